From an optimization exercise on the open Yosys and OpenROAD flow, aimed at small area; shortcuts taken in it are not production practice.
Where RTL was checked, it was by simulation tests only, not by an equivalence proof against the original.
The runs stand in the order in which they began. Some may have run side by side, so a run need not build on the results above it, and the first need not be the original design.
The series may have gaps, and a smaller design here may also do less where the tests do not look.
The RTL of runs 1, 4 and 7 was laid out without a check of its function.

==> run.sh <==
#!/bin/bash
# synth_recipe.tcl (not shown) runs the flow's synth.tcl, then flattens the netlist and writes it again
# the make line also repeats each setting of config.mk as NAME=value (left out here)
make -C /OpenROAD-flow-scripts/flow DESIGN_CONFIG=/design/flow/config.mk WORK_HOME=/design/flow/orfs CLKGATE_MAP_FILE= SYNTH_SCRIPT=/design/flow/synth_recipe.tcl finish
==> config.mk <==
export PLATFORM = sky130hd
export DESIGN_NAME = HDR_4f
export DESIGN_NICKNAME = HDR_4f
export VERILOG_FILES = /design/flow/design.v
export SDC_FILE = /design/flow/constraint.sdc
export NUM_CORES = 4
export LEC_CHECK = 0
export CAP_MARGIN = 20
export CORE_MARGIN = 2
export CORE_UTILIZATION = 40
export PLACE_DENSITY = 0.6
export SLEW_MARGIN = 20
==> constraint.sdc <==
create_clock -name core_clock -period 5.0 [get_ports {clk}]
set_input_delay 1.0000 -clock core_clock [delete_from_list [all_inputs] [get_ports {clk}]]
set_output_delay 1.0000 -clock core_clock [all_outputs]
set_load 0.01 [all_outputs]
==> design.v <==
module weight_sum_rom
(
  input  wire       clka ,
  input  wire [7:0] addra,
  output reg  [7:0] douta
);
  reg [7:0] rom_q;
  always @(*)
  begin
    case (addra)
      8'd0: rom_q = 8'h00;
      8'd1: rom_q = 8'h00;
      8'd2: rom_q = 8'h00;
      8'd3: rom_q = 8'h00;
      8'd4: rom_q = 8'h00;
      8'd5: rom_q = 8'h00;
      8'd6: rom_q = 8'h00;
      8'd7: rom_q = 8'h00;
      8'd8: rom_q = 8'h00;
      8'd9: rom_q = 8'h00;
      8'd10: rom_q = 8'h00;
      8'd11: rom_q = 8'h00;
      8'd12: rom_q = 8'h00;
      8'd13: rom_q = 8'h00;
      8'd14: rom_q = 8'h00;
      8'd15: rom_q = 8'h00;
      8'd16: rom_q = 8'h00;
      8'd17: rom_q = 8'h00;
      8'd18: rom_q = 8'h00;
      8'd19: rom_q = 8'h01;
      8'd20: rom_q = 8'h01;
      8'd21: rom_q = 8'h01;
      8'd22: rom_q = 8'h01;
      8'd23: rom_q = 8'h01;
      8'd24: rom_q = 8'h01;
      8'd25: rom_q = 8'h01;
      8'd26: rom_q = 8'h01;
      8'd27: rom_q = 8'h01;
      8'd28: rom_q = 8'h01;
      8'd29: rom_q = 8'h02;
      8'd30: rom_q = 8'h02;
      8'd31: rom_q = 8'h02;
      8'd32: rom_q = 8'h02;
      8'd33: rom_q = 8'h02;
      8'd34: rom_q = 8'h03;
      8'd35: rom_q = 8'h03;
      8'd36: rom_q = 8'h03;
      8'd37: rom_q = 8'h03;
      8'd38: rom_q = 8'h04;
      8'd39: rom_q = 8'h04;
      8'd40: rom_q = 8'h05;
      8'd41: rom_q = 8'h05;
      8'd42: rom_q = 8'h06;
      8'd43: rom_q = 8'h06;
      8'd44: rom_q = 8'h07;
      8'd45: rom_q = 8'h07;
      8'd46: rom_q = 8'h08;
      8'd47: rom_q = 8'h09;
      8'd48: rom_q = 8'h09;
      8'd49: rom_q = 8'h0A;
      8'd50: rom_q = 8'h0B;
      8'd51: rom_q = 8'h0C;
      8'd52: rom_q = 8'h0D;
      8'd53: rom_q = 8'h0E;
      8'd54: rom_q = 8'h0F;
      8'd55: rom_q = 8'h10;
      8'd56: rom_q = 8'h12;
      8'd57: rom_q = 8'h13;
      8'd58: rom_q = 8'h14;
      8'd59: rom_q = 8'h16;
      8'd60: rom_q = 8'h18;
      8'd61: rom_q = 8'h19;
      8'd62: rom_q = 8'h1B;
      8'd63: rom_q = 8'h1D;
      8'd64: rom_q = 8'h1F;
      8'd65: rom_q = 8'h21;
      8'd66: rom_q = 8'h24;
      8'd67: rom_q = 8'h26;
      8'd68: rom_q = 8'h28;
      8'd69: rom_q = 8'h2B;
      8'd70: rom_q = 8'h2E;
      8'd71: rom_q = 8'h30;
      8'd72: rom_q = 8'h33;
      8'd73: rom_q = 8'h36;
      8'd74: rom_q = 8'h3A;
      8'd75: rom_q = 8'h3D;
      8'd76: rom_q = 8'h40;
      8'd77: rom_q = 8'h44;
      8'd78: rom_q = 8'h47;
      8'd79: rom_q = 8'h4B;
      8'd80: rom_q = 8'h4F;
      8'd81: rom_q = 8'h53;
      8'd82: rom_q = 8'h57;
      8'd83: rom_q = 8'h5B;
      8'd84: rom_q = 8'h60;
      8'd85: rom_q = 8'h64;
      8'd86: rom_q = 8'h69;
      8'd87: rom_q = 8'h6D;
      8'd88: rom_q = 8'h72;
      8'd89: rom_q = 8'h77;
      8'd90: rom_q = 8'h7B;
      8'd91: rom_q = 8'h80;
      8'd92: rom_q = 8'h85;
      8'd93: rom_q = 8'h8A;
      8'd94: rom_q = 8'h8F;
      8'd95: rom_q = 8'h94;
      8'd96: rom_q = 8'h99;
      8'd97: rom_q = 8'h9E;
      8'd98: rom_q = 8'hA3;
      8'd99: rom_q = 8'hA8;
      8'd100: rom_q = 8'hAD;
      8'd101: rom_q = 8'hB2;
      8'd102: rom_q = 8'hB7;
      8'd103: rom_q = 8'hBC;
      8'd104: rom_q = 8'hC1;
      8'd105: rom_q = 8'hC5;
      8'd106: rom_q = 8'hCA;
      8'd107: rom_q = 8'hCE;
      8'd108: rom_q = 8'hD3;
      8'd109: rom_q = 8'hD7;
      8'd110: rom_q = 8'hDB;
      8'd111: rom_q = 8'hDF;
      8'd112: rom_q = 8'hE2;
      8'd113: rom_q = 8'hE6;
      8'd114: rom_q = 8'hE9;
      8'd115: rom_q = 8'hEC;
      8'd116: rom_q = 8'hEF;
      8'd117: rom_q = 8'hF2;
      8'd118: rom_q = 8'hF4;
      8'd119: rom_q = 8'hF6;
      8'd120: rom_q = 8'hF8;
      8'd121: rom_q = 8'hFA;
      8'd122: rom_q = 8'hFC;
      8'd123: rom_q = 8'hFD;
      8'd124: rom_q = 8'hFE;
      8'd125: rom_q = 8'hFE;
      8'd126: rom_q = 8'hFF;
      8'd127: rom_q = 8'hFF;
      8'd128: rom_q = 8'hFF;
      8'd129: rom_q = 8'hFE;
      8'd130: rom_q = 8'hFE;
      8'd131: rom_q = 8'hFD;
      8'd132: rom_q = 8'hFC;
      8'd133: rom_q = 8'hFA;
      8'd134: rom_q = 8'hF8;
      8'd135: rom_q = 8'hF6;
      8'd136: rom_q = 8'hF4;
      8'd137: rom_q = 8'hF2;
      8'd138: rom_q = 8'hEF;
      8'd139: rom_q = 8'hEC;
      8'd140: rom_q = 8'hE9;
      8'd141: rom_q = 8'hE6;
      8'd142: rom_q = 8'hE2;
      8'd143: rom_q = 8'hDF;
      8'd144: rom_q = 8'hDB;
      8'd145: rom_q = 8'hD7;
      8'd146: rom_q = 8'hD3;
      8'd147: rom_q = 8'hCE;
      8'd148: rom_q = 8'hCA;
      8'd149: rom_q = 8'hC5;
      8'd150: rom_q = 8'hC1;
      8'd151: rom_q = 8'hBC;
      8'd152: rom_q = 8'hB7;
      8'd153: rom_q = 8'hB2;
      8'd154: rom_q = 8'hAD;
      8'd155: rom_q = 8'hA8;
      8'd156: rom_q = 8'hA3;
      8'd157: rom_q = 8'h9E;
      8'd158: rom_q = 8'h99;
      8'd159: rom_q = 8'h94;
      8'd160: rom_q = 8'h8F;
      8'd161: rom_q = 8'h8A;
      8'd162: rom_q = 8'h85;
      8'd163: rom_q = 8'h80;
      8'd164: rom_q = 8'h7B;
      8'd165: rom_q = 8'h77;
      8'd166: rom_q = 8'h72;
      8'd167: rom_q = 8'h6D;
      8'd168: rom_q = 8'h69;
      8'd169: rom_q = 8'h64;
      8'd170: rom_q = 8'h60;
      8'd171: rom_q = 8'h5B;
      8'd172: rom_q = 8'h57;
      8'd173: rom_q = 8'h53;
      8'd174: rom_q = 8'h4F;
      8'd175: rom_q = 8'h4B;
      8'd176: rom_q = 8'h47;
      8'd177: rom_q = 8'h44;
      8'd178: rom_q = 8'h40;
      8'd179: rom_q = 8'h3D;
      8'd180: rom_q = 8'h3A;
      8'd181: rom_q = 8'h36;
      8'd182: rom_q = 8'h33;
      8'd183: rom_q = 8'h30;
      8'd184: rom_q = 8'h2E;
      8'd185: rom_q = 8'h2B;
      8'd186: rom_q = 8'h28;
      8'd187: rom_q = 8'h26;
      8'd188: rom_q = 8'h24;
      8'd189: rom_q = 8'h21;
      8'd190: rom_q = 8'h1F;
      8'd191: rom_q = 8'h1D;
      8'd192: rom_q = 8'h1B;
      8'd193: rom_q = 8'h19;
      8'd194: rom_q = 8'h18;
      8'd195: rom_q = 8'h16;
      8'd196: rom_q = 8'h14;
      8'd197: rom_q = 8'h13;
      8'd198: rom_q = 8'h12;
      8'd199: rom_q = 8'h10;
      8'd200: rom_q = 8'h0F;
      8'd201: rom_q = 8'h0E;
      8'd202: rom_q = 8'h0D;
      8'd203: rom_q = 8'h0C;
      8'd204: rom_q = 8'h0B;
      8'd205: rom_q = 8'h0A;
      8'd206: rom_q = 8'h09;
      8'd207: rom_q = 8'h09;
      8'd208: rom_q = 8'h08;
      8'd209: rom_q = 8'h07;
      8'd210: rom_q = 8'h07;
      8'd211: rom_q = 8'h06;
      8'd212: rom_q = 8'h06;
      8'd213: rom_q = 8'h05;
      8'd214: rom_q = 8'h05;
      8'd215: rom_q = 8'h04;
      8'd216: rom_q = 8'h04;
      8'd217: rom_q = 8'h03;
      8'd218: rom_q = 8'h03;
      8'd219: rom_q = 8'h03;
      8'd220: rom_q = 8'h03;
      8'd221: rom_q = 8'h02;
      8'd222: rom_q = 8'h02;
      8'd223: rom_q = 8'h02;
      8'd224: rom_q = 8'h02;
      8'd225: rom_q = 8'h02;
      8'd226: rom_q = 8'h01;
      8'd227: rom_q = 8'h01;
      8'd228: rom_q = 8'h01;
      8'd229: rom_q = 8'h01;
      8'd230: rom_q = 8'h01;
      8'd231: rom_q = 8'h01;
      8'd232: rom_q = 8'h01;
      8'd233: rom_q = 8'h01;
      8'd234: rom_q = 8'h01;
      8'd235: rom_q = 8'h01;
      8'd236: rom_q = 8'h00;
      8'd237: rom_q = 8'h00;
      8'd238: rom_q = 8'h00;
      8'd239: rom_q = 8'h00;
      8'd240: rom_q = 8'h00;
      8'd241: rom_q = 8'h00;
      8'd242: rom_q = 8'h00;
      8'd243: rom_q = 8'h00;
      8'd244: rom_q = 8'h00;
      8'd245: rom_q = 8'h00;
      8'd246: rom_q = 8'h00;
      8'd247: rom_q = 8'h00;
      8'd248: rom_q = 8'h00;
      8'd249: rom_q = 8'h00;
      8'd250: rom_q = 8'h00;
      8'd251: rom_q = 8'h00;
      8'd252: rom_q = 8'h00;
      8'd253: rom_q = 8'h00;
      8'd254: rom_q = 8'h00;
      8'd255: rom_q = 8'h00;
      default: rom_q = 8'h00;
    endcase
  end
  always @(posedge clka)
    douta <= rom_q;
endmodule
`timescale 1ns / 10ps
module div_uu(clk, ena, z, d, q, s, div0, ovf);
	parameter z_width = 16;
	parameter d_width = z_width /2;
	input clk;                
	input ena;                
	input  [z_width -1:0] z;  
	input  [d_width -1:0] d;  
	output [d_width -1:0] q;  
	output [d_width -1:0] s;  
	output div0;
	output ovf;
	reg [d_width-1:0] q;
	reg [d_width-1:0] s;
	reg div0;
	reg ovf;
	function [z_width:0] gen_s;
		input [z_width:0] si;
		input [z_width:0] di;
	begin
	  if(si[z_width])
	    gen_s = {si[z_width-1:0], 1'b0} + di;
	  else
	    gen_s = {si[z_width-1:0], 1'b0} - di;
	end
	endfunction
	function [d_width-1:0] gen_q;
		input [d_width-1:0] qi;
		input [z_width:0] si;
	begin
	  gen_q = {qi[d_width-2:0], ~si[z_width]};
	end
	endfunction
	function [d_width-1:0] assign_s;
		input [z_width:0] si;
		input [z_width:0] di;
		reg [z_width:0] tmp;
	begin
	  if(si[z_width])
	    tmp = si + di;
	  else
	    tmp = si;
	  assign_s = tmp[z_width-1:z_width-d_width];
	end
	endfunction
	wire [z_width:0] d_pipe [d_width:0];
	wire [z_width:0] s_pipe [d_width:0];
	wire [d_width-1:0] q_pipe [d_width-1:0];
	wire [d_width:0] div0_pipe, ovf_pipe;
	assign d_pipe[0] = {1'b0, d, {(z_width-d_width){1'b0}} };
	assign s_pipe[0] = {1'b0, z};
	assign q_pipe[0] = {d_width{1'b0}};
	assign ovf_pipe[0]  = !(z[z_width-1:d_width] < d);
	assign div0_pipe[0] = ~|d;
	genvar g;
	generate
	  for (g=1; g <= d_width; g=g+1)
	  begin: stage
	    reg [z_width:0] d_r;
	    reg [z_width:0] s_r;
	    reg             ovf_r, div0_r;
	    always @(posedge clk)
	      if(ena)
	      begin
	        d_r    <= d_pipe[g-1];
	        s_r    <= gen_s(s_pipe[g-1], d_pipe[g-1]);
	        ovf_r  <= ovf_pipe[g-1];
	        div0_r <= div0_pipe[g-1];
	      end
	    assign d_pipe[g]    = d_r;
	    assign s_pipe[g]    = s_r;
	    assign ovf_pipe[g]  = ovf_r;
	    assign div0_pipe[g] = div0_r;
	  end
	  for (g=1; g < d_width; g=g+1)
	  begin: qstage
	    reg [d_width-1:0] q_r;
	    always @(posedge clk)
	      if(ena)
	        q_r <= gen_q(q_pipe[g-1], s_pipe[g]);
	    assign q_pipe[g] = q_r;
	  end
	endgenerate
	always @(posedge clk)
	  if(ena)
	    ovf <= ovf_pipe[d_width];
	always @(posedge clk)
	  if(ena)
	    div0 <= div0_pipe[d_width];
	always @(posedge clk)
	  if(ena)
	    q <= gen_q(q_pipe[d_width-1], s_pipe[d_width]);
	always @(posedge clk)
	  if(ena)
	    s <= assign_s(s_pipe[d_width], d_pipe[d_width]);
endmodule
`timescale 1ns / 10ps
module div_su(clk, ena, z, d, q, s, div0, ovf);
	parameter z_width = 16;
	parameter d_width = z_width /2;
	input clk;               
	input ena;               
	input  [z_width-1:0] z;  
	input  [d_width-1:0] d;  
	output [d_width  :0] q;  
	output [d_width  :0] s;  
	output div0;
	output ovf;
	reg [d_width:0] q, s;
	reg div0;
	reg ovf;
	reg [z_width -1:0] iz;
	reg [d_width -1:0] id;
	reg [d_width +1:0] spipe;
	wire [d_width -1:0] iq, is;
	wire                idiv0, iovf;
	always @(posedge clk)
	  if (ena)
	    id <= d;
	always @(posedge clk)
	  if (ena)
	    if (z[z_width-1])
	       iz <= ~z +1'h1;
	    else
	       iz <= z;
	integer n;
	always @(posedge clk)
	  if(ena)
	  begin
	      spipe[0] <= z[z_width-1];
	      for(n=1; n <= d_width+1; n=n+1)
	         spipe[n] <= spipe[n-1];
	  end
	div_uu #(z_width, d_width)
	divider (
		.clk(clk),
		.ena(ena),
		.z(iz),
		.d(id),
		.q(iq),
		.s(is),
		.div0(idiv0),
		.ovf(iovf)
	);
	always @(posedge clk)
	  if(ena)
	    if(spipe[d_width+1])
	    begin
	        q <= (~iq) + 1'h1;
	        s <= (~is) + 1'h1;
	    end
	    else
	    begin
	        q <= {1'b0, iq};
	        s <= {1'b0, is};
	    end
	always @(posedge clk)
	  if(ena)
	  begin
	      div0 <= idiv0;
	      ovf  <= iovf;
	  end
endmodule
`timescale 1ps / 1ps
module HDR_4f  
#(
  parameter  C_DATA_WIDTH              = 24
)
(
  input  wire                    reset       , 
  input  wire                    clk         , 
  input  wire                    data_in_VS  , 
  input  wire                    data_in_HS  , 
  input  wire                    data_in_DE  , 
  input  wire [C_DATA_WIDTH-1:0] data_in_B   ,  
  input  wire [C_DATA_WIDTH-1:0] data_in_MH  , 
  input  wire [C_DATA_WIDTH-1:0] data_in_ML  ,
  input  wire [C_DATA_WIDTH-1:0] data_in_D   ,  
  output wire                    data_out_VS , 
  output wire                    data_out_HS , 
  output wire                    data_out_DE , 
  output wire [C_DATA_WIDTH+5:0] data_out    
) ;
	localparam PER_CH_DATA_W = C_DATA_WIDTH/3;
	localparam PERCENT30_1024  = 10'd341;
	wire [PER_CH_DATA_W-1:0] dataBr;
	wire [PER_CH_DATA_W-1:0] dataBg;
	wire [PER_CH_DATA_W-1:0] dataBb;
	wire [PER_CH_DATA_W-1:0] dataMHr;
	wire [PER_CH_DATA_W-1:0] dataMHg;
	wire [PER_CH_DATA_W-1:0] dataMHb;
	wire [PER_CH_DATA_W-1:0] dataMLr;
	wire [PER_CH_DATA_W-1:0] dataMLg;
	wire [PER_CH_DATA_W-1:0] dataMLb;
	wire [PER_CH_DATA_W-1:0] dataDr;
	wire [PER_CH_DATA_W-1:0] dataDg;
	wire [PER_CH_DATA_W-1:0] dataDb;
	reg  [PER_CH_DATA_W-1:0] dataBb_d ; 
  reg  [PER_CH_DATA_W-1:0] dataMHb_d; 
  reg  [PER_CH_DATA_W-1:0] dataMLb_d; 
  reg  [PER_CH_DATA_W-1:0] dataDb_d ; 
	reg  [C_DATA_WIDTH-1:0] data_B_d1 ;  
  reg  [C_DATA_WIDTH-1:0] data_MH_d1; 
  reg  [C_DATA_WIDTH-1:0] data_ML_d1;
  reg  [C_DATA_WIDTH-1:0] data_D_d1 ;  
  reg  [C_DATA_WIDTH-1:0] data_B_d2 ;  
  reg  [C_DATA_WIDTH-1:0] data_MH_d2; 
  reg  [C_DATA_WIDTH-1:0] data_ML_d2;
  reg  [C_DATA_WIDTH-1:0] data_D_d2 ;  
  reg  [C_DATA_WIDTH-1:0] data_B_d3 ;  
  reg  [C_DATA_WIDTH-1:0] data_MH_d3; 
  reg  [C_DATA_WIDTH-1:0] data_ML_d3;
  reg  [C_DATA_WIDTH-1:0] data_D_d3 ;  
  reg  [C_DATA_WIDTH-1:0] data_B_d4 ;  
  reg  [C_DATA_WIDTH-1:0] data_MH_d4; 
  reg  [C_DATA_WIDTH-1:0] data_ML_d4;
  reg  [C_DATA_WIDTH-1:0] data_D_d4 ;  
  reg  [C_DATA_WIDTH-1:0] data_B_d5 ;  
  reg  [C_DATA_WIDTH-1:0] data_MH_d5; 
  reg  [C_DATA_WIDTH-1:0] data_ML_d5;
  reg  [C_DATA_WIDTH-1:0] data_D_d5 ;  
  wire [PER_CH_DATA_W-1:0] dataBr_d5;
	wire [PER_CH_DATA_W-1:0] dataBg_d5;
	wire [PER_CH_DATA_W-1:0] dataBb_d5;
	wire [PER_CH_DATA_W-1:0] dataMHr_d5;
	wire [PER_CH_DATA_W-1:0] dataMHg_d5;
	wire [PER_CH_DATA_W-1:0] dataMHb_d5;
	wire [PER_CH_DATA_W-1:0] dataMLr_d5;
	wire [PER_CH_DATA_W-1:0] dataMLg_d5;
	wire [PER_CH_DATA_W-1:0] dataMLb_d5;
	wire [PER_CH_DATA_W-1:0] dataDr_d5;
	wire [PER_CH_DATA_W-1:0] dataDg_d5;
	wire [PER_CH_DATA_W-1:0] dataDb_d5;
	reg  [PER_CH_DATA_W  :0] dataBMr_t1;
	reg  [PER_CH_DATA_W  :0] dataBMg_t1;
	reg  [PER_CH_DATA_W  :0] dataBMb_t1;   
	reg  [PER_CH_DATA_W  :0] dataMDr_t1;
	reg  [PER_CH_DATA_W  :0] dataMDg_t1;
	reg  [PER_CH_DATA_W  :0] dataMDb_t1;   
	reg  [PER_CH_DATA_W+1:0] dataBMDr_t2;
	reg  [PER_CH_DATA_W+1:0] dataBMDg_t2;
	reg  [PER_CH_DATA_W+1:0] dataBMDb_t2;
	reg  [PER_CH_DATA_W+2:0] dataBMDrg_t3;
	reg  [PER_CH_DATA_W+1:0] dataBMDb_t3;
	reg  [PER_CH_DATA_W+3:0] dataBMDrgb_t4;
	reg  [PER_CH_DATA_W  :0] dataBrg ;
  reg  [PER_CH_DATA_W  :0] dataMHrg;
  reg  [PER_CH_DATA_W  :0] dataMLrg;
  reg  [PER_CH_DATA_W  :0] dataDrg ;
  reg  [PER_CH_DATA_W+1:0] dataBrgb ;
  reg  [PER_CH_DATA_W+1:0] dataMHrgb;
  reg  [PER_CH_DATA_W+1:0] dataMLrgb;
  reg  [PER_CH_DATA_W+1:0] dataDrgb ;
	reg  [PER_CH_DATA_W+13:0] L_HDR_t1;
	reg  [PER_CH_DATA_W+11:0] L_B_t1;
  reg  [PER_CH_DATA_W+11:0] L_MH_t1;
  reg  [PER_CH_DATA_W+11:0] L_ML_t1;
  reg  [PER_CH_DATA_W+11:0] L_D_t1;
  reg  [PER_CH_DATA_W+1:0] L_HDR_t2;
	reg  [PER_CH_DATA_W-1:0] L_B_t2;
  reg  [PER_CH_DATA_W-1:0] L_MH_t2;
  reg  [PER_CH_DATA_W-1:0] L_ML_t2;
  reg  [PER_CH_DATA_W-1:0] L_D_t2;
  wire [PER_CH_DATA_W-1:0] w_B_t1 ;
  wire [PER_CH_DATA_W-1:0] w_MH_t1;
  wire [PER_CH_DATA_W-1:0] w_ML_t1;
  wire [PER_CH_DATA_W-1:0] w_D_t1 ;
	assign dataBr  = data_in_B[C_DATA_WIDTH-1:2*PER_CH_DATA_W];
	assign dataBg  = data_in_B[2*PER_CH_DATA_W-1:PER_CH_DATA_W];
	assign dataBb  = data_in_B[PER_CH_DATA_W-1:0];
	assign dataMHr = data_in_MH[C_DATA_WIDTH-1:2*PER_CH_DATA_W]; 
	assign dataMHg = data_in_MH[2*PER_CH_DATA_W-1:PER_CH_DATA_W];
	assign dataMHb = data_in_MH[PER_CH_DATA_W-1:0];              
	assign dataMLr = data_in_ML[C_DATA_WIDTH-1:2*PER_CH_DATA_W]; 
	assign dataMLg = data_in_ML[2*PER_CH_DATA_W-1:PER_CH_DATA_W];
	assign dataMLb = data_in_ML[PER_CH_DATA_W-1:0];     
	assign dataDr  = data_in_D[C_DATA_WIDTH-1:2*PER_CH_DATA_W]; 
	assign dataDg  = data_in_D[2*PER_CH_DATA_W-1:PER_CH_DATA_W];
	assign dataDb  = data_in_D[PER_CH_DATA_W-1:0];   
  always@(posedge clk or posedge reset)
	begin
		if(reset)	
		begin
			data_B_d1   <= 0;
			data_MH_d1  <= 0;
			data_ML_d1  <= 0;
			data_D_d1   <= 0;
			data_B_d2   <= 0;
			data_MH_d2  <= 0;
			data_ML_d2  <= 0;
			data_D_d2   <= 0;
			data_B_d3   <= 0;
			data_MH_d3  <= 0;
			data_ML_d3  <= 0;
			data_D_d3   <= 0;
			data_B_d4   <= 0;
			data_MH_d4  <= 0;
			data_ML_d4  <= 0;
			data_D_d4   <= 0;
			data_B_d5   <= 0;
			data_MH_d5  <= 0;
			data_ML_d5  <= 0;
			data_D_d5   <= 0;
		end
		else
		begin
			data_B_d1   <= data_in_B ;
			data_MH_d1  <= data_in_MH;
			data_ML_d1  <= data_in_ML;
			data_D_d1   <= data_in_D ;
			data_B_d2   <= data_B_d1 ;
			data_MH_d2  <= data_MH_d1;
			data_ML_d2  <= data_ML_d1;
			data_D_d2   <= data_D_d1 ;
			data_B_d3   <= data_B_d2 ;
			data_MH_d3  <= data_MH_d2;
			data_ML_d3  <= data_ML_d2;
			data_D_d3   <= data_D_d2 ;
			data_B_d4   <= data_B_d3 ;
			data_MH_d4  <= data_MH_d3;
			data_ML_d4  <= data_ML_d3;
			data_D_d4   <= data_D_d3 ;
			data_B_d5   <= data_B_d4 ;
			data_MH_d5  <= data_MH_d4;
			data_ML_d5  <= data_ML_d4;
			data_D_d5   <= data_D_d4 ;
		end
	end
	assign dataBr_d5  = data_B_d5[C_DATA_WIDTH-1:2*PER_CH_DATA_W];
	assign dataBg_d5  = data_B_d5[2*PER_CH_DATA_W-1:PER_CH_DATA_W];
	assign dataBb_d5  = data_B_d5[PER_CH_DATA_W-1:0];
	assign dataMHr_d5 = data_MH_d5[C_DATA_WIDTH-1:2*PER_CH_DATA_W]; 
	assign dataMHg_d5 = data_MH_d5[2*PER_CH_DATA_W-1:PER_CH_DATA_W];
	assign dataMHb_d5 = data_MH_d5[PER_CH_DATA_W-1:0];              
	assign dataMLr_d5 = data_ML_d5[C_DATA_WIDTH-1:2*PER_CH_DATA_W]; 
	assign dataMLg_d5 = data_ML_d5[2*PER_CH_DATA_W-1:PER_CH_DATA_W];
	assign dataMLb_d5 = data_ML_d5[PER_CH_DATA_W-1:0];     
	assign dataDr_d5  = data_D_d5[C_DATA_WIDTH-1:2*PER_CH_DATA_W]; 
	assign dataDg_d5  = data_D_d5[2*PER_CH_DATA_W-1:PER_CH_DATA_W];
	assign dataDb_d5  = data_D_d5[PER_CH_DATA_W-1:0];
	always@(posedge clk or posedge reset)
	begin
		if(reset)	
		begin
			dataBMr_t1  <= 0;
			dataBMg_t1  <= 0;
			dataBMb_t1  <= 0;
			dataMDr_t1  <= 0;
			dataMDg_t1  <= 0;
			dataMDb_t1  <= 0; 
		end
		else
		begin
			dataBMr_t1  <= dataBr + dataMHr;
			dataBMg_t1  <= dataBg + dataMHg;
			dataBMb_t1  <= dataBb + dataMHb;
			dataMDr_t1  <= dataMLr + dataDr;
			dataMDg_t1  <= dataMLg + dataDg;
			dataMDb_t1  <= dataMLb + dataDb;  
		end
	end
	always@(posedge clk or posedge reset)
	begin
		if(reset)	
		begin
			dataBMDr_t2  <= 0;
			dataBMDg_t2  <= 0;
			dataBMDb_t2  <= 0;
		end
		else
		begin
			dataBMDr_t2  <= dataBMr_t1 + dataMDr_t1;
			dataBMDg_t2  <= dataBMg_t1 + dataMDg_t1;
			dataBMDb_t2  <= dataBMb_t1 + dataMDb_t1;
		end
	end
	always@(posedge clk or posedge reset)
	begin
		if(reset)	
		begin
			dataBMDrg_t3 <= 0;
			dataBMDb_t3  <= 0;
			dataBMDrgb_t4 <= 0;
			L_HDR_t1 <= 0;
			L_HDR_t2 <= 0;
		end
		else
		begin
			dataBMDrg_t3 <= dataBMDr_t2 + dataBMDg_t2;
			dataBMDb_t3  <= dataBMDb_t2;
			dataBMDrgb_t4  <= dataBMDrg_t3 + dataBMDb_t3;
			L_HDR_t1 <= dataBMDrgb_t4 * PERCENT30_1024;
			L_HDR_t2 <= L_HDR_t1[19:10] + L_HDR_t1[9];
		end
	end
	localparam L_HDR_delay = 17;
	reg  [L_HDR_delay-1:0] L_HDR_shift [PER_CH_DATA_W+1:0];
  wire [PER_CH_DATA_W+1:0] L_HDR_d15;
	genvar i;
  generate
     for (i=0; i<PER_CH_DATA_W+2; i=i+1) 
     begin: L_HDR_d
        always @(posedge clk or posedge reset)
        begin
        	if(reset)
        	begin
        		L_HDR_shift[i] <= {L_HDR_delay{1'b0}};
        	end
        	else
        	begin
        		L_HDR_shift[i] <= {L_HDR_shift[i][L_HDR_delay-2:0], L_HDR_t2[i]};
        	end              
        end
        assign L_HDR_d15[i] = L_HDR_shift[i][L_HDR_delay-1];
     end
  endgenerate
	always@(posedge clk or posedge reset)
	begin
		if(reset)	
		begin
			dataBrg  <= 0;
			dataMHrg <= 0;
			dataMLrg <= 0;
			dataDrg  <= 0;
			dataBb_d  <= 0;
			dataMHb_d <= 0;
			dataMLb_d <= 0;
			dataDb_d  <= 0;
		end
		else
		begin
			dataBrg  <= dataBr  + dataBg;
			dataMHrg <= dataMHr + dataMHg;
			dataMLrg <= dataMLr + dataMLg;
			dataDrg  <= dataDr  + dataDg;
			dataBb_d   <= dataBb ;
			dataMHb_d  <= dataMHb;
			dataMLb_d  <= dataMLb;
			dataDb_d   <= dataDb ;
		end
	end
	always@(posedge clk or posedge reset)
	begin
		if(reset)	
		begin
			dataBrgb  <= 0;
			dataMHrgb <= 0;
			dataMLrgb <= 0;
			dataDrgb  <= 0;
			L_B_t1    <= 0;
  		L_MH_t1   <= 0;
  		L_ML_t1   <= 0;
  		L_D_t1    <= 0;
  		L_B_t2    <= 0;
  		L_MH_t2   <= 0;
  		L_ML_t2   <= 0;
  		L_D_t2    <= 0;
		end
		else
		begin
			dataBrgb  <= dataBrg  + dataBb_d;
			dataMHrgb <= dataMHrg + dataMHb_d;
			dataMLrgb <= dataMLrg + dataMLb_d;
			dataDrgb  <= dataDrg  + dataDb_d;
			L_B_t1    <= dataBrgb  * PERCENT30_1024;
  		L_MH_t1   <= dataMHrgb * PERCENT30_1024;
  		L_ML_t1   <= dataMLrgb * PERCENT30_1024;
  		L_D_t1    <= dataDrgb  * PERCENT30_1024;
  		L_B_t2    <= L_B_t1[17:10]  + L_B_t1[9];
  		L_MH_t2   <= L_MH_t1[17:10] + L_MH_t1[9];
  		L_ML_t2   <= L_ML_t1[17:10] + L_ML_t1[9];
  		L_D_t2    <= L_D_t1[17:10]  + L_D_t1[9];
		end
	end
	weight_sum_rom
	uB_weight_sum_rom
	(
  	.clka (clk   ),  
  	.addra(L_B_t2),  
  	.douta(w_B_t1)  
	);
	weight_sum_rom
	uMH_weight_sum_rom
	(
  	.clka (clk   ),  
  	.addra(L_MH_t2),  
  	.douta(w_MH_t1)  
	);
	weight_sum_rom
	uML_weight_sum_rom
	(
  	.clka (clk   ),  
  	.addra(L_ML_t2),  
  	.douta(w_ML_t1)  
	);
	weight_sum_rom
	uD_weight_sum_rom
	(
  	.clka (clk   ),  
  	.addra(L_D_t2),  
  	.douta(w_D_t1)  
	);
	reg  [PER_CH_DATA_W+8-1:0] w_B_r ;
	reg  [PER_CH_DATA_W+8-1:0] w_MH_r;
	reg  [PER_CH_DATA_W+8-1:0] w_ML_r;
	reg  [PER_CH_DATA_W+8-1:0] w_D_r ;
	reg  [PER_CH_DATA_W+8-1:0] w_B_g ;
	reg  [PER_CH_DATA_W+8-1:0] w_MH_g;
	reg  [PER_CH_DATA_W+8-1:0] w_ML_g;
	reg  [PER_CH_DATA_W+8-1:0] w_D_g ;
	reg  [PER_CH_DATA_W+8-1:0] w_B_b ;
	reg  [PER_CH_DATA_W+8-1:0] w_MH_b;
	reg  [PER_CH_DATA_W+8-1:0] w_ML_b;
	reg  [PER_CH_DATA_W+8-1:0] w_D_b ;
	reg  [PER_CH_DATA_W+8  :0] w_BM_r ;
	reg  [PER_CH_DATA_W+8  :0] w_MD_r ;
	reg  [PER_CH_DATA_W+8+1:0] w_BMD_r;
	reg  [PER_CH_DATA_W+8+2:0] w_BMD_rp;
	reg  [PER_CH_DATA_W+8  :0] w_BM_g ;
	reg  [PER_CH_DATA_W+8  :0] w_MD_g ;
	reg  [PER_CH_DATA_W+8+1:0] w_BMD_g;
	reg  [PER_CH_DATA_W+8+2:0] w_BMD_gp;
	reg  [PER_CH_DATA_W+8  :0] w_BM_b ;
	reg  [PER_CH_DATA_W+8  :0] w_MD_b ;
	reg  [PER_CH_DATA_W+8+1:0] w_BMD_b;
	reg  [PER_CH_DATA_W+8+2:0] w_BMD_bp;
	reg  [7+1:0] w_BM ;
	reg  [7+1:0] w_MD ;
	reg  [7+2:0] w_BMD;
	reg  [7+2:0] w_BMD_d1;
	reg  [7+2:0] w_BMD_d2;
	always@(posedge clk or posedge reset)
	begin
		if(reset)
		begin
			w_B_r  <= 0;
			w_MH_r <= 0;
			w_ML_r <= 0;
			w_D_r  <= 0;
			w_B_g  <= 0;
			w_MH_g <= 0;
			w_ML_g <= 0;
			w_D_g  <= 0;
			w_B_b  <= 0;
			w_MH_b <= 0;
			w_ML_b <= 0;
			w_D_b  <= 0;
			w_BM_r <= 0;
			w_MD_r <= 0;
			w_BMD_r<= 0;
			w_BMD_rp<= 0;
			w_BM_g <= 0;
			w_MD_g <= 0;
			w_BMD_g<= 0;
			w_BMD_gp<= 0;
			w_BM_b <= 0;
			w_MD_b <= 0;
			w_BMD_b<= 0;
			w_BMD_bp<= 0;
			w_BM   <= 0;
			w_MD   <= 0;
			w_BMD  <= 0;
			w_BMD_d1 <= 0;
			w_BMD_d2 <= 0;
		end
		else
		begin
			w_B_r  <= w_B_t1 *dataBr_d5 ;
			w_MH_r <= w_MH_t1*dataMHr_d5;
			w_ML_r <= w_ML_t1*dataMLr_d5;
			w_D_r  <= w_D_t1 *dataDr_d5 ;
			w_B_g  <= w_B_t1 *dataBg_d5 ;
			w_MH_g <= w_MH_t1*dataMHg_d5;
			w_ML_g <= w_ML_t1*dataMLg_d5;
			w_D_g  <= w_D_t1 *dataDg_d5 ;
			w_B_b  <= w_B_t1 *dataBb_d5 ;
			w_MH_b <= w_MH_t1*dataMHb_d5;
			w_ML_b <= w_ML_t1*dataMLb_d5;
			w_D_b  <= w_D_t1 *dataDb_d5 ;
			w_BM_r <= w_B_r +w_MH_r;
			w_MD_r <= w_ML_r+w_D_r ;
			w_BMD_r<= w_BM_r+w_MD_r;
			w_BMD_rp<= w_BMD_r; 
			w_BM_g <= w_B_g +w_MH_g;
			w_MD_g <= w_ML_g+w_D_g ;
			w_BMD_g<= w_BM_g+w_MD_g;
			w_BMD_gp<= w_BMD_g; 
			w_BM_b <= w_B_b +w_MH_b;
			w_MD_b <= w_ML_b+w_D_b ;
			w_BMD_b<= w_BM_b+w_MD_b;
			w_BMD_bp<= w_BMD_b; 
			w_BM   <= w_B_t1+w_MH_t1;
			w_MD   <= w_ML_t1+w_D_t1;
			w_BMD  <= w_BM+w_MD;
			w_BMD_d1 <= w_BMD;
			w_BMD_d2 <= w_BMD_d1;
		end
	end
	wire [PER_CH_DATA_W+2:0] Rc_t;
	wire [PER_CH_DATA_W+2:0] Gc_t;
	wire [PER_CH_DATA_W+2:0] Bc_t;
	reg  [PER_CH_DATA_W-1:0] Rc;
	reg  [PER_CH_DATA_W-1:0] Gc;
	reg  [PER_CH_DATA_W-1:0] Bc;
	div_su  
	#(
		.z_width(2*(PER_CH_DATA_W+2)),
		.d_width(PER_CH_DATA_W+2)
	)
	u_div_R 
	(
		.clk    (clk           ),
		.ena    (1'b1          ),
		.z      ({1'd0,w_BMD_rp}), 
		.d      (w_BMD_d2      ),  
		.q      (Rc_t          ),
		.s      (              ),
		.div0   (              ),
		.ovf    (              )
	);
	div_su  
	#(
		.z_width(2*(PER_CH_DATA_W+2)),
		.d_width(PER_CH_DATA_W+2)
	)
	u_div_G 
	(
		.clk    (clk           ),
		.ena    (1'b1          ),
		.z      ({1'd0,w_BMD_gp}), 
		.d      (w_BMD_d2      ),  
		.q      (Gc_t          ),
		.s      (              ),
		.div0   (              ),
		.ovf    (              )
	);
	div_su  
	#(
		.z_width(2*(PER_CH_DATA_W+2)),
		.d_width(PER_CH_DATA_W+2)
	)
	u_div_B 
	(
		.clk    (clk           ),
		.ena    (1'b1          ),
		.z      ({1'd0,w_BMD_bp}), 
		.d      (w_BMD_d2      ),  
		.q      (Bc_t          ),
		.s      (              ),
		.div0   (              ),
		.ovf    (              )
	);
	always@(posedge clk or posedge reset)
	begin
		if(reset)
		begin
			Rc <= 0;
			Gc <= 0;
			Bc <= 0;
		end
		else
		begin
			if(Rc_t[PER_CH_DATA_W])
			begin
				Rc <= {PER_CH_DATA_W{1'b1}};
			end
			else
			begin
				Rc <= Rc_t[PER_CH_DATA_W+1:0];
			end
			if(Gc_t[PER_CH_DATA_W])
			begin
				Gc <= {PER_CH_DATA_W{1'b1}};
			end
			else
			begin
				Gc <= Gc_t[PER_CH_DATA_W+1:0];
			end
			if(Bc_t[PER_CH_DATA_W])
			begin
				Bc <= {PER_CH_DATA_W{1'b1}};
			end
			else
			begin
				Bc <= Bc_t[PER_CH_DATA_W+1:0];
			end
		end
	end
	reg  [PER_CH_DATA_W+9:0] RcLhdr_t1;
	reg  [PER_CH_DATA_W+9:0] GcLhdr_t1;
	reg  [PER_CH_DATA_W+9:0] BcLhdr_t1;
	reg  [PER_CH_DATA_W+9:0] RcLhdr_t2;
	reg  [PER_CH_DATA_W+9:0] GcLhdr_t2;
	reg  [PER_CH_DATA_W+9:0] BcLhdr_t2;
	reg  [PER_CH_DATA_W+9:0] RcLhdr_t3;
	reg  [PER_CH_DATA_W+9:0] GcLhdr_t3;
	reg  [PER_CH_DATA_W+9:0] BcLhdr_t3;
	reg  [PER_CH_DATA_W+9:0] RcLhdr_t4;
	reg  [PER_CH_DATA_W+9:0] GcLhdr_t4;
	reg  [PER_CH_DATA_W+9:0] BcLhdr_t4;
	always@(posedge clk or posedge reset)
	begin
		if(reset)
		begin
			RcLhdr_t1 <= 0;
			GcLhdr_t1 <= 0;
			BcLhdr_t1 <= 0;
			RcLhdr_t2 <= 0;
			GcLhdr_t2 <= 0;
			BcLhdr_t2 <= 0;
			RcLhdr_t3 <= 0;
			GcLhdr_t3 <= 0;
			BcLhdr_t3 <= 0;
			RcLhdr_t4 <= 0;
			GcLhdr_t4 <= 0;
			BcLhdr_t4 <= 0;
		end
		else
		begin
			RcLhdr_t1 <= Rc*L_HDR_d15;
			GcLhdr_t1 <= Gc*L_HDR_d15;
			BcLhdr_t1 <= Bc*L_HDR_d15;
			RcLhdr_t2 <= RcLhdr_t1;
			GcLhdr_t2 <= GcLhdr_t1;
			BcLhdr_t2 <= BcLhdr_t1;
			RcLhdr_t3 <= RcLhdr_t2;
			GcLhdr_t3 <= GcLhdr_t2;
			BcLhdr_t3 <= BcLhdr_t2;
			RcLhdr_t4 <= RcLhdr_t3;
			GcLhdr_t4 <= GcLhdr_t3;
			BcLhdr_t4 <= BcLhdr_t3;
		end
	end
	reg  [PER_CH_DATA_W  :0] L_c_rg;
	reg  [PER_CH_DATA_W-1:0] L_c_b_d;
	reg  [PER_CH_DATA_W+1:0] L_c_rgb;
	reg  [PER_CH_DATA_W+11:0] L_c_rgb_t1;
	reg  [PER_CH_DATA_W-1:0]  L_c_rgb_t2;
	always@(posedge clk or posedge reset)
	begin
		if(reset)	
		begin
			L_c_rg   <= 0;
			L_c_b_d  <= 0;
			L_c_rgb  <= 0;
			L_c_rgb_t1 <= 0;
			L_c_rgb_t2 <= 0;
		end
		else
		begin
			L_c_rg  <= Rc+Gc;
			L_c_b_d <= Bc;
			L_c_rgb <= L_c_rg+L_c_b_d;
			L_c_rgb_t1 <= L_c_rgb * PERCENT30_1024;
			L_c_rgb_t2 <= L_c_rgb_t1[17:10] + L_c_rgb_t1[9];
		end
	end
	wire [PER_CH_DATA_W+2:0] Rt_t;
	wire [PER_CH_DATA_W+2:0] Gt_t;
	wire [PER_CH_DATA_W+2:0] Bt_t;
	wire [PER_CH_DATA_W+1:0] Rt;
	wire [PER_CH_DATA_W+1:0] Gt;
	wire [PER_CH_DATA_W+1:0] Bt;
	div_su  
	#(
		.z_width(2*(PER_CH_DATA_W+2)),
		.d_width(PER_CH_DATA_W+2)
	)
	u_div_Rc
	(
		.clk    (clk              ),
		.ena    (1'b1             ),
		.z      ({2'd0,RcLhdr_t4} ),
		.d      ({2'd0,L_c_rgb_t2}),
		.q      (Rt_t             ),
		.s      (                 ),
		.div0   (                 ),
		.ovf    (                 )
	);
	div_su  
	#(
		.z_width(2*(PER_CH_DATA_W+2)),
		.d_width(PER_CH_DATA_W+2)
	)
	u_div_Gc
	(
		.clk    (clk              ),
		.ena    (1'b1             ),
		.z      ({2'd0,GcLhdr_t4} ),
		.d      ({2'd0,L_c_rgb_t2}),
		.q      (Gt_t             ),
		.s      (                 ),
		.div0   (                 ),
		.ovf    (                 )
	);
	div_su  
	#(
		.z_width(2*(PER_CH_DATA_W+2)),
		.d_width(PER_CH_DATA_W+2)
	)
	u_div_Bc
	(
		.clk    (clk              ),
		.ena    (1'b1             ),
		.z      ({2'd0,BcLhdr_t4} ),
		.d      ({2'd0,L_c_rgb_t2}),
		.q      (Bt_t             ),
		.s      (                 ),
		.div0   (                 ),
		.ovf    (                 )
	);
	assign Rt = Rt_t[PER_CH_DATA_W+1:0];
	assign Gt = Gt_t[PER_CH_DATA_W+1:0];
	assign Bt = Bt_t[PER_CH_DATA_W+1:0];
	localparam total_delay = 40;
	reg  [total_delay-1:0] VS_d;
	reg  [total_delay-1:0] HS_d;
	reg  [total_delay-1:0] DE_d;
	always@(posedge clk or posedge reset)
	begin
		if(reset)
		begin
			VS_d <= {total_delay{1'b1}};
			HS_d <= {total_delay{1'b1}};
			DE_d <= 0;
		end
		else
		begin
			VS_d <= {VS_d[total_delay-2:0],data_in_VS};
			HS_d <= {HS_d[total_delay-2:0],data_in_HS};
			DE_d <= {DE_d[total_delay-2:0],data_in_DE};
		end
	end
	assign data_out_VS = VS_d[total_delay-1];                     
	assign data_out_HS = HS_d[total_delay-1];                     
	assign data_out_DE = DE_d[total_delay-1];                     
	assign data_out    = {Rt,Gt,Bt};
endmodule
==> out/results.ini, run 1 <==
[critical_path]
rr_worst_depth = 15
end_kind = flop
crit_chain = buf_12, and2_1, fa_1, fa_1, inv_1, fa_1, fa_1, inv_1, ha_1, o21ai_0, a21boi_0, o211ai_1, nor2b_1, o311ai_1, xnor2_1
cp_slowest_cell = dfrtp_1
r2r-start = L_HDR_shift[3][16]$_DFF_PP0_
crit_path_start_kind = flop
r2r-end = RcLhdr_t1[17]$_DFF_PP0_
worstPathMaxFanout = 16
worstSetupPathType = flop to flop
r2r_slack_ns = 0.26
cp.arrival_ns = 5.56
crit_required_ns = 5.82
cp_common_cell = fa_1
max_stage_delay_ns = 0.50

[hold_path]
whs_path_depth = 0
min_to = u_div_B.divider.qstage[8].q_r[6]$_DFF_P_
hold_path_class = flop to flop
min_from = u_div_B.divider.qstage[7].q_r[5]$_DFF_P_

[place]
port_buffers = 133
gp_congestion = 0.873
place_ws_ns = 0.171
hpwl_microns = 270000

[synthesis]
synth.largest_area_cell = dfrtp_1
seq_area_frac_synth = 0.452
synthCells = 15200
netlist_top_cells_area = dfrtp_1 25%, dfxtp_1 18%, ha_1 14%
synth.distinct_cells = 99
ys_ff_latch = 3330
synth_area_sq_mm = 0.168
synth_warnings = 5
async_flop_share = 0.536
avgSynthCellArea_sq_um = 11.0
synth_ff_type = dfrtp_1
synth_top_area_frac = 0.255
synth-edff-count = 0

[timing]
worstMarginPinSlew_ns = 1.02
final_hold_viol_count = 0
clock_skew_ns = 0.0578
slew_viol_final = 0
fin_crit_ns = 4.74
fin_crit_sh = 0.948
finalSetupTns_ns = 0
relSlewSlack = 0.318
fin_hold_ws_ns = 0.280
rsz0062_at_grt = false
final-setup-viol-count = 0
timing.fmax_mhz = 211
worst_slack_ns = 0.262

[clock_tree]
htree_levels = 5
insertion_delay_ns = 0.94
clock_sinks = 3330
cts_buffer_depth = 4
cts_made_buffers = 349
cts-root-buf = clkbuf_16
cts_tree = done
clk_pin_slew_ns = 0.06
hold_buffers = 0
cts_setup_buffers = 0

[global_route]
grt-ovfl-total = 0
antenna_found_initial = 29
grt_max_degree = 119
grt_usage = 0.166
grt_pass1_vias = 105000
grt_pass1_wl_microns = 569000

[detailed_routing]
drtPass1Iterations = 5
drc_errors = 0
routedWlPerCell_microns = 16.4
first_iter_violations = 5686
antenna_left = 0
routed_wl_microns = 349000
vias_per_cell = 4.79
vias = 102000

[die]
rows = 237
die_w_microns = 651
initial_core_util = 0.402
core_sq_mm = 0.417
die_area_sq_mm = 0.424
die_h_microns = 651
ios = 134

[finish]
synthToLayoutAreaGrowth_pct = 12.2
n_fill_cell = 38500
multi_input_area_sq_mm = 0.0845
fin_nets = 18200
layout-drive-gt1-share = 0.0678
seq_area_sq_mm = 0.0757

[flow_run]
drv_cap = 0

[status]
status = finished clean

[registers in the layout, indices dropped and copies added (netlist names), 45 cells and up]
signal / cells
u_div_Rc.divider.qstage.q_r: 45
u_div_Bc.divider.qstage.q_r: 45
u_div_Gc.divider.stage.s_r: 144
u_div_Bc.divider.stage.s_r: 144
u_div_R.divider.stage.d_r: 90
u_div_Rc.divider.stage.s_r: 144
u_div_R.divider.stage.s_r: 145
u_div_Gc.divider.qstage.q_r: 45
u_div_B.divider.stage.s_r: 145
L_HDR_shift: 170
u_div_G.divider.stage.s_r: 145
[synth_stat cells, types with 43 or more instances]
library cell	n
mux2_2	58
nand3_1	114
a31o_2	48
nand2_1	614
a2111o_1	44
o21a_1	121
nor4_1	45
and2_1	889
dfrtp_1	1706
a21boi_0	44
inv_1	1566
o211ai_1	74
o21bai_1	113
buf_2	54
fa_1	771
nor2_1	1177
dfstp_2	80
and3_1	43
nor3_1	250
a31oi_1	58
a211oi_1	71
a21o_1	214
clkbuf_1	283
xnor2_1	828
nor2b_1	151
dfxtp_1	1544
a21oi_1	711
ha_1	1825
nand2b_1	83
o21ai_0	460
xor2_1	563
[area by class of cell]
type,count,share of cell area
antenna,3,0.0000399
clock buffer,451,0.0507
clock inverter,191,0.0142
inverter,1574,0.0314
multi-input combinational,9940,0.449
sequential,3330,0.403
tap,5497,0.0366
timing repair buffer,287,0.0149
[repair_timing]
item / in CTS / in global routing
setup endpoints to repair: 0 / 3
endpoints found under the hold margin: 0 / 0
resized for setup: 0 / 3
[per-stage QoR]
step                instance area (sq um)  utilization  instances
finish                             188000        0.451      21300
global route                       188000        0.451      21300
CTS                                188000        0.451      21300
detailed placement                 176000        0.422      20600
global placement                   176000        0.422      20600
floorplan                          168000            -      15200
[worst max-delay path, delay by kind of cell, from the launching register on]
kind / cells / cell delay (ns)
compound gates: 4 / 1.08
xor+xnor: 1 / 0.13
fa+ha+maj: 5 / 2.22
buf+inv: 3 / 0.31
flops: 1 / 0.50
simple gates: 2 / 0.38
[cells in the final DEF (no fill, tap or decap), types with 250 or more instances in the layout]
cell type,Yosys,final
fa_1,771,771
o21ai_0,460,460
a21oi_1,711,711
dfxtp_1,1544,1542
xnor2_1,828,828
nor3_1,250,250
dfrtp_1,1706,1701
and2_1,889,889
nor2_1,1177,1177
nand2_1,614,614
ha_1,1825,1825
clkbuf_16,0,349
xor2_1,563,563
inv_1,1566,1565
[layer usage]
| layer | share of wire | wire length, microns | track usage | up-vias |
|---|---|---|---|---|
| met4 | 0.031 | 10700 | 0.0498 | 0 |
| met5 | 0 | 0 | 0 | - |
| met3 | 0.034 | 11700 | 0.0182 | 549 |
| met1 | 0.47 | 165000 | 0.229 | 49100 |
| li1 | - | - | - | 50700 |
| met2 | 0.46 | 162000 | 0.275 | 1564 |
[cell families after synthesis]
| family | share of synthesized area |
|---|---|
| buffers and inverters | 0.0440 |
| DFF | 0.452 |
| AOI/OAI and AO/OA | 0.0882 |
| and+or+nand+nor | 0.107 |
| muxes | 0.00745 |
| xor gates and xnor gates | 0.0727 |
| adders and majority gates | 0.228 |
[worst max-delay path by stage]
stage                         endpoint  slack (ns)                                 from  cells past startpoint
4_1_cts        GcLhdr_t1[17]$_DFF_PP0_        0.16         L_HDR_shift[5][16]$_DFF_PP0_                     14
5_1_grt        GcLhdr_t1[17]$_DFF_PP0_        0.03                      Gc[4]$_DFF_PP0_                     14
2_1_floorplan   BcLhdr_t1[0]$_DFF_PP0_      -20.71                                reset                      1
3_5_place_dp   GcLhdr_t1[17]$_DFF_PP0_        0.17         L_HDR_shift[5][16]$_DFF_PP0_                     14
6_report       RcLhdr_t1[17]$_DFF_PP0_        0.26         L_HDR_shift[3][16]$_DFF_PP0_                     15
3_3_place_gp      w_MH_b[15]$_DFF_PP0_        0.27  uMH_weight_sum_rom.douta[3]$_DFF_P_                     16
Power of run 1 is left out: the tool's default activity adds up to more than one toggle a clock period on the data nets, which glitch-free logic cannot reach.
## Run 2: large edit since run 1, in outline
design.v: 1110 -> 3205 lines; modules unchanged: 0
  weight_lut: new, 796 lines, not shown
  HDR_4f: edited, 674 -> 2409 lines, shown in part
  removed: weight_sum_rom, div_uu, div_su
  code outside the modules changed too, not shown
==> module HDR_4f, changes in run 2, first 46 of 3074 lines <==
@@ -1,674 +1,2409 @@
-module HDR_4f  
+module HDR_4f
 #(
   parameter  C_DATA_WIDTH              = 24
 )
 (
-  input  wire                    reset       , 
-  input  wire                    clk         , 
-  input  wire                    data_in_VS  , 
-  input  wire                    data_in_HS  , 
-  input  wire                    data_in_DE  , 
-  input  wire [C_DATA_WIDTH-1:0] data_in_B   ,  
-  input  wire [C_DATA_WIDTH-1:0] data_in_MH  , 
+  input  wire                    reset       ,
+  input  wire                    clk         ,
+  input  wire                    data_in_VS  ,
+  input  wire                    data_in_HS  ,
+  input  wire                    data_in_DE  ,
+  input  wire [C_DATA_WIDTH-1:0] data_in_B   ,
+  input  wire [C_DATA_WIDTH-1:0] data_in_MH  ,
   input  wire [C_DATA_WIDTH-1:0] data_in_ML  ,
-  input  wire [C_DATA_WIDTH-1:0] data_in_D   ,  
-  output wire                    data_out_VS , 
-  output wire                    data_out_HS , 
-  output wire                    data_out_DE , 
-  output wire [C_DATA_WIDTH+5:0] data_out    
+  input  wire [C_DATA_WIDTH-1:0] data_in_D   ,
+  output wire                    data_out_VS ,
+  output wire                    data_out_HS ,
+  output wire                    data_out_DE ,
+  output wire [C_DATA_WIDTH+5:0] data_out
 ) ;
-	localparam PER_CH_DATA_W = C_DATA_WIDTH/3;
-	localparam PERCENT30_1024  = 10'd341;
-	wire [PER_CH_DATA_W-1:0] dataBr;
-	wire [PER_CH_DATA_W-1:0] dataBg;
-	wire [PER_CH_DATA_W-1:0] dataBb;
-	wire [PER_CH_DATA_W-1:0] dataMHr;
-	wire [PER_CH_DATA_W-1:0] dataMHg;
-	wire [PER_CH_DATA_W-1:0] dataMHb;
-	wire [PER_CH_DATA_W-1:0] dataMLr;
-	wire [PER_CH_DATA_W-1:0] dataMLg;
-	wire [PER_CH_DATA_W-1:0] dataMLb;
-	wire [PER_CH_DATA_W-1:0] dataDr;
-	wire [PER_CH_DATA_W-1:0] dataDg;
--- a/config.mk
+++ b/config.mk
@@ -7,6 +7,6 @@
 export LEC_CHECK = 0
 export CAP_MARGIN = 20
 export CORE_MARGIN = 2
-export CORE_UTILIZATION = 40
-export PLACE_DENSITY = 0.6
+export CORE_UTILIZATION = 65
+export PLACE_DENSITY = 0.75
 export SLEW_MARGIN = 20
==> run 2 against run 1 <==
Now fails the layout checks on capacitance limit, slew limit, setup timing. Cell count is 37% lower. Non-clock buffer count rose by 417. Hold slack improved by 0.0041 ns. Synthesized area down 33%. First-iteration DRC count grew 73%. Flip-flop and latch count decreased by 1050. Routed wire length is 12% higher. Register-to-register slack lost 0.99 ns. Core utilization rose by 29 points. Highest routed layer is now met5.
==> out/results.ini, run 2 <==
[global_route]
grt-ovfl-total = 0  ; unchanged
grt_usage = 0.410  ; +0.244
antenna_found_initial = 36  ; +24%
grt_max_degree = 59  ; -50%
grt_pass1_wl_microns = 537000  ; -5.6%
grt_pass1_vias = 87800  ; -16%

[synthesis]
synth_area_sq_mm = 0.112  ; -33%
ys_ff_latch = 2280  ; -32%
synth_warnings = 2  ; -3
avgSynthCellArea_sq_um = 10.6  ; -3.4%
netlist_top_cells_area = dfxtp_1 41%, fa_1 24%, inv_1 4.7%
synth-edff-count = 0  ; unchanged
synth.distinct_cells = 93  ; -6.1%
synth_commonest_cells = 2274 x dfxtp_1, 1397 x inv_1, 1368 x fa_1, 1035 x nand2_1, 783 x and2_1
synthCells = 10500  ; -31%
synth_ff_type = dfxtp_1
synth_top_area_frac = 0.407  ; +0.152
seq_area_frac_synth = 0.408  ; -0.0432
async_flop_share = 0.00263  ; -0.534
synth.largest_area_cell = dfxtp_1
synth_most_common_cell = dfxtp_1

[detailed_routing]
wl_met2_microns = 176000  ; +8.7%
routed_wl_microns = 390000  ; +12%
wl_met3_microns = 45000  ; +280%
routed.top_layer = met5
drtPass1Iterations = 14  ; +9
first_iter_violations = 9838  ; +73%
routedWlPerCell_microns = 29.0  ; +77%
drc_errors = 0  ; unchanged
antenna_left = 0  ; unchanged
vias_per_cell = 6.27  ; +31%
m1WireLength_microns = 132000  ; -20%
vias = 84400  ; -17%

[place]
gp_congestion = 0.990  ; +13%
hpwl_microns = 239000  ; -11%
dpl-instance-area_sq_mm = 0.119  ; -32%
place_inst = 13100  ; -37%
port_buffers = 133  ; unchanged
place_ws_ns = -0.253  ; -0.424 ns

[critical_path]
max_stage_delay_ns = 0.48  ; -0.02 ns
crit_required_ns = 5.79  ; -0.03 ns
cp_top_family = adder cells
worstPathMaxFanout = 5  ; -11
crit_chain = inv_1, ha_1, inv_1, fa_1, fa_1, fa_2, fa_1, fa_2, fa_2, inv_1, fa_2, ha_2, nor2b_4, xnor2_2, buf_4, nor2_1, a21oi_1
cp_slowest_cell = fa_2
cp_num_buf_inv = 4  ; +1
worstSetupPathType = flop to flop
cp.arrival_ns = 6.51  ; +0.95 ns
cp_common_cell = fa_2
crit_path_start_kind = flop
end_kind = flop

[finish]
final_cell_mix = 2262 x dfxtp_1, 1376 x inv_1, 1324 x fa_1, 1026 x nand2_1, 783 x and2_1
layout-drive-gt1-share = 0.122  ; +0.0538
top_register = g_nr.r
n_fill_cell = 10500  ; -73%
layout_commonest_cell = dfxtp_1
largest_reg_flops = 642  ; +280%
design_area_sq_mm = 0.127  ; -32%
fin_nets = 12800  ; -30%
synthToLayoutAreaGrowth_pct = 13.8
instances_no_fill = 13500  ; -37%

[die]
die_area_sq_mm = 0.175  ; -59%
rows = 152  ; -36%
ios = 134  ; unchanged
core_sq_mm = 0.171  ; -59%
die_h_microns = 419  ; -36%
initial_core_util = 0.653  ; +0.251
die_w_microns = 419  ; -36%

[clock_tree]
htree_levels = 4  ; -1
cts-root-buf = clkbuf_16
insertion_delay_ns = 0.89  ; -0.05 ns
clk_pin_slew_ns = 0.08  ; +0.02 ns
cts_tree = done
clock_sinks = 2280  ; -32%
cts_made_buffers = 206  ; -41%
cts_buffer_depth = 3  ; -1

[status]
failed_checks = capacitance limit, slew limit, setup timing
status = finished with violations

[timing]
clock_skew_ns = 0.0696  ; +0.0118 ns
fin_crit_ns = 5.73  ; +0.990 ns
fin_crit_sh = 1.15  ; +0.198
worst_slack_ns = -0.727  ; -0.990 ns
slew_viol_final = 4  ; +4
final_hold_viol_count = 0  ; unchanged
worstMarginPinSlew_ns = 2.50  ; +1.47 ns
final-setup-viol-count = 129  ; +129
relSlewSlack = -0.676  ; -0.994
timing.fmax_mhz = 175  ; -17%

[hold_path]
hold_path_class = flop to flop

[flow_run]
drv_cap = 1  ; +1

## run 2: changes by cell type after synthesis, sizes merged, moves of 156 or more
cell,previous run,this run
dfrtp,1706,6
ha,1825,361
nor2,1177,407
dfxtp,1544,2274
xnor2,828,145
fa,771,1368
xor2,563,40
nand2,614,1036
a21oi,712,524
a21o,216,46
inv,1567,1398
o21ai,467,311
## run 2: per-layer routing
metal / vias to the layer above / GRT usage
li1: 34500 / -
met1: 41200 / 0.486
met2: 6365 / 0.662
met3: 2266 / 0.101
met4: 42 / 0.274
met5: - / 0
## run 2: path summary, 6_finish.rpt
path / startpoint / end / slack [ns] / depth (start not counted)
setup / recovery: g_nr[7].r[19]$_DFF_P_ / g_nr[8].r[20]$_DFF_P_ / -0.73 / 17
hold reg to reg: dly[469]$_DFF_P_ / dly[499]$_DFF_P_ / 0.28 / 0
setup reg to reg: g_nr[7].r[19]$_DFF_P_ / g_nr[8].r[20]$_DFF_P_ / -0.73 / 17
hold / removal: dly[469]$_DFF_P_ / dly[499]$_DFF_P_ / 0.28 / 0
max in group asynchronous: reset / rst_cnt[1]$_DFFE_PP0N_ / 4.44 / 2
min in group asynchronous: reset / rst_cnt[4]$_DFFE_PP0N_ / 0.32 / 2
## run 2: what timing repair did
item,CTS,global route
pin swaps,0,16
setup buffers,1,5
hold buffers,0,0
gates resized for setup,31,186
endpoints found under the setup margin,135,321
cloned,2,2
## run 2: cell type report
cell class / instances / area [sq um] / share of cell area
inverter: 1399 / 5270 / 0.0414
multi-input combinational: 6368 / 59900 / 0.471
antenna: 18 / 45.0 / 0.000354
clock inverter: 108 / 1610 / 0.0127
sequential: 2280 / 45700 / 0.359
clock buffer: 272 / 5760 / 0.0452
timing repair buffer: 704 / 6030 / 0.0474
timing repair inverter: 3 / 22.5 / 0.000177
tap: 2310 / 2890 / 0.0227
## run 2: cell families (layout without fill, tap and decap cells)
logic type	Yosys count	count (layout)	share of synthesized area
other	1	21	0.0000335
multiplexers	206	206	0.0206
XOR/XNOR	185	186	0.0145
buffers and inverters	1859	2486	0.0640
AND/OR/NAND/NOR	2602	2602	0.112
flip-flops	2280	2280	0.408
adder cells (fa/ha/maj)	1750	1750	0.287
AO/OA/AOI/OAI	1621	1621	0.0934
## run 2: per-stage QoR
step	util	TNS, ns	hold WS [ns]
2_1_floorplan	-	0	0.310
3_3_place_gp	0.694	-1.52	0.309
3_5_place_dp	0.694	-2.13	0.312
4_1_cts	0.738	0	0.286
5_1_grt	0.742	-30.65	0.298
6_report	0.743	-22.80	0.284
Power of run 2 is left out for the same reason.
==> run 3: changes to the inputs <==
--- a/config.mk
+++ b/config.mk
@@ -7,6 +7,6 @@
 export LEC_CHECK = 0
 export CAP_MARGIN = 20
 export CORE_MARGIN = 2
-export CORE_UTILIZATION = 65
-export PLACE_DENSITY = 0.75
+export CORE_UTILIZATION = 40
+export PLACE_DENSITY = 0.6
 export SLEW_MARGIN = 20
==> run 3 against run 2 <==
The run now finishes clean. Via count fell by 10%. Fmax rose by 16%. Synthesized area unchanged. Clock-buffer cell count rose by 32. Critical path depth decreased by 6. Sequential share of layout area shrank 0.49 points. Setup slack better by 0.80 ns.
==> out/results.ini, run 3 <==
[status]
status = finished clean

[critical_path]
crit_chain = buf_4, and2_1, fa_1, inv_1, fa_1, fa_1, fa_1, fa_1, fa_1, inv_1, fa_1
crit_cells = 11  ; -6
cp.arrival_ns = 5.61  ; -0.90 ns
startpoint = w_2[18]$_DFF_P_
cp_slowest_cell = dfxtp_1
worstPathMaxFanout = 11  ; +6
cp_num_buf_inv = 3  ; -1
r2r_slack_ns = 0.07  ; +0.80 ns
cp_top_family = adder cells
r2r-end = zr_b_3[10]$_DFF_P_
rr_worst_depth = 11  ; -6
end_kind = flop
crit_required_ns = 5.68  ; -0.11 ns
crit_path_start_kind = flop
max_stage_delay_ns = 0.71  ; +0.23 ns
worstSetupPathType = flop to flop
cp_common_cell = fa_1
endpoint = zr_b_3[10]$_DFF_P_
r2r-start = w_2[18]$_DFF_P_

[synthesis]
seq_area_frac_synth = 0.408  ; unchanged
synth.distinct_cells = 93  ; unchanged
netlist_top_cells_area = dfxtp_1 41%, fa_1 24%, inv_1 4.7%
ys_ff_latch = 2280  ; unchanged
synth_area_sq_mm = 0.112  ; unchanged
synth_top_area_frac = 0.407  ; unchanged
synth_warnings = 2  ; unchanged
synth_commonest_cells = 2274 x dfxtp_1, 1397 x inv_1, 1368 x fa_1, 1035 x nand2_1, 783 x and2_1
async_flop_share = 0.00263  ; unchanged
synthCells = 10500  ; unchanged
avgSynthCellArea_sq_um = 10.6  ; unchanged
synth_ff_type = dfxtp_1
synth_most_common_cell = dfxtp_1
synth-edff-count = 0  ; unchanged
synth.largest_area_cell = dfxtp_1

[clock_tree]
cts-root-buf = clkbuf_16
hold_buffers = 0  ; unchanged
cts_made_buffers = 225  ; +9.2%
cts_tree = done
clk_pin_slew_ns = 0.06  ; -0.02 ns
clock_sinks = 2280  ; unchanged
insertion_delay_ns = 0.93  ; +0.04 ns
htree_levels = 4  ; unchanged
cts_buffer_depth = 4  ; +1

[detailed_routing]
drtPass1Iterations = 6  ; -8
vias_per_cell = 5.07  ; -19%
first_iter_violations = 5983  ; -39%
routedWlPerCell_microns = 21.4  ; -26%
routed_wl_microns = 319000  ; -18%
drc_errors = 0  ; unchanged
antenna_left = 0  ; unchanged
vias = 75500  ; -10%

[die]
ios = 134  ; unchanged
die_w_microns = 533  ; +27%
die_area_sq_mm = 0.284  ; +62%
core_sq_mm = 0.279  ; +63%
rows = 194  ; +28%
die_h_microns = 533  ; +27%
initial_core_util = 0.401  ; -0.251

[global_route]
grtUsageMet1 = 0.291  ; -0.195
grt_pass1_wl_microns = 492000  ; -8.5%
grt_max_degree = 76  ; +29%
grt_usage = 0.224  ; -0.185
grt-ovfl-total = 0  ; unchanged
grtUsageMet3 = 0.0305  ; -0.0709
grt.met2_usage = 0.374  ; -0.288
grt_pass1_vias = 80700  ; -8.2%
top_usage_layer = met2
antenna_found_initial = 8  ; -78%

[timing]
timing.fmax_mhz = 203  ; +16%
final_hold_viol_count = 0  ; unchanged
relSlewSlack = 0.254  ; +0.930
fin_hold_ws_ns = 0.257  ; -0.0273 ns
slew_viol_final = 0  ; -4
fin_crit_sh = 0.986  ; -0.160
final-setup-viol-count = 0  ; -100%
fin_crit_ns = 4.93  ; -0.799 ns
worstMarginPinSlew_ns = 1.11  ; -1.39 ns
clock_skew_ns = 0.129  ; +0.0591 ns

[finish]
fin_nets = 12800  ; +0.10%
final_cell_mix = 2257 x dfxtp_1, 1389 x inv_1, 1363 x fa_1, 1035 x nand2_1, 783 x and2_1
final_util = 0.463  ; -0.280
layout_commonest_cell = dfxtp_1
layout-drive-gt1-share = 0.113  ; -0.00822
top_register = g_nr.r
largest_reg_flops = 642  ; unchanged
design_area_sq_mm = 0.129  ; +1.4%
synthToLayoutAreaGrowth_pct = 15.4

[place]
hpwl_microns = 249000  ; +4.1%
port_buffers = 133  ; unchanged
gp_congestion = 0.924  ; -6.7%
dpl-instance-area_sq_mm = 0.121  ; +1.7%

[flow_run]
drv_cap = 0  ; -1

[hold_path]
hold_path_class = flop to flop
min_from = dly[89]$_DFF_P_

-- run 3: cell counts after synthesis --
No cell type changed its count.
-- run 3: layout make-up --
type	count	area, sq um
Timing Repair Buffer	702	6130
Clock inverter	113	1540
Multi-Input combinational cell	6367	59200
Fill cell	25800	150000
Tap cell	3724	4660
Clock buffer	304	6490
Antenna cell	5	12.5
Sequential cell	2280	45700
Inverter	1399	5250
-- run 3: worst min-delay path by stage --
stage	depth (start not counted)	end
after floorplan	0	DE_d[10]$_DFF_P_
after global placement	0	dly[399]$_DFF_P_
after detailed placement	0	DE_d[21]$_DFF_P_
after CTS	0	g_nr[5].r[62]$_DFF_P_
after global routing	0	g_nr[4].r[1]$_DFF_P_
final	0	dly[119]$_DFF_P_
-- run 3: logic make-up after synthesis --
logic type / count (synthesis) / synth area share
buf+inv: 1859 / 0.0640
flops: 2280 / 0.408
compound gates: 1621 / 0.0934
simple gates: 2602 / 0.112
fa+ha+maj: 1750 / 0.287
other cells: 1 / 0.0000335
xor+xnor: 185 / 0.0145
mux: 206 / 0.0206
-- run 3: stage by stage --
stage          instances  setup TNS, ns  setup slack (ns)
6_report           14900              0            0.0713
5_1_grt            14900       -0.00105          -0.00105
4_1_cts            14900              0            0.0118
3_5_place_dp       14500         -0.153           -0.0950
3_3_place_gp       14500        -0.0692           -0.0585
2_1_floorplan      10500              0             0.135
-- run 3: repair_timing --
action / in CTS / in global routing
buffers inserted: 0 / 0
setup endpoints to repair: 4 / 60
cloned: 0 / 0
resized for setup: 8 / 31
-- run 3: layer usage --
layer / vias to the layer above / wire length (microns)
met5: - / 36
met4: 6 / 15300
met3: 745 / 19600
met2: 2669 / 151000
met1: 37600 / 133000
li1: 34500 / -
Power of run 3 is left out for the same reason.
==> run 4: too many edits to list; what changed since run 3 <==
design.v: 3205 -> 3175 lines; modules unchanged: 1
  hdr_fa: new, 11 lines
  hdr_ha: new, 10 lines
  hdr_d1step: new, 24 lines
  hdr_nrstep: new, 27 lines
  HDR_4f: edited, 2409 -> 2307 lines, shown in part
==> module hdr_fa as of run 4 <==
module hdr_fa
(
  input  wire a,
  input  wire b,
  input  wire c,
  output wire s,
  output wire co
);
  assign s  = a ^ b ^ c;
  assign co = (a & b) | (a & c) | (b & c);
endmodule
==> module hdr_ha as of run 4 <==
module hdr_ha
(
  input  wire a,
  input  wire b,
  output wire s,
  output wire co
);
  assign s  = a ^ b;
  assign co = a & b;
endmodule
==> module hdr_d1step as of run 4 <==
module hdr_d1step
(
  input  wire [10:0] sh,
  input  wire [9:0]  nws,
  output wire        qb,
  output wire [9:0]  rn
);
  wire [11:0] cy;
  wire [10:0] t;
  assign t[0]  = ~(sh[0] ^ nws[0]);
  assign cy[1] = sh[0] | nws[0];
  genvar i;
  generate
    for (i = 1; i < 10; i = i + 1)
    begin: g_fa
      hdr_fa u_fa (.a(sh[i]), .b(nws[i]), .c(cy[i]), .s(t[i]), .co(cy[i+1]));
    end
  endgenerate
  assign t[10]  = ~(sh[10] ^ cy[10]);
  assign cy[11] = sh[10] | cy[10];
  assign cy[0]  = 1'b1;
  assign qb = cy[11];
  assign rn = qb ? t[9:0] : sh[9:0];
endmodule
==> module hdr_nrstep as of run 4 <==
module hdr_nrstep
(
  input  wire [10:0] sh,
  input  wire [7:0]  nd,
  output wire        qb,
  output wire [9:0]  wn
);
  wire [11:0] cy;
  wire [10:0] t;
  assign cy[0] = 1'b1;
  assign t[0]  = ~(sh[0] ^ nd[0]);
  assign cy[1] = sh[0] | nd[0];
  genvar i;
  generate
    for (i = 1; i < 8; i = i + 1)
    begin: g_fa
      hdr_fa u_fa (.a(sh[i]), .b(nd[i]), .c(cy[i]), .s(t[i]), .co(cy[i+1]));
    end
    for (i = 8; i < 11; i = i + 1)
    begin: g_inc
      assign t[i]    = ~(sh[i] ^ cy[i]);
      assign cy[i+1] = sh[i] | cy[i];
    end
  endgenerate
  assign qb = ~t[10];
  assign wn = qb ? t[9:0] : sh[9:0];
endmodule
==> module HDR_4f, changes in run 4, first 47 of 4465 lines <==
@@ -18,24 +18,9 @@
   output wire [C_DATA_WIDTH+5:0] data_out
 ) ;
   localparam TOTAL_DELAY = 40;
-  localparam NCOMP       = 22;
+  localparam NCOMP       = 21;
   localparam NDLY        = TOTAL_DELAY - NCOMP;
   genvar gi;
-  function [11:0] rip11;
-    input [10:0] a;
-    input [10:0] bb;
-    integer i;
-    reg cy;
-    begin
-      cy = 1'b1;
-      for (i = 0; i < 11; i = i + 1)
-      begin
-        rip11[i] = a[i] ^ bb[i] ^ cy;
-        cy       = (a[i] & bb[i]) | (a[i] & cy) | (bb[i] & cy);
-      end
-      rip11[11] = cy;
-    end
-  endfunction
   reg [TOTAL_DELAY-1:0] VS_d;
   reg [TOTAL_DELAY-1:0] HS_d;
   reg [TOTAL_DELAY-1:0] DE_d;
@@ -57,194 +42,69 @@
   assign data_out_VS = VS_d[TOTAL_DELAY-1] | ~out_ok;
   assign data_out_HS = HS_d[TOTAL_DELAY-1] | ~out_ok;
   assign data_out_DE = DE_d[TOTAL_DELAY-1] &  out_ok;
-  reg [95:0] ch_1;
-  always @(posedge clk)
-    ch_1 <= {data_in_B, data_in_MH, data_in_ML, data_in_D};
-  wire [9:0]  s_B  = ch_1[95:88] + ch_1[87:80] + ch_1[79:72];
-  wire [9:0]  s_MH = ch_1[71:64] + ch_1[63:56] + ch_1[55:48];
-  wire [9:0]  s_ML = ch_1[47:40] + ch_1[39:32] + ch_1[31:24];
-  wire [9:0]  s_D  = ch_1[23:16] + ch_1[15:8]  + ch_1[7:0];
+  wire [95:0] ch_in = {data_in_B, data_in_MH, data_in_ML, data_in_D};
+  wire [9:0]  s_B  = ch_in[95:88] + ch_in[87:80] + ch_in[79:72];
+  wire [9:0]  s_MH = ch_in[71:64] + ch_in[63:56] + ch_in[55:48];
+  wire [9:0]  s_ML = ch_in[47:40] + ch_in[39:32] + ch_in[31:24];
+  wire [9:0]  s_D  = ch_in[23:16] + ch_in[15:8]  + ch_in[7:0];
   wire [7:0]  wl_B, wl_MH, wl_ML, wl_D;
   weight_lut u_lut_B  (.s(s_B ), .w(wl_B ));
   weight_lut u_lut_MH (.s(s_MH), .w(wl_MH));
   weight_lut u_lut_ML (.s(s_ML), .w(wl_ML));
   weight_lut u_lut_D  (.s(s_D ), .w(wl_D ));
--- a/config.mk
+++ b/config.mk
@@ -8,5 +8,9 @@
 export CAP_MARGIN = 20
 export CORE_MARGIN = 2
 export CORE_UTILIZATION = 40
+export CTS_CLUSTER_DIAMETER = 100
+export CTS_CLUSTER_SIZE = 20
 export PLACE_DENSITY = 0.6
 export SLEW_MARGIN = 20
+export SYNTH_HIERARCHICAL = 1
+export SYNTH_MINIMUM_KEEP_SIZE = 0
==> run 4 against run 3 <==
Fmax up 0.70%. Still clean. Critical endpoint is now d1_st[2][25]$_DFF_P_. Die area down 3.5%. Clock skew down 0.032 ns. Flip-flop and latch count down 54. Clock-buffer cell count down 160. Hold slack better by 0.022 ns. Routed wire length down 3.3%. Highest routed layer unchanged.
==> out/results.ini, run 4 <==
[timing]
rsz0062_at_grt = false
timing.fmax_mhz = 204  ; +0.70%
slew_viol_final = 0  ; unchanged
worst_slack_ns = 0.105  ; +0.0341 ns
fin_crit_ns = 4.89  ; -0.0341 ns
worstMarginPinSlew_ns = 0.863  ; -0.248 ns
final_hold_viol_count = 0  ; unchanged
fin_crit_sh = 0.979  ; -0.00682
fin_hold_ws_ns = 0.278  ; +0.0215 ns
relSlewSlack = 0.420  ; +0.166
clock_skew_ns = 0.0970  ; -0.0317 ns
final-setup-viol-count = 0  ; unchanged

[global_route]
grt_usage = 0.226  ; +0.00182
grt_pass1_wl_microns = 470000  ; -4.4%
antenna_found_initial = 11  ; +3
grt-ovfl-total = 0  ; unchanged
grt_max_degree = 41  ; -46%
grt_pass1_vias = 76000  ; -5.7%

[die]
die_area_sq_mm = 0.274  ; -3.5%
rows = 190  ; -2.1%
die_w_microns = 523  ; -1.8%
die_h_microns = 523  ; -1.8%
ios = 134  ; unchanged
initial_core_util = 0.402  ; +0.00101
core_sq_mm = 0.268  ; -3.8%

[critical_path]
r2r-start = d1_st[1][15]$_DFF_P_
cp.arrival_ns = 5.56  ; -0.05 ns
max_stage_delay_ns = 0.40  ; -0.31 ns
cp_slowest_cell = fa_1
startpoint = d1_st[1][15]$_DFF_P_
end_kind = flop
cp_top_family = adder cells
crit_required_ns = 5.66  ; -0.02 ns
crit_chain = inv_1, ha_1, inv_1, fa_1, fa_1, fa_2, fa_1, fa_1, fa_1, fa_1, fa_1, fa_2, nor2_4, buf_12, mux2_2
cp_num_buf_inv = 3  ; unchanged
crit_path_start_kind = flop
worstPathMaxFanout = 10  ; -1
cp_common_cell = fa_1
worstSetupPathType = flop to flop

[finish]
final_util = 0.465  ; +0.00216
fin_nets = 11800  ; -7.9%
final_cell_mix = 2213 x dfxtp_1, 1308 x fa_1, 1152 x nand2_1, 975 x buf_4, 494 x inv_1
synthToLayoutAreaGrowth_pct = 15.6
layout_commonest_cell = dfxtp_1
layout-drive-gt1-share = 0.193  ; +0.0794
largest_reg_flops = 574  ; -11%
top_register = g_nr.r
n_fill_cell = 24400  ; -5.6%

[synthesis]
synth_area_sq_mm = 0.108  ; -3.5%
synth_warnings = 8  ; +6
synthCells = 9105  ; -13%
avgSynthCellArea_sq_um = 11.8  ; +11%

[detailed_routing]
vias_per_cell = 5.23  ; +3.1%
drtPass1Iterations = 8  ; +2
first_iter_violations = 5523  ; -7.7%
antenna_left = 0  ; unchanged
routedWlPerCell_microns = 22.8  ; +6.3%
drc_errors = 0  ; unchanged
routed_wl_microns = 308000  ; -3.3%
vias = 70800  ; -6.3%

[flow_run]
drv_cap = 0  ; unchanged

[place]
place_ws_ns = -0.751  ; -0.656 ns
hpwl_microns = 242000  ; -2.7%
port_buffers = 133  ; unchanged
gp_congestion = 0.945  ; +2.2%

[clock_tree]
cts_buffer_depth = 3  ; -1
htree_levels = 4  ; unchanged
cts-root-buf = clkbuf_16
cts_tree = done
clock_sinks = 2226  ; -2.4%
cts_made_buffers = 139  ; -38%
insertion_delay_ns = 0.83  ; -0.10 ns
clk_pin_slew_ns = 0.09  ; +0.03 ns

[hold_path]
hold_path_class = flop to flop
min_from = VS_d[19]$_DFF_P_

[status]
status = finished clean

==> run 4: what timing repair did <==
item / 4_1_cts / 5_1_grt
pin swaps: 10 / 16
gates resized for setup: 13 / 61
buffers inserted: 5 / 2
gates cloned: 2 / 5
hold buffers: 0 / 0
endpoints found under the setup margin: 124 / 180
==> run 4: area by class of cell <==
| class | instances | area [sq um] | share of cell area |
|---|---|---|---|
| Multi-Input combinational cell | 5874 | 59200 | 0.475 |
| Antenna cell | 4 | 10.0 | 0.0000803 |
| Clock inverter | 33 | 687 | 0.00551 |
| Inverter | 522 | 1960 | 0.0157 |
| Sequential cell | 2226 | 44600 | 0.358 |
| Clock buffer | 144 | 3500 | 0.0280 |
| Tap cell | 3552 | 4440 | 0.0356 |
| Timing Repair Buffer | 1192 | 10300 | 0.0828 |
==> run 4: path summary, 6_finish.rpt <==
kind	to	slack [ns]	depth (start not counted)
setup reg to reg	d1_st[2][25]$_DFF_P_	0.11	15
hold / removal	VS_d[20]$_DFF_P_	0.28	0
setup / recovery	d1_st[2][25]$_DFF_P_	0.11	15
hold reg to reg	VS_d[20]$_DFF_P_	0.28	0
min in group asynchronous	rst_cnt[3]$_DFFE_PP0N_	0.40	2
max in group asynchronous	rst_cnt[1]$_DFFE_PP0N_	4.40	2
==> run 4: metal layers <==
metal,track usage,routed length (microns),vias to the layer above
met1,0.303,133000,35600
met4,0.0853,12900,4
met2,0.353,137000,2901
li1,-,-,31700
met3,0.0561,26000,612
met5,0,23,-
==> run 4: worst register-to-register path, delay by kind of cell (launching register included) <==
family / cells / cell delay, ns
flops: 1 / 0.34
simple gates: 1 / 0.11
fa+ha+maj: 10 / 3.67
mux: 1 / 0.36
buf+inv: 3 / 0.26
==> run 4: through the flow <==
stage / cell area (sq um) / cells / TNS (ns)
after floorplan: 108000 / 9116 / 0
after global placement: 120000 / 13400 / -13.64
after detailed placement: 120000 / 13400 / -14.79
after CTS: 124000 / 13500 / 0
after global routing: 125000 / 13500 / 0
final: 125000 / 13500 / 0
Power of run 4 is left out for the same reason.
==> run 5: changes to the inputs <==
--- a/design.v
+++ b/design.v
@@ -886,7 +886,7 @@
   output wire [C_DATA_WIDTH+5:0] data_out
 ) ;
   localparam TOTAL_DELAY = 40;
-  localparam NCOMP       = 21;
+  localparam NCOMP       = 22;
   localparam NDLY        = TOTAL_DELAY - NCOMP;
   genvar gi;
   reg [TOTAL_DELAY-1:0] VS_d;
@@ -910,11 +910,13 @@
   assign data_out_VS = VS_d[TOTAL_DELAY-1] | ~out_ok;
   assign data_out_HS = HS_d[TOTAL_DELAY-1] | ~out_ok;
   assign data_out_DE = DE_d[TOTAL_DELAY-1] &  out_ok;
-  wire [95:0] ch_in = {data_in_B, data_in_MH, data_in_ML, data_in_D};
-  wire [9:0]  s_B  = ch_in[95:88] + ch_in[87:80] + ch_in[79:72];
-  wire [9:0]  s_MH = ch_in[71:64] + ch_in[63:56] + ch_in[55:48];
-  wire [9:0]  s_ML = ch_in[47:40] + ch_in[39:32] + ch_in[31:24];
-  wire [9:0]  s_D  = ch_in[23:16] + ch_in[15:8]  + ch_in[7:0];
+  reg [95:0] ch_1;
+  always @(posedge clk)
+    ch_1 <= {data_in_B, data_in_MH, data_in_ML, data_in_D};
+  wire [9:0]  s_B  = ch_1[95:88] + ch_1[87:80] + ch_1[79:72];
+  wire [9:0]  s_MH = ch_1[71:64] + ch_1[63:56] + ch_1[55:48];
+  wire [9:0]  s_ML = ch_1[47:40] + ch_1[39:32] + ch_1[31:24];
+  wire [9:0]  s_D  = ch_1[23:16] + ch_1[15:8]  + ch_1[7:0];
   wire [7:0]  wl_B, wl_MH, wl_ML, wl_D;
   weight_lut u_lut_B  (.s(s_B ), .w(wl_B ));
   weight_lut u_lut_MH (.s(s_MH), .w(wl_MH));
@@ -962,17 +964,16 @@
   hdr_fa u_ts_fa60 (.a(s_D[9]), .b(ts_n26), .c(ts_n28), .s(ts_n58), .co(ts_n59));
   wire [11:0] ts_a = {1'b0, ts_n29, ts_n56, ts_n53, ts_n50, ts_n47, ts_n44, ts_n41, ts_n38, ts_n35, ts_n32, ts_n1};
   wire [11:0] ts_b = {1'b0, ts_n59, ts_n58, ts_n55, ts_n52, ts_n49, ts_n46, ts_n43, ts_n40, ts_n37, ts_n34, ts_n31};
+  wire [11:0] t_sum = ts_a + ts_b;
   reg [95:0] ch_2;
   reg [31:0] w_2;
-  reg [11:0] ta_2, tb_2;
+  reg [11:0] t_2;
   always @(posedge clk)
   begin
-    ch_2 <= ch_in;
+    ch_2 <= ch_1;
     w_2  <= {wl_B, wl_MH, wl_ML, wl_D};
-    ta_2 <= ts_a;
-    tb_2 <= ts_b;
+    t_2  <= t_sum;
   end
-  wire [11:0] t_2 = ta_2 + tb_2;
   wire [7:0] w_B  = w_2[31:24];
   wire [7:0] w_MH = w_2[23:16];
   wire [7:0] w_ML = w_2[15:8];
@@ -2519,46 +2520,30 @@
   wire [9:0] ws_a = {1'b0, ws_n23, ws_n44, ws_n41, ws_n38, ws_n35, ws_n32, ws_n29, ws_n26, ws_n1};
   wire [9:0] ws_b = {1'b0, ws_n47, ws_n46, ws_n43, ws_n40, ws_n37, ws_n34, ws_n31, ws_n28, ws_n25};
   wire [9:0]  w_sum = ws_a + ws_b;
-  reg [17:0] zr_a_3, zr_b_3, zg_a_3, zg_b_3, zb_a_3, zb_b_3;
-  reg [10:0] nws_3;
-  reg [11:0] t_3;
-  always @(posedge clk)
-  begin
-    zr_a_3 <= mac_r_a;  zr_b_3 <= mac_r_b;
-    zg_a_3 <= mac_g_a;  zg_b_3 <= mac_g_b;
-    zb_a_3 <= mac_b_a;  zb_b_3 <= mac_b_b;
-    nws_3  <= ~{1'b0, w_sum};
-    t_3    <= t_2;
-  end
-  localparam D1W = 3*26 + 21;
-  wire [D1W-1:0] d1_st [0:8];
-  wire [17:0] z_r = ~(zr_a_3 + zr_b_3 + 18'd1);
-  wire [17:0] z_g = ~(zg_a_3 + zg_b_3 + 18'd1);
-  wire [17:0] z_b = ~(zb_a_3 + zb_b_3 + 18'd1);
   wire lh_n1, lh_n2;
-  hdr_ha u_lh_ha3 (.a(t_3[8]), .b(t_3[6]), .s(lh_n1), .co(lh_n2));
+  hdr_ha u_lh_ha3 (.a(t_2[8]), .b(t_2[6]), .s(lh_n1), .co(lh_n2));
   wire lh_n4, lh_n5;
-  hdr_fa u_lh_fa6 (.a(t_3[9]), .b(t_3[7]), .c(t_3[5]), .s(lh_n4), .co(lh_n5));
+  hdr_fa u_lh_fa6 (.a(t_2[9]), .b(t_2[7]), .c(t_2[5]), .s(lh_n4), .co(lh_n5));
   wire lh_n7, lh_n8;
-  hdr_ha u_lh_ha9 (.a(t_3[3]), .b(t_3[1]), .s(lh_n7), .co(lh_n8));
+  hdr_ha u_lh_ha9 (.a(t_2[3]), .b(t_2[1]), .s(lh_n7), .co(lh_n8));
   wire lh_n10, lh_n11;
-  hdr_fa u_lh_fa12 (.a(t_3[10]), .b(t_3[8]), .c(t_3[6]), .s(lh_n10), .co(lh_n11));
+  hdr_fa u_lh_fa12 (.a(t_2[10]), .b(t_2[8]), .c(t_2[6]), .s(lh_n10), .co(lh_n11));
   wire lh_n13, lh_n14;
-  hdr_ha u_lh_ha15 (.a(t_3[4]), .b(t_3[2]), .s(lh_n13), .co(lh_n14));
+  hdr_ha u_lh_ha15 (.a(t_2[4]), .b(t_2[2]), .s(lh_n13), .co(lh_n14));
   wire lh_n16, lh_n17;
-  hdr_fa u_lh_fa18 (.a(t_3[11]), .b(t_3[9]), .c(t_3[7]), .s(lh_n16), .co(lh_n17));
+  hdr_fa u_lh_fa18 (.a(t_2[11]), .b(t_2[9]), .c(t_2[7]), .s(lh_n16), .co(lh_n17));
   wire lh_n19, lh_n20;
-  hdr_ha u_lh_ha21 (.a(t_3[5]), .b(t_3[3]), .s(lh_n19), .co(lh_n20));
+  hdr_ha u_lh_ha21 (.a(t_2[5]), .b(t_2[3]), .s(lh_n19), .co(lh_n20));
   wire lh_n22, lh_n23;
-  hdr_fa u_lh_fa24 (.a(t_3[10]), .b(t_3[8]), .c(t_3[6]), .s(lh_n22), .co(lh_n23));
+  hdr_fa u_lh_fa24 (.a(t_2[10]), .b(t_2[8]), .c(t_2[6]), .s(lh_n22), .co(lh_n23));
   wire lh_n25, lh_n26;
-  hdr_ha u_lh_ha27 (.a(t_3[11]), .b(t_3[9]), .s(lh_n25), .co(lh_n26));
+  hdr_ha u_lh_ha27 (.a(t_2[11]), .b(t_2[9]), .s(lh_n25), .co(lh_n26));
   wire lh_n28, lh_n29;
-  hdr_ha u_lh_ha30 (.a(t_3[6]), .b(t_3[4]), .s(lh_n28), .co(lh_n29));
+  hdr_ha u_lh_ha30 (.a(t_2[6]), .b(t_2[4]), .s(lh_n28), .co(lh_n29));
   wire lh_n31, lh_n32;
-  hdr_fa u_lh_fa33 (.a(t_3[7]), .b(t_3[5]), .c(t_3[3]), .s(lh_n31), .co(lh_n32));
+  hdr_fa u_lh_fa33 (.a(t_2[7]), .b(t_2[5]), .c(t_2[3]), .s(lh_n31), .co(lh_n32));
   wire lh_n34, lh_n35;
-  hdr_fa u_lh_fa36 (.a(t_3[4]), .b(t_3[2]), .c(t_3[0]), .s(lh_n34), .co(lh_n35));
+  hdr_fa u_lh_fa36 (.a(t_2[4]), .b(t_2[2]), .c(t_2[0]), .s(lh_n34), .co(lh_n35));
   wire lh_n37, lh_n38;
   assign lh_n37 = ~(lh_n2 ^ lh_n4);
   assign lh_n38 = lh_n2 | lh_n4;
@@ -2567,21 +2552,21 @@
   wire lh_n42, lh_n43;
   hdr_fa u_lh_fa44 (.a(lh_n11), .b(lh_n14), .c(lh_n16), .s(lh_n42), .co(lh_n43));
   wire lh_n45, lh_n46;
-  hdr_fa u_lh_fa47 (.a(t_3[4]), .b(lh_n17), .c(lh_n20), .s(lh_n45), .co(lh_n46));
+  hdr_fa u_lh_fa47 (.a(t_2[4]), .b(lh_n17), .c(lh_n20), .s(lh_n45), .co(lh_n46));
   wire lh_n48, lh_n49;
-  hdr_fa u_lh_fa50 (.a(t_3[7]), .b(t_3[5]), .c(lh_n23), .s(lh_n48), .co(lh_n49));
+  hdr_fa u_lh_fa50 (.a(t_2[7]), .b(t_2[5]), .c(lh_n23), .s(lh_n48), .co(lh_n49));
   wire lh_n51, lh_n52;
-  hdr_fa u_lh_fa53 (.a(t_3[10]), .b(t_3[8]), .c(t_3[6]), .s(lh_n51), .co(lh_n52));
+  hdr_fa u_lh_fa53 (.a(t_2[10]), .b(t_2[8]), .c(t_2[6]), .s(lh_n51), .co(lh_n52));
   wire lh_n54, lh_n55;
-  hdr_ha u_lh_ha56 (.a(t_3[11]), .b(t_3[9]), .s(lh_n54), .co(lh_n55));
+  hdr_ha u_lh_ha56 (.a(t_2[11]), .b(t_2[9]), .s(lh_n54), .co(lh_n55));
   wire lh_n57, lh_n58;
-  hdr_ha u_lh_ha59 (.a(t_3[4]), .b(t_3[2]), .s(lh_n57), .co(lh_n58));
+  hdr_ha u_lh_ha59 (.a(t_2[4]), .b(t_2[2]), .s(lh_n57), .co(lh_n58));
   wire lh_n60, lh_n61;
-  hdr_fa u_lh_fa62 (.a(t_3[5]), .b(t_3[3]), .c(t_3[1]), .s(lh_n60), .co(lh_n61));
+  hdr_fa u_lh_fa62 (.a(t_2[5]), .b(t_2[3]), .c(t_2[1]), .s(lh_n60), .co(lh_n61));
   wire lh_n63, lh_n64;
-  hdr_fa u_lh_fa65 (.a(t_3[2]), .b(t_3[0]), .c(lh_n28), .s(lh_n63), .co(lh_n64));
+  hdr_fa u_lh_fa65 (.a(t_2[2]), .b(t_2[0]), .c(lh_n28), .s(lh_n63), .co(lh_n64));
   wire lh_n66, lh_n67;
-  hdr_fa u_lh_fa68 (.a(t_3[1]), .b(lh_n29), .c(lh_n31), .s(lh_n66), .co(lh_n67));
+  hdr_fa u_lh_fa68 (.a(t_2[1]), .b(lh_n29), .c(lh_n31), .s(lh_n66), .co(lh_n67));
   wire lh_n69, lh_n70;
   hdr_fa u_lh_fa71 (.a(lh_n1), .b(lh_n32), .c(lh_n34), .s(lh_n69), .co(lh_n70));
   wire lh_n72, lh_n73;
@@ -2597,15 +2582,30 @@
   wire lh_n87, lh_n88;
   hdr_fa u_lh_fa89 (.a(lh_n26), .b(lh_n49), .c(lh_n51), .s(lh_n87), .co(lh_n88));
   wire lh_n90, lh_n91;
-  hdr_fa u_lh_fa92 (.a(t_3[7]), .b(lh_n52), .c(lh_n54), .s(lh_n90), .co(lh_n91));
+  hdr_fa u_lh_fa92 (.a(t_2[7]), .b(lh_n52), .c(lh_n54), .s(lh_n90), .co(lh_n91));
   wire lh_n93, lh_n94;
-  hdr_fa u_lh_fa95 (.a(t_3[10]), .b(t_3[8]), .c(lh_n55), .s(lh_n93), .co(lh_n94));
+  hdr_fa u_lh_fa95 (.a(t_2[10]), .b(t_2[8]), .c(lh_n55), .s(lh_n93), .co(lh_n94));
   wire lh_n96, lh_n97;
-  hdr_ha u_lh_ha98 (.a(t_3[11]), .b(t_3[9]), .s(lh_n96), .co(lh_n97));
-  wire [21:0] lh_a = {1'b0, 1'b0, t_3[11], t_3[10], lh_n94, lh_n91, lh_n88, lh_n85, lh_n82, lh_n79, lh_n76, lh_n73, lh_n70, lh_n67, lh_n64, lh_n61, lh_n58, t_3[0], t_3[3], t_3[2], t_3[1], t_3[0]};
-  wire [21:0] lh_b = {1'b0, 1'b0, 1'b0, lh_n97, lh_n96, lh_n93, lh_n90, lh_n87, lh_n84, lh_n81, lh_n78, lh_n75, lh_n72, lh_n69, lh_n66, lh_n63, lh_n60, lh_n57, t_3[1], t_3[0], 1'b0, 1'b0};
+  hdr_ha u_lh_ha98 (.a(t_2[11]), .b(t_2[9]), .s(lh_n96), .co(lh_n97));
+  wire [21:0] lh_a = {1'b0, 1'b0, t_2[11], t_2[10], lh_n94, lh_n91, lh_n88, lh_n85, lh_n82, lh_n79, lh_n76, lh_n73, lh_n70, lh_n67, lh_n64, lh_n61, lh_n58, t_2[0], t_2[3], t_2[2], t_2[1], t_2[0]};
+  wire [21:0] lh_b = {1'b0, 1'b0, 1'b0, lh_n97, lh_n96, lh_n93, lh_n90, lh_n87, lh_n84, lh_n81, lh_n78, lh_n75, lh_n72, lh_n69, lh_n66, lh_n63, lh_n60, lh_n57, t_2[1], t_2[0], 1'b0, 1'b0};
   wire [21:0] lh_s = lh_a + lh_b;
-  wire [9:0]  l_3  = lh_s[19:10];
+  reg [17:0] zr_a_3, zr_b_3, zg_a_3, zg_b_3, zb_a_3, zb_b_3;
+  reg [10:0] nws_3;
+  reg [9:0]  l_3;
+  always @(posedge clk)
+  begin
+    zr_a_3 <= mac_r_a;  zr_b_3 <= mac_r_b;
+    zg_a_3 <= mac_g_a;  zg_b_3 <= mac_g_b;
+    zb_a_3 <= mac_b_a;  zb_b_3 <= mac_b_b;
+    nws_3  <= ~{1'b0, w_sum};
+    l_3    <= lh_s[19:10];
+  end
+  localparam D1W = 3*26 + 21;
+  wire [D1W-1:0] d1_st [0:8];
+  wire [17:0] z_r = ~(zr_a_3 + zr_b_3 + 18'd1);
+  wire [17:0] z_g = ~(zg_a_3 + zg_b_3 + 18'd1);
+  wire [17:0] z_b = ~(zb_a_3 + zb_b_3 + 18'd1);
   assign d1_st[0] = {nws_3, l_3, z_b, 8'd0, z_g, 8'd0, z_r, 8'd0};
   generate
     for (gi = 1; gi <= 8; gi = gi + 1)
==> run 5 against run 4 <==
First-iteration DRC count rose by 6.3%. Via count decreased by 3.7%. Hold slack improved by 0.026 ns. Routed wire length down 7.9%. Critical path depth stayed put. Synthesized cell count is 1.0% higher. Non-clock buffer count is 723 lower. Clock skew shrank 0.033 ns. Synthesized area grew 1.1%. Cell count is 4.5% lower. Setup slack improved by 0.0051 ns. Die area up 1.1%.
==> out/results.ini, run 5 <==
[status]
status = finished clean

[clock_tree]
insertion_delay_ns = 0.83  ; about the same
clk_pin_slew_ns = 0.08  ; about the same
cts_buffer_depth = 4  ; +1
cts_tree = done
cts-root-buf = clkbuf_16
cts_made_buffers = 146  ; +5.0%
clock_sinks = 2280  ; +2.4%
htree_levels = 4  ; unchanged

[detailed_routing]
vias = 68200  ; -3.7%
routedWlPerCell_microns = 22.0  ; -3.5%
drc_errors = 0  ; unchanged
antenna_left = 0  ; unchanged
routed_wl_microns = 284000  ; -7.9%
drtPass1Iterations = 8  ; unchanged
vias_per_cell = 5.27  ; +0.82%
first_iter_violations = 5871  ; +6.3%

[critical_path]
cp_num_buf_inv = 3  ; unchanged
max_stage_delay_ns = 0.44  ; +0.04 ns
r2r-start = d1_st[3][88]$_DFF_P_
worstPathMaxFanout = 10  ; unchanged
cp_common_cell = fa_1
worstSetupPathType = flop to flop
cp_slowest_cell = fa_1
crit_chain = inv_1, ha_1, inv_1, fa_1, fa_1, fa_1, fa_1, fa_1, fa_1, fa_1, fa_1, fa_1, nor2_4, buf_12, mux2_2
r2r-end = d1_st[4][20]$_DFF_P_
rr_worst_depth = 15  ; unchanged
cp.arrival_ns = 5.59  ; +0.03 ns
crit_required_ns = 5.70  ; +0.04 ns
r2r_slack_ns = 0.11  ; about the same
end_kind = flop
crit_path_start_kind = flop
cp_top_family = adder cells

[timing]
fin_crit_ns = 4.89  ; -0.00508 ns
worstMarginPinSlew_ns = 1.05  ; +0.189 ns
fin_crit_sh = 0.978  ; -0.00102
fin_hold_ws_ns = 0.305  ; +0.0262 ns
final_hold_viol_count = 0  ; unchanged
slew_viol_final = 0  ; unchanged
final-setup-viol-count = 0  ; unchanged
clock_skew_ns = 0.0643  ; -0.0327 ns
timing.fmax_mhz = 205  ; +0.10%
relSlewSlack = 0.297  ; -0.123

[finish]
synthToLayoutAreaGrowth_pct = 9.88
layout-drive-gt1-share = 0.126  ; -0.0667
final_util = 0.442  ; -0.0230
top_register = g_nr.r
fin_nets = 11200  ; -5.2%
largest_reg_flops = 574  ; unchanged
final_cell_mix = 2267 x dfxtp_1, 1331 x fa_1, 1168 x nand2_1, 490 x inv_1, 399 x mux2_2
layout_commonest_cell = dfxtp_1

[global_route]
grtUsageMet3 = 0.0351  ; -0.0210
top_usage_layer = met2
antenna_found_initial = 6  ; -5
grt-ovfl-total = 0  ; unchanged
grt_pass1_wl_microns = 439000  ; -6.5%
grt_pass1_vias = 72500  ; -4.6%
grt.met2_usage = 0.327  ; -0.0261
grt_usage = 0.204  ; -0.0224
grt_max_degree = 85  ; +110%
grtUsageMet1 = 0.277  ; -0.0263

[synthesis]
synth_area_sq_mm = 0.109  ; +1.1%
synthCells = 9198  ; +1.0%
avgSynthCellArea_sq_um = 11.9  ; about the same
synth_warnings = 8  ; unchanged

[flow_run]
drv_cap = 0  ; unchanged

[die]
initial_core_util = 0.402  ; about the same
die_w_microns = 526  ; +0.53%
rows = 191  ; +0.53%
die_area_sq_mm = 0.277  ; +1.1%
core_sq_mm = 0.271  ; +1.1%
ios = 134  ; unchanged
die_h_microns = 526  ; +0.53%

[place]
gp_congestion = 0.946  ; +0.17%
hpwl_microns = 213000  ; -12%
port_buffers = 133  ; unchanged

[hold_path]
hold_path_class = flop to flop
whs_path_depth = 0  ; unchanged
min_from = HS_d[9]$_DFF_P_
min_to = HS_d[10]$_DFF_P_

run 5: cell count changes in the layout (fill, tap and decap cells not counted), sizes merged, moves of 7 or more:
cell    delta
a211oi     +7
a31oi      -7
and3       -8
buf      -723
clkbuf    +12
clkinv    -17
dfxtp     +54
nand2     +18
nand2b    +12
nand3      +8
nor2b     +14
o21ai      +9
or3        +8
run 5: final cells by class:
cell class / count / area, sq um
Sequential cell: 2280 / 45700
Antenna cell: 3 / 7.51
Clock buffer: 156 / 3770
Multi-Input combinational cell: 5923 / 59400
Tap cell: 3570 / 4470
Clock inverter: 15 / 193
Timing Repair Buffer: 469 / 4350
Inverter: 518 / 1940
Fill cell: 24900 / 151000
run 5: layer usage:
metal / wire (microns) / vias up / part of all wire
met1: 124000 / 34300 / 0.44
met5: 0 / - / 0
met4: 11100 / 0 / 0.039
met3: 19600 / 616 / 0.069
met2: 130000 / 2700 / 0.46
li1: - / 30600 / -
run 5: through the flow:
step | std cells | cell area (sq um) | TNS, ns | setup slack [ns]
after detailed placement | 12700 | 115000 | -0.0698 | -0.0146
after global placement | 12700 | 115000 | 0 | 0.0449
after global routing | 12900 | 120000 | -0.151 | -0.0240
after CTS | 12900 | 119000 | 0 | 0.00228
after floorplan | 9209 | 109000 | 0 | 0.329
final | 12900 | 120000 | 0 | 0.110
run 5: how the worst max path moves through the flow:
stage                    startpoint                    to  slack [ns]  cells past startpoint
2_1_floorplan  d1_st[1][88]$_DFF_P_  d1_st[2][17]$_DFF_P_        0.33                     14
3_3_place_gp   d1_st[5][88]$_DFF_P_  d1_st[6][22]$_DFF_P_        0.04                     14
3_5_place_dp   d1_st[2][88]$_DFF_P_  d1_st[3][71]$_DFF_P_       -0.01                     14
4_1_cts        d1_st[5][88]$_DFF_P_  d1_st[6][72]$_DFF_P_       0.002                     14
5_1_grt        d1_st[3][88]$_DFF_P_  d1_st[4][20]$_DFF_P_       -0.02                     15
6_report       d1_st[3][88]$_DFF_P_  d1_st[4][20]$_DFF_P_        0.11                     15
run 5: timing repair:
item                       CTS  global route
setup endpoints to repair   51           185
setup buffers                1            10
cloned                       0            15
resized for setup            1            75
hold buffers                 0             0
pin swaps                    8            29
Power of run 5 is left out for the same reason.
==> run 6: changes to the inputs <==
--- a/config.mk
+++ b/config.mk
@@ -8,8 +8,8 @@
 export CAP_MARGIN = 20
 export CORE_MARGIN = 2
 export CORE_UTILIZATION = 40
-export CTS_CLUSTER_DIAMETER = 100
-export CTS_CLUSTER_SIZE = 20
+export CTS_CLUSTER_DIAMETER = 80
+export CTS_CLUSTER_SIZE = 26
 export PLACE_DENSITY = 0.6
 export SLEW_MARGIN = 20
 export SYNTH_HIERARCHICAL = 1
==> run 6 against run 5 <==
Register-to-register slack about the same. Die area unchanged. Still clean. Clock skew up 0.0092 ns. Routed wire length down 0.67%. Clock-buffer cell count down 39. Cell count down 0.15%. Hold slack worse by 0.023 ns. Synthesized area unchanged. Fmax up 0.25%. Flip-flop and latch count unchanged. Sequential share of layout area up 0.17 points.
==> out/results.ini, run 6 <==
[finish]
synthToLayoutAreaGrowth_pct = 9.39
top_register = g_nr.r
largest_reg_flops = 574  ; unchanged
layout_commonest_cell = dfxtp_1
n_fill_cell = 25000  ; +0.13%
final_cell_mix = 2267 x dfxtp_1, 1337 x fa_1, 1168 x nand2_1, 490 x inv_1, 399 x mux2_2
multi_input_area_sq_mm = 0.0594  ; about the same
final_util = 0.440  ; -0.00200
layout-drive-gt1-share = 0.123  ; -0.00259
fin_nets = 11100  ; -0.32%
seq_area_sq_mm = 0.0457  ; unchanged

[critical_path]
r2r-end = d1_st[4][76]$_DFF_P_
crit_required_ns = 5.67  ; -0.03 ns
r2r-start = d1_st[3][88]$_DFF_P_
end_kind = flop
worstSetupPathType = flop to flop
cp_slowest_cell = fa_2
crit_path_start_kind = flop
crit_chain = inv_1, ha_1, inv_1, fa_1, fa_2, fa_1, fa_2, fa_1, fa_1, fa_1, fa_2, fa_2, nor2_4, mux2_2
worstPathMaxFanout = 5  ; -5
max_stage_delay_ns = 0.46  ; +0.02 ns
rr_worst_depth = 14  ; -1
startpoint = d1_st[3][88]$_DFF_P_
cp_top_family = adder cells
r2r_slack_ns = 0.12  ; about the same
cp.arrival_ns = 5.55  ; -0.04 ns
cp_num_buf_inv = 2  ; -1
cp_common_cell = fa_1

[detailed_routing]
drtPass1Iterations = 7  ; -1
vias = 68000  ; -0.24%
routedWlPerCell_microns = 21.8  ; -0.52%
routed_wl_microns = 282000  ; -0.67%
first_iter_violations = 5851  ; -0.34%
antenna_left = 0  ; unchanged
vias_per_cell = 5.26  ; about the same
drc_errors = 0  ; unchanged

[hold_path]
min_to = d1_st[4][85]$_DFF_P_
whs_path_depth = 0  ; unchanged
min_from = d1_st[3][85]$_DFF_P_
hold_path_class = flop to flop

[timing]
fin_crit_ns = 4.88  ; -0.0123 ns
timing.fmax_mhz = 205  ; +0.25%
rsz0062_at_grt = true
worstMarginPinSlew_ns = 1.04  ; -0.0113 ns
final_hold_viol_count = 0  ; unchanged
slew_viol_final = 0  ; unchanged
clock_skew_ns = 0.0735  ; +0.00916 ns
fin_crit_sh = 0.975  ; -0.00246
relSlewSlack = 0.305  ; +0.00754
final-setup-viol-count = 0  ; unchanged

[die]
core_sq_mm = 0.271  ; unchanged
initial_core_util = 0.402  ; unchanged
die_area_sq_mm = 0.277  ; unchanged
ios = 134  ; unchanged
die_w_microns = 526  ; unchanged
die_h_microns = 526  ; unchanged
rows = 191  ; unchanged

[clock_tree]
htree_levels = 3  ; -1
cts_tree = done
clk_pin_slew_ns = 0.10  ; +0.02 ns
insertion_delay_ns = 0.77  ; -0.06 ns
cts_buffer_depth = 3  ; -1
clock_sinks = 2280  ; unchanged
cts-root-buf = clkbuf_16
cts_made_buffers = 111  ; -24%

[synthesis]
synth_area_sq_mm = 0.109  ; unchanged
synth_warnings = 8  ; unchanged
synthCells = 9198  ; unchanged
avgSynthCellArea_sq_um = 11.9  ; unchanged

[global_route]
grt_pass1_wl_microns = 437000  ; -0.58%
grt_max_degree = 85  ; unchanged
grt_usage = 0.202  ; -0.00137
grt_pass1_vias = 72200  ; -0.41%
grt-ovfl-total = 0  ; unchanged
antenna_found_initial = 7  ; +1

[flow_run]
drv_cap = 0  ; unchanged

[status]
status = finished clean

[place]
hpwl_microns = 213000  ; unchanged
gp_congestion = 0.946  ; unchanged
port_buffers = 133  ; unchanged

## run 6: final cells by class
type,instances,area share
clock buffers,117,0.0237
well taps,3570,0.0375
repair buffers,468,0.0364
flip-flops and latches,2280,0.383
diodes,5,0.000105
clock inverters,33,0.00506
inverters,518,0.0163
multi-input cells,5923,0.498
## run 6: repair_timing
action,in CTS,in global routing
endpoints found under the setup margin,27,185
buffers inserted,1,9
pin swaps,5,25
hold buffers,0,0
gates resized for setup,0,72
cloned,0,15
## run 6: worst max-delay path by stage
| stage | end | slack [ns] | depth (start not counted) |
|---|---|---|---|
| floorplan | d1_st[2][17]$_DFF_P_ | 0.33 | 14 |
| global placement | d1_st[6][22]$_DFF_P_ | 0.04 | 14 |
| detailed placement | d1_st[3][71]$_DFF_P_ | -0.01 | 14 |
| finish | d1_st[4][76]$_DFF_P_ | 0.12 | 14 |
| global route | t_2[10]$_DFF_P_ | -0.08 | 20 |
| CTS | d1_st[6][22]$_DFF_P_ | 0.002 | 14 |
## run 6: per-layer routing
metal  part of all wire  GRT usage  vias to the layer above
met1               0.44      0.276                    34200
li1                   -          -                    30500
met2               0.46      0.324                     2699
met4              0.039     0.0731                        0
met5                  0          0                        -
met3              0.068     0.0334                      594
## run 6: through the flow
step	cells	hold WS [ns]	setup WS, ns	area [sq um]	TNS (ns)
final	12900	0.282	0.123	119000	0
after floorplan	9209	0.310	0.329	109000	0
after global placement	12700	0.310	0.0449	115000	0
after global routing	12900	0.280	-0.0773	119000	-0.0781
after CTS	12900	0.259	0.00208	119000	0
after detailed placement	12700	0.312	-0.0146	115000	-0.0698
Power of run 6 is left out for the same reason.
--- run 7: outline of the changes from run 6 ---
design.v: 3175 -> 3176 lines; modules unchanged: 4
  weight_lut: edited, 796 -> 668 lines, not shown
  wl_a211oi: new, 3 lines
  wl_a21oi: new, 3 lines
  wl_a221oi: new, 3 lines
  wl_a22oi: new, 3 lines
  wl_a311oi: new, 3 lines
  wl_a31o: new, 3 lines
  wl_a31oi: new, 3 lines
  wl_a32oi: new, 3 lines
  wl_a41oi: new, 3 lines
  wl_clkinv: new, 3 lines
  wl_nand2: new, 3 lines
  wl_nand3: new, 3 lines
  wl_nand4: new, 3 lines
  wl_nor2: new, 3 lines
  wl_nor3: new, 3 lines
  wl_o2111ai: new, 3 lines
  wl_o211ai: new, 3 lines
  wl_o21a: new, 3 lines
  wl_o21ai: new, 3 lines
  wl_o221ai: new, 3 lines
  wl_o22ai: new, 3 lines
  wl_o311ai: new, 3 lines
  wl_o31ai: new, 3 lines
  hdr_pp3: new, 7 lines
  hdr_pp2: new, 7 lines
  HDR_4f: edited, 2307 -> 2353 lines, shown in part
==> module wl_a211oi as of run 7 <==
module wl_a211oi (input wire a1, input wire a2, input wire b1, input wire c1, output wire y);
  assign y = (~a1&~b1&~c1) | (~a2&~b1&~c1);
endmodule
==> module wl_a21oi as of run 7 <==
module wl_a21oi (input wire a1, input wire a2, input wire b1, output wire y);
  assign y = (~a1&~b1) | (~a2&~b1);
endmodule
==> module wl_a221oi as of run 7 <==
module wl_a221oi (input wire a1, input wire a2, input wire b1, input wire b2, input wire c1, output wire y);
  assign y = (~a1&~b1&~c1) | (~a1&~b2&~c1) | (~a2&~b1&~c1) | (~a2&~b2&~c1);
endmodule
==> module wl_a22oi as of run 7 <==
module wl_a22oi (input wire a1, input wire a2, input wire b1, input wire b2, output wire y);
  assign y = (~a1&~b1) | (~a1&~b2) | (~a2&~b1) | (~a2&~b2);
endmodule
==> module wl_a311oi as of run 7 <==
module wl_a311oi (input wire a1, input wire a2, input wire a3, input wire b1, input wire c1, output wire y);
  assign y = (~a1&~b1&~c1) | (~a2&~b1&~c1) | (~a3&~b1&~c1);
endmodule
==> module wl_a31o as of run 7 <==
module wl_a31o (input wire a1, input wire a2, input wire a3, input wire b1, output wire x);
  assign x = (a1&a2&a3) | (b1);
endmodule
==> module wl_a31oi as of run 7 <==
module wl_a31oi (input wire a1, input wire a2, input wire a3, input wire b1, output wire y);
  assign y = (~a1&~b1) | (~a2&~b1) | (~a3&~b1);
endmodule
==> module wl_a32oi as of run 7 <==
module wl_a32oi (input wire a1, input wire a2, input wire a3, input wire b1, input wire b2, output wire y);
  assign y = (~a1&~b1) | (~a1&~b2) | (~a2&~b1) | (~a3&~b1) | (~a2&~b2) | (~a3&~b2);
endmodule
==> module wl_a41oi as of run 7 <==
module wl_a41oi (input wire a1, input wire a2, input wire a3, input wire a4, input wire b1, output wire y);
  assign y = (~a1&~b1) | (~a2&~b1) | (~a3&~b1) | (~a4&~b1);
endmodule
==> module wl_clkinv as of run 7 <==
module wl_clkinv (input wire a, output wire y);
  assign y = (~a);
endmodule
==> module wl_nand2 as of run 7 <==
module wl_nand2 (input wire a, input wire b, output wire y);
  assign y = (~a) | (~b);
endmodule
==> module wl_nand3 as of run 7 <==
module wl_nand3 (input wire a, input wire b, input wire c, output wire y);
  assign y = (~a) | (~b) | (~c);
endmodule
==> module wl_nand4 as of run 7 <==
module wl_nand4 (input wire a, input wire b, input wire c, input wire d, output wire y);
  assign y = (~a) | (~b) | (~c) | (~d);
endmodule
==> module wl_nor2 as of run 7 <==
module wl_nor2 (input wire a, input wire b, output wire y);
  assign y = (~a&~b);
endmodule
==> module wl_nor3 as of run 7 <==
module wl_nor3 (input wire a, input wire b, input wire c, output wire y);
  assign y = (~a&~b&~c);
endmodule
==> module wl_o2111ai as of run 7 <==
module wl_o2111ai (input wire a1, input wire a2, input wire b1, input wire c1, input wire d1, output wire y);
  assign y = (~a1&~a2) | (~b1) | (~c1) | (~d1);
endmodule
==> module wl_o211ai as of run 7 <==
module wl_o211ai (input wire a1, input wire a2, input wire b1, input wire c1, output wire y);
  assign y = (~a1&~a2) | (~b1) | (~c1);
endmodule
==> module wl_o21a as of run 7 <==
module wl_o21a (input wire a1, input wire a2, input wire b1, output wire x);
  assign x = (a1&b1) | (a2&b1);
endmodule
==> module wl_o21ai as of run 7 <==
module wl_o21ai (input wire a1, input wire a2, input wire b1, output wire y);
  assign y = (~a1&~a2) | (~b1);
endmodule
==> module wl_o221ai as of run 7 <==
module wl_o221ai (input wire a1, input wire a2, input wire b1, input wire b2, input wire c1, output wire y);
  assign y = (~b1&~b2) | (~a1&~a2) | (~c1);
endmodule
==> module wl_o22ai as of run 7 <==
module wl_o22ai (input wire a1, input wire a2, input wire b1, input wire b2, output wire y);
  assign y = (~b1&~b2) | (~a1&~a2);
endmodule
==> module wl_o311ai as of run 7 <==
module wl_o311ai (input wire a1, input wire a2, input wire a3, input wire b1, input wire c1, output wire y);
  assign y = (~a1&~a2&~a3) | (~b1) | (~c1);
endmodule
==> module wl_o31ai as of run 7 <==
module wl_o31ai (input wire a1, input wire a2, input wire a3, input wire b1, output wire y);
  assign y = (~a1&~a2&~a3) | (~b1);
endmodule
==> module hdr_pp3 as of run 7 <==
module hdr_pp3
(
  input  wire d1, x1, d2, x2, d3, x3,
  output wire y
);
  assign y = ~((d1 & x1) | (d2 & x2) | (d3 & x3));
endmodule
==> module hdr_pp2 as of run 7 <==
module hdr_pp2
(
  input  wire d1, x1, d2, x2,
  output wire y
);
  assign y = ~((d1 & x1) | (d2 & x2));
endmodule
==> module HDR_4f as of run 7, first 50 of 2353 lines <==
module HDR_4f
#(
  parameter  C_DATA_WIDTH              = 24
)
(
  input  wire                    reset       ,
  input  wire                    clk         ,
  input  wire                    data_in_VS  ,
  input  wire                    data_in_HS  ,
  input  wire                    data_in_DE  ,
  input  wire [C_DATA_WIDTH-1:0] data_in_B   ,
  input  wire [C_DATA_WIDTH-1:0] data_in_MH  ,
  input  wire [C_DATA_WIDTH-1:0] data_in_ML  ,
  input  wire [C_DATA_WIDTH-1:0] data_in_D   ,
  output wire                    data_out_VS ,
  output wire                    data_out_HS ,
  output wire                    data_out_DE ,
  output wire [C_DATA_WIDTH+5:0] data_out
) ;
  localparam TOTAL_DELAY = 40;
  localparam NCOMP       = 22;
  localparam NDLY        = TOTAL_DELAY - NCOMP;
  genvar gi;
  reg [TOTAL_DELAY-1:0] VS_d;
  reg [TOTAL_DELAY-1:0] HS_d;
  reg [TOTAL_DELAY-1:0] DE_d;
  reg [5:0]             rst_cnt;
  wire                  out_ok = rst_cnt[5] & rst_cnt[3];    
  always @(posedge clk)
  begin
    VS_d <= {VS_d[TOTAL_DELAY-2:0], data_in_VS};
    HS_d <= {HS_d[TOTAL_DELAY-2:0], data_in_HS};
    DE_d <= {DE_d[TOTAL_DELAY-2:0], data_in_DE};
  end
  always @(posedge clk or posedge reset)
  begin
    if (reset)
      rst_cnt <= 6'd0;
    else if (!out_ok)
      rst_cnt <= rst_cnt + 6'd1;
  end
  assign data_out_VS = VS_d[TOTAL_DELAY-1] | ~out_ok;
  assign data_out_HS = HS_d[TOTAL_DELAY-1] | ~out_ok;
  assign data_out_DE = DE_d[TOTAL_DELAY-1] &  out_ok;
  reg [95:0] ch_1;
  always @(posedge clk)
    ch_1 <= {data_in_B, data_in_MH, data_in_ML, data_in_D};
  wire [9:0]  s_B  = ch_1[95:88] + ch_1[87:80] + ch_1[79:72];
  wire [9:0]  s_MH = ch_1[71:64] + ch_1[63:56] + ch_1[55:48];
  wire [9:0]  s_ML = ch_1[47:40] + ch_1[39:32] + ch_1[31:24];
==> run 7 against run 6 <==
Now fails the layout checks on setup timing. Register-to-register slack got worse by 0.32 ns. Critical path depth increased by 3. Clock skew decreased by 0.0028 ns. Synthesized area decreased by 6.7%. Critical path type unchanged. Largest cell class unchanged.
==> out/results.ini, run 7 <==
[detailed_routing]
drtPass1Iterations = 17  ; +10
antenna_left = 0  ; unchanged
routedWlPerCell_microns = 22.9  ; +4.7%
drc_errors = 0  ; unchanged
first_iter_violations = 6689  ; +14%
routed_wl_microns = 281000  ; -0.24%
vias_per_cell = 5.21  ; -0.97%
vias = 64100  ; -5.7%

[critical_path]
crit_cells = 17  ; +3
crit_path_start_kind = flop
cp_slowest_cell = fa_2
startpoint = w_2[25]$_DFF_P_
max_stage_delay_ns = 0.56  ; +0.10 ns
worstSetupPathType = flop to flop
r2r-start = w_2[25]$_DFF_P_
cp.arrival_ns = 5.89  ; +0.34 ns
crit_chain = ha_4, inv_2, fa_2, inv_2, a21oi_2, o21bai_1, a21o_1, a21o_1, xnor2_4, a222oi_1, buf_4, fa_1, fa_2, fa_2, fa_2, fa_2, fa_2
endpoint = zb_b_3[8]$_DFF_P_
crit_required_ns = 5.69  ; +0.02 ns
rr_worst_depth = 17  ; +3
cp_top_family = adder cells
r2r_slack_ns = -0.20  ; -0.32 ns
end_kind = flop
r2r-end = zb_b_3[8]$_DFF_P_
cp_common_cell = fa_2
worstPathMaxFanout = 8  ; +3
cp_num_buf_inv = 3  ; +1

[hold_path]
min_from = dly[14]$_DFF_P_
hold_path_class = flop to flop

[clock_tree]
hold_buffers = 0  ; unchanged
cts-root-buf = clkbuf_16
cts_buffer_depth = 3  ; unchanged
clk_pin_slew_ns = 0.09  ; about the same
cts_made_buffers = 117  ; +5.4%
cts_tree = done
insertion_delay_ns = 0.82  ; +0.05 ns
htree_levels = 3  ; unchanged
clock_sinks = 2283  ; +0.13%

[die]
ios = 134  ; unchanged
die_w_microns = 508  ; -3.4%
die_area_sq_mm = 0.258  ; -6.7%
initial_core_util = 0.401  ; -0.00114
rows = 185  ; -3.1%
core_sq_mm = 0.253  ; -6.5%
die_h_microns = 508  ; -3.4%

[flow_run]
drv_cap = 0  ; unchanged

[synthesis]
synthCells = 8042  ; -13%
synth_area_sq_mm = 0.102  ; -6.7%
synth_warnings = 7  ; -1
avgSynthCellArea_sq_um = 12.6  ; +6.7%

[timing]
clock_skew_ns = 0.0707  ; -0.00282 ns
timing.fmax_mhz = 192  ; -6.2%
fin_crit_sh = 1.04  ; +0.0648
rsz0062_at_grt = true
fin_hold_ws_ns = 0.304  ; +0.0221 ns
slew_viol_final = 0  ; unchanged
worst_slack_ns = -0.201  ; -0.324 ns
final_hold_viol_count = 0  ; unchanged
finalSetupTns_ns = -1.48  ; -1.48 ns
relSlewSlack = 0.0900  ; -0.215
final-setup-viol-count = 16  ; +16
worstMarginPinSlew_ns = 1.36  ; +0.315 ns
fin_crit_ns = 5.20  ; +0.324 ns

[place]
port_buffers = 133  ; unchanged
place_ws_ns = -0.245  ; -0.230 ns
hpwl_microns = 223000  ; +4.4%
gp_congestion = 0.968  ; +2.3%

[finish]
final_cell_mix = 2250 x dfxtp_1, 941 x fa_1, 783 x inv_1, 604 x buf_4, 462 x nand2_1
layout-drive-gt1-share = 0.216  ; +0.0925
layout_commonest_cell = dfxtp_1
synthToLayoutAreaGrowth_pct = 14.9
fin_nets = 10500  ; -6.1%
largest_reg_flops = 574  ; unchanged
top_register = g_nr.r

[global_route]
grt-ovfl-total = 0  ; unchanged
grt_usage = 0.216  ; +0.0137
grt_max_degree = 38  ; -55%
antenna_found_initial = 3  ; -4
grt_pass1_wl_microns = 424000  ; -2.9%
grt_pass1_vias = 67900  ; -6.0%

[status]
failed_checks = setup timing
status = finished with violations

-- run 7: how the worst min path moves through the flow --
| stage | to | slack, ns | cells after the start |
|---|---|---|---|
| after floorplan | DE_d[10]$_DFF_P_ | 0.31 | 0 |
| after global placement | HS_d[32]$_DFF_P_ | 0.31 | 0 |
| after detailed placement | DE_d[38]$_DFF_P_ | 0.31 | 0 |
| after CTS | dly[44]$_DFF_P_ | 0.30 | 0 |
| after global routing | dly[44]$_DFF_P_ | 0.31 | 0 |
| final | dly[44]$_DFF_P_ | 0.30 | 0 |
-- run 7: metrics by stage --
stage,util,std cells,area [sq um]
detailed placement,0.442,12100,112000
finish,0.461,12300,117000
CTS,0.459,12300,116000
global route,0.461,12300,117000
floorplan,-,8053,102000
global placement,0.442,12100,112000
-- run 7: per-layer routing --
| metal | share of wire | vias to the layer above | global-route usage |
|---|---|---|---|
| met2 | 0.46 | 2523 | 0.352 |
| met4 | 0.059 | 0 | 0.110 |
| met3 | 0.063 | 622 | 0.0347 |
| li1 | - | 29100 | - |
| met1 | 0.42 | 31900 | 0.278 |
| met5 | 0 | - | 0 |
-- run 7: timing repair --
item                                   CTS  global route
gates resized for setup                 35           132
gates cloned                             2            14
pin swaps                               69           107
endpoints found under the hold margin    0             0
setup endpoints to repair               85           263
buffers inserted                        22            14
-- run 7: area by class of cell --
type	count	area, sq um
clock inverter	48	801
inverter	789	2960
sequential	2283	45800
tap	3366	4210
fill	22900	137000
antenna	2	5.00
multi-input combinational	4913	53600
timing repair buffer	776	6520
clock buffer	124	2980
Power of run 7 is left out for the same reason.
==> run 8: too many edits to list; what changed since run 7 <==
design.v: 3176 -> 3116 lines; modules unchanged: 28
  HDR_4f: edited, 2353 -> 2307 lines, shown in part
  removed: hdr_pp3, hdr_pp2
==> module HDR_4f as of run 8, first 50 of 2307 lines <==
module HDR_4f
#(
  parameter  C_DATA_WIDTH              = 24
)
(
  input  wire                    reset       ,
  input  wire                    clk         ,
  input  wire                    data_in_VS  ,
  input  wire                    data_in_HS  ,
  input  wire                    data_in_DE  ,
  input  wire [C_DATA_WIDTH-1:0] data_in_B   ,
  input  wire [C_DATA_WIDTH-1:0] data_in_MH  ,
  input  wire [C_DATA_WIDTH-1:0] data_in_ML  ,
  input  wire [C_DATA_WIDTH-1:0] data_in_D   ,
  output wire                    data_out_VS ,
  output wire                    data_out_HS ,
  output wire                    data_out_DE ,
  output wire [C_DATA_WIDTH+5:0] data_out
) ;
  localparam TOTAL_DELAY = 40;
  localparam NCOMP       = 22;
  localparam NDLY        = TOTAL_DELAY - NCOMP;
  genvar gi;
  reg [TOTAL_DELAY-1:0] VS_d;
  reg [TOTAL_DELAY-1:0] HS_d;
  reg [TOTAL_DELAY-1:0] DE_d;
  reg [5:0]             rst_cnt;
  wire                  out_ok = rst_cnt[5] & rst_cnt[3];    
  always @(posedge clk)
  begin
    VS_d <= {VS_d[TOTAL_DELAY-2:0], data_in_VS};
    HS_d <= {HS_d[TOTAL_DELAY-2:0], data_in_HS};
    DE_d <= {DE_d[TOTAL_DELAY-2:0], data_in_DE};
  end
  always @(posedge clk or posedge reset)
  begin
    if (reset)
      rst_cnt <= 6'd0;
    else if (!out_ok)
      rst_cnt <= rst_cnt + 6'd1;
  end
  assign data_out_VS = VS_d[TOTAL_DELAY-1] | ~out_ok;
  assign data_out_HS = HS_d[TOTAL_DELAY-1] | ~out_ok;
  assign data_out_DE = DE_d[TOTAL_DELAY-1] &  out_ok;
  reg [95:0] ch_1;
  always @(posedge clk)
    ch_1 <= {data_in_B, data_in_MH, data_in_ML, data_in_D};
  wire [9:0]  s_B  = ch_1[95:88] + ch_1[87:80] + ch_1[79:72];
  wire [9:0]  s_MH = ch_1[71:64] + ch_1[63:56] + ch_1[55:48];
  wire [9:0]  s_ML = ch_1[47:40] + ch_1[39:32] + ch_1[31:24];
==> run 8 against run 7 <==
Cell area fell by 0.22%. Now clean on timing, DRC and antenna. Hold slack lost 0.0031 ns. Critical path type unchanged. Cell count up 0.80%. Setup slack gained 0.33 ns. Die area grew 2.5%. First-iteration DRC count decreased by 38%. Register-to-register slack better by 0.33 ns. Synthesized cell count rose by 5.0%. Largest cell class unchanged. Non-clock buffer count fell by 181.
==> out/results.ini, run 8 <==
[detailed_routing]
drtPass1Iterations = 6  ; -11
drc_errors = 0  ; unchanged
routed_wl_microns = 261000  ; -7.3%
vias_per_cell = 4.98  ; -4.5%
first_iter_violations = 4173  ; -38%
vias = 61700  ; -3.8%
antenna_left = 0  ; unchanged
routedWlPerCell_microns = 21.1  ; -8.0%

[finish]
fin_nets = 10800  ; +3.2%
layout-drive-gt1-share = 0.165  ; -0.0507
layout_commonest_cell = dfxtp_1
largest_reg_flops = 574  ; unchanged
top_register = g_nr.r
final_cell_mix = 2264 x dfxtp_1, 1337 x fa_1, 1122 x nand2_1, 725 x inv_1, 437 x buf_4
synthToLayoutAreaGrowth_pct = 11.8

[timing]
worstMarginPinSlew_ns = 0.999  ; -0.356 ns
timing.fmax_mhz = 205  ; +6.8%
final-setup-viol-count = 0  ; -16
finalSetupTns_ns = 0  ; +1.48 ns
slew_viol_final = 0  ; unchanged
clock_skew_ns = 0.0494  ; -0.0213 ns
fin_crit_ns = 4.87  ; -0.330 ns
relSlewSlack = 0.331  ; +0.241
final_hold_viol_count = 0  ; unchanged
fin_crit_sh = 0.974  ; -0.0659

[flow_run]
drv_cap = 0  ; unchanged

[die]
ios = 134  ; unchanged
rows = 187  ; +1.1%
die_h_microns = 515  ; +1.3%
die_area_sq_mm = 0.265  ; +2.5%
die_w_microns = 515  ; +1.3%
core_sq_mm = 0.259  ; +2.4%
initial_core_util = 0.402  ; +0.000709

[clock_tree]
hold_buffers = 0  ; unchanged
clk_pin_slew_ns = 0.09  ; about the same
cts-root-buf = clkbuf_16
cts_made_buffers = 112  ; -4.3%
htree_levels = 3  ; unchanged
cts_tree = done
insertion_delay_ns = 0.80  ; -0.02 ns
clock_sinks = 2280  ; -0.13%
cts_buffer_depth = 3  ; unchanged

[synthesis]
synth_area_sq_mm = 0.104  ; +2.6%
synthCells = 8447  ; +5.0%
synth_warnings = 7  ; unchanged
avgSynthCellArea_sq_um = 12.3  ; -2.4%

[status]
status = finished clean

[critical_path]
crit_path_start_kind = flop
cp.arrival_ns = 5.57  ; -0.32 ns
worstSetupPathType = flop to flop
end_kind = flop
worstPathMaxFanout = 5  ; -3
crit_required_ns = 5.70  ; about the same

[global_route]
grt_pass1_wl_microns = 404000  ; -4.7%
grt_usage = 0.199  ; -0.0174
grt-ovfl-total = 0  ; unchanged
grt_pass1_vias = 67100  ; -1.1%
antenna_found_initial = 11  ; +8
grt_max_degree = 37  ; -2.6%

[place]
gp_congestion = 0.915  ; -5.4%
hpwl_microns = 207000  ; -7.0%
port_buffers = 133  ; unchanged

[hold_path]
hold_path_class = flop to flop

-- run 8: worst paths after layout --
kind                            slack [ns]                 start                     end  cells past startpoint
worst min-delay path                  0.30      VS_d[11]$_DFF_P_        VS_d[12]$_DFF_P_                      0
max in group asynchronous             4.43                 reset  rst_cnt[5]$_DFFE_PP0N_                      2
worst max-delay path                  0.13  d1_st[5][88]$_DFF_P_    d1_st[6][45]$_DFF_P_                     14
worst max register to register        0.13  d1_st[5][88]$_DFF_P_    d1_st[6][45]$_DFF_P_                     14
worst min register to register        0.30      VS_d[11]$_DFF_P_        VS_d[12]$_DFF_P_                      0
min in group asynchronous             0.38                 reset  rst_cnt[0]$_DFFE_PP0N_                      2
-- run 8: what timing repair did --
action / in CTS / in global routing
pin swaps: 4 / 21
gates resized for setup: 0 / 62
cloned: 0 / 15
setup endpoints to repair: 23 / 190
endpoints found under the hold margin: 0 / 0
buffers inserted: 1 / 9
-- run 8: metal layers --
layer | routed length, microns | global-route usage | vias to the layer above | share of wire
met1 | 114000 | 0.266 | 31200 | 0.44
met3 | 15800 | 0.0340 | 509 | 0.060
met5 | 47 | 0 | - | 0.00018
li1 | - | - | 28000 | -
met4 | 11800 | 0.0796 | 8 | 0.045
met2 | 120000 | 0.319 | 2032 | 0.46
-- run 8: final cells by class --
class | count | area (sq um)
fillers | 23600 | 143000
repair buffers | 595 | 5080
inverters | 725 | 2720
multi-input cells | 5241 | 55300
flip-flops and latches | 2280 | 45700
clock inverters | 36 | 638
well taps | 3402 | 4260
diodes | 2 | 5.00
clock buffers | 118 | 2880
-- run 8: stage by stage --
step | instance area (sq um) | setup slack (ns) | hold WS [ns] | util | instances
4_1_cts | 116000 | 0.00236 | 0.294 | 0.448 | 12400
3_5_place_dp | 113000 | -0.0165 | 0.312 | 0.434 | 12200
2_1_floorplan | 104000 | 0.00986 | 0.310 | - | 8458
3_3_place_gp | 113000 | 0.0756 | 0.310 | 0.434 | 12200
6_report | 117000 | 0.129 | 0.301 | 0.449 | 12400
5_1_grt | 117000 | -0.0166 | 0.310 | 0.449 | 12400
-- run 8: worst max-delay path, stage by stage (launching register included) --
cell and delay (ns):
dfxtp_2 0.36, inv_1 0.06, ha_1 0.14, inv_1 0.05, fa_1 0.37, fa_1 0.41, fa_1 0.40, fa_1 0.39
fa_1 0.39, fa_1 0.42, fa_1 0.39, fa_1 0.39, fa_2 0.42, nor2_4 0.21, mux2_2 0.36
Power of run 8 is left out for the same reason.
==> run 9: changes to the inputs <==
--- a/config.mk
+++ b/config.mk
@@ -10,6 +10,7 @@
 export CORE_UTILIZATION = 40
 export CTS_CLUSTER_DIAMETER = 80
 export CTS_CLUSTER_SIZE = 26
+export GPL_TIMING_DRIVEN = 0
 export PLACE_DENSITY = 0.6
 export SLEW_MARGIN = 20
 export SYNTH_HIERARCHICAL = 1
==> run 9 against run 8 <==
Flip-flop and latch count unchanged. Global-route usage up 0.19 points. Core utilization down 0.34 points. Critical path depth down 5.
==> out/results.ini, run 9 <==
[timing]
slew_viol_final = 0  ; unchanged
worst_slack_ns = 0.0750  ; -0.0537 ns
finalSetupTns_ns = 0  ; unchanged
final-setup-viol-count = 0  ; unchanged
fin_crit_ns = 4.93  ; +0.0537 ns
fin_crit_sh = 0.985  ; +0.0107
timing.fmax_mhz = 203  ; -1.1%
clock_skew_ns = 0.0868  ; +0.0374 ns
relSlewSlack = 0.290  ; -0.0411
worstMarginPinSlew_ns = 1.06  ; +0.0642 ns
final_hold_viol_count = 0  ; unchanged

[global_route]
grt_pass1_vias = 66800  ; -0.46%
antenna_found_initial = 6  ; -5
grt_pass1_wl_microns = 406000  ; +0.37%
grt-ovfl-total = 0  ; unchanged
grt_max_degree = 28  ; -24%
grt_usage = 0.200  ; +0.00189

[clock_tree]
cts_made_buffers = 111  ; -0.89%
cts-root-buf = clkbuf_16
hold_buffers = 0  ; unchanged
clk_pin_slew_ns = 0.09  ; about the same
clock_sinks = 2280  ; unchanged
insertion_delay_ns = 0.81  ; about the same
htree_levels = 3  ; unchanged
cts_buffer_depth = 3  ; unchanged
cts_tree = done

[detailed_routing]
antenna_left = 0  ; unchanged
drc_errors = 0  ; unchanged
routed_wl_microns = 264000  ; +1.1%
drtPass1Iterations = 6  ; unchanged
first_iter_violations = 4220  ; +1.1%
routedWlPerCell_microns = 21.5  ; +2.2%
vias_per_cell = 5.03  ; +1.1%
vias = 61700  ; -0.034%

[critical_path]
worstPathMaxFanout = 10  ; +5
worstSetupPathType = flop to flop
crit_chain = clkbuf_2, nand2_1, fa_1, fa_1, fa_1, fa_1, fa_1, fa_1, fa_1
cp_num_buf_inv = 1  ; -1
r2r-start = w_2[13]$_DFF_P_
end_kind = flop
r2r-end = zg_b_3[11]$_DFF_P_
crit_required_ns = 5.64  ; -0.06 ns
max_stage_delay_ns = 0.65  ; +0.23 ns
cp_top_family = adder cells
cp.arrival_ns = 5.57  ; about the same
cp_slowest_cell = dfxtp_2
crit_cells = 9  ; -5
rr_worst_depth = 9  ; -5
r2r_slack_ns = 0.07  ; -0.05 ns
cp_common_cell = fa_1
crit_path_start_kind = flop

[place]
place_ws_ns = -1.41  ; -1.39 ns
port_buffers = 133  ; unchanged
gp_congestion = 0.933  ; +2.0%
hpwl_microns = 209000  ; +0.89%

[finish]
largest_reg_flops = 574  ; unchanged
n_fill_cell = 23600  ; +0.13%
layout-drive-gt1-share = 0.159  ; -0.00646
layout_commonest_cell = dfxtp_1
top_register = g_nr.r
final_cell_mix = 2236 x dfxtp_1, 1300 x fa_1, 1122 x nand2_1, 707 x inv_1, 381 x mux2_2
synthToLayoutAreaGrowth_pct = 11.0
final_util = 0.446  ; -0.00344
fin_nets = 10700  ; -1.3%

[die]
die_w_microns = 515  ; unchanged
rows = 187  ; unchanged
ios = 134  ; unchanged
initial_core_util = 0.402  ; unchanged
core_sq_mm = 0.259  ; unchanged
die_area_sq_mm = 0.265  ; unchanged
die_h_microns = 515  ; unchanged

[hold_path]
min_to = g_nr[2].r[72]$_DFF_P_
hold_path_class = flop to flop
whs_path_depth = 0  ; unchanged
min_from = g_nr[1].r[71]$_DFF_P_

[synthesis]
synthCells = 8447  ; unchanged
avgSynthCellArea_sq_um = 12.3  ; unchanged
synth_area_sq_mm = 0.104  ; unchanged
synth_warnings = 7  ; unchanged

[status]
status = finished clean

[flow_run]
drv_cap = 0  ; unchanged

[run 9: per-layer routing]
layer	GRT usage	wire length, microns	vias up
met5	0	255	-
met4	0.0871	14100	4
met3	0.0320	14900	635
met2	0.335	125000	2083
met1	0.256	109000	31300
li1	-	-	27700
[run 9: worst max path at each step]
stage	to	start	slack [ns]
finish	zg_b_3[11]$_DFF_P_	w_2[13]$_DFF_P_	0.07
detailed placement	w_2[26]$_DFF_P_	ch_1[72]$_DFF_P_	-1.41
CTS	d1_st[2][74]$_DFF_P_	d1_st[1][88]$_DFF_P_	0.0005
global placement	w_2[4]$_DFF_P_	ch_1[18]$_DFF_P_	-3.84
floorplan	w_2[3]$_DFF_P_	ch_1[1]$_DFF_P_	0.01
global route	t_2[9]$_DFF_P_	ch_1[25]$_DFF_P_	-0.05
[run 9: final cells by class]
type	count	area (sq um)	share of cell area
clock inverters	40	638	0.00551
diodes	6	15.0	0.000130
clock buffers	116	2830	0.0244
well taps	3402	4260	0.0368
plain buffers	227	1110	0.00962
inverters	725	2770	0.0239
repair buffers	235	2550	0.0221
repair inverters	4	20.0	0.000173
multi-input cells	5230	55800	0.482
flip-flops and latches	2280	45700	0.395
[run 9: what timing repair did]
item                                    in CTS  in global routing
endpoints found under the setup margin     271                246
cloned                                       6                  2
buffers inserted                            35                 39
pin swaps                                   29                 26
gates resized for setup                    191                182
[run 9: through the flow]
stage	hold WS [ns]	area (sq um)	cells
final	0.264	116000	12300
after global routing	0.270	116000	12300
after CTS	0.278	115000	12200
after detailed placement	0.312	111000	12000
after global placement	0.310	110000	12000
after floorplan	0.310	104000	8458
[run 9: worst register-to-register path: cells and delay by family (launching register included)]
family	cells	cell delay, ns
flip-flops	1	0.65
AND/OR/NAND/NOR	1	0.15
adder cells (fa/ha/maj)	7	3.52
buffers and inverters	1	0.49
Power of run 9 is left out for the same reason.
==> run 10: changes to the inputs <==
--- a/config.mk
+++ b/config.mk
@@ -8,9 +8,8 @@
 export CAP_MARGIN = 20
 export CORE_MARGIN = 2
 export CORE_UTILIZATION = 40
-export CTS_CLUSTER_DIAMETER = 80
-export CTS_CLUSTER_SIZE = 26
-export GPL_TIMING_DRIVEN = 0
+export CTS_CLUSTER_DIAMETER = 60
+export CTS_CLUSTER_SIZE = 32
 export PLACE_DENSITY = 0.6
 export SLEW_MARGIN = 20
 export SYNTH_HIERARCHICAL = 1
==> run 10 against run 9 <==
Routed wire length fell by 0.87%. Synthesized area did not move. Global-route usage fell by 0.13 points. Register-to-register slack improved by 0.06 ns. Via count rose by 0.29%. Clock-buffer cell count rose by 27. Sequential share of layout area fell by 0.85 points. Hold slack improved by 0.021 ns. Setup slack improved by 0.060 ns. First-iteration DRC count rose by 2.2%. Core utilization rose by 0.94 points. Still clean on timing, DRC and antenna. Synthesized cell count did not move.
==> out/results.ini, run 10 <==
[timing]
worstMarginPinSlew_ns = 1.03  ; -0.0287 ns
slew_viol_final = 0  ; unchanged
final_hold_viol_count = 0  ; unchanged
fin_crit_sh = 0.973  ; -0.0120
timing.fmax_mhz = 206  ; +1.2%
clock_skew_ns = 0.103  ; +0.0158 ns
worst_slack_ns = 0.135  ; +0.0601 ns
fin_crit_ns = 4.86  ; -0.0601 ns
relSlewSlack = 0.310  ; +0.0199
final-setup-viol-count = 0  ; unchanged

[die]
die_h_microns = 515  ; unchanged
initial_core_util = 0.402  ; unchanged
core_sq_mm = 0.259  ; unchanged
rows = 187  ; unchanged
ios = 134  ; unchanged
die_area_sq_mm = 0.265  ; unchanged
die_w_microns = 515  ; unchanged

[detailed_routing]
antenna_left = 0  ; unchanged
routed_wl_microns = 262000  ; -0.87%
vias = 61900  ; +0.29%
routedWlPerCell_microns = 21.0  ; -2.6%
drc_errors = 0  ; unchanged
drtPass1Iterations = 6  ; unchanged
first_iter_violations = 4313  ; +2.2%
vias_per_cell = 4.96  ; -1.5%

[critical_path]
cp.arrival_ns = 5.57  ; about the same
worstSetupPathType = flop to flop
crit_path_start_kind = flop
end_kind = flop
r2r_slack_ns = 0.14  ; +0.06 ns
crit_required_ns = 5.70  ; +0.06 ns
worstPathMaxFanout = 5  ; -5

[synthesis]
synthCells = 8447  ; unchanged
avgSynthCellArea_sq_um = 12.3  ; unchanged
synth_warnings = 7  ; unchanged
synth_area_sq_mm = 0.104  ; unchanged

[place]
place_ws_ns = -0.0165  ; +1.39 ns
gp_congestion = 0.915  ; -1.9%
hpwl_microns = 207000  ; -0.88%
place_inst = 12200  ; +1.6%
port_buffers = 133  ; unchanged

[finish]
layout-drive-gt1-share = 0.173  ; +0.0145
fin_nets = 10800  ; +1.5%
final_cell_mix = 2263 x dfxtp_1, 1335 x fa_1, 1122 x nand2_1, 724 x inv_1, 441 x buf_4
instances_no_fill = 12500  ; +1.8%
largest_reg_flops = 574  ; unchanged
top_register = g_nr.r
layout_commonest_cell = dfxtp_1
synthToLayoutAreaGrowth_pct = 13.3

[global_route]
antenna_found_initial = 7  ; +1
grt_pass1_vias = 67400  ; +0.86%
grt_pass1_wl_microns = 405000  ; -0.20%
grt_usage = 0.199  ; -0.00128
grt_max_degree = 37  ; +32%
grt-ovfl-total = 0  ; unchanged

[clock_tree]
cts-root-buf = clkbuf_16
cts_buffer_depth = 3  ; unchanged
clk_pin_slew_ns = 0.10  ; about the same
clock_sinks = 2280  ; unchanged
cts_made_buffers = 133  ; +20%
htree_levels = 4  ; +1
cts_tree = done
insertion_delay_ns = 0.84  ; +0.03 ns

[status]
status = finished clean

[hold_path]
hold_path_class = flop to flop

[flow_run]
drv_cap = 0  ; unchanged

## run 10: cell types whose count changed in the layout (fill, tap and decap cells not counted), moves of 27 or more
cell / before / now
fa_1: 1300 / 1335
buf_1: 30 / 0
nor2_1: 356 / 400
clkbuf_2: 69 / 0
clkbuf_1: 78 / 7
dfxtp_1: 2236 / 2263
fa_2: 66 / 31
buf_4: 86 / 441
## run 10: layer usage
| layer | vias up | part of all wire | global-route usage |
|---|---|---|---|
| li1 | 28100 | - | - |
| met3 | 525 | 0.063 | 0.0366 |
| met1 | 31100 | 0.43 | 0.266 |
| met2 | 2095 | 0.46 | 0.320 |
| met5 | - | 0.000038 | 0 |
| met4 | 2 | 0.044 | 0.0802 |
## run 10: cell type report
class                      count  area (sq um)
antenna                        2          5.00
sequential                  2280         45700
clock buffer                 143          3420
clock inverter                95          1610
fill                       23400        141000
inverter                     725          2730
tap                         3402          4260
timing repair buffer         596          5080
multi-input combinational   5242         55400
## run 10: worst max-delay path, cell delays in order (launching register included)
cell	delay, ns
dfxtp_2	0.36
inv_1	0.06
ha_1	0.14
inv_1	0.05
fa_1	0.39
fa_1	0.39
fa_1	0.39
fa_1	0.40
fa_1	0.39
fa_1	0.39
fa_1	0.40
fa_2	0.36
fa_2	0.46
nor2_4	0.19
mux2_2	0.36
## run 10: repair_timing
action,4_1_cts,5_1_grt
setup buffers,2,9
hold buffers,0,0
setup endpoints to repair,38,190
endpoints found under the hold margin,0,0
pin swaps,5,25
cloned,0,16
gates resized for setup,2,69
## run 10: final timing paths
kind	from	end	cells after the start
setup / recovery	d1_st[3][88]$_DFF_P_	d1_st[4][45]$_DFF_P_	14
max in group asynchronous	reset	rst_cnt[0]$_DFFE_PP0N_	2
min in group asynchronous	reset	rst_cnt[5]$_DFFE_PP0N_	2
hold / removal	VS_d[11]$_DFF_P_	VS_d[12]$_DFF_P_	0
setup reg to reg	d1_st[3][88]$_DFF_P_	d1_st[4][45]$_DFF_P_	14
hold reg to reg	VS_d[11]$_DFF_P_	VS_d[12]$_DFF_P_	0
## run 10: stage by stage
stage	hold WS [ns]	setup TNS, ns	util	area, sq um
6_report	0.286	0	0.455	118000
5_1_grt	0.283	-0.00706	0.455	118000
4_1_cts	0.282	0	0.454	118000
3_5_place_dp	0.312	-0.0583	0.434	113000
3_3_place_gp	0.310	0	0.434	113000
2_1_floorplan	0.310	0	-	104000
Power of run 10 is left out for the same reason.
==> run 11: changes to the inputs <==
--- a/design.v
+++ b/design.v
@@ -851,13 +851,17 @@
   assign data_out_VS = VS_d[TOTAL_DELAY-1] | ~out_ok;
   assign data_out_HS = HS_d[TOTAL_DELAY-1] | ~out_ok;
   assign data_out_DE = DE_d[TOTAL_DELAY-1] &  out_ok;
-  reg [95:0] ch_1;
+  wire [95:0] ch_in = {data_in_B, data_in_MH, data_in_ML, data_in_D};
+  reg  [95:0] ch_1;
+  reg  [9:0]  s_B, s_MH, s_ML, s_D;
   always @(posedge clk)
-    ch_1 <= {data_in_B, data_in_MH, data_in_ML, data_in_D};
-  wire [9:0]  s_B  = ch_1[95:88] + ch_1[87:80] + ch_1[79:72];
-  wire [9:0]  s_MH = ch_1[71:64] + ch_1[63:56] + ch_1[55:48];
-  wire [9:0]  s_ML = ch_1[47:40] + ch_1[39:32] + ch_1[31:24];
-  wire [9:0]  s_D  = ch_1[23:16] + ch_1[15:8]  + ch_1[7:0];
+  begin
+    ch_1 <= ch_in;
+    s_B  <= ch_in[95:88] + ch_in[87:80] + ch_in[79:72];
+    s_MH <= ch_in[71:64] + ch_in[63:56] + ch_in[55:48];
+    s_ML <= ch_in[47:40] + ch_in[39:32] + ch_in[31:24];
+    s_D  <= ch_in[23:16] + ch_in[15:8]  + ch_in[7:0];
+  end
   wire [7:0]  wl_B, wl_MH, wl_ML, wl_D;
   weight_lut u_lut_B  (.s(s_B ), .w(wl_B ));
   weight_lut u_lut_MH (.s(s_MH), .w(wl_MH));
--- a/config.mk
+++ b/config.mk
@@ -8,8 +8,8 @@
 export CAP_MARGIN = 20
 export CORE_MARGIN = 2
 export CORE_UTILIZATION = 40
-export CTS_CLUSTER_DIAMETER = 60
-export CTS_CLUSTER_SIZE = 32
+export CTS_CLUSTER_DIAMETER = 80
+export CTS_CLUSTER_SIZE = 26
 export PLACE_DENSITY = 0.6
 export SLEW_MARGIN = 20
 export SYNTH_HIERARCHICAL = 1
==> run 11 against run 10 <==
Critical endpoint is now d1_st[3][72]$_DFF_P_. Synthesized area rose by 0.68%. Register-to-register slack is essentially flat. Critical path depth is 1 higher. Largest cell class unchanged. Highest routed layer unchanged.
==> out/results.ini, run 11 <==
[status]
status = finished clean

[detailed_routing]
drc_errors = 0  ; unchanged
antenna_left = 0  ; unchanged
first_iter_violations = 4596  ; +6.6%
routed_wl_microns = 264000  ; +0.89%
drtPass1Iterations = 6  ; unchanged
routedWlPerCell_microns = 21.4  ; +2.3%
vias = 61500  ; -0.53%
vias_per_cell = 5.00  ; +0.90%

[clock_tree]
cts_buffer_depth = 3  ; unchanged
insertion_delay_ns = 0.82  ; -0.02 ns
cts-root-buf = clkbuf_16
hold_buffers = 0  ; unchanged
cts_made_buffers = 118  ; -11%
clock_sinks = 2320  ; +1.8%
cts_tree = done
htree_levels = 3  ; -1
clk_pin_slew_ns = 0.09  ; about the same

[timing]
timing.fmax_mhz = 206  ; about the same
slew_viol_final = 0  ; unchanged
relSlewSlack = 0.286  ; -0.0238
fin_crit_ns = 4.87  ; +0.000688 ns
worstMarginPinSlew_ns = 1.07  ; +0.0310 ns
clock_skew_ns = 0.0691  ; -0.0335 ns
final_hold_viol_count = 0  ; unchanged
fin_crit_sh = 0.973  ; about the same
final-setup-viol-count = 0  ; unchanged

[finish]
largest_reg_flops = 574  ; unchanged
final_cell_mix = 2308 x dfxtp_1, 1326 x fa_1, 1117 x nand2_1, 731 x inv_1, 412 x nor2_1
fin_nets = 10600  ; -2.2%
layout_commonest_cell = dfxtp_1
synthToLayoutAreaGrowth_pct = 10.3
top_register = g_nr.r
layout-drive-gt1-share = 0.137  ; -0.0366
final_util = 0.442  ; -0.0131

[die]
die_area_sq_mm = 0.267  ; +0.67%
core_sq_mm = 0.262  ; +0.90%
initial_core_util = 0.401  ; -0.000884
die_h_microns = 516  ; +0.33%
rows = 188  ; +0.53%
die_w_microns = 516  ; +0.33%
ios = 134  ; unchanged

[global_route]
antenna_found_initial = 13  ; +6
grt_usage = 0.199  ; +0.000247
grt_max_degree = 36  ; -2.7%
grt_pass1_wl_microns = 407000  ; +0.46%
grt-ovfl-total = 0  ; unchanged
grt_pass1_vias = 67000  ; -0.57%

[critical_path]
cp_num_buf_inv = 3  ; +1
worstPathMaxFanout = 5  ; unchanged
crit_required_ns = 5.71  ; about the same
end_kind = flop
worstSetupPathType = flop to flop
crit_path_start_kind = flop
cp_common_cell = fa_1
max_stage_delay_ns = 0.40  ; -0.06 ns
crit_chain = inv_1, ha_1, inv_1, fa_1, fa_1, fa_1, fa_1, fa_1, fa_2, fa_1, fa_1, fa_2, nor2_4, buf_4, mux2_2
cp_slowest_cell = fa_1
cp_top_family = adder cells
cp.arrival_ns = 5.58  ; about the same

[place]
gp_congestion = 0.888  ; -2.9%
port_buffers = 133  ; unchanged
hpwl_microns = 207000  ; -0.27%

[flow_run]
drv_cap = 0  ; unchanged

[synthesis]
synth_area_sq_mm = 0.105  ; +0.68%
synth_warnings = 7  ; unchanged
avgSynthCellArea_sq_um = 12.4  ; +0.12%
synthCells = 8494  ; +0.56%

[hold_path]
hold_path_class = flop to flop

[run 11: cell types whose count changed in the layout (fill, tap and decap cells not counted), moves of 9 or more]
cell       change
a21o_1         -9
buf_4        -275
clkbuf_16     -16
clkinv_8      -15
dfxtp_1       +45
fa_1           -9
fa_2           +9
inv_12        -11
nor2_1        +12
o21ai_1        +9
xnor2_1       +12
[run 11: layout make-up]
type	count	area [sq um]
Inverter	731	2740
Timing Repair Buffer	325	3100
Tap cell	3515	4400
Clock buffer	126	3010
Sequential cell	2320	46500
Fill cell	23900	146000
Antenna cell	3	7.51
Multi-Input combinational cell	5240	55100
Clock inverter	48	946
[run 11: worst reg2reg max path: stages (launching register included)]
cell and delay (ns):
dfxtp_2 0.36, inv_1 0.10, ha_1 0.16, inv_1 0.05
fa_1 0.37, fa_1 0.40, fa_1 0.39, fa_1 0.39
fa_1 0.40, fa_2 0.36, fa_1 0.38, fa_1 0.39
fa_2 0.38, nor2_4 0.13, buf_4 0.15, mux2_2 0.34
[run 11: metal layers]
metal / GRT usage / share of wire
met5: 0 / 0.000095
met1: 0.269 / 0.44
met4: 0.0738 / 0.042
met2: 0.325 / 0.46
met3: 0.0301 / 0.060
[run 11: worst paths after layout]
path | start | depth (start not counted) | slack, ns | end
worst max-delay path | d1_st[2][88]$_DFF_P_ | 15 | 0.13 | d1_st[3][72]$_DFF_P_
worst min-delay path | g_nr[1].cur[44]$_DFF_P_ | 0 | 0.29 | g_nr[1].r[45]$_DFF_P_
worst max register to register | d1_st[2][88]$_DFF_P_ | 15 | 0.13 | d1_st[3][72]$_DFF_P_
worst min register to register | g_nr[1].cur[44]$_DFF_P_ | 0 | 0.29 | g_nr[1].r[45]$_DFF_P_
max in group asynchronous | reset | 2 | 4.45 | rst_cnt[2]$_DFFE_PP0N_
min in group asynchronous | reset | 2 | 0.36 | rst_cnt[3]$_DFFE_PP0N_
[run 11: repair_timing]
action | CTS | global route
cloned | 2 | 12
gates resized for setup | 4 | 58
buffers inserted | 3 | 7
pin swaps | 8 | 24
setup endpoints to repair | 38 | 177
[run 11: per-stage QoR]
stage               instance area, sq um  hold WS, ns  setup slack (ns)  TNS (ns)  std cells
finish                            116000        0.292             0.134         0      12300
global route                      116000        0.291          -0.00706   -0.0188      12300
CTS                               115000        0.281           0.00270         0      12300
detailed placement                111000        0.312           -0.0360    -0.405      12100
global placement                  111000        0.310          -0.00787  -0.00787      12100
floorplan                         105000        0.310             0.329         0       8505
Power of run 11 is left out for the same reason.
==> run 12: changes to the inputs <==
--- a/design.v
+++ b/design.v
@@ -782,30 +782,29 @@
 endmodule
 module hdr_nrstep
 (
-  input  wire [10:0] sh,
-  input  wire [7:0]  nd,
+  input  wire [10:0] shc,
+  input  wire [7:0]  d,
   output wire        qb,
   output wire [9:0]  wn
 );
   wire [11:0] cy;
   wire [10:0] t;
-  assign cy[0] = 1'b1;
-  assign t[0]  = ~(sh[0] ^ nd[0]);
-  assign cy[1] = sh[0] | nd[0];
+  assign cy[0] = 1'b0;
+  hdr_ha u_ha (.a(shc[0]), .b(d[0]), .s(t[0]), .co(cy[1]));
   genvar i;
   generate
     for (i = 1; i < 8; i = i + 1)
     begin: g_fa
-      hdr_fa u_fa (.a(sh[i]), .b(nd[i]), .c(cy[i]), .s(t[i]), .co(cy[i+1]));
+      hdr_fa u_fa (.a(shc[i]), .b(d[i]), .c(cy[i]), .s(t[i]), .co(cy[i+1]));
     end
     for (i = 8; i < 11; i = i + 1)
     begin: g_inc
-      assign t[i]    = ~(sh[i] ^ cy[i]);
-      assign cy[i+1] = sh[i] | cy[i];
+      assign t[i]    = shc[i] ^ cy[i];
+      assign cy[i+1] = shc[i] & cy[i];
     end
   endgenerate
-  assign qb = ~t[10];
-  assign wn = qb ? t[9:0] : sh[9:0];
+  assign qb = t[10];
+  assign wn = qb ? t[9:0] : shc[9:0];
 endmodule
 module HDR_4f
 #(
@@ -3077,15 +3076,15 @@
   wire [17:0] zm_b_b = {1'b1, zm_b_n154, zm_b_n153, zm_b_n150, zm_b_n147, zm_b_n144, zm_b_n141, zm_b_n138, zm_b_n135, zm_b_n132, zm_b_n129, zm_b_n126, zm_b_n123, zm_b_n120, zm_b_n117, zm_b_n115, ~(a_b[1] & l_a[0]), 1'b1};
   localparam NRW = 3*30 + 11;
   wire [NRW-1:0] nr_st [0:10];
-  wire [17:0] zp_r = ~(zm_r_a + zm_r_b + 18'd1);
-  wire [17:0] zp_g = ~(zm_g_a + zm_g_b + 18'd1);
-  wire [17:0] zp_b = ~(zm_b_a + zm_b_b + 18'd1);
+  wire [17:0] zp_r = zm_r_a + zm_r_b + 18'd1;
+  wire [17:0] zp_g = zm_g_a + zm_g_b + 18'd1;
+  wire [17:0] zp_b = zm_b_a + zm_b_b + 18'd1;
   reg [NRW-1:0] z_12;
   always @(posedge clk)
-    z_12 <= {~{3'd0, lc_s[17:10]},
-             2'd0, zp_b, 10'd0,
-             2'd0, zp_g, 10'd0,
-             2'd0, zp_r, 10'd0};
+    z_12 <= {3'd0, lc_s[17:10],
+             2'b11, zp_b, 10'd0,
+             2'b11, zp_g, 10'd0,
+             2'b11, zp_r, 10'd0};
   assign nr_st[0] = z_12;
   generate
     for (gi = 1; gi <= 10; gi = gi + 1)
@@ -3103,7 +3102,7 @@
         wire [10:0] sh  = {win, zl[9]};
         wire        qb;
         wire [9:0]  wn;
-        hdr_nrstep u_step (.sh(sh), .nd(nd[7:0]), .qb(qb), .wn(wn));
+        hdr_nrstep u_step (.shc(sh), .d(nd[7:0]), .qb(qb), .wn(wn));
         assign nxt[30*c+29 -: 30] = {wn, zl[8:0], 1'b0, q[8:0], qb};
       end
       assign nxt[NRW-1 -: 11] = nd;
==> run 12 against run 11 <==
Routed wire length is 0.87% higher. Register-to-register slack worse by 0.04 ns. Sequential share of layout area is 0.31 points higher. Non-clock buffer count is 19 lower. Largest cell class unchanged. Clock-buffer cell count is 3 lower. Hold slack worse by 0.0080 ns.
==> out/results.ini, run 12 <==
[finish]
final_util = 0.442  ; about the same
fin_nets = 10500  ; -0.89%
layout-drive-gt1-share = 0.138  ; +0.00105
top_register = g_nr.r
largest_reg_flops = 574  ; unchanged
synthToLayoutAreaGrowth_pct = 9.97
final_cell_mix = 2307 x dfxtp_1, 1336 x fa_1, 1175 x nand2_1, 613 x inv_1, 438 x mux2_2
layout_commonest_cell = dfxtp_1
instances_no_fill = 12100  ; -1.7%

[die]
die_w_microns = 515  ; -0.24%
initial_core_util = 0.402  ; +0.00129
rows = 187  ; -0.53%
die_area_sq_mm = 0.265  ; -0.48%
core_sq_mm = 0.260  ; -0.80%
ios = 134  ; unchanged
die_h_microns = 515  ; -0.24%

[synthesis]
synth_warnings = 7  ; unchanged
synth_area_sq_mm = 0.104  ; -0.48%
synthCells = 8419  ; -0.88%
avgSynthCellArea_sq_um = 12.4  ; +0.41%

[timing]
final-setup-viol-count = 0  ; unchanged
timing.fmax_mhz = 204  ; -0.80%
relSlewSlack = 0.355  ; +0.0684
slew_viol_final = 0  ; unchanged
clock_skew_ns = 0.0532  ; -0.0159 ns
fin_crit_sh = 0.981  ; +0.00780
final_hold_viol_count = 0  ; unchanged
worstMarginPinSlew_ns = 0.967  ; -0.0992 ns
fin_crit_ns = 4.90  ; +0.0390 ns

[critical_path]
crit_path_start_kind = flop
worstPathMaxFanout = 5  ; unchanged
crit_chain = inv_1, ha_1, inv_1, fa_1, fa_1, fa_1, fa_1, fa_1, fa_1, fa_2, fa_2, fa_2, nor2_4, mux2_2
startpoint = d1_st[5][88]$_DFF_P_
cp.arrival_ns = 5.60  ; +0.02 ns
r2r-start = d1_st[5][88]$_DFF_P_
cp_slowest_cell = fa_2
end_kind = flop
crit_required_ns = 5.69  ; -0.02 ns
cp_common_cell = fa_1
max_stage_delay_ns = 0.47  ; +0.07 ns
worstSetupPathType = flop to flop

[global_route]
antenna_found_initial = 9  ; -4
grt_max_degree = 36  ; unchanged
grt_usage = 0.202  ; +0.00250
grt_pass1_vias = 66800  ; -0.36%
grt_pass1_wl_microns = 409000  ; +0.59%
grt-ovfl-total = 0  ; unchanged

[place]
port_buffers = 133  ; unchanged
gp_congestion = 0.904  ; +1.8%
place_inst = 11900  ; -1.7%
hpwl_microns = 207000  ; +0.20%

[clock_tree]
cts_buffer_depth = 3  ; unchanged
cts-root-buf = clkbuf_16
insertion_delay_ns = 0.86  ; +0.04 ns
clock_sinks = 2320  ; unchanged
cts_made_buffers = 117  ; -0.85%
hold_buffers = 0  ; unchanged
htree_levels = 3  ; unchanged
clk_pin_slew_ns = 0.10  ; about the same
cts_tree = done

[detailed_routing]
antenna_left = 0  ; unchanged
vias_per_cell = 5.07  ; +1.3%
first_iter_violations = 4643  ; +1.0%
drc_errors = 0  ; unchanged
routedWlPerCell_microns = 22.0  ; +2.6%
drtPass1Iterations = 7  ; +1
vias = 61300  ; -0.34%
routed_wl_microns = 266000  ; +0.87%

[status]
status = finished clean

[hold_path]
hold_path_class = flop to flop
min_from = VS_d[16]$_DFF_P_

[flow_run]
drv_cap = 0  ; unchanged

-- run 12: layout make-up --
type	instances	area, sq um
multi-input combinational	5284	55000
clock buffer	123	2990
inverter	613	2300
antenna	7	17.5
fill	23700	145000
sequential	2320	46500
timing repair buffer	306	3010
tap	3402	4260
clock inverter	48	851
-- run 12: stage by stage --
step | setup TNS (ns) | area, sq um | setup slack (ns) | hold slack (ns)
final | 0 | 115000 | 0.0954 | 0.284
after global routing | -0.266 | 115000 | -0.0417 | 0.287
after CTS | 0 | 115000 | 0.000715 | 0.287
after detailed placement | -0.911 | 111000 | -0.0694 | 0.312
after global placement | 0 | 111000 | 0.122 | 0.310
after floorplan | 0 | 105000 | 0.329 | 0.310
-- run 12: worst paths after layout --
kind / endpoint / slack (ns) / cells past startpoint
max: d1_st[6][49]$_DFF_P_ / 0.1 / 14
min: VS_d[17]$_DFF_P_ / 0.28 / 0
max reg2reg: d1_st[6][49]$_DFF_P_ / 0.1 / 14
min reg2reg: VS_d[17]$_DFF_P_ / 0.28 / 0
max in group asynchronous: rst_cnt[5]$_DFFE_PP0N_ / 4.40 / 2
min in group asynchronous: rst_cnt[2]$_DFFE_PP0N_ / 0.40 / 2
-- run 12: repair_timing --
action                     4_1_cts  5_1_grt
pin swaps                        4       23
setup endpoints to repair       36      174
setup buffers                    2        5
cloned                           1       12
gates resized for setup          2       45
-- run 12: layer usage --
layer | vias up | routed length [microns] | global-route usage
met4 | 0 | 12600 | 0.0832
met3 | 581 | 17400 | 0.0365
met1 | 31100 | 111000 | 0.260
met2 | 2261 | 125000 | 0.335
met5 | - | 0 | 0
li1 | 27400 | - | -
-- run 12: critical path: cells and delay by family, from the launching register on --
| kind | cells | cell delay (ns) |
|---|---|---|
| simple gates | 1 | 0.21 |
| fa+ha+maj | 10 | 3.76 |
| mux | 1 | 0.35 |
| buf+inv | 2 | 0.12 |
| flops | 1 | 0.36 |
Power of run 12 is left out for the same reason.
==> run 13: changes to the inputs <==
--- a/design.v
+++ b/design.v
@@ -328,370 +328,437 @@
   wire _322_;
   wire _323_;
   wire _324_;
+  wire _325_;
+  wire _326_;
+  wire _327_;
+  wire _328_;
+  wire _329_;
+  wire _330_;
+  wire _331_;
+  wire _332_;
+  wire _333_;
+  wire _334_;
+  wire _335_;
+  wire _336_;
+  wire _337_;
+  wire _338_;
+  wire _339_;
+  wire _340_;
+  wire _341_;
+  wire _342_;
+  wire _343_;
+  wire _344_;
+  wire _345_;
+  wire _346_;
+  wire _347_;
+  wire _348_;
+  wire _349_;
+  wire _350_;
+  wire _351_;
+  wire _352_;
+  wire _353_;
+  wire _354_;
+  wire _355_;
+  wire _356_;
+  wire _357_;
+  wire _358_;
+  wire _359_;
+  wire _360_;
+  wire _361_;
+  wire _362_;
+  wire _363_;
+  wire _364_;
+  wire _365_;
+  wire _366_;
+  wire _367_;
+  wire _368_;
   wire [7:0] w0;
   wire [7:0] w2;
   assign w2[7] = 1'h0;
   assign w0[7] = 1'h0;
-  wl_clkinv g1 (.a(s[2]), .y(_088_));
-  wl_clkinv g2 (.a(s[3]), .y(_099_));
+  wl_clkinv g1 (.a(s[7]), .y(_088_));
+  wl_clkinv g2 (.a(s[6]), .y(_099_));
   wl_nor2 g3 (.a(_088_), .b(_099_), .y(_110_));
-  wl_nor2 g4 (.a(s[0]), .b(s[1]), .y(_121_));
-  wl_clkinv g5 (.a(s[0]), .y(_131_));
-  wl_clkinv g6 (.a(s[1]), .y(_142_));
-  wl_nor2 g7 (.a(_131_), .b(_142_), .y(_153_));
-  wl_nor2 g8 (.a(_088_), .b(_153_), .y(_164_));
-  wl_nor3 g9 (.a(_099_), .b(_121_), .c(_164_), .y(_175_));
-  wl_o21ai g10 (.a1(_110_), .a2(_175_), .b1(s[4]), .y(_186_));
-  wl_clkinv g11 (.a(s[5]), .y(_196_));
-  wl_nand2 g12 (.a(_186_), .b(_196_), .y(_207_));
-  wl_clkinv g13 (.a(s[9]), .y(_218_));
-  wl_nor2 g14 (.a(s[7]), .b(s[6]), .y(_229_));
-  wl_clkinv g15 (.a(_229_), .y(_239_));
-  wl_nor2 g16 (.a(_218_), .b(_239_), .y(_250_));
-  wl_clkinv g17 (.a(_250_), .y(_260_));
-  wl_nor2 g18 (.a(s[2]), .b(s[3]), .y(_262_));
-  wl_clkinv g19 (.a(_262_), .y(_263_));
-  wl_nor2 g20 (.a(s[4]), .b(_263_), .y(_264_));
-  wl_nor2 g21 (.a(_196_), .b(_264_), .y(_265_));
-  wl_nor2 g22 (.a(_088_), .b(_142_), .y(_266_));
-  wl_clkinv g23 (.a(_266_), .y(_267_));
-  wl_clkinv g24 (.a(s[4]), .y(_268_));
-  wl_nor2 g25 (.a(_099_), .b(_268_), .y(_269_));
-  wl_nor2 g26 (.a(s[4]), .b(_110_), .y(_270_));
-  wl_clkinv g27 (.a(_270_), .y(_271_));
-  wl_nor2 g28 (.a(s[2]), .b(_153_), .y(_272_));
-  wl_nor2 g29 (.a(s[3]), .b(_266_), .y(_273_));
-  wl_clkinv g30 (.a(_273_), .y(_274_));
-  wl_nor2 g31 (.a(_272_), .b(_274_), .y(_275_));
-  wl_o21ai g32 (.a1(_271_), .a2(_275_), .b1(s[5]), .y(_276_));
-  wl_a21oi g33 (.a1(_267_), .a2(_269_), .b1(_276_), .y(_277_));
-  wl_nor2 g34 (.a(_265_), .b(_277_), .y(_278_));
-  wl_clkinv g35 (.a(s[7]), .y(_279_));
-  wl_nor3 g36 (.a(s[8]), .b(s[9]), .c(_279_), .y(_280_));
-  wl_nand2 g37 (.a(_280_), .b(s[6]), .y(_281_));
-  wl_nor2 g38 (.a(s[4]), .b(s[5]), .y(_282_));
-  wl_clkinv g39 (.a(s[6]), .y(_283_));
-  wl_nor2 g40 (.a(_279_), .b(_283_), .y(_284_));
-  wl_clkinv g41 (.a(_284_), .y(_285_));
-  wl_a21oi g42 (.a1(_262_), .a2(_282_), .b1(_285_), .y(_286_));
-  wl_clkinv g43 (.a(_286_), .y(_287_));
-  wl_nor2 g44 (.a(_099_), .b(_272_), .y(_288_));
-  wl_clkinv g45 (.a(_288_), .y(_289_));
-  wl_nor2 g46 (.a(_268_), .b(_196_), .y(_290_));
-  wl_clkinv g47 (.a(_290_), .y(_291_));
-  wl_o21ai g48 (.a1(_196_), .a2(_289_), .b1(_291_), .y(_292_));
-  wl_nor2 g49 (.a(s[6]), .b(_282_), .y(_293_));
-  wl_nand2 g50 (.a(_293_), .b(_279_), .y(_294_));
-  wl_nand2 g51 (.a(_164_), .b(_099_), .y(_295_));
-  wl_clkinv g52 (.a(_295_), .y(_296_));
-  wl_nor2 g53 (.a(_262_), .b(_296_), .y(_297_));
-  wl_clkinv g54 (.a(_297_), .y(_298_));
-  wl_nor2 g55 (.a(_291_), .b(_298_), .y(_299_));
-  wl_clkinv g56 (.a(s[8]), .y(_300_));
-  wl_nor2 g57 (.a(s[9]), .b(_300_), .y(_301_));
-  wl_o221ai g58 (.a1(_287_), .a2(_292_), .b1(_294_), .b2(_299_), .c1(_301_), .y(_302_));
-  wl_o221ai g59 (.a1(_207_), .a2(_260_), .b1(_278_), .b2(_281_), .c1(_302_), .y(w[6]));
-  wl_clkinv g60 (.a(_269_), .y(_303_));
-  wl_nor2 g61 (.a(_303_), .b(_272_), .y(_304_));
-  wl_nor2 g62 (.a(_304_), .b(_278_), .y(_305_));
-  wl_clkinv g63 (.a(_282_), .y(_306_));
-  wl_nor2 g64 (.a(s[1]), .b(_263_), .y(_307_));
-  wl_clkinv g65 (.a(_307_), .y(_308_));
-  wl_nor2 g66 (.a(_306_), .b(_308_), .y(_309_));
-  wl_nor2 g67 (.a(s[2]), .b(s[1]), .y(_310_));
-  wl_nor2 g68 (.a(_099_), .b(_310_), .y(_311_));
-  wl_clkinv g69 (.a(_311_), .y(_312_));
-  wl_nor2 g70 (.a(_291_), .b(_312_), .y(_313_));
-  wl_clkinv g71 (.a(_313_), .y(_314_));
-  wl_nand3 g72 (.a(_207_), .b(_250_), .c(_314_), .y(_315_));
-  wl_nor2 g73 (.a(_268_), .b(_273_), .y(_316_));
-  wl_nor2 g74 (.a(s[5]), .b(_316_), .y(_317_));
-  wl_clkinv g75 (.a(_317_), .y(_318_));
-  wl_nor2 g76 (.a(s[6]), .b(_279_), .y(_319_));
-  wl_o21ai g77 (.a1(_196_), .a2(_270_), .b1(_319_), .y(_320_));
-  wl_nand2 g78 (.a(_292_), .b(_284_), .y(_321_));
-  wl_o311ai g79 (.a1(_279_), .a2(_264_), .a3(_318_), .b1(_320_), .c1(_321_), .y(_322_));
-  wl_nand2 g80 (.a(_121_), .b(_099_), .y(_323_));
-  wl_nand2 g81 (.a(_263_), .b(_323_), .y(_324_));
-  wl_nor2 g82 (.a(s[4]), .b(_324_), .y(_000_));
-  wl_clkinv g83 (.a(_000_), .y(_001_));
-  wl_o21ai g84 (.a1(_268_), .a2(_297_), .b1(_001_), .y(_002_));
-  wl_nand2 g85 (.a(_002_), .b(s[5]), .y(_003_));
-  wl_nor2 g86 (.a(_099_), .b(_267_), .y(_004_));
-  wl_clkinv g87 (.a(_004_), .y(_005_));
-  wl_nor2 g88 (.a(_131_), .b(_005_), .y(_006_));
-  wl_nor3 g89 (.a(_283_), .b(_306_), .c(_006_), .y(_007_));
-  wl_a211oi g90 (.a1(_003_), .a2(_293_), .b1(s[7]), .c1(_007_), .y(_008_));
-  wl_o21ai g91 (.a1(_322_), .a2(_008_), .b1(_301_), .y(_009_));
-  wl_o311ai g92 (.a1(_281_), .a2(_305_), .a3(_309_), .b1(_315_), .c1(_009_), .y(w[5]));
-  wl_nor2 g93 (.a(_268_), .b(_263_), .y(_010_));
-  wl_a21oi g94 (.a1(_308_), .a2(_268_), .b1(_010_), .y(_011_));
-  wl_nor3 g95 (.a(_268_), .b(_307_), .c(_288_), .y(_012_));
-  wl_o22ai g96 (.a1(s[5]), .a2(_011_), .b1(_012_), .b2(_278_), .y(_013_));
-  wl_nand2 g97 (.a(_013_), .b(s[6]), .y(_014_));
-  wl_o2111ai g98 (.a1(s[6]), .a2(_265_), .b1(s[7]), .c1(_300_), .d1(_014_), .y(_015_));
-  wl_clkinv g99 (.a(_301_), .y(_016_));
-  wl_nor2 g100 (.a(_306_), .b(_298_), .y(_017_));
-  wl_nor3 g101 (.a(s[5]), .b(_110_), .c(_017_), .y(_018_));
+  wl_clkinv g4 (.a(_110_), .y(_121_));
+  wl_nor2 g5 (.a(s[2]), .b(s[3]), .y(_132_));
+  wl_clkinv g6 (.a(_132_), .y(_143_));
+  wl_nor2 g7 (.a(s[4]), .b(s[5]), .y(_153_));
+  wl_clkinv g8 (.a(_153_), .y(_164_));
+  wl_nor2 g9 (.a(_143_), .b(_164_), .y(_175_));
+  wl_nor2 g10 (.a(_121_), .b(_175_), .y(_186_));
+  wl_clkinv g11 (.a(_186_), .y(_197_));
+  wl_clkinv g12 (.a(s[5]), .y(_208_));
+  wl_clkinv g13 (.a(s[3]), .y(_218_));
+  wl_clkinv g14 (.a(s[0]), .y(_229_));
+  wl_clkinv g15 (.a(s[1]), .y(_240_));
+  wl_nor2 g16 (.a(_229_), .b(_240_), .y(_251_));
+  wl_nor2 g17 (.a(s[2]), .b(_251_), .y(_262_));
+  wl_nor2 g18 (.a(_218_), .b(_262_), .y(_272_));
+  wl_clkinv g19 (.a(_272_), .y(_283_));
+  wl_clkinv g20 (.a(s[4]), .y(_294_));
+  wl_nor2 g21 (.a(_294_), .b(_208_), .y(_305_));
+  wl_clkinv g22 (.a(_305_), .y(_310_));
+  wl_o21ai g23 (.a1(_208_), .a2(_283_), .b1(_310_), .y(_311_));
+  wl_nor2 g24 (.a(_197_), .b(_311_), .y(_312_));
+  wl_clkinv g25 (.a(s[8]), .y(_313_));
+  wl_nor2 g26 (.a(s[9]), .b(_313_), .y(_314_));
+  wl_clkinv g27 (.a(_314_), .y(_315_));
+  wl_nor2 g28 (.a(s[6]), .b(_153_), .y(_316_));
+  wl_nand2 g29 (.a(_316_), .b(_088_), .y(_317_));
+  wl_clkinv g30 (.a(s[2]), .y(_318_));
+  wl_nor2 g31 (.a(_318_), .b(_251_), .y(_319_));
+  wl_clkinv g32 (.a(_319_), .y(_320_));
+  wl_nor2 g33 (.a(s[3]), .b(_320_), .y(_321_));
+  wl_nor2 g34 (.a(_132_), .b(_321_), .y(_322_));
+  wl_clkinv g35 (.a(_322_), .y(_323_));
+  wl_nor2 g36 (.a(_310_), .b(_323_), .y(_324_));
+  wl_nor2 g37 (.a(_317_), .b(_324_), .y(_325_));
+  wl_nor2 g38 (.a(_318_), .b(_218_), .y(_326_));
+  wl_nor2 g39 (.a(s[0]), .b(s[1]), .y(_327_));
+  wl_nor2 g40 (.a(_218_), .b(_327_), .y(_328_));
+  wl_nor2 g41 (.a(_326_), .b(_328_), .y(_329_));
+  wl_nor2 g42 (.a(_294_), .b(_329_), .y(_330_));
+  wl_nor2 g43 (.a(s[5]), .b(_330_), .y(_331_));
+  wl_clkinv g44 (.a(s[9]), .y(_332_));
+  wl_nor2 g45 (.a(s[7]), .b(s[6]), .y(_333_));
+  wl_clkinv g46 (.a(_333_), .y(_334_));
+  wl_nor2 g47 (.a(_332_), .b(_334_), .y(_335_));
+  wl_nand2 g48 (.a(_331_), .b(_335_), .y(_336_));
+  wl_nor2 g49 (.a(s[4]), .b(_143_), .y(_337_));
+  wl_nor2 g50 (.a(_208_), .b(_337_), .y(_338_));
+  wl_nor2 g51 (.a(_318_), .b(_240_), .y(_339_));
+  wl_nor2 g52 (.a(s[3]), .b(_339_), .y(_340_));
+  wl_clkinv g53 (.a(_340_), .y(_341_));
+  wl_nor2 g54 (.a(_262_), .b(_341_), .y(_342_));
+  wl_clkinv g55 (.a(_342_), .y(_343_));
+  wl_clkinv g56 (.a(_326_), .y(_344_));
+  wl_nor2 g57 (.a(_218_), .b(_294_), .y(_345_));
+  wl_clkinv g58 (.a(_345_), .y(_346_));
+  wl_o21ai g59 (.a1(_339_), .a2(_346_), .b1(s[5]), .y(_347_));
+  wl_a31oi g60 (.a1(_343_), .a2(_294_), .a3(_344_), .b1(_347_), .y(_348_));
+  wl_nor2 g61 (.a(_338_), .b(_348_), .y(_349_));
+  wl_clkinv g62 (.a(_349_), .y(_350_));
+  wl_nor2 g63 (.a(s[8]), .b(_088_), .y(_351_));
+  wl_nand2 g64 (.a(_351_), .b(_332_), .y(_352_));
+  wl_nor2 g65 (.a(_099_), .b(_352_), .y(_353_));
+  wl_nand2 g66 (.a(_350_), .b(_353_), .y(_354_));
+  wl_o311ai g67 (.a1(_312_), .a2(_315_), .a3(_325_), .b1(_336_), .c1(_354_), .y(w[6]));
+  wl_nand2 g68 (.a(_327_), .b(_218_), .y(_355_));
+  wl_nand2 g69 (.a(_143_), .b(_355_), .y(_356_));
+  wl_nor2 g70 (.a(s[4]), .b(_356_), .y(_357_));
+  wl_nor2 g71 (.a(_294_), .b(_322_), .y(_358_));
+  wl_o21ai g72 (.a1(_357_), .a2(_358_), .b1(s[5]), .y(_359_));
+  wl_nand2 g73 (.a(_359_), .b(_316_), .y(_360_));
+  wl_nand2 g74 (.a(_251_), .b(_326_), .y(_361_));
+  wl_nand3 g75 (.a(_361_), .b(s[6]), .c(_153_), .y(_362_));
+  wl_nor2 g76 (.a(_294_), .b(_340_), .y(_363_));
+  wl_nor2 g77 (.a(s[5]), .b(_363_), .y(_364_));
+  wl_clkinv g78 (.a(_364_), .y(_365_));
+  wl_nor2 g79 (.a(s[4]), .b(_326_), .y(_366_));
+  wl_clkinv g80 (.a(_366_), .y(_367_));
+  wl_nand2 g81 (.a(_367_), .b(s[5]), .y(_368_));
+  wl_nor2 g82 (.a(s[6]), .b(_088_), .y(_000_));
+  wl_nand2 g83 (.a(_368_), .b(_000_), .y(_001_));
+  wl_nand2 g84 (.a(_311_), .b(_110_), .y(_002_));
+  wl_o311ai g85 (.a1(_088_), .a2(_337_), .a3(_365_), .b1(_001_), .c1(_002_), .y(_003_));
+  wl_a31oi g86 (.a1(_360_), .a2(_088_), .a3(_362_), .b1(_003_), .y(_004_));
+  wl_nand2 g87 (.a(_272_), .b(s[4]), .y(_005_));
+  wl_nand2 g88 (.a(_350_), .b(_005_), .y(_006_));
+  wl_nor2 g89 (.a(s[1]), .b(_143_), .y(_007_));
+  wl_nand2 g90 (.a(_007_), .b(_153_), .y(_008_));
+  wl_nor2 g91 (.a(s[2]), .b(s[1]), .y(_009_));
+  wl_nor2 g92 (.a(_218_), .b(_009_), .y(_010_));
+  wl_clkinv g93 (.a(_010_), .y(_011_));
+  wl_nor2 g94 (.a(_310_), .b(_011_), .y(_012_));
+  wl_clkinv g95 (.a(_012_), .y(_013_));
+  wl_nand2 g96 (.a(_013_), .b(_335_), .y(_014_));
+  wl_nor2 g97 (.a(_331_), .b(_014_), .y(_015_));
+  wl_a31oi g98 (.a1(_006_), .a2(_353_), .a3(_008_), .b1(_015_), .y(_016_));
+  wl_o21ai g99 (.a1(_315_), .a2(_004_), .b1(_016_), .y(w[5]));
+  wl_clkinv g100 (.a(_339_), .y(_017_));
+  wl_nor2 g101 (.a(_218_), .b(_017_), .y(_018_));
   wl_clkinv g102 (.a(_018_), .y(_019_));
-  wl_nor2 g103 (.a(_004_), .b(_001_), .y(_020_));
-  wl_clkinv g104 (.a(_324_), .y(_021_));
-  wl_nand2 g105 (.a(_289_), .b(_021_), .y(_022_));
-  wl_nand2 g106 (.a(_022_), .b(_268_), .y(_023_));
-  wl_o21a g107 (.a1(_268_), .a2(_297_), .b1(_023_), .x(_024_));
-  wl_o21ai g108 (.a1(_020_), .a2(_024_), .b1(s[5]), .y(_025_));
-  wl_clkinv g109 (.a(_319_), .y(_026_));
-  wl_clkinv g110 (.a(_110_), .y(_027_));
-  wl_nor2 g111 (.a(_121_), .b(_027_), .y(_028_));
-  wl_clkinv g112 (.a(_028_), .y(_029_));
-  wl_a22oi g113 (.a1(_271_), .a2(_303_), .b1(_029_), .b2(_196_), .y(_030_));
-  wl_nor2 g114 (.a(_196_), .b(_010_), .y(_031_));
-  wl_o21ai g115 (.a1(s[4]), .a2(_289_), .b1(_031_), .y(_032_));
-  wl_nand2 g116 (.a(_032_), .b(_284_), .y(_033_));
-  wl_nor2 g117 (.a(_262_), .b(_028_), .y(_034_));
-  wl_nand2 g118 (.a(_034_), .b(_268_), .y(_035_));
-  wl_nand2 g119 (.a(_035_), .b(_196_), .y(_036_));
-  wl_clkinv g120 (.a(_316_), .y(_037_));
-  wl_nor2 g121 (.a(_037_), .b(_006_), .y(_038_));
-  wl_nor2 g122 (.a(_036_), .b(_038_), .y(_039_));
-  wl_o22ai g123 (.a1(_026_), .a2(_030_), .b1(_033_), .b2(_039_), .y(_040_));
-  wl_nor2 g124 (.a(_306_), .b(_006_), .y(_041_));
-  wl_a21oi g125 (.a1(_041_), .a2(_274_), .b1(s[5]), .y(_042_));
-  wl_o21ai g126 (.a1(_263_), .a2(_153_), .b1(_270_), .y(_043_));
-  wl_nand2 g127 (.a(_266_), .b(_269_), .y(_044_));
-  wl_nor2 g128 (.a(s[7]), .b(_283_), .y(_045_));
-  wl_clkinv g129 (.a(_045_), .y(_046_));
-  wl_a31oi g130 (.a1(_042_), .a2(_043_), .a3(_044_), .b1(_046_), .y(_047_));
-  wl_a311oi g131 (.a1(_019_), .a2(_229_), .a3(_025_), .b1(_040_), .c1(_047_), .y(_048_));
-  wl_nor2 g132 (.a(s[4]), .b(_311_), .y(_049_));
-  wl_a21oi g133 (.a1(_099_), .a2(_268_), .b1(_196_), .y(_050_));
-  wl_nand2 g134 (.a(_314_), .b(_050_), .y(_051_));
-  wl_o21ai g135 (.a1(_049_), .a2(_207_), .b1(_051_), .y(_052_));
-  wl_nand2 g136 (.a(_052_), .b(_283_), .y(_053_));
-  wl_nor2 g137 (.a(s[7]), .b(_218_), .y(_054_));
-  wl_o21ai g138 (.a1(s[5]), .a2(_269_), .b1(s[6]), .y(_055_));
-  wl_nand3 g139 (.a(_053_), .b(_054_), .c(_055_), .y(_056_));
-  wl_o221ai g140 (.a1(s[9]), .a2(_015_), .b1(_016_), .b2(_048_), .c1(_056_), .y(w[4]));
-  wl_nor2 g141 (.a(_310_), .b(_021_), .y(_057_));
-  wl_a21oi g142 (.a1(_288_), .a2(_267_), .b1(_057_), .y(_058_));
-  wl_nand2 g143 (.a(_058_), .b(_088_), .y(_059_));
-  wl_clkinv g144 (.a(_059_), .y(_060_));
-  wl_nor2 g145 (.a(_004_), .b(_060_), .y(_061_));
-  wl_nand2 g146 (.a(_061_), .b(s[4]), .y(_062_));
-  wl_nand2 g147 (.a(_028_), .b(s[4]), .y(_063_));
-  wl_nor2 g148 (.a(_268_), .b(_028_), .y(_064_));
-  wl_clkinv g149 (.a(_064_), .y(_065_));
-  wl_o21ai g150 (.a1(_262_), .a2(_065_), .b1(_196_), .y(_066_));
-  wl_a31oi g151 (.a1(_268_), .a2(_289_), .a3(_308_), .b1(_066_), .y(_067_));
-  wl_a41oi g152 (.a1(_062_), .a2(s[5]), .a3(_043_), .a4(_063_), .b1(_067_), .y(_068_));
-  wl_nor2 g153 (.a(s[4]), .b(_196_), .y(_069_));
-  wl_clkinv g154 (.a(_069_), .y(_070_));
-  wl_nor2 g155 (.a(_070_), .b(_297_), .y(_071_));
-  wl_nor2 g156 (.a(_271_), .b(_175_), .y(_072_));
-  wl_clkinv g157 (.a(_072_), .y(_073_));
-  wl_a21oi g158 (.a1(_073_), .a2(_303_), .b1(s[5]), .y(_074_));
-  wl_nor2 g159 (.a(_263_), .b(_153_), .y(_075_));
-  wl_nor2 g160 (.a(_268_), .b(_075_), .y(_076_));
-  wl_clkinv g161 (.a(_076_), .y(_077_));
-  wl_nand2 g162 (.a(_077_), .b(_265_), .y(_078_));
-  wl_nand2 g163 (.a(_078_), .b(s[6]), .y(_079_));
-  wl_nor3 g164 (.a(s[4]), .b(_262_), .c(_311_), .y(_080_));
-  wl_nor2 g165 (.a(_110_), .b(_175_), .y(_081_));
-  wl_nor2 g166 (.a(_081_), .b(_006_), .y(_082_));
-  wl_nor2 g167 (.a(_268_), .b(_082_), .y(_083_));
-  wl_nand2 g168 (.a(_262_), .b(_121_), .y(_084_));
-  wl_nand3 g169 (.a(_312_), .b(s[4]), .c(_084_), .y(_085_));
-  wl_a21oi g170 (.a1(_085_), .a2(_050_), .b1(s[6]), .y(_086_));
-  wl_o31ai g171 (.a1(s[5]), .a2(_080_), .a3(_083_), .b1(_086_), .y(_087_));
-  wl_o311ai g172 (.a1(_071_), .a2(_074_), .a3(_079_), .b1(_054_), .c1(_087_), .y(_089_));
-  wl_a21oi g173 (.a1(_074_), .a2(_282_), .b1(s[6]), .y(_090_));
-  wl_nand3 g174 (.a(_090_), .b(_280_), .c(_078_), .y(_091_));
-  wl_nor2 g175 (.a(s[5]), .b(_268_), .y(_092_));
+  wl_clkinv g103 (.a(_356_), .y(_020_));
+  wl_nand2 g104 (.a(_019_), .b(_020_), .y(_021_));
+  wl_nor2 g105 (.a(s[4]), .b(_021_), .y(_022_));
+  wl_o21ai g106 (.a1(_356_), .a2(_272_), .b1(_294_), .y(_023_));
+  wl_clkinv g107 (.a(_023_), .y(_024_));
+  wl_nor2 g108 (.a(_024_), .b(_358_), .y(_025_));
+  wl_o21ai g109 (.a1(_022_), .a2(_025_), .b1(s[5]), .y(_026_));
+  wl_nand2 g110 (.a(_322_), .b(_153_), .y(_027_));
+  wl_nand3 g111 (.a(_027_), .b(_208_), .c(_344_), .y(_028_));
+  wl_nor2 g112 (.a(_143_), .b(_251_), .y(_029_));
+  wl_nor2 g113 (.a(_029_), .b(_367_), .y(_030_));
+  wl_a31oi g114 (.a1(_341_), .a2(_294_), .a3(_361_), .b1(s[5]), .y(_031_));
+  wl_clkinv g115 (.a(_031_), .y(_032_));
+  wl_nor2 g116 (.a(_030_), .b(_032_), .y(_033_));
+  wl_nand2 g117 (.a(_339_), .b(_345_), .y(_034_));
+  wl_nand2 g118 (.a(_033_), .b(_034_), .y(_035_));
+  wl_nor2 g119 (.a(s[7]), .b(_099_), .y(_036_));
+  wl_nand2 g120 (.a(_035_), .b(_036_), .y(_037_));
+  wl_nor2 g121 (.a(_327_), .b(_344_), .y(_038_));
+  wl_nor2 g122 (.a(_132_), .b(_038_), .y(_039_));
+  wl_nand2 g123 (.a(_039_), .b(_294_), .y(_040_));
+  wl_nand2 g124 (.a(_363_), .b(_361_), .y(_041_));
+  wl_nand3 g125 (.a(_040_), .b(_208_), .c(_041_), .y(_042_));
+  wl_nor2 g126 (.a(_294_), .b(_143_), .y(_043_));
+  wl_nor2 g127 (.a(_208_), .b(_043_), .y(_044_));
+  wl_o21ai g128 (.a1(s[4]), .a2(_283_), .b1(_044_), .y(_045_));
+  wl_nand3 g129 (.a(_042_), .b(_110_), .c(_045_), .y(_046_));
+  wl_o22ai g130 (.a1(_366_), .a2(_345_), .b1(s[5]), .b2(_038_), .y(_047_));
+  wl_nand2 g131 (.a(_047_), .b(_000_), .y(_048_));
+  wl_nand3 g132 (.a(_037_), .b(_046_), .c(_048_), .y(_049_));
+  wl_a31oi g133 (.a1(_333_), .a2(_026_), .a3(_028_), .b1(_049_), .y(_050_));
+  wl_nor2 g134 (.a(s[3]), .b(s[4]), .y(_051_));
+  wl_nor2 g135 (.a(_208_), .b(_051_), .y(_052_));
+  wl_clkinv g136 (.a(_052_), .y(_053_));
+  wl_o21ai g137 (.a1(s[4]), .a2(_010_), .b1(_331_), .y(_054_));
+  wl_o21ai g138 (.a1(_012_), .a2(_053_), .b1(_054_), .y(_055_));
+  wl_nand2 g139 (.a(_055_), .b(_099_), .y(_056_));
+  wl_nor2 g140 (.a(s[7]), .b(_332_), .y(_057_));
+  wl_o21ai g141 (.a1(s[5]), .a2(_345_), .b1(s[6]), .y(_058_));
+  wl_nand3 g142 (.a(_056_), .b(_057_), .c(_058_), .y(_059_));
+  wl_nor2 g143 (.a(s[4]), .b(_007_), .y(_060_));
+  wl_nor2 g144 (.a(_043_), .b(_060_), .y(_061_));
+  wl_nor2 g145 (.a(s[5]), .b(_061_), .y(_062_));
+  wl_clkinv g146 (.a(_007_), .y(_063_));
+  wl_a31oi g147 (.a1(s[4]), .a2(_283_), .a3(_063_), .b1(_349_), .y(_064_));
+  wl_o21ai g148 (.a1(_062_), .a2(_064_), .b1(s[6]), .y(_065_));
+  wl_clkinv g149 (.a(_352_), .y(_066_));
+  wl_o21ai g150 (.a1(_208_), .a2(_337_), .b1(_099_), .y(_067_));
+  wl_nand3 g151 (.a(_065_), .b(_066_), .c(_067_), .y(_068_));
+  wl_o311ai g152 (.a1(_313_), .a2(s[9]), .a3(_050_), .b1(_059_), .c1(_068_), .y(w[4]));
+  wl_nor2 g153 (.a(_009_), .b(_020_), .y(_069_));
+  wl_nor2 g154 (.a(_218_), .b(_339_), .y(_070_));
+  wl_clkinv g155 (.a(_070_), .y(_071_));
+  wl_nor2 g156 (.a(_262_), .b(_071_), .y(_072_));
+  wl_nor2 g157 (.a(_069_), .b(_072_), .y(_073_));
+  wl_nand2 g158 (.a(_073_), .b(_318_), .y(_074_));
+  wl_nand3 g159 (.a(_074_), .b(s[4]), .c(_019_), .y(_075_));
+  wl_clkinv g160 (.a(_030_), .y(_076_));
+  wl_clkinv g161 (.a(_038_), .y(_077_));
+  wl_nor2 g162 (.a(_294_), .b(_077_), .y(_078_));
+  wl_nor2 g163 (.a(_208_), .b(_078_), .y(_079_));
+  wl_clkinv g164 (.a(_039_), .y(_080_));
+  wl_o21ai g165 (.a1(_294_), .a2(_080_), .b1(_208_), .y(_081_));
+  wl_a31oi g166 (.a1(_294_), .a2(_283_), .a3(_063_), .b1(_081_), .y(_082_));
+  wl_a31oi g167 (.a1(_075_), .a2(_076_), .a3(_079_), .b1(_082_), .y(_083_));
+  wl_nor2 g168 (.a(_038_), .b(_321_), .y(_084_));
+  wl_nor2 g169 (.a(_070_), .b(_069_), .y(_085_));
+  wl_nor2 g170 (.a(s[4]), .b(_085_), .y(_086_));
+  wl_nor2 g171 (.a(_337_), .b(_086_), .y(_087_));
+  wl_o21ai g172 (.a1(_294_), .a2(_084_), .b1(_087_), .y(_089_));
+  wl_nand2 g173 (.a(_089_), .b(s[5]), .y(_090_));
+  wl_clkinv g174 (.a(_321_), .y(_091_));
+  wl_o21ai g175 (.a1(_327_), .a2(_039_), .b1(_091_), .y(_092_));
   wl_clkinv g176 (.a(_092_), .y(_093_));
-  wl_a21oi g177 (.a1(_005_), .a2(_021_), .b1(_093_), .y(_094_));
-  wl_nor3 g178 (.a(_306_), .b(_075_), .c(_082_), .y(_095_));
-  wl_nor3 g179 (.a(_094_), .b(_071_), .c(_095_), .y(_096_));
-  wl_o21ai g180 (.a1(_273_), .a2(_271_), .b1(s[5]), .y(_097_));
-  wl_clkinv g181 (.a(_097_), .y(_098_));
-  wl_nor2 g182 (.a(_099_), .b(_266_), .y(_100_));
-  wl_nor2 g183 (.a(_310_), .b(_100_), .y(_101_));
-  wl_nand2 g184 (.a(_101_), .b(s[4]), .y(_102_));
-  wl_nand2 g185 (.a(_098_), .b(_102_), .y(_103_));
-  wl_a31oi g186 (.a1(_066_), .a2(_103_), .a3(_319_), .b1(_016_), .y(_104_));
-  wl_nor2 g187 (.a(_100_), .b(_057_), .y(_105_));
-  wl_clkinv g188 (.a(_105_), .y(_106_));
-  wl_o21ai g189 (.a1(_262_), .a2(_106_), .b1(_268_), .y(_107_));
-  wl_nor2 g190 (.a(_121_), .b(_034_), .y(_108_));
-  wl_nor2 g191 (.a(_296_), .b(_108_), .y(_109_));
-  wl_clkinv g192 (.a(_109_), .y(_111_));
-  wl_nor2 g193 (.a(s[5]), .b(_010_), .y(_112_));
-  wl_o21ai g194 (.a1(s[4]), .a2(_111_), .b1(_112_), .y(_113_));
-  wl_nor2 g195 (.a(_275_), .b(_082_), .y(_114_));
-  wl_nor3 g196 (.a(_175_), .b(_077_), .c(_114_), .y(_115_));
-  wl_nor2 g197 (.a(_028_), .b(_296_), .y(_116_));
-  wl_clkinv g198 (.a(_116_), .y(_117_));
-  wl_a21oi g199 (.a1(_117_), .a2(_290_), .b1(_239_), .y(_118_));
-  wl_o221ai g200 (.a1(_196_), .a2(_107_), .b1(_113_), .b2(_115_), .c1(_118_), .y(_119_));
-  wl_nand2 g201 (.a(_019_), .b(_036_), .y(_120_));
-  wl_o21ai g202 (.a1(_263_), .a2(_306_), .b1(_120_), .y(_122_));
-  wl_clkinv g203 (.a(_100_), .y(_123_));
-  wl_o21ai g204 (.a1(_272_), .a2(_123_), .b1(_000_), .y(_124_));
-  wl_a31oi g205 (.a1(_124_), .a2(_314_), .a3(_031_), .b1(_285_), .y(_125_));
-  wl_o21ai g206 (.a1(_115_), .a2(_122_), .b1(_125_), .y(_126_));
-  wl_o2111ai g207 (.a1(_046_), .a2(_096_), .b1(_104_), .c1(_119_), .d1(_126_), .y(_127_));
-  wl_o2111ai g208 (.a1(_281_), .a2(_068_), .b1(_089_), .c1(_091_), .d1(_127_), .y(w[3]));
-  wl_nor2 g209 (.a(_306_), .b(_288_), .y(_128_));
-  wl_nor3 g210 (.a(s[5]), .b(_269_), .c(_082_), .y(_129_));
-  wl_nor2 g211 (.a(_175_), .b(_037_), .y(_130_));
-  wl_clkinv g212 (.a(_130_), .y(_132_));
-  wl_nand2 g213 (.a(_295_), .b(_323_), .y(_133_));
-  wl_nor2 g214 (.a(_311_), .b(_133_), .y(_134_));
-  wl_clkinv g215 (.a(_134_), .y(_135_));
-  wl_nand2 g216 (.a(_135_), .b(_029_), .y(_136_));
-  wl_o21ai g217 (.a1(_262_), .a2(_136_), .b1(_268_), .y(_137_));
-  wl_nor2 g218 (.a(_311_), .b(_111_), .y(_138_));
-  wl_nor2 g219 (.a(_268_), .b(_138_), .y(_139_));
-  wl_clkinv g220 (.a(_139_), .y(_140_));
-  wl_nand2 g221 (.a(_060_), .b(_268_), .y(_141_));
-  wl_a21oi g222 (.a1(_140_), .a2(_141_), .b1(_196_), .y(_143_));
-  wl_a31oi g223 (.a1(_196_), .a2(_132_), .a3(_137_), .b1(_143_), .y(_144_));
-  wl_o22ai g224 (.a1(_079_), .a2(_129_), .b1(s[6]), .b2(_144_), .y(_145_));
-  wl_a22oi g225 (.a1(_319_), .a2(_128_), .b1(_145_), .b2(_279_), .y(_146_));
-  wl_nand3 g226 (.a(_290_), .b(_084_), .c(_045_), .y(_147_));
-  wl_nand2 g227 (.a(_147_), .b(_300_), .y(_148_));
-  wl_nor2 g228 (.a(_117_), .b(_140_), .y(_149_));
-  wl_clkinv g229 (.a(_128_), .y(_150_));
-  wl_o21ai g230 (.a1(_057_), .a2(_150_), .b1(s[6]), .y(_151_));
-  wl_a21oi g231 (.a1(_149_), .a2(_196_), .b1(_151_), .y(_152_));
-  wl_nor2 g232 (.a(_075_), .b(_175_), .y(_154_));
-  wl_nor2 g233 (.a(s[2]), .b(_154_), .y(_155_));
-  wl_nor2 g234 (.a(s[4]), .b(_155_), .y(_156_));
-  wl_o21ai g235 (.a1(_275_), .a2(_082_), .b1(_156_), .y(_157_));
-  wl_o211ai g236 (.a1(_268_), .a2(_105_), .b1(s[5]), .c1(_157_), .y(_158_));
-  wl_a21oi g237 (.a1(_076_), .a2(_027_), .b1(_196_), .y(_159_));
-  wl_a211oi g238 (.a1(_035_), .a2(_159_), .b1(s[6]), .c1(_074_), .y(_160_));
-  wl_a211oi g239 (.a1(_152_), .a2(_158_), .b1(_279_), .c1(_160_), .y(_161_));
-  wl_o21ai g240 (.a1(_148_), .a2(_161_), .b1(_218_), .y(_162_));
-  wl_nand2 g241 (.a(_061_), .b(_021_), .y(_163_));
-  wl_a21oi g242 (.a1(_163_), .a2(_308_), .b1(_268_), .y(_165_));
-  wl_nor2 g243 (.a(_175_), .b(_275_), .y(_166_));
-  wl_o21ai g244 (.a1(s[4]), .a2(_166_), .b1(s[5]), .y(_167_));
-  wl_clkinv g245 (.a(_149_), .y(_168_));
-  wl_nand2 g246 (.a(_004_), .b(_268_), .y(_169_));
-  wl_a31oi g247 (.a1(_168_), .a2(_112_), .a3(_169_), .b1(_026_), .y(_170_));
-  wl_o21ai g248 (.a1(_165_), .a2(_167_), .b1(_170_), .y(_171_));
-  wl_o21ai g249 (.a1(_272_), .a2(_274_), .b1(_083_), .y(_172_));
-  wl_nand2 g250 (.a(_136_), .b(_268_), .y(_173_));
-  wl_a21oi g251 (.a1(_172_), .a2(_173_), .b1(s[5]), .y(_174_));
-  wl_o21ai g252 (.a1(s[4]), .a2(_058_), .b1(s[5]), .y(_176_));
-  wl_nor2 g253 (.a(_065_), .b(_138_), .y(_177_));
-  wl_nor2 g254 (.a(_176_), .b(_177_), .y(_178_));
-  wl_o21ai g255 (.a1(_174_), .a2(_178_), .b1(_279_), .y(_179_));
-  wl_o22ai g256 (.a1(_106_), .a2(_070_), .b1(_291_), .b2(_136_), .y(_180_));
-  wl_nor3 g257 (.a(s[4]), .b(_117_), .c(_138_), .y(_181_));
-  wl_a211oi g258 (.a1(_064_), .a2(_132_), .b1(s[5]), .c1(_181_), .y(_182_));
-  wl_o21ai g259 (.a1(_180_), .a2(_182_), .b1(s[7]), .y(_183_));
-  wl_nand2 g260 (.a(_183_), .b(s[6]), .y(_184_));
-  wl_clkinv g261 (.a(_166_), .y(_185_));
-  wl_a21oi g262 (.a1(_106_), .a2(s[4]), .b1(s[5]), .y(_187_));
-  wl_o21ai g263 (.a1(s[4]), .a2(_185_), .b1(_187_), .y(_188_));
-  wl_o211ai g264 (.a1(_070_), .a2(_111_), .b1(_045_), .c1(_188_), .y(_189_));
-  wl_nand2 g265 (.a(_189_), .b(s[8]), .y(_190_));
-  wl_a31oi g266 (.a1(_171_), .a2(_179_), .a3(_184_), .b1(_190_), .y(_191_));
-  wl_o22ai g267 (.a1(_218_), .a2(_146_), .b1(_162_), .b2(_191_), .y(w[2]));
-  wl_nand3 g268 (.a(_168_), .b(s[5]), .c(_107_), .y(_192_));
-  wl_o311ai g269 (.a1(s[5]), .a2(_110_), .a3(_077_), .b1(_229_), .c1(_192_), .y(_193_));
-  wl_o21ai g270 (.a1(_269_), .a2(_154_), .b1(_187_), .y(_194_));
-  wl_nor2 g271 (.a(_080_), .b(_038_), .y(_195_));
-  wl_nand2 g272 (.a(_195_), .b(_159_), .y(_197_));
-  wl_nand3 g273 (.a(_194_), .b(_045_), .c(_197_), .y(_198_));
-  wl_a21oi g274 (.a1(_097_), .a2(_123_), .b1(_050_), .y(_199_));
-  wl_clkinv g275 (.a(_199_), .y(_200_));
-  wl_a21oi g276 (.a1(_200_), .a2(s[5]), .b1(_026_), .y(_201_));
-  wl_a21oi g277 (.a1(_201_), .a2(_150_), .b1(_218_), .y(_202_));
-  wl_o21ai g278 (.a1(_004_), .a2(_060_), .b1(_282_), .y(_203_));
-  wl_nor3 g279 (.a(_196_), .b(_304_), .c(_072_), .y(_204_));
-  wl_a21oi g280 (.a1(_295_), .a2(_092_), .b1(_204_), .y(_205_));
-  wl_a21oi g281 (.a1(_203_), .a2(_205_), .b1(_285_), .y(_206_));
-  wl_nand3 g282 (.a(_154_), .b(s[4]), .c(s[5]), .y(_208_));
-  wl_nand3 g283 (.a(_073_), .b(_196_), .c(_102_), .y(_209_));
-  wl_o2111ai g284 (.a1(_070_), .a2(_116_), .b1(_319_), .c1(_208_), .d1(_209_), .y(_210_));
-  wl_nand3 g285 (.a(_029_), .b(_290_), .c(_084_), .y(_211_));
-  wl_nand3 g286 (.a(_318_), .b(_045_), .c(_211_), .y(_212_));
-  wl_nand3 g287 (.a(_210_), .b(_300_), .c(_212_), .y(_213_));
-  wl_nand2 g288 (.a(_075_), .b(s[4]), .y(_214_));
-  wl_nand2 g289 (.a(_173_), .b(_214_), .y(_215_));
-  wl_o21ai g290 (.a1(_093_), .a2(_022_), .b1(_045_), .y(_216_));
-  wl_a21oi g291 (.a1(_215_), .a2(s[5]), .b1(_216_), .y(_217_));
-  wl_a21oi g292 (.a1(_200_), .a2(_044_), .b1(_092_), .y(_219_));
-  wl_o21ai g293 (.a1(_093_), .a2(_135_), .b1(_319_), .y(_220_));
-  wl_nand2 g294 (.a(_023_), .b(_031_), .y(_221_));
-  wl_nand2 g295 (.a(_221_), .b(_284_), .y(_222_));
-  wl_nor2 g296 (.a(_077_), .b(_082_), .y(_223_));
-  wl_a21oi g297 (.a1(_019_), .a2(_036_), .b1(_223_), .y(_224_));
-  wl_a32oi g298 (.a1(_316_), .a2(_196_), .a3(_027_), .b1(_069_), .b2(_101_), .y(_225_));
-  wl_o221ai g299 (.a1(_291_), .a2(_034_), .b1(_306_), .b2(_298_), .c1(_225_), .y(_226_));
-  wl_a21oi g300 (.a1(_226_), .a2(_229_), .b1(_300_), .y(_227_));
-  wl_o221ai g301 (.a1(_219_), .a2(_220_), .b1(_222_), .b2(_224_), .c1(_227_), .y(_228_));
-  wl_o22ai g302 (.a1(_206_), .a2(_213_), .b1(_217_), .b2(_228_), .y(_230_));
-  wl_a32oi g303 (.a1(_193_), .a2(_198_), .a3(_202_), .b1(_230_), .b2(_218_), .y(w[1]));
-  wl_a21oi g304 (.a1(_141_), .a2(_063_), .b1(s[5]), .y(_231_));
-  wl_nor3 g305 (.a(s[6]), .b(_277_), .c(_231_), .y(_232_));
-  wl_nand4 g306 (.a(_106_), .b(_268_), .c(_289_), .d(_308_), .y(_233_));
-  wl_o221ai g307 (.a1(_093_), .a2(_166_), .b1(s[5]), .b2(_137_), .c1(s[6]), .y(_234_));
-  wl_a41oi g308 (.a1(_168_), .a2(s[5]), .a3(_063_), .a4(_233_), .b1(_234_), .y(_235_));
-  wl_o21ai g309 (.a1(_133_), .a2(_065_), .b1(s[5]), .y(_236_));
-  wl_a21oi g310 (.a1(_163_), .a2(_308_), .b1(s[4]), .y(_237_));
-  wl_a21oi g311 (.a1(_138_), .a2(_282_), .b1(_239_), .y(_238_));
-  wl_o221ai g312 (.a1(_093_), .a2(_185_), .b1(_236_), .b2(_237_), .c1(_238_), .y(_240_));
-  wl_nand3 g313 (.a(_163_), .b(_043_), .c(_042_), .y(_241_));
-  wl_a31oi g314 (.a1(_186_), .a2(s[5]), .a3(_214_), .b1(_046_), .y(_242_));
-  wl_a21oi g315 (.a1(_241_), .a2(_242_), .b1(_300_), .y(_243_));
-  wl_o311ai g316 (.a1(_279_), .a2(_232_), .a3(_235_), .b1(_240_), .c1(_243_), .y(_244_));
-  wl_nor3 g317 (.a(_196_), .b(_316_), .c(_181_), .y(_245_));
-  wl_nor3 g318 (.a(s[5]), .b(_156_), .c(_165_), .y(_246_));
-  wl_o2111ai g319 (.a1(_291_), .a2(_111_), .b1(s[6]), .c1(_001_), .d1(_318_), .y(_247_));
-  wl_o21ai g320 (.a1(_196_), .a2(_303_), .b1(_283_), .y(_248_));
-  wl_a31oi g321 (.a1(_247_), .a2(_279_), .a3(_248_), .b1(s[8]), .y(_249_));
-  wl_o21ai g322 (.a1(_020_), .a2(_139_), .b1(_196_), .y(_251_));
-  wl_o211ai g323 (.a1(_278_), .a2(_204_), .b1(_284_), .c1(_251_), .y(_252_));
-  wl_o311ai g324 (.a1(_026_), .a2(_245_), .a3(_246_), .b1(_249_), .c1(_252_), .y(_253_));
-  wl_o22ai g325 (.a1(_093_), .a2(_155_), .b1(_176_), .b2(_299_), .y(_254_));
-  wl_a221oi g326 (.a1(_069_), .a2(_135_), .b1(_223_), .b2(s[5]), .c1(_046_), .y(_255_));
-  wl_nand2 g327 (.a(_062_), .b(_042_), .y(_256_));
-  wl_o21ai g328 (.a1(s[5]), .a2(_024_), .b1(_201_), .y(_257_));
-  wl_nand3 g329 (.a(_257_), .b(s[9]), .c(_287_), .y(_258_));
-  wl_a221oi g330 (.a1(_229_), .a2(_254_), .b1(_255_), .b2(_256_), .c1(_258_), .y(_259_));
-  wl_a31o g331 (.a1(_244_), .a2(_218_), .a3(_253_), .b1(_259_), .x(w[0]));
-  wl_nand2 g332 (.a(_321_), .b(_301_), .y(_261_));
-  wl_a21oi g333 (.a1(_282_), .a2(_229_), .b1(_261_), .y(w[7]));
-endmodule
-module wl_a211oi (input wire a1, input wire a2, input wire b1, input wire c1, output wire y);
-  assign y = (~a1&~b1&~c1) | (~a2&~b1&~c1);
-endmodule
-module wl_a21oi (input wire a1, input wire a2, input wire b1, output wire y);
-  assign y = (~a1&~b1) | (~a2&~b1);
-endmodule
-module wl_a221oi (input wire a1, input wire a2, input wire b1, input wire b2, input wire c1, output wire y);
-  assign y = (~a1&~b1&~c1) | (~a1&~b2&~c1) | (~a2&~b1&~c1) | (~a2&~b2&~c1);
-endmodule
-module wl_a22oi (input wire a1, input wire a2, input wire b1, input wire b2, output wire y);
-  assign y = (~a1&~b1) | (~a1&~b2) | (~a2&~b1) | (~a2&~b2);
-endmodule
-module wl_a311oi (input wire a1, input wire a2, input wire a3, input wire b1, input wire c1, output wire y);
-  assign y = (~a1&~b1&~c1) | (~a2&~b1&~c1) | (~a3&~b1&~c1);
-endmodule
-module wl_a31o (input wire a1, input wire a2, input wire a3, input wire b1, output wire x);
-  assign x = (a1&a2&a3) | (b1);
+  wl_nand2 g177 (.a(_093_), .b(_294_), .y(_094_));
+  wl_clkinv g178 (.a(_329_), .y(_095_));
+  wl_nand2 g179 (.a(_095_), .b(_361_), .y(_096_));
+  wl_nand2 g180 (.a(_343_), .b(_096_), .y(_097_));
+  wl_nor2 g181 (.a(_294_), .b(_029_), .y(_098_));
+  wl_clkinv g182 (.a(_098_), .y(_100_));
+  wl_nand2 g183 (.a(_320_), .b(_328_), .y(_101_));
+  wl_clkinv g184 (.a(_101_), .y(_102_));
+  wl_nor2 g185 (.a(_100_), .b(_102_), .y(_103_));
+  wl_nand2 g186 (.a(_097_), .b(_103_), .y(_104_));
+  wl_nor2 g187 (.a(s[5]), .b(_043_), .y(_105_));
+  wl_nand3 g188 (.a(_094_), .b(_104_), .c(_105_), .y(_106_));
+  wl_nand3 g189 (.a(_090_), .b(_106_), .c(_333_), .y(_107_));
+  wl_nand2 g190 (.a(_040_), .b(_208_), .y(_108_));
+  wl_nand2 g191 (.a(_028_), .b(_108_), .y(_109_));
+  wl_clkinv g192 (.a(_175_), .y(_111_));
+  wl_nand3 g193 (.a(_109_), .b(_104_), .c(_111_), .y(_112_));
+  wl_o311ai g194 (.a1(s[4]), .a2(_356_), .a3(_072_), .b1(_013_), .c1(_044_), .y(_113_));
+  wl_nand3 g195 (.a(_112_), .b(_110_), .c(_113_), .y(_114_));
+  wl_nor2 g196 (.a(s[4]), .b(_208_), .y(_115_));
+  wl_nand2 g197 (.a(_323_), .b(_115_), .y(_116_));
+  wl_clkinv g198 (.a(_029_), .y(_117_));
+  wl_nand3 g199 (.a(_096_), .b(_153_), .c(_117_), .y(_118_));
+  wl_nor2 g200 (.a(s[5]), .b(_294_), .y(_119_));
+  wl_nand2 g201 (.a(_021_), .b(_119_), .y(_120_));
+  wl_nand3 g202 (.a(_116_), .b(_118_), .c(_120_), .y(_122_));
+  wl_nand2 g203 (.a(_122_), .b(_036_), .y(_123_));
+  wl_o21ai g204 (.a1(_208_), .a2(_341_), .b1(_368_), .y(_124_));
+  wl_nor2 g205 (.a(_009_), .b(_070_), .y(_125_));
+  wl_nand2 g206 (.a(_125_), .b(s[4]), .y(_126_));
+  wl_nand2 g207 (.a(_124_), .b(_126_), .y(_127_));
+  wl_a31oi g208 (.a1(_081_), .a2(_000_), .a3(_127_), .b1(_315_), .y(_128_));
+  wl_nand4 g209 (.a(_107_), .b(_114_), .c(_123_), .d(_128_), .y(_129_));
+  wl_nand2 g210 (.a(_100_), .b(_338_), .y(_130_));
+  wl_nor2 g211 (.a(s[4]), .b(_095_), .y(_131_));
+  wl_o21ai g212 (.a1(_345_), .a2(_131_), .b1(_208_), .y(_133_));
+  wl_o21a g213 (.a1(_164_), .a2(_133_), .b1(_099_), .x(_134_));
+  wl_nand2 g214 (.a(_096_), .b(s[4]), .y(_135_));
+  wl_nand3 g215 (.a(_011_), .b(_294_), .c(_143_), .y(_136_));
+  wl_nand3 g216 (.a(_135_), .b(_208_), .c(_136_), .y(_137_));
+  wl_nand2 g217 (.a(_132_), .b(_327_), .y(_138_));
+  wl_nand2 g218 (.a(_138_), .b(s[4]), .y(_139_));
+  wl_o21ai g219 (.a1(_010_), .a2(_139_), .b1(_052_), .y(_140_));
+  wl_nand4 g220 (.a(_116_), .b(s[6]), .c(_133_), .d(_130_), .y(_141_));
+  wl_nand2 g221 (.a(_141_), .b(_057_), .y(_142_));
+  wl_a31oi g222 (.a1(_099_), .a2(_137_), .a3(_140_), .b1(_142_), .y(_144_));
+  wl_a31oi g223 (.a1(_066_), .a2(_130_), .a3(_134_), .b1(_144_), .y(_145_));
+  wl_o311ai g224 (.a1(_099_), .a2(_352_), .a3(_083_), .b1(_129_), .c1(_145_), .y(w[3]));
+  wl_nor2 g225 (.a(_294_), .b(_038_), .y(_146_));
+  wl_clkinv g226 (.a(_146_), .y(_147_));
+  wl_nor2 g227 (.a(_010_), .b(_092_), .y(_148_));
+  wl_nor2 g228 (.a(_147_), .b(_148_), .y(_149_));
+  wl_o21ai g229 (.a1(s[4]), .a2(_073_), .b1(s[5]), .y(_150_));
+  wl_nand3 g230 (.a(_091_), .b(_355_), .c(_011_), .y(_151_));
+  wl_clkinv g231 (.a(_151_), .y(_152_));
+  wl_nor2 g232 (.a(_038_), .b(_152_), .y(_154_));
+  wl_nor2 g233 (.a(s[4]), .b(_154_), .y(_155_));
+  wl_a31oi g234 (.a1(s[4]), .a2(_343_), .a3(_096_), .b1(_155_), .y(_156_));
+  wl_o22ai g235 (.a1(_149_), .a2(_150_), .b1(s[5]), .b2(_156_), .y(_157_));
+  wl_nand2 g236 (.a(_157_), .b(_088_), .y(_158_));
+  wl_nor2 g237 (.a(_342_), .b(_102_), .y(_159_));
+  wl_o21ai g238 (.a1(s[4]), .a2(_159_), .b1(s[5]), .y(_160_));
+  wl_a31oi g239 (.a1(_074_), .a2(_020_), .a3(_019_), .b1(_007_), .y(_161_));
+  wl_nor2 g240 (.a(_294_), .b(_161_), .y(_162_));
+  wl_nor2 g241 (.a(_294_), .b(_148_), .y(_163_));
+  wl_nand2 g242 (.a(_163_), .b(_084_), .y(_165_));
+  wl_nand2 g243 (.a(_018_), .b(_294_), .y(_166_));
+  wl_clkinv g244 (.a(_000_), .y(_167_));
+  wl_a31oi g245 (.a1(_165_), .a2(_105_), .a3(_166_), .b1(_167_), .y(_168_));
+  wl_o21ai g246 (.a1(_160_), .a2(_162_), .b1(_168_), .y(_169_));
+  wl_clkinv g247 (.a(_084_), .y(_170_));
+  wl_nor2 g248 (.a(_170_), .b(_148_), .y(_171_));
+  wl_nand2 g249 (.a(_171_), .b(_294_), .y(_172_));
+  wl_clkinv g250 (.a(_363_), .y(_173_));
+  wl_nor2 g251 (.a(_173_), .b(_102_), .y(_174_));
+  wl_clkinv g252 (.a(_174_), .y(_176_));
+  wl_nand2 g253 (.a(_176_), .b(_146_), .y(_177_));
+  wl_nand3 g254 (.a(_172_), .b(_208_), .c(_177_), .y(_178_));
+  wl_nor2 g255 (.a(_208_), .b(_086_), .y(_179_));
+  wl_o21ai g256 (.a1(_294_), .a2(_154_), .b1(_179_), .y(_180_));
+  wl_a31oi g257 (.a1(_178_), .a2(s[6]), .a3(_180_), .b1(_036_), .y(_181_));
+  wl_nor2 g258 (.a(_294_), .b(_085_), .y(_182_));
+  wl_clkinv g259 (.a(_159_), .y(_183_));
+  wl_nor2 g260 (.a(s[4]), .b(_183_), .y(_184_));
+  wl_nand2 g261 (.a(_093_), .b(_115_), .y(_185_));
+  wl_o311ai g262 (.a1(s[5]), .a2(_182_), .a3(_184_), .b1(_036_), .c1(_185_), .y(_187_));
+  wl_nand2 g263 (.a(_187_), .b(s[8]), .y(_188_));
+  wl_a31oi g264 (.a1(_158_), .a2(_169_), .a3(_181_), .b1(_188_), .y(_189_));
+  wl_a31oi g265 (.a1(_117_), .a2(s[4]), .a3(_344_), .b1(_208_), .y(_190_));
+  wl_nand2 g266 (.a(_040_), .b(_190_), .y(_191_));
+  wl_and3 g267 (.a(_191_), .b(_133_), .c(_099_), .x(_192_));
+  wl_clkinv g268 (.a(_182_), .y(_193_));
+  wl_nor2 g269 (.a(_029_), .b(_102_), .y(_194_));
+  wl_nor2 g270 (.a(s[2]), .b(_194_), .y(_195_));
+  wl_nor2 g271 (.a(s[4]), .b(_195_), .y(_196_));
+  wl_nand2 g272 (.a(_196_), .b(_097_), .y(_198_));
+  wl_nand2 g273 (.a(_283_), .b(_153_), .y(_199_));
+  wl_nor2 g274 (.a(_069_), .b(_199_), .y(_200_));
+  wl_nor2 g275 (.a(_099_), .b(_200_), .y(_201_));
+  wl_o21ai g276 (.a1(s[5]), .a2(_165_), .b1(_201_), .y(_202_));
+  wl_a31oi g277 (.a1(s[5]), .a2(_193_), .a3(_198_), .b1(_202_), .y(_203_));
+  wl_nand3 g278 (.a(_305_), .b(_138_), .c(_036_), .y(_204_));
+  wl_o311ai g279 (.a1(_088_), .a2(_192_), .a3(_203_), .b1(_313_), .c1(_204_), .y(_205_));
+  wl_nand2 g280 (.a(_205_), .b(_332_), .y(_206_));
+  wl_a31oi g281 (.a1(_151_), .a2(_143_), .a3(_077_), .b1(s[4]), .y(_207_));
+  wl_nand2 g282 (.a(_176_), .b(_208_), .y(_209_));
+  wl_nor2 g283 (.a(s[4]), .b(_074_), .y(_210_));
+  wl_o21ai g284 (.a1(_210_), .a2(_163_), .b1(s[5]), .y(_211_));
+  wl_o21ai g285 (.a1(_207_), .a2(_209_), .b1(_211_), .y(_212_));
+  wl_nand3 g286 (.a(_096_), .b(_208_), .c(_346_), .y(_213_));
+  wl_nor2 g287 (.a(_167_), .b(_199_), .y(_214_));
+  wl_a31oi g288 (.a1(_213_), .a2(_036_), .a3(_130_), .b1(_214_), .y(_215_));
+  wl_nor2 g289 (.a(_332_), .b(_215_), .y(_216_));
+  wl_a31oi g290 (.a1(_212_), .a2(s[9]), .a3(_333_), .b1(_216_), .y(_217_));
+  wl_o21ai g291 (.a1(_189_), .a2(_206_), .b1(_217_), .y(w[2]));
+  wl_clkinv g292 (.a(_119_), .y(_219_));
+  wl_nor2 g293 (.a(_294_), .b(_117_), .y(_220_));
+  wl_o21ai g294 (.a1(_220_), .a2(_155_), .b1(s[5]), .y(_221_));
+  wl_o311ai g295 (.a1(_272_), .a2(_356_), .a3(_219_), .b1(_036_), .c1(_221_), .y(_222_));
+  wl_o21ai g296 (.a1(_070_), .a2(_124_), .b1(_053_), .y(_223_));
+  wl_nand3 g297 (.a(_223_), .b(_034_), .c(_219_), .y(_224_));
+  wl_o21ai g298 (.a1(_219_), .a2(_152_), .b1(_224_), .y(_225_));
+  wl_nand2 g299 (.a(_225_), .b(_000_), .y(_226_));
+  wl_o21ai g300 (.a1(_029_), .a2(_135_), .b1(_109_), .y(_227_));
+  wl_nand2 g301 (.a(_023_), .b(_044_), .y(_228_));
+  wl_nand3 g302 (.a(_227_), .b(_110_), .c(_228_), .y(_230_));
+  wl_nand2 g303 (.a(_080_), .b(_305_), .y(_231_));
+  wl_nand3 g304 (.a(_363_), .b(_208_), .c(_344_), .y(_232_));
+  wl_nand2 g305 (.a(_125_), .b(_115_), .y(_233_));
+  wl_nand4 g306 (.a(_027_), .b(_231_), .c(_232_), .d(_233_), .y(_234_));
+  wl_a31oi g307 (.a1(_234_), .a2(_088_), .a3(_099_), .b1(_313_), .y(_235_));
+  wl_nand4 g308 (.a(_222_), .b(_226_), .c(_230_), .d(_235_), .y(_236_));
+  wl_nand2 g309 (.a(_074_), .b(_019_), .y(_237_));
+  wl_nand2 g310 (.a(_237_), .b(_153_), .y(_238_));
+  wl_nand2 g311 (.a(_005_), .b(s[5]), .y(_239_));
+  wl_nor2 g312 (.a(_131_), .b(_239_), .y(_241_));
+  wl_a31oi g313 (.a1(s[4]), .a2(_208_), .a3(_091_), .b1(_241_), .y(_242_));
+  wl_nand2 g314 (.a(_238_), .b(_242_), .y(_243_));
+  wl_nand2 g315 (.a(_243_), .b(_110_), .y(_244_));
+  wl_nand3 g316 (.a(_077_), .b(_305_), .c(_138_), .y(_245_));
+  wl_a31oi g317 (.a1(_365_), .a2(_245_), .a3(_036_), .b1(s[8]), .y(_246_));
+  wl_nand2 g318 (.a(_170_), .b(_115_), .y(_247_));
+  wl_nand2 g319 (.a(_103_), .b(s[5]), .y(_248_));
+  wl_clkinv g320 (.a(_131_), .y(_249_));
+  wl_nand3 g321 (.a(_249_), .b(_208_), .c(_126_), .y(_250_));
+  wl_nand4 g322 (.a(_247_), .b(_248_), .c(_000_), .d(_250_), .y(_252_));
+  wl_nand3 g323 (.a(_244_), .b(_246_), .c(_252_), .y(_253_));
+  wl_nand2 g324 (.a(_236_), .b(_253_), .y(_254_));
+  wl_nand3 g325 (.a(_098_), .b(_208_), .c(_344_), .y(_255_));
+  wl_nand2 g326 (.a(_255_), .b(_333_), .y(_256_));
+  wl_a31oi g327 (.a1(_165_), .a2(s[5]), .a3(_087_), .b1(_256_), .y(_257_));
+  wl_clkinv g328 (.a(_223_), .y(_258_));
+  wl_nor2 g329 (.a(_208_), .b(_258_), .y(_259_));
+  wl_nor2 g330 (.a(_167_), .b(_259_), .y(_260_));
+  wl_nand2 g331 (.a(_260_), .b(_199_), .y(_261_));
+  wl_nor2 g332 (.a(_345_), .b(_194_), .y(_263_));
+  wl_nand3 g333 (.a(_190_), .b(_041_), .c(_136_), .y(_264_));
+  wl_o311ai g334 (.a1(s[5]), .a2(_182_), .a3(_263_), .b1(_036_), .c1(_264_), .y(_265_));
+  wl_nand3 g335 (.a(_261_), .b(s[9]), .c(_265_), .y(_266_));
+  wl_o2bb2a g336 (.a1_n(_332_), .a2_n(_254_), .b1(_257_), .b2(_266_), .x(w[1]));
+  wl_nor2 g337 (.a(_078_), .b(_210_), .y(_267_));
+  wl_nor2 g338 (.a(s[5]), .b(_267_), .y(_268_));
+  wl_clkinv g339 (.a(_060_), .y(_269_));
+  wl_o311ai g340 (.a1(_272_), .a2(_269_), .a3(_085_), .b1(_079_), .c1(_165_), .y(_270_));
+  wl_nor2 g341 (.a(_294_), .b(_159_), .y(_271_));
+  wl_o21ai g342 (.a1(_271_), .a2(_207_), .b1(_208_), .y(_273_));
+  wl_nand3 g343 (.a(_270_), .b(s[6]), .c(_273_), .y(_274_));
+  wl_o311ai g344 (.a1(s[6]), .a2(_348_), .a3(_268_), .b1(s[7]), .c1(_274_), .y(_275_));
+  wl_a31oi g345 (.a1(_091_), .a2(_355_), .a3(_146_), .b1(_208_), .y(_276_));
+  wl_o21ai g346 (.a1(s[4]), .a2(_161_), .b1(_276_), .y(_277_));
+  wl_nand2 g347 (.a(_148_), .b(_153_), .y(_278_));
+  wl_nand2 g348 (.a(_159_), .b(_119_), .y(_279_));
+  wl_nand4 g349 (.a(_277_), .b(_333_), .c(_278_), .d(_279_), .y(_280_));
+  wl_o21ai g350 (.a1(_356_), .a2(_237_), .b1(_033_), .y(_281_));
+  wl_or3 g351 (.a(_208_), .b(_330_), .c(_220_), .x(_282_));
+  wl_a31oi g352 (.a1(_281_), .a2(_036_), .a3(_282_), .b1(_313_), .y(_284_));
+  wl_nand3 g353 (.a(_275_), .b(_280_), .c(_284_), .y(_285_));
+  wl_nor2 g354 (.a(_241_), .b(_349_), .y(_286_));
+  wl_nor2 g355 (.a(_022_), .b(_163_), .y(_287_));
+  wl_nor2 g356 (.a(s[5]), .b(_287_), .y(_288_));
+  wl_nand3 g357 (.a(_172_), .b(s[5]), .c(_173_), .y(_289_));
+  wl_o311ai g358 (.a1(s[5]), .a2(_196_), .a3(_162_), .b1(_000_), .c1(_289_), .y(_290_));
+  wl_nand2 g359 (.a(_365_), .b(s[6]), .y(_291_));
+  wl_nor2 g360 (.a(_357_), .b(_291_), .y(_292_));
+  wl_o21ai g361 (.a1(_310_), .a2(_092_), .b1(_292_), .y(_293_));
+  wl_o21ai g362 (.a1(_208_), .a2(_346_), .b1(_099_), .y(_295_));
+  wl_a31oi g363 (.a1(_293_), .a2(_088_), .a3(_295_), .b1(s[8]), .y(_296_));
+  wl_o311ai g364 (.a1(_121_), .a2(_286_), .a3(_288_), .b1(_290_), .c1(_296_), .y(_297_));
+  wl_nand3 g365 (.a(_285_), .b(_332_), .c(_297_), .y(_298_));
+  wl_o21ai g366 (.a1(s[5]), .a2(_025_), .b1(_260_), .y(_299_));
+  wl_nand2 g367 (.a(_075_), .b(_031_), .y(_300_));
+  wl_nand2 g368 (.a(_151_), .b(_115_), .y(_301_));
+  wl_nand3 g369 (.a(_096_), .b(s[5]), .c(_098_), .y(_302_));
+  wl_nand4 g370 (.a(_300_), .b(_036_), .c(_301_), .d(_302_), .y(_303_));
+  wl_nor2 g371 (.a(_332_), .b(_186_), .y(_304_));
+  wl_o22ai g372 (.a1(_219_), .a2(_195_), .b1(_150_), .b2(_324_), .y(_306_));
+  wl_nand2 g373 (.a(_306_), .b(_333_), .y(_307_));
+  wl_nand4 g374 (.a(_299_), .b(_303_), .c(_304_), .d(_307_), .y(_308_));
+  wl_nand2 g375 (.a(_298_), .b(_308_), .y(w[0]));
+  wl_nand2 g376 (.a(_002_), .b(_314_), .y(_309_));
+  wl_a31oi g377 (.a1(_294_), .a2(_208_), .a3(_333_), .b1(_309_), .y(w[7]));
 endmodule
 module wl_a31oi (input wire a1, input wire a2, input wire a3, input wire b1, output wire y);
   assign y = (~a1&~b1) | (~a2&~b1) | (~a3&~b1);
 endmodule
-module wl_a32oi (input wire a1, input wire a2, input wire a3, input wire b1, input wire b2, output wire y);
-  assign y = (~a1&~b1) | (~a1&~b2) | (~a2&~b1) | (~a3&~b1) | (~a2&~b2) | (~a3&~b2);
-endmodule
-module wl_a41oi (input wire a1, input wire a2, input wire a3, input wire a4, input wire b1, output wire y);
-  assign y = (~a1&~b1) | (~a2&~b1) | (~a3&~b1) | (~a4&~b1);
+module wl_and3 (input wire a, input wire b, input wire c, output wire x);
+  assign x = (a&b&c);
 endmodule
 module wl_clkinv (input wire a, output wire y);
   assign y = (~a);
@@ -708,32 +775,23 @@
 module wl_nor2 (input wire a, input wire b, output wire y);
   assign y = (~a&~b);
 endmodule
-module wl_nor3 (input wire a, input wire b, input wire c, output wire y);
-  assign y = (~a&~b&~c);
-endmodule
-module wl_o2111ai (input wire a1, input wire a2, input wire b1, input wire c1, input wire d1, output wire y);
-  assign y = (~a1&~a2) | (~b1) | (~c1) | (~d1);
-endmodule
-module wl_o211ai (input wire a1, input wire a2, input wire b1, input wire c1, output wire y);
-  assign y = (~a1&~a2) | (~b1) | (~c1);
-endmodule
 module wl_o21a (input wire a1, input wire a2, input wire b1, output wire x);
   assign x = (a1&b1) | (a2&b1);
 endmodule
 module wl_o21ai (input wire a1, input wire a2, input wire b1, output wire y);
   assign y = (~a1&~a2) | (~b1);
 endmodule
-module wl_o221ai (input wire a1, input wire a2, input wire b1, input wire b2, input wire c1, output wire y);
-  assign y = (~b1&~b2) | (~a1&~a2) | (~c1);
-endmodule
 module wl_o22ai (input wire a1, input wire a2, input wire b1, input wire b2, output wire y);
   assign y = (~b1&~b2) | (~a1&~a2);
 endmodule
+module wl_o2bb2a (input wire a1_n, input wire a2_n, input wire b1, input wire b2, output wire x);
+  assign x = (~a1_n&b1) | (~a2_n&b1) | (~a1_n&b2) | (~a2_n&b2);
+endmodule
 module wl_o311ai (input wire a1, input wire a2, input wire a3, input wire b1, input wire c1, output wire y);
   assign y = (~a1&~a2&~a3) | (~b1) | (~c1);
 endmodule
-module wl_o31ai (input wire a1, input wire a2, input wire a3, input wire b1, output wire y);
-  assign y = (~a1&~a2&~a3) | (~b1);
+module wl_or3 (input wire a, input wire b, input wire c, output wire x);
+  assign x = (a) | (b) | (c);
 endmodule
 module hdr_fa
 (
==> run 13 against run 12 <==
First-iteration DRC count decreased by 3.7%. Highest routed layer unchanged. Clock skew rose by 0.0028 ns. Register-to-register slack improved by 0.05 ns. Critical endpoint is now d1_st[2][45]$_DFF_P_. Critical path type unchanged. Largest cell class unchanged. Still clean on timing, DRC and antenna. Synthesized cell count increased by 2.4%. Routed wire length fell by 2.4%. Via count up 0.92%. Hold slack better by 0.0053 ns. Sequential share of layout area rose by 0.35 points. Clock-buffer cell count increased by 4.
==> out/results.ini, run 13 <==
[status]
status = finished clean

[critical_path]
end_kind = flop
crit_path_start_kind = flop
cp_common_cell = fa_1
worstSetupPathType = flop to flop
max_stage_delay_ns = 0.40  ; -0.07 ns
crit_chain = inv_1, ha_1, inv_1, fa_1, fa_1, fa_1, fa_1, fa_1, fa_1, fa_1, fa_1, fa_2, nor2_2, mux2_2
cp_slowest_cell = fa_1
worstPathMaxFanout = 5  ; unchanged
cp.arrival_ns = 5.58  ; -0.02 ns
crit_required_ns = 5.72  ; +0.03 ns

[global_route]
grt_pass1_vias = 66600  ; -0.32%
grt-ovfl-total = 0  ; unchanged
antenna_found_initial = 15  ; +6
grt_usage = 0.197  ; -0.00491
grt_pass1_wl_microns = 401000  ; -2.0%
grt_max_degree = 35  ; -2.8%

[finish]
fin_nets = 10700  ; +1.9%
synthToLayoutAreaGrowth_pct = 9.84
layout_commonest_cell = dfxtp_1
final_cell_mix = 2300 x dfxtp_1, 1335 x fa_1, 1314 x nand2_1, 633 x inv_1, 526 x nor2_1
final_util = 0.443  ; about the same
layout-drive-gt1-share = 0.106  ; -0.0316
largest_reg_flops = 574  ; unchanged
instances_no_fill = 12300  ; +1.4%
top_register = g_nr.r

[detailed_routing]
first_iter_violations = 4471  ; -3.7%
routed_wl_microns = 260000  ; -2.4%
antenna_left = 0  ; unchanged
routedWlPerCell_microns = 21.2  ; -3.8%
drc_errors = 0  ; unchanged
drtPass1Iterations = 10  ; +3
vias_per_cell = 5.04  ; -0.51%
vias = 61900  ; +0.92%

[timing]
final_hold_viol_count = 0  ; unchanged
clock_skew_ns = 0.0560  ; +0.00280 ns
final-setup-viol-count = 0  ; unchanged
fin_crit_sh = 0.971  ; -0.00987
fin_crit_ns = 4.86  ; -0.0494 ns
worstMarginPinSlew_ns = 1.08  ; +0.117 ns
relSlewSlack = 0.275  ; -0.0796
fin_hold_ws_ns = 0.289  ; +0.00526 ns
timing.fmax_mhz = 206  ; +1.0%
slew_viol_final = 0  ; unchanged

[synthesis]
avgSynthCellArea_sq_um = 12.0  ; -3.0%
synth_warnings = 7  ; unchanged
synthCells = 8620  ; +2.4%
synth_area_sq_mm = 0.104  ; -0.72%

[die]
rows = 186  ; -0.53%
core_sq_mm = 0.257  ; -0.89%
die_h_microns = 513  ; -0.36%
initial_core_util = 0.403  ; +0.000699
die_area_sq_mm = 0.263  ; -0.72%
ios = 134  ; unchanged
die_w_microns = 513  ; -0.36%

[clock_tree]
cts_tree = done
hold_buffers = 0  ; unchanged
cts_buffer_depth = 3  ; unchanged
clock_sinks = 2320  ; unchanged
clk_pin_slew_ns = 0.09  ; about the same
cts-root-buf = clkbuf_16
htree_levels = 3  ; unchanged
insertion_delay_ns = 0.83  ; -0.03 ns
cts_made_buffers = 117  ; unchanged

[place]
port_buffers = 133  ; unchanged
gp_congestion = 0.917  ; +1.4%
hpwl_microns = 204000  ; -1.5%
place_inst = 12100  ; +1.5%

[flow_run]
drv_cap = 0  ; unchanged

[hold_path]
hold_path_class = flop to flop

## run 13: worst max-delay path: cells and delay by family (launching register included)
family                   cells  cell delay [ns]
adder cells (fa/ha/maj)     10             3.69
flip-flops                   1             0.37
multiplexers                 1             0.37
AND/OR/NAND/NOR              1             0.24
buffers and inverters        2             0.12
## run 13: final timing paths
path                                           start                      to  slack [ns]  cells past startpoint
worst max-delay path            d1_st[1][88]$_DFF_P_    d1_st[2][45]$_DFF_P_        0.14                     14
worst min-delay path                HS_d[34]$_DFF_P_        HS_d[35]$_DFF_P_        0.29                      0
worst max register to register  d1_st[1][88]$_DFF_P_    d1_st[2][45]$_DFF_P_        0.14                     14
worst min register to register      HS_d[34]$_DFF_P_        HS_d[35]$_DFF_P_        0.29                      0
max in group asynchronous                      reset  rst_cnt[0]$_DFFE_PP0N_        4.43                      2
min in group asynchronous                      reset  rst_cnt[3]$_DFFE_PP0N_        0.38                      2
## run 13: repair_timing
item,CTS,global route
pin swaps,4,22
setup endpoints to repair,24,187
buffers inserted,0,13
cloned,0,13
gates resized for setup,1,53
## run 13: cell type report
type / count / area (sq um)
antenna: 1 / 2.50
inverter: 634 / 2380
fill: 23600 / 143000
clock buffer: 127 / 3000
multi-input combinational: 5458 / 54100
timing repair buffer: 309 / 2880
tap: 3384 / 4230
clock inverter: 44 / 812
sequential: 2320 / 46500
## run 13: metal layers
layer	track usage	part of all wire
met2	0.323	0.47
met4	0.0837	0.050
met3	0.0304	0.058
met1	0.259	0.43
met5	0	0
## run 13: through the flow
step | instance area (sq um) | worst slack, ns | TNS, ns
floorplan | 104000 | 0.329 | 0
CTS | 114000 | 0.000790 | 0
detailed placement | 110000 | -0.0207 | -0.0380
finish | 114000 | 0.145 | 0
global route | 114000 | -0.0425 | -0.341
global placement | 110000 | 0.102 | 0
Power of run 13 is left out for the same reason.

-- what the ideal ports hide --
The results above use ideal ports. As a check the final layouts listed here were re-extracted and re-timed, cells and wires unchanged. Step 1 (the two cells are an assumption about what drives the block):
set clk [get_ports {clk}]
set_driving_cell -lib_cell sky130_fd_sc_hd__clkbuf_16 $clk
set_driving_cell -lib_cell sky130_fd_sc_hd__buf_2 [delete_from_list [all_inputs] $clk]
Step 2, shift: input delay + t, output delay - t, t = (earliest + latest rising clock arrival at the registers) / 2. This alone moves slack from input paths to output paths. Three values: ideal ports, drivers, drivers and shift; two values: the first two.
run | t, ns | slack for setup (ns) | clock arrival spread, ns | slew at the worst register clock pin (ns)
run 1 | 1.029 | 0.262 / 0.262 / 0.262 | 0.079 / 0.080 | 0.07 / 0.07
run 2 | 0.970 | -0.727 / -0.727 / -0.727 | 0.097 / 0.096 | 0.11 / 0.11
run 3 | 0.946 | 0.071 / 0.071 / 0.071 | 0.131 / 0.131 | 0.07 / 0.07
run 4 | 0.889 | 0.105 / 0.105 / -0.652 | 0.113 / 0.113 | 0.09 / 0.09
run 5 | 0.893 | 0.110 / 0.110 / 0.110 | 0.071 / 0.071 | 0.09 / 0.09
run 6 | 0.839 | 0.123 / 0.123 / 0.123 | 0.081 / 0.082 | 0.10 / 0.10
run 7 | 0.889 | -0.201 / -0.201 / -0.201 | 0.073 / 0.073 | 0.10 / 0.10
run 8 | 0.891 | 0.129 / 0.129 / 0.129 | 0.080 / 0.080 | 0.11 / 0.11
run 9 | 0.867 | 0.075 / 0.075 / 0.075 | 0.090 / 0.090 | 0.10 / 0.10
run 10 | 0.886 | 0.135 / 0.135 / 0.135 | 0.103 / 0.103 | 0.11 / 0.11
run 11 | 0.898 | 0.134 / 0.134 / 0.134 | 0.104 / 0.104 | 0.10 / 0.10
run 12 | 0.918 | 0.095 / 0.095 / 0.095 | 0.090 / 0.090 | 0.10 / 0.10
run 13 | 0.884 | 0.145 / 0.145 / 0.145 | 0.069 / 0.070 | 0.10 / 0.10
With both steps, setup timing fails in run 4, where it was met with ideal ports. The setup slack of run 4, which loses most, moves by 0.000 ns with the drivers and by -0.757 ns with both steps.
